From an optimization exercise on the open Yosys and OpenROAD flow, aimed at small area and a short achievable clock period; shortcuts taken in it are not production practice.
At most, simulation tests tie the RTL to the original design; equivalence was not proved.
Runs are listed by start time; runs that overlapped did not see each other's results, and the first one shown may already differ from the original design.
Some runs may be left out. An edit can pass the tests and still lose a function that they never use.
Only the layout flow was run in run 2; the RTL was not checked for function there.
Power figures rest on the tool's default switching activity, not on a simulated workload.

`design/flow/config.mk`:
```
export PLATFORM = sky130hd
export DESIGN_NAME = game_2048
export DESIGN_NICKNAME = game_2048
export VERILOG_FILES = /design/flow/design.v
export SDC_FILE = /design/flow/constraint.sdc
export NUM_CORES = 4
export LEC_CHECK = 0
export ABC_AREA = 1
export CAP_MARGIN = 20
export CORE_MARGIN = 2
export CORE_UTILIZATION = 40
export SLEW_MARGIN = 20
```
`design/flow/constraint.sdc`:
```
create_clock -name core_clock -period 11.0 [get_ports {clk}]
set_input_delay 2.2000 -clock core_clock [delete_from_list [all_inputs] [get_ports {clk}]]
set_output_delay 2.2000 -clock core_clock [all_outputs]
set_load 0.01 [all_outputs]
```
`design/flow/design.v`:
```
`timescale 1ns / 1ps
module StartGame(
   input wire start,
   output wire [63:0] Board
    );
   assign Board = 64'h0100_0000_0000_0010;
endmodule
`timescale 1ns / 1ps
module CheckBoard(
   input wire [63:0] slots,
   input wire [15:0] nz,
   input wire [23:0] adj_eq,
   output wire over,
   output wire full,
   output wire success
    );
   wire [15:0] is11;
   genvar k;
   generate for (k = 0; k < 16; k = k + 1) begin : g
      assign is11[k] = (slots[4*k +: 4] == 4'd11);
   end endgenerate
   assign full = &nz;
   assign success = |is11;
   assign over = full & ~(|adj_eq);
endmodule
`timescale 1ns / 1ps
module Line(
   input wire [15:0] v,
   input wire [15:0] inc,
   input wire [3:0] nz,
   input wire e01, e02, e03, e12, e13, e23,
   output wire [15:0] y,
   output wire [3:0] occ
    );
   wire E0 = nz[0] & (nz[1] ? e01 : nz[2] ? e02 : e03);
   wire E1 = nz[1] & (nz[2] ? e12 : e13);
   wire E2 = nz[2] & e23;
   wire M0 = E0;
   wire A1 = nz[0] & M0;                        
   wire M1 = E1 & ~A1;
   wire A2 = nz[1] ? M1 : (nz[0] & M0);         
   wire M2 = E2 & ~A2;
   wire A3 = nz[2] ? M2 : nz[1] ? M1 : (nz[0] & M0);
   wire [3:0] M = {1'b0, M2, M1, M0};
   wire [3:0] A = {A3, A2, A1, 1'b0};
   wire [3:0] f15;
   wire [3:0] K;           
   wire [15:0] val;
   genvar i;
   generate for (i = 0; i < 4; i = i + 1) begin : t
      assign f15[i] = &v[4*i +: 4];
      assign K[i] = nz[i] & ~A[i] & ~(M[i] & f15[i]);
      assign val[4*i +: 4] = M[i] ? inc[4*i +: 4] : v[4*i +: 4];
   end endgenerate
   wire [3:0] s0 = {~K[0] & ~K[1] & ~K[2] & K[3], ~K[0] & ~K[1] & K[2], ~K[0] & K[1], K[0]};
   wire [3:0] s1;
   assign s1[0] = 1'b0;
   assign s1[1] = K[0] & K[1];
   assign s1[2] = K[2] & (K[0] ^ K[1]);
   assign s1[3] = K[3] & ((K[0] + K[1] + K[2]) == 2'd1);
   wire [3:0] s2;
   assign s2[0] = 1'b0;
   assign s2[1] = 1'b0;
   assign s2[2] = K[0] & K[1] & K[2];
   assign s2[3] = K[3] & ((K[0] + K[1] + K[2]) == 2'd2);
   wire [3:0] s3 = {&K, 3'b000};
   function [3:0] sel4(input [3:0] s, input [15:0] d);
      sel4 = ({4{s[0]}} & d[3:0]) | ({4{s[1]}} & d[7:4]) | ({4{s[2]}} & d[11:8]) | ({4{s[3]}} & d[15:12]);
   endfunction
   assign y = {sel4(s3, val), sel4(s2, val), sel4(s1, val), sel4(s0, val)};
   assign occ = {|s3, |s2, |s1, |s0};
endmodule
module Event(
   input wire [63:0] slots,
   input wire dR, dL, dU, dD,         
   output wire [63:0] uy,             
   output wire [15:0] nz,
   output wire [23:0] adj_eq
    );
   function [3:0] cl(input [63:0] b, input integer c);
      cl = b[4*c +: 4];
   endfunction
   genvar k, l;
   generate for (k = 0; k < 16; k = k + 1) begin : gc
      assign nz[k] = |slots[4*k +: 4];
   end endgenerate
   wire [15:0] uocc;
   wire [3:0] F;
   wire [3:0] uall;
   wire [15:0] ubefore;
   generate for (l = 0; l < 4; l = l + 1) begin : un
      wire h01 = cl(slots, 4*l) == cl(slots, 4*l+1);
      wire h02 = cl(slots, 4*l) == cl(slots, 4*l+2);
      wire h03 = cl(slots, 4*l) == cl(slots, 4*l+3);
      wire h12 = cl(slots, 4*l+1) == cl(slots, 4*l+2);
      wire h13 = cl(slots, 4*l+1) == cl(slots, 4*l+3);
      wire h23 = cl(slots, 4*l+2) == cl(slots, 4*l+3);
      wire v01 = cl(slots, l) == cl(slots, l+4);
      wire v02 = cl(slots, l) == cl(slots, l+8);
      wire v03 = cl(slots, l) == cl(slots, l+12);
      wire v12 = cl(slots, l+4) == cl(slots, l+8);
      wire v13 = cl(slots, l+4) == cl(slots, l+12);
      wire v23 = cl(slots, l+8) == cl(slots, l+12);
      assign adj_eq[6*l +: 6] = {h01, h12, h23, v01, v12, v23};
      wire [15:0] v;
      wire [3:0] n;
      genvar p;
      for (p = 0; p < 4; p = p + 1) begin : ip
         assign v[4*p +: 4] = ({4{dR}} & cl(slots, 4*l+3-p)) | ({4{dL}} & cl(slots, 4*l+p))
                            | ({4{dU}} & cl(slots, 4*p+l))   | ({4{dD}} & cl(slots, 4*(3-p)+l));
         assign n[p] = (dR & nz[4*l+3-p]) | (dL & nz[4*l+p]) | (dU & nz[4*p+l]) | (dD & nz[4*(3-p)+l]);
      end
      wire e01 = (dR & h23) | (dL & h01) | (dU & v01) | (dD & v23);
      wire e02 = (dR & h13) | (dL & h02) | (dU & v02) | (dD & v13);
      wire e03 = (dR & h03) | (dL & h03) | (dU & v03) | (dD & v03);
      wire e12 = (dR & h12) | (dL & h12) | (dU & v12) | (dD & v12);
      wire e13 = (dR & h02) | (dL & h13) | (dU & v13) | (dD & v02);
      wire e23 = (dR & h01) | (dL & h23) | (dU & v23) | (dD & v01);
      wire [15:0] inc = {v[15:12] + 4'd1, v[11:8] + 4'd1, v[7:4] + 4'd1, v[3:0] + 4'd1};
      wire [15:0] y;
      wire [3:0] o;
      Line u(.v(v), .inc(inc), .nz(n), .e01(e01), .e02(e02), .e03(e03), .e12(e12), .e13(e13), .e23(e23), .y(y), .occ(o));
      assign uocc[4*l +: 4] = o;
      wire [3:0] t;
      for (p = 0; p < 4; p = p + 1) begin : tp
         assign t[p] = ((dR | dD) & (p == 3) & F[l])
                     | (dL & F[l] & ~o[p] & (p == 0 ? 1'b1 : o[(p+3)%4]))
                     | (dU & ~o[p] & (p == 0 ? 1'b1 : uall[(p+3)%4]) & ubefore[4*p+l]);
      end
      assign uy[16*l +: 16] = y | {3'b000, t[3], 3'b000, t[2], 3'b000, t[1], 3'b000, t[0]};
   end endgenerate
   wire [3:0] last = {uocc[15], uocc[11], uocc[7], uocc[3]};
   assign F = ~last & {last[0] & last[1] & last[2], last[0] & last[1], last[0], 1'b1};
   generate for (k = 0; k < 4; k = k + 1) begin : ua
      assign uall[k] = uocc[k] & uocc[4+k] & uocc[8+k] & uocc[12+k];
      assign ubefore[4*k +: 4] = {uocc[k] & uocc[4+k] & uocc[8+k], uocc[k] & uocc[4+k], uocc[k], 1'b1};
   end endgenerate
endmodule
`timescale 1ns / 1ps
module game_2048(
   input wire clk,
   input wire [3:0] btn,
   input wire start,
   input wire load,
   input wire [63:0] load_board,
   output wire [63:0] Board_out,
   output wire full,
   output wire ifEnd,
   output wire success
    );
   reg [63:0] temp;
   wire [63:0] InitialBoard;
   wire [63:0] uy;
   wire [15:0] nz;
   wire [23:0] adj_eq;
   wire dR = btn[0];
   wire dL = ~btn[0] & btn[1];
   wire dU = ~btn[0] & ~btn[1] & btn[2];
   wire dD = ~btn[0] & ~btn[1] & ~btn[2] & btn[3];
   StartGame d0(.start(start), .Board(InitialBoard));
   Event d1(.slots(temp), .dR(dR), .dL(dL), .dU(dU), .dD(dD), .uy(uy), .nz(nz), .adj_eq(adj_eq));
   CheckBoard d2(.slots(temp), .nz(nz), .adj_eq(adj_eq), .over(ifEnd), .full(full), .success(success));
   wire [63:0] moved;
   genvar r, c;
   generate for (r = 0; r < 4; r = r + 1) begin : gr
      for (c = 0; c < 4; c = c + 1) begin : gcol
         assign moved[4*(4*r+c) +: 4] = ({4{dR}} & uy[16*r + 4*(3-c) +: 4]) | ({4{dL}} & uy[16*r + 4*c +: 4])
                                      | ({4{dU}} & uy[16*c + 4*r +: 4])     | ({4{dD}} & uy[16*c + 4*(3-r) +: 4]);
      end
   end endgenerate
   always @(posedge clk) begin
      if (start)
         temp <= InitialBoard;
      else if (load)
         temp <= load_board;
      else if (|btn)
         temp <= moved;
   end
   assign Board_out = temp;
endmodule
```
`design/flow/run.sh`:
```
#!/bin/bash
# synth_recipe.tcl (not shown) runs the flow's synth.tcl, then flattens the netlist and writes it again
# the make line also repeats each setting of config.mk as NAME=value (left out here)
make -C /OpenROAD-flow-scripts/flow DESIGN_CONFIG=/design/flow/config.mk WORK_HOME=/design/flow/orfs CLKGATE_MAP_FILE= SYNTH_SCRIPT=/design/flow/synth_recipe.tcl finish
```
==> metrics.cfg, run 1 <==
[synthesis]
ys_warn_count = 3
synth_edf_count = 0
synthCells = 2316
yosys_most_used_dff = dfxtp_1
async_flop_share_pct = 0
postSynthAreaPerCell_um2 = 5.51
ys_types = 57
synth-seq-cells = 64
yosysMostFrequentCell = nand2_1
yosysTopAreaCellShare_pct = 21.5
synth_common_cells = nand2_1 (733), nor2_1 (230), inv_1 (188), nand3_1 (144), a21oi_1 (130)
ys_seq_area_share_pct = 10.0
synth_top_area_cell = nand2_1
synthesis.area_um2 = 12800
syn_nets = 2418
synth_area_leaders = nand2_1 (22%), dfxtp_1 (10%), xor2_1 (8.2%)

[setup_path]
cp_max_fo = 26
start_kind = primary input
critPathArrivalTime_ps = 8110
critical-path-slowest-cell = clkinv_1
required_ps = 11290
r2r_end = temp[52]
critPathMaxStageDelay_ps = 710
reg2reg_slack_ps = 5590
setup.worst_path.start = btn[1]
reg2reg_depth = 24
crit_path_frequent_cell = nand3_1
crit_buf_inv = 5
crit_type = primary input to flop
cp_cell_sequence = clkdlybuf4s50_1 > inv_2 > nor2_8 > inv_2 > nand2_2 > clkinv_1 > o221ai_1 > ha_1 > inv_1 > nor2_1 > nand3_1 > nand3_1 > fa_1 > nor2_1 > nand4_1 > nand2_1 > nand3_1 > nor2_2 > nand4_1 > nand3_2 > nand2_1 > nand3_1 > nand2_1 > a21oi_2
path_delay_family = simple AND/OR/NAND/NOR gates
r2r-start = temp[16]
cp-end-kind = flop

[global_route]
grt_max_degree = 82
grt_pass1_vias = 15591
antenna_found_initial = 0
grt_pass1_wl_um = 105000
overflow = 0
grt_use_total_pct = 42.4

[clock_tree]
clock-sinks = 64
postCtsSetupRepairBufs = 0
cts_made_buffers = 9
cts_root_buffer = clkbuf_16
cts_max_path_buffers = 2
cts_tree = done
cts-resized-gates = 0
cts_hold_buf = 0
cts-htree-levels = 3
insertion_delay_ps = 370
path_clk_slew_ps = 60

[timing]
relSlewSlack_pct = 16.8
fin_tns_setup_ps = 0
min_period_ps = 7820
fmax_mhz = 128
slew_viol_final = 0
rsz0062_at_grt = false
post-route-period-util_pct = 71.1
timing.final.ws_setup_ps = 3180
worst_pin_slew_ps = 1240
hold_viol = 0
finalSetupViolCount = 0
fin_skew_ps = 10.4

[place]
io_buffers = 137
pre_cts_slack_ps = 3020
gp_congestion = 1.05
hpwl_um = 53500

[hold_path]
min_from = temp[11]
holdPathStages = 2
min_to = temp[11]
hold_path.class = flop to flop

[floorplanning]
initial_core_util_pct = 40.6
die_h_um = 183
core_area_um2 = 31500
die-area_um2 = 33400
ioPinCount = 138
die_x_um = 183
num_rows = 65

[pwr]
p_leak_uw = 0.00667
switchingPower_uw = 892
internal_power_uw = 733
p_per_area_nw_per_um2 = 112
combPwrFrac_pct = 60.8
p_seq_share_pct = 19.9
power_frac_clock_pct = 19.3
switching_share_pct = 54.9
ir_drop_v = 0.000118

[route]
totalWireLength_um = 72300
drcViolationCount = 0
detail_route.first_pass.iterations = 6
routedWlPerCell_um = 26.2
ant_nets = 0
drt-vias-per-instance = 6.23
first_iter_violations = 2702
vias = 17237

[finish]
syn_to_final_growth_pct = 13.9
top_register = temp
top_regs = temp: 64 flops
largest_reg_flops = 64
drive_above_1_share_pct = 6.73
layout.nets = 2461
antennaDiodeCount = 0

[run_status]
status = finished clean

[job]
max_cap_viol_count = 0

worst reg2reg max path, stage by stage (launching register included):
cell     delay (ps)
dfxtp_1         960
inv_1           530
o21ai_0         380
nor2_1           70
nand3_1         110
nand2_1         100
a21oi_1         130
nand2_1         100
nand2_2         160
nand2_1         150
nor2_1          180
nand3_1          90
nand3_1         210
fa_1            500
nor2_1          130
nand4_1         210
nand2_1         340
nand3_1         160
nor2_2          220
nand4_1         140
nand3_2         140
nand2_1          60
nand3_1         100
nand2_1          60
a21oi_2         120
logic make-up (layout without fill, tap and decap cells):
| logic type | Yosys count | count (layout) | share of synthesized area [%] |
|---|---|---|---|
| and+or+nand+nor | 1285 | 1285 | 44.7 |
| AOI/OAI and AO/OA | 427 | 427 | 20.0 |
| muxes | 1 | 1 | 0.0784 |
| DFF | 64 | 64 | 10.0 |
| adders and majority gates | 31 | 31 | 3.27 |
| buffers and inverters | 363 | 411 | 12.0 |
| xor gates and xnor gates | 145 | 145 | 9.95 |
power groups by stage:
| stage | clock network, µW | registers (µW) | logic (µW) |
|---|---|---|---|
| floorplan | 0 | 274 | 642 |
| global placement | 0 | 323 | 948 |
| detailed placement | 0 | 324 | 945 |
| CTS | 313 | 318 | 950 |
| global route | 319 | 323 | 1060 |
| finish | 313 | 324 | 989 |
routing by layer:
metal | vias to the layer above | GRT usage (%) | share of wire (%)
li1 | 7723 | - | -
met3 | 270 | 11.3 | 13
met1 | 7959 | 58.2 | 41
met2 | 1285 | 60.8 | 40
met5 | - | 0.593 | 0
met4 | 0 | 21.1 | 5.4
metrics by stage:
step	utilization, %	area (µm²)	total power [µW]	hold WS (ps)	std cells
finish	46.2	14500	1630	476	2766
global route	46.2	14500	1700	531	2766
CTS	46.2	14500	1580	479	2766
detailed placement	45.3	14200	1270	469	2750
global placement	45.3	14200	1270	454	2750
floorplan	-	12800	916	631	2316
placed cells by master (no fill, tap or decap), types with 12 or more instances in the layout:
cell type / instances
inv_1: 187
nand2_2: 15
nand4_1: 82
nand2_1: 733
o221ai_1: 28
ha_1: 27
o22ai_1: 58
a21oi_1: 130
nor3_1: 17
nand3_1: 144
o21ai_1: 14
o21a_1: 22
o21ai_0: 104
xnor2_1: 26
dfxtp_1: 64
clkdlybuf4s50_1: 134
nor2_1: 230
buf_4: 45
inv_2: 19
xor2_1: 119
a22oi_1: 12
a31oi_1: 19
nand3_2: 14
worst max path at each step:
stage	end	cells past startpoint
after floorplan	temp[52]	27
after global placement	temp[24]	24
after detailed placement	temp[32]	24
after CTS	temp[32]	24
after global routing	temp[28]	24
final	temp[52]	24
area by class of cell:
class | count | area, µm²
flip-flops and latches | 64 | 1280
multi-input cells | 1889 | 9960
fillers | 3446 | 16900
clock buffers | 9 | 225
repair buffers | 182 | 1690
clock inverters | 7 | 78.8
inverters | 213 | 803
well taps | 402 | 503
==> inputs of run 2 (changes only) <==
==> design/flow/design.v (replaced) <==
`timescale 1ns / 1ps
module StartGame(
   input wire start,
   output wire [63:0] Board
    );
   assign Board = 64'h0100_0000_0000_0010;
endmodule
`timescale 1ns / 1ps
module CheckBoard(
   input wire [63:0] slots,
   input wire [15:0] nz,
   input wire [23:0] adj_eq,
   output wire over,
   output wire full,
   output wire success
    );
   wire [15:0] is11;
   genvar k;
   generate for (k = 0; k < 16; k = k + 1) begin : g
      assign is11[k] = (slots[4*k +: 4] == 4'd11);
   end endgenerate
   assign full = &nz;
   assign success = |is11;
   assign over = full & ~(|adj_eq);
endmodule
`timescale 1ns / 1ps
module LineCtl(
   input wire [3:0] nz,
   input wire [3:0] f15,
   input wire e01, e02, e03, e12, e13, e23,
   output wire s0_0, s0_1, s0_2, s0_3, s1_1, s1_2, s1_3, s2_2, s2_3, s3_3,
   output wire m0, m1, m2,
   output wire [3:0] occ
    );
   wire E0 = nz[0] & (nz[1] ? e01 : nz[2] ? e02 : e03);
   wire E1 = nz[1] & (nz[2] ? e12 : e13);
   wire E2 = nz[2] & e23;
   wire M0 = E0;
   wire A1 = nz[1] & M0;
   wire M1 = E1 & ~A1;
   wire A2 = nz[1] ? M1 : M0;
   wire M2 = E2 & ~A2;
   wire A3 = nz[2] ? M2 : nz[1] ? M1 : M0;
   wire K0 = nz[0] & ~(M0 & f15[0]);
   wire K1 = nz[1] & ~A1 & ~(M1 & f15[1]);
   wire K2 = nz[2] & ~A2 & ~(M2 & f15[2]);
   wire K3 = nz[3] & ~A3;
   assign s0_0 = K0;
   assign s0_1 = ~K0 & K1;
   assign s0_2 = ~K0 & ~K1 & K2;
   assign s0_3 = ~K0 & ~K1 & ~K2 & K3;
   assign s1_1 = K0 & K1;
   assign s1_2 = K2 & (K0 ^ K1);
   assign s1_3 = K3 & ((K0 & ~K1 & ~K2) | (~K0 & K1 & ~K2) | (~K0 & ~K1 & K2));
   assign s2_2 = K0 & K1 & K2;
   assign s2_3 = K3 & ((K0 & K1 & ~K2) | (K0 & ~K1 & K2) | (~K0 & K1 & K2));
   assign s3_3 = K0 & K1 & K2 & K3;
   assign m0 = (s0_0 & M0) | (s0_1 & M1) | (s0_2 & M2);
   assign m1 = (s1_1 & M1) | (s1_2 & M2);
   assign m2 = s2_2 & M2;
   assign occ = {s3_3, s2_2 | s2_3, s1_1 | s1_2 | s1_3, s0_0 | s0_1 | s0_2 | s0_3};
endmodule
module Event(
   input wire [63:0] slots,
   input wire dR, dL, dU, dD,         
   input wire hold, ld, st,           
   input wire [63:0] load_board,
   input wire [63:0] init_board,
   output wire [63:0] next,           
   output wire [15:0] nz,
   output wire [23:0] adj_eq
    );
   wire [3:0] c [0:15];
   wire [15:0] f15;
   genvar k;
   generate for (k = 0; k < 16; k = k + 1) begin : gc
      assign c[k] = slots[4*k +: 4];
      assign nz[k] = |slots[4*k +: 4];
      assign f15[k] = &slots[4*k +: 4];
   end endgenerate
   wire h0_01 = c[0] == c[1];
   wire v0_01 = c[0] == c[4];
   wire h0_02 = c[0] == c[2];
   wire v0_02 = c[0] == c[8];
   wire h0_03 = c[0] == c[3];
   wire v0_03 = c[0] == c[12];
   wire h0_12 = c[1] == c[2];
   wire v0_12 = c[4] == c[8];
   wire h0_13 = c[1] == c[3];
   wire v0_13 = c[4] == c[12];
   wire h0_23 = c[2] == c[3];
   wire v0_23 = c[8] == c[12];
   wire h1_01 = c[4] == c[5];
   wire v1_01 = c[1] == c[5];
   wire h1_02 = c[4] == c[6];
   wire v1_02 = c[1] == c[9];
   wire h1_03 = c[4] == c[7];
   wire v1_03 = c[1] == c[13];
   wire h1_12 = c[5] == c[6];
   wire v1_12 = c[5] == c[9];
   wire h1_13 = c[5] == c[7];
   wire v1_13 = c[5] == c[13];
   wire h1_23 = c[6] == c[7];
   wire v1_23 = c[9] == c[13];
   wire h2_01 = c[8] == c[9];
   wire v2_01 = c[2] == c[6];
   wire h2_02 = c[8] == c[10];
   wire v2_02 = c[2] == c[10];
   wire h2_03 = c[8] == c[11];
   wire v2_03 = c[2] == c[14];
   wire h2_12 = c[9] == c[10];
   wire v2_12 = c[6] == c[10];
   wire h2_13 = c[9] == c[11];
   wire v2_13 = c[6] == c[14];
   wire h2_23 = c[10] == c[11];
   wire v2_23 = c[10] == c[14];
   wire h3_01 = c[12] == c[13];
   wire v3_01 = c[3] == c[7];
   wire h3_02 = c[12] == c[14];
   wire v3_02 = c[3] == c[11];
   wire h3_03 = c[12] == c[15];
   wire v3_03 = c[3] == c[15];
   wire h3_12 = c[13] == c[14];
   wire v3_12 = c[7] == c[11];
   wire h3_13 = c[13] == c[15];
   wire v3_13 = c[7] == c[15];
   wire h3_23 = c[14] == c[15];
   wire v3_23 = c[11] == c[15];
   assign adj_eq = {h0_01, h0_12, h0_23, v0_01, v0_12, v0_23, h1_01, h1_12, h1_23, v1_01, v1_12, v1_23, h2_01, h2_12, h2_23, v2_01, v2_12, v2_23, h3_01, h3_12, h3_23, v3_01, v3_12, v3_23};
   wire R0_s0_0,R0_s0_1,R0_s0_2,R0_s0_3,R0_s1_1,R0_s1_2,R0_s1_3,R0_s2_2,R0_s2_3,R0_s3_3;
   wire R0_m0, R0_m1, R0_m2;
   wire [3:0] R0_o;
   LineCtl uR0(.nz({nz[0], nz[1], nz[2], nz[3]}), .f15({f15[0], f15[1], f15[2], f15[3]}), .e01(h0_23), .e02(h0_13), .e03(h0_03), .e12(h0_12), .e13(h0_02), .e23(h0_01),
      .s0_0(R0_s0_0), .s0_1(R0_s0_1), .s0_2(R0_s0_2), .s0_3(R0_s0_3), .s1_1(R0_s1_1), .s1_2(R0_s1_2), .s1_3(R0_s1_3), .s2_2(R0_s2_2), .s2_3(R0_s2_3), .s3_3(R0_s3_3),
      .m0(R0_m0), .m1(R0_m1), .m2(R0_m2), .occ(R0_o));
   wire R1_s0_0,R1_s0_1,R1_s0_2,R1_s0_3,R1_s1_1,R1_s1_2,R1_s1_3,R1_s2_2,R1_s2_3,R1_s3_3;
   wire R1_m0, R1_m1, R1_m2;
   wire [3:0] R1_o;
   LineCtl uR1(.nz({nz[4], nz[5], nz[6], nz[7]}), .f15({f15[4], f15[5], f15[6], f15[7]}), .e01(h1_23), .e02(h1_13), .e03(h1_03), .e12(h1_12), .e13(h1_02), .e23(h1_01),
      .s0_0(R1_s0_0), .s0_1(R1_s0_1), .s0_2(R1_s0_2), .s0_3(R1_s0_3), .s1_1(R1_s1_1), .s1_2(R1_s1_2), .s1_3(R1_s1_3), .s2_2(R1_s2_2), .s2_3(R1_s2_3), .s3_3(R1_s3_3),
      .m0(R1_m0), .m1(R1_m1), .m2(R1_m2), .occ(R1_o));
   wire R2_s0_0,R2_s0_1,R2_s0_2,R2_s0_3,R2_s1_1,R2_s1_2,R2_s1_3,R2_s2_2,R2_s2_3,R2_s3_3;
   wire R2_m0, R2_m1, R2_m2;
   wire [3:0] R2_o;
   LineCtl uR2(.nz({nz[8], nz[9], nz[10], nz[11]}), .f15({f15[8], f15[9], f15[10], f15[11]}), .e01(h2_23), .e02(h2_13), .e03(h2_03), .e12(h2_12), .e13(h2_02), .e23(h2_01),
      .s0_0(R2_s0_0), .s0_1(R2_s0_1), .s0_2(R2_s0_2), .s0_3(R2_s0_3), .s1_1(R2_s1_1), .s1_2(R2_s1_2), .s1_3(R2_s1_3), .s2_2(R2_s2_2), .s2_3(R2_s2_3), .s3_3(R2_s3_3),
      .m0(R2_m0), .m1(R2_m1), .m2(R2_m2), .occ(R2_o));
   wire R3_s0_0,R3_s0_1,R3_s0_2,R3_s0_3,R3_s1_1,R3_s1_2,R3_s1_3,R3_s2_2,R3_s2_3,R3_s3_3;
   wire R3_m0, R3_m1, R3_m2;
   wire [3:0] R3_o;
   LineCtl uR3(.nz({nz[12], nz[13], nz[14], nz[15]}), .f15({f15[12], f15[13], f15[14], f15[15]}), .e01(h3_23), .e02(h3_13), .e03(h3_03), .e12(h3_12), .e13(h3_02), .e23(h3_01),
      .s0_0(R3_s0_0), .s0_1(R3_s0_1), .s0_2(R3_s0_2), .s0_3(R3_s0_3), .s1_1(R3_s1_1), .s1_2(R3_s1_2), .s1_3(R3_s1_3), .s2_2(R3_s2_2), .s2_3(R3_s2_3), .s3_3(R3_s3_3),
      .m0(R3_m0), .m1(R3_m1), .m2(R3_m2), .occ(R3_o));
   wire L0_s0_0,L0_s0_1,L0_s0_2,L0_s0_3,L0_s1_1,L0_s1_2,L0_s1_3,L0_s2_2,L0_s2_3,L0_s3_3;
   wire L0_m0, L0_m1, L0_m2;
   wire [3:0] L0_o;
   LineCtl uL0(.nz({nz[3], nz[2], nz[1], nz[0]}), .f15({f15[3], f15[2], f15[1], f15[0]}), .e01(h0_01), .e02(h0_02), .e03(h0_03), .e12(h0_12), .e13(h0_13), .e23(h0_23),
      .s0_0(L0_s0_0), .s0_1(L0_s0_1), .s0_2(L0_s0_2), .s0_3(L0_s0_3), .s1_1(L0_s1_1), .s1_2(L0_s1_2), .s1_3(L0_s1_3), .s2_2(L0_s2_2), .s2_3(L0_s2_3), .s3_3(L0_s3_3),
      .m0(L0_m0), .m1(L0_m1), .m2(L0_m2), .occ(L0_o));
   wire L1_s0_0,L1_s0_1,L1_s0_2,L1_s0_3,L1_s1_1,L1_s1_2,L1_s1_3,L1_s2_2,L1_s2_3,L1_s3_3;
   wire L1_m0, L1_m1, L1_m2;
   wire [3:0] L1_o;
   LineCtl uL1(.nz({nz[7], nz[6], nz[5], nz[4]}), .f15({f15[7], f15[6], f15[5], f15[4]}), .e01(h1_01), .e02(h1_02), .e03(h1_03), .e12(h1_12), .e13(h1_13), .e23(h1_23),
      .s0_0(L1_s0_0), .s0_1(L1_s0_1), .s0_2(L1_s0_2), .s0_3(L1_s0_3), .s1_1(L1_s1_1), .s1_2(L1_s1_2), .s1_3(L1_s1_3), .s2_2(L1_s2_2), .s2_3(L1_s2_3), .s3_3(L1_s3_3),
      .m0(L1_m0), .m1(L1_m1), .m2(L1_m2), .occ(L1_o));
   wire L2_s0_0,L2_s0_1,L2_s0_2,L2_s0_3,L2_s1_1,L2_s1_2,L2_s1_3,L2_s2_2,L2_s2_3,L2_s3_3;
   wire L2_m0, L2_m1, L2_m2;
   wire [3:0] L2_o;
   LineCtl uL2(.nz({nz[11], nz[10], nz[9], nz[8]}), .f15({f15[11], f15[10], f15[9], f15[8]}), .e01(h2_01), .e02(h2_02), .e03(h2_03), .e12(h2_12), .e13(h2_13), .e23(h2_23),
      .s0_0(L2_s0_0), .s0_1(L2_s0_1), .s0_2(L2_s0_2), .s0_3(L2_s0_3), .s1_1(L2_s1_1), .s1_2(L2_s1_2), .s1_3(L2_s1_3), .s2_2(L2_s2_2), .s2_3(L2_s2_3), .s3_3(L2_s3_3),
      .m0(L2_m0), .m1(L2_m1), .m2(L2_m2), .occ(L2_o));
   wire L3_s0_0,L3_s0_1,L3_s0_2,L3_s0_3,L3_s1_1,L3_s1_2,L3_s1_3,L3_s2_2,L3_s2_3,L3_s3_3;
   wire L3_m0, L3_m1, L3_m2;
   wire [3:0] L3_o;
   LineCtl uL3(.nz({nz[15], nz[14], nz[13], nz[12]}), .f15({f15[15], f15[14], f15[13], f15[12]}), .e01(h3_01), .e02(h3_02), .e03(h3_03), .e12(h3_12), .e13(h3_13), .e23(h3_23),
      .s0_0(L3_s0_0), .s0_1(L3_s0_1), .s0_2(L3_s0_2), .s0_3(L3_s0_3), .s1_1(L3_s1_1), .s1_2(L3_s1_2), .s1_3(L3_s1_3), .s2_2(L3_s2_2), .s2_3(L3_s2_3), .s3_3(L3_s3_3),
      .m0(L3_m0), .m1(L3_m1), .m2(L3_m2), .occ(L3_o));
   wire U0_s0_0,U0_s0_1,U0_s0_2,U0_s0_3,U0_s1_1,U0_s1_2,U0_s1_3,U0_s2_2,U0_s2_3,U0_s3_3;
   wire U0_m0, U0_m1, U0_m2;
   wire [3:0] U0_o;
   LineCtl uU0(.nz({nz[12], nz[8], nz[4], nz[0]}), .f15({f15[12], f15[8], f15[4], f15[0]}), .e01(v0_01), .e02(v0_02), .e03(v0_03), .e12(v0_12), .e13(v0_13), .e23(v0_23),
      .s0_0(U0_s0_0), .s0_1(U0_s0_1), .s0_2(U0_s0_2), .s0_3(U0_s0_3), .s1_1(U0_s1_1), .s1_2(U0_s1_2), .s1_3(U0_s1_3), .s2_2(U0_s2_2), .s2_3(U0_s2_3), .s3_3(U0_s3_3),
      .m0(U0_m0), .m1(U0_m1), .m2(U0_m2), .occ(U0_o));
   wire U1_s0_0,U1_s0_1,U1_s0_2,U1_s0_3,U1_s1_1,U1_s1_2,U1_s1_3,U1_s2_2,U1_s2_3,U1_s3_3;
   wire U1_m0, U1_m1, U1_m2;
   wire [3:0] U1_o;
   LineCtl uU1(.nz({nz[13], nz[9], nz[5], nz[1]}), .f15({f15[13], f15[9], f15[5], f15[1]}), .e01(v1_01), .e02(v1_02), .e03(v1_03), .e12(v1_12), .e13(v1_13), .e23(v1_23),
      .s0_0(U1_s0_0), .s0_1(U1_s0_1), .s0_2(U1_s0_2), .s0_3(U1_s0_3), .s1_1(U1_s1_1), .s1_2(U1_s1_2), .s1_3(U1_s1_3), .s2_2(U1_s2_2), .s2_3(U1_s2_3), .s3_3(U1_s3_3),
      .m0(U1_m0), .m1(U1_m1), .m2(U1_m2), .occ(U1_o));
   wire U2_s0_0,U2_s0_1,U2_s0_2,U2_s0_3,U2_s1_1,U2_s1_2,U2_s1_3,U2_s2_2,U2_s2_3,U2_s3_3;
   wire U2_m0, U2_m1, U2_m2;
   wire [3:0] U2_o;
   LineCtl uU2(.nz({nz[14], nz[10], nz[6], nz[2]}), .f15({f15[14], f15[10], f15[6], f15[2]}), .e01(v2_01), .e02(v2_02), .e03(v2_03), .e12(v2_12), .e13(v2_13), .e23(v2_23),
      .s0_0(U2_s0_0), .s0_1(U2_s0_1), .s0_2(U2_s0_2), .s0_3(U2_s0_3), .s1_1(U2_s1_1), .s1_2(U2_s1_2), .s1_3(U2_s1_3), .s2_2(U2_s2_2), .s2_3(U2_s2_3), .s3_3(U2_s3_3),
      .m0(U2_m0), .m1(U2_m1), .m2(U2_m2), .occ(U2_o));
   wire U3_s0_0,U3_s0_1,U3_s0_2,U3_s0_3,U3_s1_1,U3_s1_2,U3_s1_3,U3_s2_2,U3_s2_3,U3_s3_3;
   wire U3_m0, U3_m1, U3_m2;
   wire [3:0] U3_o;
   LineCtl uU3(.nz({nz[15], nz[11], nz[7], nz[3]}), .f15({f15[15], f15[11], f15[7], f15[3]}), .e01(v3_01), .e02(v3_02), .e03(v3_03), .e12(v3_12), .e13(v3_13), .e23(v3_23),
      .s0_0(U3_s0_0), .s0_1(U3_s0_1), .s0_2(U3_s0_2), .s0_3(U3_s0_3), .s1_1(U3_s1_1), .s1_2(U3_s1_2), .s1_3(U3_s1_3), .s2_2(U3_s2_2), .s2_3(U3_s2_3), .s3_3(U3_s3_3),
      .m0(U3_m0), .m1(U3_m1), .m2(U3_m2), .occ(U3_o));
   wire D0_s0_0,D0_s0_1,D0_s0_2,D0_s0_3,D0_s1_1,D0_s1_2,D0_s1_3,D0_s2_2,D0_s2_3,D0_s3_3;
   wire D0_m0, D0_m1, D0_m2;
   wire [3:0] D0_o;
   LineCtl uD0(.nz({nz[0], nz[4], nz[8], nz[12]}), .f15({f15[0], f15[4], f15[8], f15[12]}), .e01(v0_23), .e02(v0_13), .e03(v0_03), .e12(v0_12), .e13(v0_02), .e23(v0_01),
      .s0_0(D0_s0_0), .s0_1(D0_s0_1), .s0_2(D0_s0_2), .s0_3(D0_s0_3), .s1_1(D0_s1_1), .s1_2(D0_s1_2), .s1_3(D0_s1_3), .s2_2(D0_s2_2), .s2_3(D0_s2_3), .s3_3(D0_s3_3),
      .m0(D0_m0), .m1(D0_m1), .m2(D0_m2), .occ(D0_o));
   wire D1_s0_0,D1_s0_1,D1_s0_2,D1_s0_3,D1_s1_1,D1_s1_2,D1_s1_3,D1_s2_2,D1_s2_3,D1_s3_3;
   wire D1_m0, D1_m1, D1_m2;
   wire [3:0] D1_o;
   LineCtl uD1(.nz({nz[1], nz[5], nz[9], nz[13]}), .f15({f15[1], f15[5], f15[9], f15[13]}), .e01(v1_23), .e02(v1_13), .e03(v1_03), .e12(v1_12), .e13(v1_02), .e23(v1_01),
      .s0_0(D1_s0_0), .s0_1(D1_s0_1), .s0_2(D1_s0_2), .s0_3(D1_s0_3), .s1_1(D1_s1_1), .s1_2(D1_s1_2), .s1_3(D1_s1_3), .s2_2(D1_s2_2), .s2_3(D1_s2_3), .s3_3(D1_s3_3),
      .m0(D1_m0), .m1(D1_m1), .m2(D1_m2), .occ(D1_o));
   wire D2_s0_0,D2_s0_1,D2_s0_2,D2_s0_3,D2_s1_1,D2_s1_2,D2_s1_3,D2_s2_2,D2_s2_3,D2_s3_3;
   wire D2_m0, D2_m1, D2_m2;
   wire [3:0] D2_o;
   LineCtl uD2(.nz({nz[2], nz[6], nz[10], nz[14]}), .f15({f15[2], f15[6], f15[10], f15[14]}), .e01(v2_23), .e02(v2_13), .e03(v2_03), .e12(v2_12), .e13(v2_02), .e23(v2_01),
      .s0_0(D2_s0_0), .s0_1(D2_s0_1), .s0_2(D2_s0_2), .s0_3(D2_s0_3), .s1_1(D2_s1_1), .s1_2(D2_s1_2), .s1_3(D2_s1_3), .s2_2(D2_s2_2), .s2_3(D2_s2_3), .s3_3(D2_s3_3),
      .m0(D2_m0), .m1(D2_m1), .m2(D2_m2), .occ(D2_o));
   wire D3_s0_0,D3_s0_1,D3_s0_2,D3_s0_3,D3_s1_1,D3_s1_2,D3_s1_3,D3_s2_2,D3_s2_3,D3_s3_3;
   wire D3_m0, D3_m1, D3_m2;
   wire [3:0] D3_o;
   LineCtl uD3(.nz({nz[3], nz[7], nz[11], nz[15]}), .f15({f15[3], f15[7], f15[11], f15[15]}), .e01(v3_23), .e02(v3_13), .e03(v3_03), .e12(v3_12), .e13(v3_02), .e23(v3_01),
      .s0_0(D3_s0_0), .s0_1(D3_s0_1), .s0_2(D3_s0_2), .s0_3(D3_s0_3), .s1_1(D3_s1_1), .s1_2(D3_s1_2), .s1_3(D3_s1_3), .s2_2(D3_s2_2), .s2_3(D3_s2_3), .s3_3(D3_s3_3),
      .m0(D3_m0), .m1(D3_m1), .m2(D3_m2), .occ(D3_o));
   wire [15:0] occR = {R3_o[0], R3_o[1], R3_o[2], R3_o[3], R2_o[0], R2_o[1], R2_o[2], R2_o[3], R1_o[0], R1_o[1], R1_o[2], R1_o[3], R0_o[0], R0_o[1], R0_o[2], R0_o[3]};
   wire [15:0] occL = {L3_o[3], L3_o[2], L3_o[1], L3_o[0], L2_o[3], L2_o[2], L2_o[1], L2_o[0], L1_o[3], L1_o[2], L1_o[1], L1_o[0], L0_o[3], L0_o[2], L0_o[1], L0_o[0]};
   wire [15:0] occU = {U3_o[3], U2_o[3], U1_o[3], U0_o[3], U3_o[2], U2_o[2], U1_o[2], U0_o[2], U3_o[1], U2_o[1], U1_o[1], U0_o[1], U3_o[0], U2_o[0], U1_o[0], U0_o[0]};
   wire [15:0] occD = {D3_o[0], D2_o[0], D1_o[0], D0_o[0], D3_o[1], D2_o[1], D1_o[1], D0_o[1], D3_o[2], D2_o[2], D1_o[2], D0_o[2], D3_o[3], D2_o[3], D1_o[3], D0_o[3]};
   function [15:0] first_empty(input [15:0] o);
      integer i;
      reg f;
      begin
         f = 1'b1;
         for (i = 0; i < 16; i = i + 1) begin
            first_empty[i] = f & ~o[i];
            f = f & o[i];
         end
      end
   endfunction
   wire [3:0] fR = first_empty({12'hfff, occR[12], occR[8], occR[4], occR[0]});
   wire [15:0] tR = {3'b000, fR[3], 3'b000, fR[2], 3'b000, fR[1], 3'b000, fR[0]};
   wire [15:0] tD = {12'h000, first_empty({12'hfff, occD[3:0]})};
   wire [15:0] tL = first_empty(occL);
   wire [15:0] tU = first_empty(occU);
   wire g0_0 = (dR & R0_s3_3) | (dL & L0_s0_0) | (dU & U0_s0_0) | (dD & D0_s3_3) | hold;
   wire g0_1 = (dL & L0_s0_1);
   wire g0_2 = (dL & L0_s0_2);
   wire g0_3 = (dL & L0_s0_3);
   wire g0_4 = (dU & U0_s0_1);
   wire g0_8 = (dU & U0_s0_2);
   wire g0_12 = (dU & U0_s0_3);
   wire [3:0] sel0 = ({4{g0_0}} & c[0]) | ({4{g0_1}} & c[1]) | ({4{g0_2}} & c[2]) | ({4{g0_3}} & c[3]) | ({4{g0_4}} & c[4]) | ({4{g0_8}} & c[8]) | ({4{g0_12}} & c[12]) | ({4{ld}} & load_board[3:0]);
   wire mg0 = (dL & L0_m0) | (dU & U0_m0);
   wire t0 = (dR & tR[0]) | (dL & tL[0]) | (dU & tU[0]) | (dD & tD[0]);
   assign next[3:0] = (sel0 + {3'b000, mg0}) | {3'b000, t0} | ({4{st}} & init_board[3:0]);
   wire g1_0 = (dR & R0_s2_3);
   wire g1_1 = (dR & R0_s2_2) | (dL & L0_s1_1) | (dU & U1_s0_0) | (dD & D1_s3_3) | hold;
   wire g1_2 = (dL & L0_s1_2);
   wire g1_3 = (dL & L0_s1_3);
   wire g1_5 = (dU & U1_s0_1);
   wire g1_9 = (dU & U1_s0_2);
   wire g1_13 = (dU & U1_s0_3);
   wire [3:0] sel1 = ({4{g1_0}} & c[0]) | ({4{g1_1}} & c[1]) | ({4{g1_2}} & c[2]) | ({4{g1_3}} & c[3]) | ({4{g1_5}} & c[5]) | ({4{g1_9}} & c[9]) | ({4{g1_13}} & c[13]) | ({4{ld}} & load_board[7:4]);
   wire mg1 = (dR & R0_m2) | (dL & L0_m1) | (dU & U1_m0);
   wire t1 = (dR & tR[1]) | (dL & tL[1]) | (dU & tU[1]) | (dD & tD[1]);
   assign next[7:4] = (sel1 + {3'b000, mg1}) | {3'b000, t1} | ({4{st}} & init_board[7:4]);
   wire g2_0 = (dR & R0_s1_3);
   wire g2_1 = (dR & R0_s1_2);
   wire g2_2 = (dR & R0_s1_1) | (dL & L0_s2_2) | (dU & U2_s0_0) | (dD & D2_s3_3) | hold;
   wire g2_3 = (dL & L0_s2_3);
   wire g2_6 = (dU & U2_s0_1);
   wire g2_10 = (dU & U2_s0_2);
   wire g2_14 = (dU & U2_s0_3);
   wire [3:0] sel2 = ({4{g2_0}} & c[0]) | ({4{g2_1}} & c[1]) | ({4{g2_2}} & c[2]) | ({4{g2_3}} & c[3]) | ({4{g2_6}} & c[6]) | ({4{g2_10}} & c[10]) | ({4{g2_14}} & c[14]) | ({4{ld}} & load_board[11:8]);
   wire mg2 = (dR & R0_m1) | (dL & L0_m2) | (dU & U2_m0);
   wire t2 = (dR & tR[2]) | (dL & tL[2]) | (dU & tU[2]) | (dD & tD[2]);
   assign next[11:8] = (sel2 + {3'b000, mg2}) | {3'b000, t2} | ({4{st}} & init_board[11:8]);
   wire g3_0 = (dR & R0_s0_3);
   wire g3_1 = (dR & R0_s0_2);
   wire g3_2 = (dR & R0_s0_1);
   wire g3_3 = (dR & R0_s0_0) | (dL & L0_s3_3) | (dU & U3_s0_0) | (dD & D3_s3_3) | hold;
   wire g3_7 = (dU & U3_s0_1);
   wire g3_11 = (dU & U3_s0_2);
   wire g3_15 = (dU & U3_s0_3);
   wire [3:0] sel3 = ({4{g3_0}} & c[0]) | ({4{g3_1}} & c[1]) | ({4{g3_2}} & c[2]) | ({4{g3_3}} & c[3]) | ({4{g3_7}} & c[7]) | ({4{g3_11}} & c[11]) | ({4{g3_15}} & c[15]) | ({4{ld}} & load_board[15:12]);
   wire mg3 = (dR & R0_m0) | (dU & U3_m0);
   wire t3 = (dR & tR[3]) | (dL & tL[3]) | (dU & tU[3]) | (dD & tD[3]);
   assign next[15:12] = (sel3 + {3'b000, mg3}) | {3'b000, t3} | ({4{st}} & init_board[15:12]);
   wire g4_0 = (dD & D0_s2_3);
   wire g4_4 = (dR & R1_s3_3) | (dL & L1_s0_0) | (dU & U0_s1_1) | (dD & D0_s2_2) | hold;
   wire g4_5 = (dL & L1_s0_1);
   wire g4_6 = (dL & L1_s0_2);
   wire g4_7 = (dL & L1_s0_3);
   wire g4_8 = (dU & U0_s1_2);
   wire g4_12 = (dU & U0_s1_3);
   wire [3:0] sel4 = ({4{g4_0}} & c[0]) | ({4{g4_4}} & c[4]) | ({4{g4_5}} & c[5]) | ({4{g4_6}} & c[6]) | ({4{g4_7}} & c[7]) | ({4{g4_8}} & c[8]) | ({4{g4_12}} & c[12]) | ({4{ld}} & load_board[19:16]);
   wire mg4 = (dL & L1_m0) | (dU & U0_m1) | (dD & D0_m2);
   wire t4 = (dR & tR[4]) | (dL & tL[4]) | (dU & tU[4]) | (dD & tD[4]);
   assign next[19:16] = (sel4 + {3'b000, mg4}) | {3'b000, t4} | ({4{st}} & init_board[19:16]);
   wire g5_1 = (dD & D1_s2_3);
   wire g5_4 = (dR & R1_s2_3);
   wire g5_5 = (dR & R1_s2_2) | (dL & L1_s1_1) | (dU & U1_s1_1) | (dD & D1_s2_2) | hold;
   wire g5_6 = (dL & L1_s1_2);
   wire g5_7 = (dL & L1_s1_3);
   wire g5_9 = (dU & U1_s1_2);
   wire g5_13 = (dU & U1_s1_3);
   wire [3:0] sel5 = ({4{g5_1}} & c[1]) | ({4{g5_4}} & c[4]) | ({4{g5_5}} & c[5]) | ({4{g5_6}} & c[6]) | ({4{g5_7}} & c[7]) | ({4{g5_9}} & c[9]) | ({4{g5_13}} & c[13]) | ({4{ld}} & load_board[23:20]);
   wire mg5 = (dR & R1_m2) | (dL & L1_m1) | (dU & U1_m1) | (dD & D1_m2);
   wire t5 = (dR & tR[5]) | (dL & tL[5]) | (dU & tU[5]) | (dD & tD[5]);
   assign next[23:20] = (sel5 + {3'b000, mg5}) | {3'b000, t5} | ({4{st}} & init_board[23:20]);
   wire g6_2 = (dD & D2_s2_3);
   wire g6_4 = (dR & R1_s1_3);
   wire g6_5 = (dR & R1_s1_2);
   wire g6_6 = (dR & R1_s1_1) | (dL & L1_s2_2) | (dU & U2_s1_1) | (dD & D2_s2_2) | hold;
   wire g6_7 = (dL & L1_s2_3);
   wire g6_10 = (dU & U2_s1_2);
   wire g6_14 = (dU & U2_s1_3);
   wire [3:0] sel6 = ({4{g6_2}} & c[2]) | ({4{g6_4}} & c[4]) | ({4{g6_5}} & c[5]) | ({4{g6_6}} & c[6]) | ({4{g6_7}} & c[7]) | ({4{g6_10}} & c[10]) | ({4{g6_14}} & c[14]) | ({4{ld}} & load_board[27:24]);
   wire mg6 = (dR & R1_m1) | (dL & L1_m2) | (dU & U2_m1) | (dD & D2_m2);
   wire t6 = (dR & tR[6]) | (dL & tL[6]) | (dU & tU[6]) | (dD & tD[6]);
   assign next[27:24] = (sel6 + {3'b000, mg6}) | {3'b000, t6} | ({4{st}} & init_board[27:24]);
   wire g7_3 = (dD & D3_s2_3);
   wire g7_4 = (dR & R1_s0_3);
   wire g7_5 = (dR & R1_s0_2);
   wire g7_6 = (dR & R1_s0_1);
   wire g7_7 = (dR & R1_s0_0) | (dL & L1_s3_3) | (dU & U3_s1_1) | (dD & D3_s2_2) | hold;
   wire g7_11 = (dU & U3_s1_2);
   wire g7_15 = (dU & U3_s1_3);
   wire [3:0] sel7 = ({4{g7_3}} & c[3]) | ({4{g7_4}} & c[4]) | ({4{g7_5}} & c[5]) | ({4{g7_6}} & c[6]) | ({4{g7_7}} & c[7]) | ({4{g7_11}} & c[11]) | ({4{g7_15}} & c[15]) | ({4{ld}} & load_board[31:28]);
   wire mg7 = (dR & R1_m0) | (dU & U3_m1) | (dD & D3_m2);
   wire t7 = (dR & tR[7]) | (dL & tL[7]) | (dU & tU[7]) | (dD & tD[7]);
   assign next[31:28] = (sel7 + {3'b000, mg7}) | {3'b000, t7} | ({4{st}} & init_board[31:28]);
   wire g8_0 = (dD & D0_s1_3);
   wire g8_4 = (dD & D0_s1_2);
   wire g8_8 = (dR & R2_s3_3) | (dL & L2_s0_0) | (dU & U0_s2_2) | (dD & D0_s1_1) | hold;
   wire g8_9 = (dL & L2_s0_1);
   wire g8_10 = (dL & L2_s0_2);
   wire g8_11 = (dL & L2_s0_3);
   wire g8_12 = (dU & U0_s2_3);
   wire [3:0] sel8 = ({4{g8_0}} & c[0]) | ({4{g8_4}} & c[4]) | ({4{g8_8}} & c[8]) | ({4{g8_9}} & c[9]) | ({4{g8_10}} & c[10]) | ({4{g8_11}} & c[11]) | ({4{g8_12}} & c[12]) | ({4{ld}} & load_board[35:32]);
   wire mg8 = (dL & L2_m0) | (dU & U0_m2) | (dD & D0_m1);
   wire t8 = (dR & tR[8]) | (dL & tL[8]) | (dU & tU[8]) | (dD & tD[8]);
   assign next[35:32] = (sel8 + {3'b000, mg8}) | {3'b000, t8} | ({4{st}} & init_board[35:32]);
   wire g9_1 = (dD & D1_s1_3);
   wire g9_5 = (dD & D1_s1_2);
   wire g9_8 = (dR & R2_s2_3);
   wire g9_9 = (dR & R2_s2_2) | (dL & L2_s1_1) | (dU & U1_s2_2) | (dD & D1_s1_1) | hold;
   wire g9_10 = (dL & L2_s1_2);
   wire g9_11 = (dL & L2_s1_3);
   wire g9_13 = (dU & U1_s2_3);
   wire [3:0] sel9 = ({4{g9_1}} & c[1]) | ({4{g9_5}} & c[5]) | ({4{g9_8}} & c[8]) | ({4{g9_9}} & c[9]) | ({4{g9_10}} & c[10]) | ({4{g9_11}} & c[11]) | ({4{g9_13}} & c[13]) | ({4{ld}} & load_board[39:36]);
   wire mg9 = (dR & R2_m2) | (dL & L2_m1) | (dU & U1_m2) | (dD & D1_m1);
   wire t9 = (dR & tR[9]) | (dL & tL[9]) | (dU & tU[9]) | (dD & tD[9]);
   assign next[39:36] = (sel9 + {3'b000, mg9}) | {3'b000, t9} | ({4{st}} & init_board[39:36]);
   wire g10_2 = (dD & D2_s1_3);
   wire g10_6 = (dD & D2_s1_2);
   wire g10_8 = (dR & R2_s1_3);
   wire g10_9 = (dR & R2_s1_2);
   wire g10_10 = (dR & R2_s1_1) | (dL & L2_s2_2) | (dU & U2_s2_2) | (dD & D2_s1_1) | hold;
   wire g10_11 = (dL & L2_s2_3);
   wire g10_14 = (dU & U2_s2_3);
   wire [3:0] sel10 = ({4{g10_2}} & c[2]) | ({4{g10_6}} & c[6]) | ({4{g10_8}} & c[8]) | ({4{g10_9}} & c[9]) | ({4{g10_10}} & c[10]) | ({4{g10_11}} & c[11]) | ({4{g10_14}} & c[14]) | ({4{ld}} & load_board[43:40]);
   wire mg10 = (dR & R2_m1) | (dL & L2_m2) | (dU & U2_m2) | (dD & D2_m1);
   wire t10 = (dR & tR[10]) | (dL & tL[10]) | (dU & tU[10]) | (dD & tD[10]);
   assign next[43:40] = (sel10 + {3'b000, mg10}) | {3'b000, t10} | ({4{st}} & init_board[43:40]);
   wire g11_3 = (dD & D3_s1_3);
   wire g11_7 = (dD & D3_s1_2);
   wire g11_8 = (dR & R2_s0_3);
   wire g11_9 = (dR & R2_s0_2);
   wire g11_10 = (dR & R2_s0_1);
   wire g11_11 = (dR & R2_s0_0) | (dL & L2_s3_3) | (dU & U3_s2_2) | (dD & D3_s1_1) | hold;
   wire g11_15 = (dU & U3_s2_3);
   wire [3:0] sel11 = ({4{g11_3}} & c[3]) | ({4{g11_7}} & c[7]) | ({4{g11_8}} & c[8]) | ({4{g11_9}} & c[9]) | ({4{g11_10}} & c[10]) | ({4{g11_11}} & c[11]) | ({4{g11_15}} & c[15]) | ({4{ld}} & load_board[47:44]);
   wire mg11 = (dR & R2_m0) | (dU & U3_m2) | (dD & D3_m1);
   wire t11 = (dR & tR[11]) | (dL & tL[11]) | (dU & tU[11]) | (dD & tD[11]);
   assign next[47:44] = (sel11 + {3'b000, mg11}) | {3'b000, t11} | ({4{st}} & init_board[47:44]);
   wire g12_0 = (dD & D0_s0_3);
   wire g12_4 = (dD & D0_s0_2);
   wire g12_8 = (dD & D0_s0_1);
   wire g12_12 = (dR & R3_s3_3) | (dL & L3_s0_0) | (dU & U0_s3_3) | (dD & D0_s0_0) | hold;
   wire g12_13 = (dL & L3_s0_1);
   wire g12_14 = (dL & L3_s0_2);
   wire g12_15 = (dL & L3_s0_3);
   wire [3:0] sel12 = ({4{g12_0}} & c[0]) | ({4{g12_4}} & c[4]) | ({4{g12_8}} & c[8]) | ({4{g12_12}} & c[12]) | ({4{g12_13}} & c[13]) | ({4{g12_14}} & c[14]) | ({4{g12_15}} & c[15]) | ({4{ld}} & load_board[51:48]);
   wire mg12 = (dL & L3_m0) | (dD & D0_m0);
   wire t12 = (dR & tR[12]) | (dL & tL[12]) | (dU & tU[12]) | (dD & tD[12]);
   assign next[51:48] = (sel12 + {3'b000, mg12}) | {3'b000, t12} | ({4{st}} & init_board[51:48]);
   wire g13_1 = (dD & D1_s0_3);
   wire g13_5 = (dD & D1_s0_2);
   wire g13_9 = (dD & D1_s0_1);
   wire g13_12 = (dR & R3_s2_3);
   wire g13_13 = (dR & R3_s2_2) | (dL & L3_s1_1) | (dU & U1_s3_3) | (dD & D1_s0_0) | hold;
   wire g13_14 = (dL & L3_s1_2);
   wire g13_15 = (dL & L3_s1_3);
   wire [3:0] sel13 = ({4{g13_1}} & c[1]) | ({4{g13_5}} & c[5]) | ({4{g13_9}} & c[9]) | ({4{g13_12}} & c[12]) | ({4{g13_13}} & c[13]) | ({4{g13_14}} & c[14]) | ({4{g13_15}} & c[15]) | ({4{ld}} & load_board[55:52]);
   wire mg13 = (dR & R3_m2) | (dL & L3_m1) | (dD & D1_m0);
   wire t13 = (dR & tR[13]) | (dL & tL[13]) | (dU & tU[13]) | (dD & tD[13]);
   assign next[55:52] = (sel13 + {3'b000, mg13}) | {3'b000, t13} | ({4{st}} & init_board[55:52]);
   wire g14_2 = (dD & D2_s0_3);
   wire g14_6 = (dD & D2_s0_2);
   wire g14_10 = (dD & D2_s0_1);
   wire g14_12 = (dR & R3_s1_3);
   wire g14_13 = (dR & R3_s1_2);
   wire g14_14 = (dR & R3_s1_1) | (dL & L3_s2_2) | (dU & U2_s3_3) | (dD & D2_s0_0) | hold;
   wire g14_15 = (dL & L3_s2_3);
   wire [3:0] sel14 = ({4{g14_2}} & c[2]) | ({4{g14_6}} & c[6]) | ({4{g14_10}} & c[10]) | ({4{g14_12}} & c[12]) | ({4{g14_13}} & c[13]) | ({4{g14_14}} & c[14]) | ({4{g14_15}} & c[15]) | ({4{ld}} & load_board[59:56]);
   wire mg14 = (dR & R3_m1) | (dL & L3_m2) | (dD & D2_m0);
   wire t14 = (dR & tR[14]) | (dL & tL[14]) | (dU & tU[14]) | (dD & tD[14]);
   assign next[59:56] = (sel14 + {3'b000, mg14}) | {3'b000, t14} | ({4{st}} & init_board[59:56]);
   wire g15_3 = (dD & D3_s0_3);
   wire g15_7 = (dD & D3_s0_2);
   wire g15_11 = (dD & D3_s0_1);
   wire g15_12 = (dR & R3_s0_3);
   wire g15_13 = (dR & R3_s0_2);
   wire g15_14 = (dR & R3_s0_1);
   wire g15_15 = (dR & R3_s0_0) | (dL & L3_s3_3) | (dU & U3_s3_3) | (dD & D3_s0_0) | hold;
   wire [3:0] sel15 = ({4{g15_3}} & c[3]) | ({4{g15_7}} & c[7]) | ({4{g15_11}} & c[11]) | ({4{g15_12}} & c[12]) | ({4{g15_13}} & c[13]) | ({4{g15_14}} & c[14]) | ({4{g15_15}} & c[15]) | ({4{ld}} & load_board[63:60]);
   wire mg15 = (dR & R3_m0) | (dD & D3_m0);
   wire t15 = (dR & tR[15]) | (dL & tL[15]) | (dU & tU[15]) | (dD & tD[15]);
   assign next[63:60] = (sel15 + {3'b000, mg15}) | {3'b000, t15} | ({4{st}} & init_board[63:60]);
endmodule
`timescale 1ns / 1ps
module game_2048(
   input wire clk,
   input wire [3:0] btn,
   input wire start,
   input wire load,
   input wire [63:0] load_board,
   output wire [63:0] Board_out,
   output wire full,
   output wire ifEnd,
   output wire success
    );
   reg [63:0] temp;
   wire [63:0] InitialBoard;
   wire [63:0] next;
   wire [15:0] nz;
   wire [23:0] adj_eq;
   wire st = start;
   wire ld = ~start & load;
   wire mv = ~start & ~load;
   wire dR = mv & btn[0];
   wire dL = mv & ~btn[0] & btn[1];
   wire dU = mv & ~btn[0] & ~btn[1] & btn[2];
   wire dD = mv & ~btn[0] & ~btn[1] & ~btn[2] & btn[3];
   wire hold = mv & ~(|btn);
   StartGame d0(.start(start), .Board(InitialBoard));
   Event d1(.slots(temp), .dR(dR), .dL(dL), .dU(dU), .dD(dD), .hold(hold), .ld(ld), .st(st),
            .load_board(load_board), .init_board(InitialBoard), .next(next), .nz(nz), .adj_eq(adj_eq));
   CheckBoard d2(.slots(temp), .nz(nz), .adj_eq(adj_eq), .over(ifEnd), .full(full), .success(success));
   always @(posedge clk)
      temp <= next;
   assign Board_out = temp;
endmodule
==> design/flow/flow/run.sh (new file) <==
#!/bin/bash
# Layout flow: the standard flow with fast port buffers and a timing repair
# that aims for 5 ns of setup slack (the clock period and constraints are unchanged).
export BUFFER_PORTS_ARGS="-buffer_cell sky130_fd_sc_hd__buf_4"
export SETUP_SLACK_MARGIN=5
bash standard.sh > standard.log 2>&1
==> design/flow/standard.sh (new file) <==
#!/bin/bash
# synth_recipe.tcl (not shown) runs the flow's synth.tcl, then flattens the netlist and writes it again
# the make line also repeats each setting of config.mk as NAME=value (left out here)
make -C /OpenROAD-flow-scripts/flow DESIGN_CONFIG=/design/flow/config.mk WORK_HOME=/design/flow/orfs CLKGATE_MAP_FILE= SYNTH_SCRIPT=/design/flow/synth_recipe.tcl "${@:-finish}"
removed: design/flow/run.sh
==> run 2 against run 1 <==
Non-clock buffer count is 35 higher. Worst setup slack better by 2100 ps. Combinational power grew 72%. Wire length is 46% higher. Cell area up 22%. Die area grew 24%. Critical path type is now flop to primary output. Critical endpoint is now ifEnd. Highest routed layer is now met5.
==> metrics.cfg, run 2 <==
[synthesis]
synth-seq-cells = 64  ; unchanged
yosysMostFrequentCell = nand2_1
ys_warn_count = 2  ; -1
yosysTopAreaCellShare_pct = 20.8  ; -0.76 points
yosys_most_used_dff = dfxtp_1
postSynthAreaPerCell_um2 = 5.51  ; about the same
async_flop_share_pct = 0  ; unchanged
synth_top_area_cell = nand2_1
synth_common_cells = nand2_1 (878), nor2_1 (390), inv_1 (293), nand3_1 (258), xor2_1 (136)
ys_seq_area_share_pct = 8.08  ; -2.0 points
synthCells = 2876  ; +24%
ys_types = 64  ; +12%
synth_edf_count = 0  ; unchanged
synth_area_leaders = nand2_1 (21%), nor2_1 (9.2%), nand3_1 (8.1%)
synthesis.area_um2 = 15900  ; +24%
syn_nets = 3045  ; +26%

[finish]
drive_above_1_share_pct = 13.8  ; +7.1 points
top_regs = temp: 64 flops
top_register = temp
largest_reg_flops = 64  ; unchanged
final_cells = 3516  ; +27%
final_common_cell = nand2_1
layout_common_cells = nand2_1 (878), nor2_1 (390), inv_1 (293), nand3_1 (258), buf_4 (217)
layout.nets = 3161  ; +28%
syn_to_final_growth_pct = 11.5

[setup_path]
required_ps = 8800  ; -2490 ps
r2r-start = temp[20]
cp_max_fo = 13  ; -50%
critPathArrivalTime_ps = 3540  ; -4570 ps
cp-end-kind = primary output
start_kind = flop
setup.worst_path.start = temp[2]
crit_type = flop to primary output

[job]
max_cap_viol_count = 0  ; unchanged

[timing]
rsz0062_at_grt = false
finalSetupViolCount = 0  ; unchanged
slew_viol_final = 0  ; unchanged
min_period_ps = 5740  ; -2080 ps
fin_skew_ps = 17.6  ; +7.19 ps
hold_viol = 0  ; unchanged
fmax_mhz = 174  ; +36%
post-route-period-util_pct = 52.2  ; -19 points
relSlewSlack_pct = 39.9  ; +23 points
worst_pin_slew_ps = 898  ; -338 ps
fin_tns_setup_ps = 0  ; unchanged

[clock_tree]
cts_root_buffer = clkbuf_16
insertion_delay_ps = 420  ; +50 ps
cts_made_buffers = 9  ; unchanged
cts-htree-levels = 3  ; unchanged
postCtsSetupRepairBufs = 0  ; unchanged
clock-sinks = 64  ; unchanged
cts_tree = done
cts-resized-gates = 0  ; unchanged
cts_hold_buf = 0  ; unchanged
cts_max_path_buffers = 2  ; unchanged
path_clk_slew_ps = 70  ; about the same

[global_route]
antenna_found_initial = 3  ; +3
grt_use_total_pct = 50.4  ; +8.0 points
overflow = 0  ; unchanged
grt_pass1_vias = 20805  ; +33%
grt_pass1_wl_um = 148000  ; +41%
grt_max_degree = 39  ; -52%

[pwr]
ir_drop_v = 0.0000992  ; -16%
p_per_area_nw_per_um2 = 130  ; +16%
p_leak_uw = 0.00935  ; +40%

[route]
routedWlPerCell_um = 30.1  ; +15%
detail_route.first_pass.iterations = 9  ; +3
first_iter_violations = 3126  ; +16%
drcViolationCount = 0  ; unchanged
ant_nets = 0  ; unchanged
drt-vias-per-instance = 6.27  ; +0.55%
totalWireLength_um = 106000  ; +46%
vias = 22031  ; +28%

[place]
dpl.cell_count = 3499  ; +27%
gp_congestion = 1.16  ; +10%
hpwl_um = 81100  ; +51%
io_buffers = 137  ; unchanged

[floorplanning]
core_area_um2 = 38900  ; +24%
ioPinCount = 138  ; unchanged
die-area_um2 = 41300  ; +24%
num_rows = 72  ; +11%
die_x_um = 203  ; +11%
die_h_um = 203  ; +11%
initial_core_util_pct = 40.7  ; +0.17 points

[run_status]
status = finished clean

[hold_path]
min_from = temp[11]
hold_path.class = flop to flop

run 2: changes by cell type after synthesis, moves of 26 or more:
| cell | before | now |
|---|---|---|
| o22ai_1 | 58 | 14 |
| nand2_1 | 733 | 878 |
| o21ai_0 | 104 | 77 |
| ha_1 | 27 | 98 |
| a21oi_1 | 130 | 72 |
| clkbuf_1 | 42 | 16 |
| nand3_1 | 144 | 258 |
| buf_4 | 7 | 51 |
| nor2_1 | 230 | 390 |
| inv_1 | 188 | 293 |
| inv_2 | 19 | 54 |
| nor3_1 | 18 | 45 |
| buf_2 | 76 | 28 |
run 2: logic make-up after synthesis:
family                     count (synthesis)  share of synthesized area (%)
xor gates and xnor gates                 147                           8.12
buffers and inverters                    463                           13.0
and+or+nand+nor                         1804                           51.1
AOI/OAI and AO/OA                        300                           11.9
DFF                                       64                           8.08
adders and majority gates                 98                           7.73
run 2: final timing paths:
kind              endpoint  slack, ps  depth (start not counted)
setup reg to reg  temp[20]       5820                         18
hold reg to reg   temp[11]        850                          5
setup / recovery     ifEnd       5260                          8
hold / removal    temp[11]        850                          5
run 2: per-layer routing:
layer	share of wire, %	vias to the layer above	GRT usage, %
met5	0.013	-	0
met4	9.2	2	37.2
met3	15	530	18.9
met2	39	1847	71.7
met1	37	10077	61.7
li1	-	9575	-
run 2: critical path, cell delays in order (launching register included):
cell and delay [ps]:
dfxtp_1 310, buf_4 310, inv_1 350, nand4_2 470, nand4_1 230, nor4_1 540
nand4_1 150, nor4_1 540, buf_4 220
run 2: final cells by class:
class / count / area, µm²
fillers: 4416 / 21200
multi-input cells: 2349 / 12500
repair buffers: 217 / 1630
inverters: 351 / 1320
flip-flops and latches: 64 / 1280
well taps: 518 / 648
clock buffers: 11 / 233
clock inverters: 5 / 57.6
diodes: 1 / 2.50
run 2: per-stage QoR:
stage	util [%]	cell area [µm²]	setup slack (ps)	hold WS (ps)	total power, µW
floorplan	-	15900	6570	791	1280
global placement	44.7	17400	5410	807	1850
detailed placement	44.7	17400	5490	820	1860
CTS	45.4	17700	5500	830	2200
global route	45.4	17700	5330	894	2380
finish	45.5	17700	5260	848	2300
run 2: power by group:
part	total [µW]	switching, µW	internal (µW)
Combinational	1700	1270	426
Clock	339	163	176
Sequential	266	13.4	253
==> inputs of run 3 (changes only) <==
--- a/design/flow/design.v
+++ b/design/flow/design.v
@@ -27,14 +27,11 @@
 module LineCtl(
    input wire [3:0] nz,
    input wire [3:0] f15,
-   input wire e01, e02, e03, e12, e13, e23,
+   input wire E0, E1, E2,
    output wire s0_0, s0_1, s0_2, s0_3, s1_1, s1_2, s1_3, s2_2, s2_3, s3_3,
    output wire m0, m1, m2,
    output wire [3:0] occ
     );
-   wire E0 = nz[0] & (nz[1] ? e01 : nz[2] ? e02 : e03);
-   wire E1 = nz[1] & (nz[2] ? e12 : e13);
-   wire E2 = nz[2] & e23;
    wire M0 = E0;
    wire A1 = nz[1] & M0;
    wire M1 = E1 & ~A1;
@@ -45,20 +42,23 @@
    wire K1 = nz[1] & ~A1 & ~(M1 & f15[1]);
    wire K2 = nz[2] & ~A2 & ~(M2 & f15[2]);
    wire K3 = nz[3] & ~A3;
+   wire b1_1 = K0;
+   wire b2_1 = K0 | K1, b2_2 = K0 & K1;
+   wire b3_1 = b2_1 | K2, b3_2 = b2_2 | (b2_1 & K2), b3_3 = b2_2 & K2;
    assign s0_0 = K0;
-   assign s0_1 = ~K0 & K1;
-   assign s0_2 = ~K0 & ~K1 & K2;
-   assign s0_3 = ~K0 & ~K1 & ~K2 & K3;
-   assign s1_1 = K0 & K1;
-   assign s1_2 = K2 & (K0 ^ K1);
-   assign s1_3 = K3 & ((K0 & ~K1 & ~K2) | (~K0 & K1 & ~K2) | (~K0 & ~K1 & K2));
-   assign s2_2 = K0 & K1 & K2;
-   assign s2_3 = K3 & ((K0 & K1 & ~K2) | (K0 & ~K1 & K2) | (~K0 & K1 & K2));
-   assign s3_3 = K0 & K1 & K2 & K3;
+   assign s0_1 = K1 & ~b1_1;
+   assign s0_2 = K2 & ~b2_1;
+   assign s0_3 = K3 & ~b3_1;
+   assign s1_1 = K1 & b1_1;
+   assign s1_2 = K2 & b2_1 & ~b2_2;
+   assign s1_3 = K3 & b3_1 & ~b3_2;
+   assign s2_2 = K2 & b2_2;
+   assign s2_3 = K3 & b3_2 & ~b3_3;
+   assign s3_3 = K3 & b3_3;
    assign m0 = (s0_0 & M0) | (s0_1 & M1) | (s0_2 & M2);
    assign m1 = (s1_1 & M1) | (s1_2 & M2);
    assign m2 = s2_2 & M2;
-   assign occ = {s3_3, s2_2 | s2_3, s1_1 | s1_2 | s1_3, s0_0 | s0_1 | s0_2 | s0_3};
+   assign occ = {K3 & b3_3, b3_3 | (K3 & b3_2), b3_2 | (K3 & b3_1), b3_1 | K3};
 endmodule
 module Event(
    input wire [63:0] slots,
@@ -78,149 +78,165 @@
       assign nz[k] = |slots[4*k +: 4];
       assign f15[k] = &slots[4*k +: 4];
    end endgenerate
-   wire h0_01 = c[0] == c[1];
-   wire v0_01 = c[0] == c[4];
-   wire h0_02 = c[0] == c[2];
-   wire v0_02 = c[0] == c[8];
-   wire h0_03 = c[0] == c[3];
-   wire v0_03 = c[0] == c[12];
-   wire h0_12 = c[1] == c[2];
-   wire v0_12 = c[4] == c[8];
-   wire h0_13 = c[1] == c[3];
-   wire v0_13 = c[4] == c[12];
-   wire h0_23 = c[2] == c[3];
-   wire v0_23 = c[8] == c[12];
-   wire h1_01 = c[4] == c[5];
-   wire v1_01 = c[1] == c[5];
-   wire h1_02 = c[4] == c[6];
-   wire v1_02 = c[1] == c[9];
-   wire h1_03 = c[4] == c[7];
-   wire v1_03 = c[1] == c[13];
-   wire h1_12 = c[5] == c[6];
-   wire v1_12 = c[5] == c[9];
-   wire h1_13 = c[5] == c[7];
-   wire v1_13 = c[5] == c[13];
-   wire h1_23 = c[6] == c[7];
-   wire v1_23 = c[9] == c[13];
-   wire h2_01 = c[8] == c[9];
-   wire v2_01 = c[2] == c[6];
-   wire h2_02 = c[8] == c[10];
-   wire v2_02 = c[2] == c[10];
-   wire h2_03 = c[8] == c[11];
-   wire v2_03 = c[2] == c[14];
-   wire h2_12 = c[9] == c[10];
-   wire v2_12 = c[6] == c[10];
-   wire h2_13 = c[9] == c[11];
-   wire v2_13 = c[6] == c[14];
-   wire h2_23 = c[10] == c[11];
-   wire v2_23 = c[10] == c[14];
-   wire h3_01 = c[12] == c[13];
-   wire v3_01 = c[3] == c[7];
-   wire h3_02 = c[12] == c[14];
-   wire v3_02 = c[3] == c[11];
-   wire h3_03 = c[12] == c[15];
-   wire v3_03 = c[3] == c[15];
-   wire h3_12 = c[13] == c[14];
-   wire v3_12 = c[7] == c[11];
-   wire h3_13 = c[13] == c[15];
-   wire v3_13 = c[7] == c[15];
-   wire h3_23 = c[14] == c[15];
-   wire v3_23 = c[11] == c[15];
-   assign adj_eq = {h0_01, h0_12, h0_23, v0_01, v0_12, v0_23, h1_01, h1_12, h1_23, v1_01, v1_12, v1_23, h2_01, h2_12, h2_23, v2_01, v2_12, v2_23, h3_01, h3_12, h3_23, v3_01, v3_12, v3_23};
+   wire [3:0] h0_n0 = c[1] | ({4{~nz[1]}} & (c[2] | ({4{~nz[2]}} & c[3])));
+   wire [3:0] h0_n1 = c[2] | ({4{~nz[2]}} & c[3]);
+   wire h0_NE0 = nz[0] & (c[0] == h0_n0);
+   wire h0_NE1 = nz[1] & (c[1] == h0_n1);
+   wire h0_NE2 = nz[2] & (c[2] == c[3]);
+   wire h0_PE3 = nz[3] & (nz[2] ? h0_NE2 : nz[1] ? h0_NE1 : h0_NE0);
+   wire h0_PE2 = nz[2] & (nz[1] ? h0_NE1 : h0_NE0);
+   wire h0_PE1 = nz[1] & h0_NE0;
+   wire [3:0] h1_n0 = c[5] | ({4{~nz[5]}} & (c[6] | ({4{~nz[6]}} & c[7])));
+   wire [3:0] h1_n1 = c[6] | ({4{~nz[6]}} & c[7]);
+   wire h1_NE0 = nz[4] & (c[4] == h1_n0);
+   wire h1_NE1 = nz[5] & (c[5] == h1_n1);
+   wire h1_NE2 = nz[6] & (c[6] == c[7]);
+   wire h1_PE3 = nz[7] & (nz[6] ? h1_NE2 : nz[5] ? h1_NE1 : h1_NE0);
+   wire h1_PE2 = nz[6] & (nz[5] ? h1_NE1 : h1_NE0);
+   wire h1_PE1 = nz[5] & h1_NE0;
+   wire [3:0] h2_n0 = c[9] | ({4{~nz[9]}} & (c[10] | ({4{~nz[10]}} & c[11])));
+   wire [3:0] h2_n1 = c[10] | ({4{~nz[10]}} & c[11]);
+   wire h2_NE0 = nz[8] & (c[8] == h2_n0);
+   wire h2_NE1 = nz[9] & (c[9] == h2_n1);
+   wire h2_NE2 = nz[10] & (c[10] == c[11]);
+   wire h2_PE3 = nz[11] & (nz[10] ? h2_NE2 : nz[9] ? h2_NE1 : h2_NE0);
+   wire h2_PE2 = nz[10] & (nz[9] ? h2_NE1 : h2_NE0);
+   wire h2_PE1 = nz[9] & h2_NE0;
+   wire [3:0] h3_n0 = c[13] | ({4{~nz[13]}} & (c[14] | ({4{~nz[14]}} & c[15])));
+   wire [3:0] h3_n1 = c[14] | ({4{~nz[14]}} & c[15]);
+   wire h3_NE0 = nz[12] & (c[12] == h3_n0);
+   wire h3_NE1 = nz[13] & (c[13] == h3_n1);
+   wire h3_NE2 = nz[14] & (c[14] == c[15]);
+   wire h3_PE3 = nz[15] & (nz[14] ? h3_NE2 : nz[13] ? h3_NE1 : h3_NE0);
+   wire h3_PE2 = nz[14] & (nz[13] ? h3_NE1 : h3_NE0);
+   wire h3_PE1 = nz[13] & h3_NE0;
+   wire [3:0] v0_n0 = c[4] | ({4{~nz[4]}} & (c[8] | ({4{~nz[8]}} & c[12])));
+   wire [3:0] v0_n1 = c[8] | ({4{~nz[8]}} & c[12]);
+   wire v0_NE0 = nz[0] & (c[0] == v0_n0);
+   wire v0_NE1 = nz[4] & (c[4] == v0_n1);
+   wire v0_NE2 = nz[8] & (c[8] == c[12]);
+   wire v0_PE3 = nz[12] & (nz[8] ? v0_NE2 : nz[4] ? v0_NE1 : v0_NE0);
+   wire v0_PE2 = nz[8] & (nz[4] ? v0_NE1 : v0_NE0);
+   wire v0_PE1 = nz[4] & v0_NE0;
+   wire [3:0] v1_n0 = c[5] | ({4{~nz[5]}} & (c[9] | ({4{~nz[9]}} & c[13])));
+   wire [3:0] v1_n1 = c[9] | ({4{~nz[9]}} & c[13]);
+   wire v1_NE0 = nz[1] & (c[1] == v1_n0);
+   wire v1_NE1 = nz[5] & (c[5] == v1_n1);
+   wire v1_NE2 = nz[9] & (c[9] == c[13]);
+   wire v1_PE3 = nz[13] & (nz[9] ? v1_NE2 : nz[5] ? v1_NE1 : v1_NE0);
+   wire v1_PE2 = nz[9] & (nz[5] ? v1_NE1 : v1_NE0);
+   wire v1_PE1 = nz[5] & v1_NE0;
+   wire [3:0] v2_n0 = c[6] | ({4{~nz[6]}} & (c[10] | ({4{~nz[10]}} & c[14])));
+   wire [3:0] v2_n1 = c[10] | ({4{~nz[10]}} & c[14]);
+   wire v2_NE0 = nz[2] & (c[2] == v2_n0);
+   wire v2_NE1 = nz[6] & (c[6] == v2_n1);
+   wire v2_NE2 = nz[10] & (c[10] == c[14]);
+   wire v2_PE3 = nz[14] & (nz[10] ? v2_NE2 : nz[6] ? v2_NE1 : v2_NE0);
+   wire v2_PE2 = nz[10] & (nz[6] ? v2_NE1 : v2_NE0);
+   wire v2_PE1 = nz[6] & v2_NE0;
+   wire [3:0] v3_n0 = c[7] | ({4{~nz[7]}} & (c[11] | ({4{~nz[11]}} & c[15])));
+   wire [3:0] v3_n1 = c[11] | ({4{~nz[11]}} & c[15]);
+   wire v3_NE0 = nz[3] & (c[3] == v3_n0);
+   wire v3_NE1 = nz[7] & (c[7] == v3_n1);
+   wire v3_NE2 = nz[11] & (c[11] == c[15]);
+   wire v3_PE3 = nz[15] & (nz[11] ? v3_NE2 : nz[7] ? v3_NE1 : v3_NE0);
+   wire v3_PE2 = nz[11] & (nz[7] ? v3_NE1 : v3_NE0);
+   wire v3_PE1 = nz[7] & v3_NE0;
+   assign adj_eq = {h0_NE0, h0_NE1, h0_NE2, v0_NE0, v0_NE1, v0_NE2, h1_NE0, h1_NE1, h1_NE2, v1_NE0, v1_NE1, v1_NE2, h2_NE0, h2_NE1, h2_NE2, v2_NE0, v2_NE1, v2_NE2, h3_NE0, h3_NE1, h3_NE2, v3_NE0, v3_NE1, v3_NE2};
    wire R0_s0_0,R0_s0_1,R0_s0_2,R0_s0_3,R0_s1_1,R0_s1_2,R0_s1_3,R0_s2_2,R0_s2_3,R0_s3_3;
    wire R0_m0, R0_m1, R0_m2;
    wire [3:0] R0_o;
-   LineCtl uR0(.nz({nz[0], nz[1], nz[2], nz[3]}), .f15({f15[0], f15[1], f15[2], f15[3]}), .e01(h0_23), .e02(h0_13), .e03(h0_03), .e12(h0_12), .e13(h0_02), .e23(h0_01),
+   LineCtl uR0(.nz({nz[0], nz[1], nz[2], nz[3]}), .f15({f15[0], f15[1], f15[2], f15[3]}), .E0(h0_PE3), .E1(h0_PE2), .E2(h0_PE1),
       .s0_0(R0_s0_0), .s0_1(R0_s0_1), .s0_2(R0_s0_2), .s0_3(R0_s0_3), .s1_1(R0_s1_1), .s1_2(R0_s1_2), .s1_3(R0_s1_3), .s2_2(R0_s2_2), .s2_3(R0_s2_3), .s3_3(R0_s3_3),
       .m0(R0_m0), .m1(R0_m1), .m2(R0_m2), .occ(R0_o));
    wire R1_s0_0,R1_s0_1,R1_s0_2,R1_s0_3,R1_s1_1,R1_s1_2,R1_s1_3,R1_s2_2,R1_s2_3,R1_s3_3;
    wire R1_m0, R1_m1, R1_m2;
    wire [3:0] R1_o;
-   LineCtl uR1(.nz({nz[4], nz[5], nz[6], nz[7]}), .f15({f15[4], f15[5], f15[6], f15[7]}), .e01(h1_23), .e02(h1_13), .e03(h1_03), .e12(h1_12), .e13(h1_02), .e23(h1_01),
+   LineCtl uR1(.nz({nz[4], nz[5], nz[6], nz[7]}), .f15({f15[4], f15[5], f15[6], f15[7]}), .E0(h1_PE3), .E1(h1_PE2), .E2(h1_PE1),
       .s0_0(R1_s0_0), .s0_1(R1_s0_1), .s0_2(R1_s0_2), .s0_3(R1_s0_3), .s1_1(R1_s1_1), .s1_2(R1_s1_2), .s1_3(R1_s1_3), .s2_2(R1_s2_2), .s2_3(R1_s2_3), .s3_3(R1_s3_3),
       .m0(R1_m0), .m1(R1_m1), .m2(R1_m2), .occ(R1_o));
    wire R2_s0_0,R2_s0_1,R2_s0_2,R2_s0_3,R2_s1_1,R2_s1_2,R2_s1_3,R2_s2_2,R2_s2_3,R2_s3_3;
    wire R2_m0, R2_m1, R2_m2;
    wire [3:0] R2_o;
-   LineCtl uR2(.nz({nz[8], nz[9], nz[10], nz[11]}), .f15({f15[8], f15[9], f15[10], f15[11]}), .e01(h2_23), .e02(h2_13), .e03(h2_03), .e12(h2_12), .e13(h2_02), .e23(h2_01),
+   LineCtl uR2(.nz({nz[8], nz[9], nz[10], nz[11]}), .f15({f15[8], f15[9], f15[10], f15[11]}), .E0(h2_PE3), .E1(h2_PE2), .E2(h2_PE1),
       .s0_0(R2_s0_0), .s0_1(R2_s0_1), .s0_2(R2_s0_2), .s0_3(R2_s0_3), .s1_1(R2_s1_1), .s1_2(R2_s1_2), .s1_3(R2_s1_3), .s2_2(R2_s2_2), .s2_3(R2_s2_3), .s3_3(R2_s3_3),
       .m0(R2_m0), .m1(R2_m1), .m2(R2_m2), .occ(R2_o));
    wire R3_s0_0,R3_s0_1,R3_s0_2,R3_s0_3,R3_s1_1,R3_s1_2,R3_s1_3,R3_s2_2,R3_s2_3,R3_s3_3;
    wire R3_m0, R3_m1, R3_m2;
    wire [3:0] R3_o;
-   LineCtl uR3(.nz({nz[12], nz[13], nz[14], nz[15]}), .f15({f15[12], f15[13], f15[14], f15[15]}), .e01(h3_23), .e02(h3_13), .e03(h3_03), .e12(h3_12), .e13(h3_02), .e23(h3_01),
+   LineCtl uR3(.nz({nz[12], nz[13], nz[14], nz[15]}), .f15({f15[12], f15[13], f15[14], f15[15]}), .E0(h3_PE3), .E1(h3_PE2), .E2(h3_PE1),
       .s0_0(R3_s0_0), .s0_1(R3_s0_1), .s0_2(R3_s0_2), .s0_3(R3_s0_3), .s1_1(R3_s1_1), .s1_2(R3_s1_2), .s1_3(R3_s1_3), .s2_2(R3_s2_2), .s2_3(R3_s2_3), .s3_3(R3_s3_3),
       .m0(R3_m0), .m1(R3_m1), .m2(R3_m2), .occ(R3_o));
    wire L0_s0_0,L0_s0_1,L0_s0_2,L0_s0_3,L0_s1_1,L0_s1_2,L0_s1_3,L0_s2_2,L0_s2_3,L0_s3_3;
    wire L0_m0, L0_m1, L0_m2;
    wire [3:0] L0_o;
-   LineCtl uL0(.nz({nz[3], nz[2], nz[1], nz[0]}), .f15({f15[3], f15[2], f15[1], f15[0]}), .e01(h0_01), .e02(h0_02), .e03(h0_03), .e12(h0_12), .e13(h0_13), .e23(h0_23),
+   LineCtl uL0(.nz({nz[3], nz[2], nz[1], nz[0]}), .f15({f15[3], f15[2], f15[1], f15[0]}), .E0(h0_NE0), .E1(h0_NE1), .E2(h0_NE2),
       .s0_0(L0_s0_0), .s0_1(L0_s0_1), .s0_2(L0_s0_2), .s0_3(L0_s0_3), .s1_1(L0_s1_1), .s1_2(L0_s1_2), .s1_3(L0_s1_3), .s2_2(L0_s2_2), .s2_3(L0_s2_3), .s3_3(L0_s3_3),
       .m0(L0_m0), .m1(L0_m1), .m2(L0_m2), .occ(L0_o));
    wire L1_s0_0,L1_s0_1,L1_s0_2,L1_s0_3,L1_s1_1,L1_s1_2,L1_s1_3,L1_s2_2,L1_s2_3,L1_s3_3;
    wire L1_m0, L1_m1, L1_m2;
    wire [3:0] L1_o;
-   LineCtl uL1(.nz({nz[7], nz[6], nz[5], nz[4]}), .f15({f15[7], f15[6], f15[5], f15[4]}), .e01(h1_01), .e02(h1_02), .e03(h1_03), .e12(h1_12), .e13(h1_13), .e23(h1_23),
+   LineCtl uL1(.nz({nz[7], nz[6], nz[5], nz[4]}), .f15({f15[7], f15[6], f15[5], f15[4]}), .E0(h1_NE0), .E1(h1_NE1), .E2(h1_NE2),
       .s0_0(L1_s0_0), .s0_1(L1_s0_1), .s0_2(L1_s0_2), .s0_3(L1_s0_3), .s1_1(L1_s1_1), .s1_2(L1_s1_2), .s1_3(L1_s1_3), .s2_2(L1_s2_2), .s2_3(L1_s2_3), .s3_3(L1_s3_3),
       .m0(L1_m0), .m1(L1_m1), .m2(L1_m2), .occ(L1_o));
    wire L2_s0_0,L2_s0_1,L2_s0_2,L2_s0_3,L2_s1_1,L2_s1_2,L2_s1_3,L2_s2_2,L2_s2_3,L2_s3_3;
    wire L2_m0, L2_m1, L2_m2;
    wire [3:0] L2_o;
-   LineCtl uL2(.nz({nz[11], nz[10], nz[9], nz[8]}), .f15({f15[11], f15[10], f15[9], f15[8]}), .e01(h2_01), .e02(h2_02), .e03(h2_03), .e12(h2_12), .e13(h2_13), .e23(h2_23),
+   LineCtl uL2(.nz({nz[11], nz[10], nz[9], nz[8]}), .f15({f15[11], f15[10], f15[9], f15[8]}), .E0(h2_NE0), .E1(h2_NE1), .E2(h2_NE2),
       .s0_0(L2_s0_0), .s0_1(L2_s0_1), .s0_2(L2_s0_2), .s0_3(L2_s0_3), .s1_1(L2_s1_1), .s1_2(L2_s1_2), .s1_3(L2_s1_3), .s2_2(L2_s2_2), .s2_3(L2_s2_3), .s3_3(L2_s3_3),
       .m0(L2_m0), .m1(L2_m1), .m2(L2_m2), .occ(L2_o));
    wire L3_s0_0,L3_s0_1,L3_s0_2,L3_s0_3,L3_s1_1,L3_s1_2,L3_s1_3,L3_s2_2,L3_s2_3,L3_s3_3;
    wire L3_m0, L3_m1, L3_m2;
    wire [3:0] L3_o;
-   LineCtl uL3(.nz({nz[15], nz[14], nz[13], nz[12]}), .f15({f15[15], f15[14], f15[13], f15[12]}), .e01(h3_01), .e02(h3_02), .e03(h3_03), .e12(h3_12), .e13(h3_13), .e23(h3_23),
+   LineCtl uL3(.nz({nz[15], nz[14], nz[13], nz[12]}), .f15({f15[15], f15[14], f15[13], f15[12]}), .E0(h3_NE0), .E1(h3_NE1), .E2(h3_NE2),
       .s0_0(L3_s0_0), .s0_1(L3_s0_1), .s0_2(L3_s0_2), .s0_3(L3_s0_3), .s1_1(L3_s1_1), .s1_2(L3_s1_2), .s1_3(L3_s1_3), .s2_2(L3_s2_2), .s2_3(L3_s2_3), .s3_3(L3_s3_3),
       .m0(L3_m0), .m1(L3_m1), .m2(L3_m2), .occ(L3_o));
    wire U0_s0_0,U0_s0_1,U0_s0_2,U0_s0_3,U0_s1_1,U0_s1_2,U0_s1_3,U0_s2_2,U0_s2_3,U0_s3_3;
    wire U0_m0, U0_m1, U0_m2;
    wire [3:0] U0_o;
-   LineCtl uU0(.nz({nz[12], nz[8], nz[4], nz[0]}), .f15({f15[12], f15[8], f15[4], f15[0]}), .e01(v0_01), .e02(v0_02), .e03(v0_03), .e12(v0_12), .e13(v0_13), .e23(v0_23),
+   LineCtl uU0(.nz({nz[12], nz[8], nz[4], nz[0]}), .f15({f15[12], f15[8], f15[4], f15[0]}), .E0(v0_NE0), .E1(v0_NE1), .E2(v0_NE2),
       .s0_0(U0_s0_0), .s0_1(U0_s0_1), .s0_2(U0_s0_2), .s0_3(U0_s0_3), .s1_1(U0_s1_1), .s1_2(U0_s1_2), .s1_3(U0_s1_3), .s2_2(U0_s2_2), .s2_3(U0_s2_3), .s3_3(U0_s3_3),
       .m0(U0_m0), .m1(U0_m1), .m2(U0_m2), .occ(U0_o));
    wire U1_s0_0,U1_s0_1,U1_s0_2,U1_s0_3,U1_s1_1,U1_s1_2,U1_s1_3,U1_s2_2,U1_s2_3,U1_s3_3;
    wire U1_m0, U1_m1, U1_m2;
    wire [3:0] U1_o;
-   LineCtl uU1(.nz({nz[13], nz[9], nz[5], nz[1]}), .f15({f15[13], f15[9], f15[5], f15[1]}), .e01(v1_01), .e02(v1_02), .e03(v1_03), .e12(v1_12), .e13(v1_13), .e23(v1_23),
+   LineCtl uU1(.nz({nz[13], nz[9], nz[5], nz[1]}), .f15({f15[13], f15[9], f15[5], f15[1]}), .E0(v1_NE0), .E1(v1_NE1), .E2(v1_NE2),
       .s0_0(U1_s0_0), .s0_1(U1_s0_1), .s0_2(U1_s0_2), .s0_3(U1_s0_3), .s1_1(U1_s1_1), .s1_2(U1_s1_2), .s1_3(U1_s1_3), .s2_2(U1_s2_2), .s2_3(U1_s2_3), .s3_3(U1_s3_3),
       .m0(U1_m0), .m1(U1_m1), .m2(U1_m2), .occ(U1_o));
    wire U2_s0_0,U2_s0_1,U2_s0_2,U2_s0_3,U2_s1_1,U2_s1_2,U2_s1_3,U2_s2_2,U2_s2_3,U2_s3_3;
    wire U2_m0, U2_m1, U2_m2;
    wire [3:0] U2_o;
-   LineCtl uU2(.nz({nz[14], nz[10], nz[6], nz[2]}), .f15({f15[14], f15[10], f15[6], f15[2]}), .e01(v2_01), .e02(v2_02), .e03(v2_03), .e12(v2_12), .e13(v2_13), .e23(v2_23),
+   LineCtl uU2(.nz({nz[14], nz[10], nz[6], nz[2]}), .f15({f15[14], f15[10], f15[6], f15[2]}), .E0(v2_NE0), .E1(v2_NE1), .E2(v2_NE2),
       .s0_0(U2_s0_0), .s0_1(U2_s0_1), .s0_2(U2_s0_2), .s0_3(U2_s0_3), .s1_1(U2_s1_1), .s1_2(U2_s1_2), .s1_3(U2_s1_3), .s2_2(U2_s2_2), .s2_3(U2_s2_3), .s3_3(U2_s3_3),
       .m0(U2_m0), .m1(U2_m1), .m2(U2_m2), .occ(U2_o));
    wire U3_s0_0,U3_s0_1,U3_s0_2,U3_s0_3,U3_s1_1,U3_s1_2,U3_s1_3,U3_s2_2,U3_s2_3,U3_s3_3;
    wire U3_m0, U3_m1, U3_m2;
    wire [3:0] U3_o;
-   LineCtl uU3(.nz({nz[15], nz[11], nz[7], nz[3]}), .f15({f15[15], f15[11], f15[7], f15[3]}), .e01(v3_01), .e02(v3_02), .e03(v3_03), .e12(v3_12), .e13(v3_13), .e23(v3_23),
+   LineCtl uU3(.nz({nz[15], nz[11], nz[7], nz[3]}), .f15({f15[15], f15[11], f15[7], f15[3]}), .E0(v3_NE0), .E1(v3_NE1), .E2(v3_NE2),
       .s0_0(U3_s0_0), .s0_1(U3_s0_1), .s0_2(U3_s0_2), .s0_3(U3_s0_3), .s1_1(U3_s1_1), .s1_2(U3_s1_2), .s1_3(U3_s1_3), .s2_2(U3_s2_2), .s2_3(U3_s2_3), .s3_3(U3_s3_3),
       .m0(U3_m0), .m1(U3_m1), .m2(U3_m2), .occ(U3_o));
    wire D0_s0_0,D0_s0_1,D0_s0_2,D0_s0_3,D0_s1_1,D0_s1_2,D0_s1_3,D0_s2_2,D0_s2_3,D0_s3_3;
    wire D0_m0, D0_m1, D0_m2;
    wire [3:0] D0_o;
-   LineCtl uD0(.nz({nz[0], nz[4], nz[8], nz[12]}), .f15({f15[0], f15[4], f15[8], f15[12]}), .e01(v0_23), .e02(v0_13), .e03(v0_03), .e12(v0_12), .e13(v0_02), .e23(v0_01),
+   LineCtl uD0(.nz({nz[0], nz[4], nz[8], nz[12]}), .f15({f15[0], f15[4], f15[8], f15[12]}), .E0(v0_PE3), .E1(v0_PE2), .E2(v0_PE1),
       .s0_0(D0_s0_0), .s0_1(D0_s0_1), .s0_2(D0_s0_2), .s0_3(D0_s0_3), .s1_1(D0_s1_1), .s1_2(D0_s1_2), .s1_3(D0_s1_3), .s2_2(D0_s2_2), .s2_3(D0_s2_3), .s3_3(D0_s3_3),
       .m0(D0_m0), .m1(D0_m1), .m2(D0_m2), .occ(D0_o));
    wire D1_s0_0,D1_s0_1,D1_s0_2,D1_s0_3,D1_s1_1,D1_s1_2,D1_s1_3,D1_s2_2,D1_s2_3,D1_s3_3;
    wire D1_m0, D1_m1, D1_m2;
    wire [3:0] D1_o;
-   LineCtl uD1(.nz({nz[1], nz[5], nz[9], nz[13]}), .f15({f15[1], f15[5], f15[9], f15[13]}), .e01(v1_23), .e02(v1_13), .e03(v1_03), .e12(v1_12), .e13(v1_02), .e23(v1_01),
+   LineCtl uD1(.nz({nz[1], nz[5], nz[9], nz[13]}), .f15({f15[1], f15[5], f15[9], f15[13]}), .E0(v1_PE3), .E1(v1_PE2), .E2(v1_PE1),
       .s0_0(D1_s0_0), .s0_1(D1_s0_1), .s0_2(D1_s0_2), .s0_3(D1_s0_3), .s1_1(D1_s1_1), .s1_2(D1_s1_2), .s1_3(D1_s1_3), .s2_2(D1_s2_2), .s2_3(D1_s2_3), .s3_3(D1_s3_3),
       .m0(D1_m0), .m1(D1_m1), .m2(D1_m2), .occ(D1_o));
    wire D2_s0_0,D2_s0_1,D2_s0_2,D2_s0_3,D2_s1_1,D2_s1_2,D2_s1_3,D2_s2_2,D2_s2_3,D2_s3_3;
    wire D2_m0, D2_m1, D2_m2;
    wire [3:0] D2_o;
-   LineCtl uD2(.nz({nz[2], nz[6], nz[10], nz[14]}), .f15({f15[2], f15[6], f15[10], f15[14]}), .e01(v2_23), .e02(v2_13), .e03(v2_03), .e12(v2_12), .e13(v2_02), .e23(v2_01),
+   LineCtl uD2(.nz({nz[2], nz[6], nz[10], nz[14]}), .f15({f15[2], f15[6], f15[10], f15[14]}), .E0(v2_PE3), .E1(v2_PE2), .E2(v2_PE1),
       .s0_0(D2_s0_0), .s0_1(D2_s0_1), .s0_2(D2_s0_2), .s0_3(D2_s0_3), .s1_1(D2_s1_1), .s1_2(D2_s1_2), .s1_3(D2_s1_3), .s2_2(D2_s2_2), .s2_3(D2_s2_3), .s3_3(D2_s3_3),
       .m0(D2_m0), .m1(D2_m1), .m2(D2_m2), .occ(D2_o));
    wire D3_s0_0,D3_s0_1,D3_s0_2,D3_s0_3,D3_s1_1,D3_s1_2,D3_s1_3,D3_s2_2,D3_s2_3,D3_s3_3;
    wire D3_m0, D3_m1, D3_m2;
    wire [3:0] D3_o;
-   LineCtl uD3(.nz({nz[3], nz[7], nz[11], nz[15]}), .f15({f15[3], f15[7], f15[11], f15[15]}), .e01(v3_23), .e02(v3_13), .e03(v3_03), .e12(v3_12), .e13(v3_02), .e23(v3_01),
+   LineCtl uD3(.nz({nz[3], nz[7], nz[11], nz[15]}), .f15({f15[3], f15[7], f15[11], f15[15]}), .E0(v3_PE3), .E1(v3_PE2), .E2(v3_PE1),
       .s0_0(D3_s0_0), .s0_1(D3_s0_1), .s0_2(D3_s0_2), .s0_3(D3_s0_3), .s1_1(D3_s1_1), .s1_2(D3_s1_2), .s1_3(D3_s1_3), .s2_2(D3_s2_2), .s2_3(D3_s2_3), .s3_3(D3_s3_3),
       .m0(D3_m0), .m1(D3_m1), .m2(D3_m2), .occ(D3_o));
    wire [15:0] occR = {R3_o[0], R3_o[1], R3_o[2], R3_o[3], R2_o[0], R2_o[1], R2_o[2], R2_o[3], R1_o[0], R1_o[1], R1_o[2], R1_o[3], R0_o[0], R0_o[1], R0_o[2], R0_o[3]};
==> design/flow/flow/run.sh (replaced) <==
#!/bin/bash
# Layout flow: the standard flow with small port buffers and a timing repair
# that aims for 6 ns of setup slack (the clock period and constraints are unchanged).
export BUFFER_PORTS_ARGS="-buffer_cell sky130_fd_sc_hd__buf_1"
export SETUP_SLACK_MARGIN=6
bash standard.sh > standard.log 2>&1
==> run 3 against run 2 <==
First-iteration DRC count down 0.32%. Worst setup slack improved by 520 ps. Clock skew grew 12 ps. Sequential share of layout area increased by 1.1 points. Hold slack worse by 120 ps. Final cell count down 8.6%. Critical path depth grew 1. Fmax up 10%. Combinational power is 12% lower. Register-to-register slack improved by 530 ps. Largest cell class unchanged. Largest power group unchanged.
==> metrics.cfg, run 3 <==
[finish]
top_regs = temp: 64 flops
syn_to_final_growth_pct = 14.6
final_area_um2 = 16400  ; -7.5%
drive_above_1_share_pct = 17.9  ; +4.1 points
ff_latch_area_um2 = 1360  ; +6.3%
multi_input_area_um2 = 11500  ; -8.5%
layout_common_cells = nand2_1 (771), nor2_1 (306), nand3_1 (258), inv_1 (200), buf_1 (135)
largest_reg_flops = 64  ; unchanged
utilization_pct = 46.3  ; +0.89 points
top_register = temp
final_common_cell = nand2_1
fillers = 3919  ; -11%
layout.nets = 2848  ; -9.9%

[global_route]
grt_use_total_pct = 51.1  ; +0.70 points
overflow = 0  ; unchanged
grt_max_degree = 44  ; +13%
grt_pass1_vias = 18837  ; -9.5%
antenna_found_initial = 3  ; unchanged
grt_pass1_wl_um = 133000  ; -9.6%

[pwr]
switching_share_pct = 61.5  ; -1.3 points
ir_drop_v = 0.0000968  ; -2.4%
p_per_area_nw_per_um2 = 134  ; +3.3%
power_frac_clock_pct = 17.3  ; +2.6 points
p_leak_uw = 0.00757  ; -19%
combPwrFrac_pct = 67.9  ; -5.8 points
internal_power_uw = 847  ; -0.95%
p_seq_share_pct = 14.8  ; +3.2 points
switchingPower_uw = 1350  ; -6.5%

[clock_tree]
cts_root_buffer = clkbuf_16
clock-sinks = 64  ; unchanged
cts_made_buffers = 9  ; unchanged
cts_tree = done
cts-htree-levels = 3  ; unchanged
insertion_delay_ps = 420  ; about the same
path_clk_slew_ps = 70  ; about the same
cts_hold_buf = 0  ; unchanged
cts_max_path_buffers = 2  ; unchanged

[floorplanning]
core_area_um2 = 35300  ; -9.3%
die-area_um2 = 37200  ; -9.8%
num_rows = 69  ; -4.2%
die_h_um = 193  ; -5.0%
initial_core_util_pct = 40.4  ; -0.33 points
die_x_um = 193  ; -5.0%
ioPinCount = 138  ; unchanged

[route]
drt-vias-per-instance = 6.49  ; +3.6%
ant_nets = 0  ; unchanged
totalWireLength_um = 96000  ; -9.2%
detail_route.first_pass.iterations = 7  ; -2
first_iter_violations = 3116  ; -0.32%
vias = 20864  ; -5.3%
drcViolationCount = 0  ; unchanged
routedWlPerCell_um = 29.9  ; -0.62%

[synthesis]
synth_common_cells = nand2_1 (778), nor2_1 (312), nand3_1 (259), inv_1 (220), nand4_1 (125)
ys_seq_area_share_pct = 8.98  ; +0.90 points
postSynthAreaPerCell_um2 = 5.51  ; -0.14%
ys_warn_count = 2  ; unchanged
async_flop_share_pct = 0  ; unchanged
synthesis.area_um2 = 14300  ; -10%
ys_types = 74  ; +16%
synth_top_area_cell = nand2_1
synth_edf_count = 0  ; unchanged
synthCells = 2592  ; -9.9%
yosysTopAreaCellShare_pct = 20.5  ; -0.32 points
yosysMostFrequentCell = nand2_1
syn_nets = 2695  ; -11%
synth_area_leaders = nand2_1 (20%), nand3_1 (9.1%), dfxtp_1 (9.0%)
yosys_most_used_dff = dfxtp_1
synth-seq-cells = 64  ; unchanged

[place]
gp_congestion = 1.14  ; -1.8%
io_buffers = 137  ; unchanged
place_area_um2 = 15200  ; -13%
hpwl_um = 73700  ; -9.1%
pre_cts_slack_ps = 5070  ; -420 ps

[hold_path]
hold_path.class = flop to flop

[setup_path]
r2r-start = temp[37]
cp_max_fo = 11  ; -2
crit_end = ifEnd
r2r_end = temp[32]
crit_type = flop to primary output
start_kind = flop
critPathArrivalTime_ps = 3020  ; -520 ps
reg2reg_depth = 21  ; +3
reg2reg_slack_ps = 6350  ; +530 ps
cp-end-kind = primary output
required_ps = 8800  ; about the same
setup.worst_path.start = temp[37]

[timing]
timing.final.ws_setup_ps = 5780  ; +522 ps
hold_ws_ps = 725  ; -124 ps
worst_pin_slew_ps = 1040  ; +140 ps
finalSetupViolCount = 0  ; unchanged
relSlewSlack_pct = 30.2  ; -9.7 points
fin_skew_ps = 29.9  ; +12.3 ps
min_period_ps = 5220  ; -522 ps
post-route-period-util_pct = 47.5  ; -4.7 points
fmax_mhz = 192  ; +10%
slew_viol_final = 0  ; unchanged
hold_viol = 0  ; unchanged
fin_tns_setup_ps = 0  ; unchanged
rsz0062_at_grt = true

[job]
max_cap_viol_count = 0  ; unchanged

[run_status]
status = finished clean

[run 3: changes by cell type after synthesis, moves of 38 or more]
cell	delta
inv_1	-73
ha_1	-66
nor2_1	-78
nand2_1	-100
xor2_1	-106
buf_4	-38
nand2_2	+48
[run 3: power by group through the flow]
stage	clock network [µW]	registers (µW)	logic [µW]
floorplan	0	285	910
global placement	0	316	1340
detailed placement	0	318	1330
CTS	374	317	1390
global route	383	321	1560
finish	380	325	1490
[run 3: kinds of logic (layout without fill, tap and decap cells)]
group	after synthesis	count (layout)	share of synthesized area [%]
compound gates	284	284	12.8
xor+xnor	35	35	2.25
fa+ha+maj	32	32	2.81
buf+inv	386	543	11.9
flops	64	64	8.98
other cells	0	3	0
simple gates	1791	1791	61.3
[run 3: metrics by stage]
step	std cells	total power, µW
floorplan	2592	1190
global placement	3145	1650
detailed placement	3145	1650
CTS	3192	2080
global route	3211	2260
finish	3213	2200
[run 3: worst min path at each step]
stage / startpoint / endpoint / slack, ps / depth (start not counted)
6_report: temp[3] / temp[3] / 720 / 4
3_3_place_gp: temp[51] / temp[51] / 750 / 4
2_1_floorplan: temp[15] / temp[47] / 700 / 3
3_5_place_dp: temp[51] / temp[51] / 780 / 4
4_1_cts: temp[3] / temp[3] / 700 / 4
5_1_grt: temp[3] / temp[3] / 770 / 4
[run 3: layer usage]
layer	up-vias	track usage, %	share of wire [%]
met3	495	19.1	15
met2	1849	71.3	39
met1	9517	63.8	37
li1	8999	-	-
met5	-	0	0.027
met4	4	37.0	8.9
[run 3: cell type report]
cell class                 count  area share, %
sequential                    64           8.33
inverter                     292           7.56
tap                          461           3.53
multi-input combinational   2142           70.0
antenna                        3         0.0459
clock inverter                 6          0.665
clock buffer                   9           1.38
timing repair buffer         236           8.50
[run 3: critical path, cell delays in order (launching register included)]
cell and delay (ps):
dfxtp_2 670, inv_1 280, nand2_1 270, nand3_1 220, a21oi_1 270, nor2_4 80, nand3_4 150, nand4_1 160
nor4_4 320, buf_2 200
[run 3: repair_timing]
| action | CTS | global route |
|---|---|---|
| buffers inserted | 32 | 18 |
| setup endpoints to repair | 57 | 43 |
| resized for setup | 110 | 45 |
| pin swaps | 9 | 8 |
==> inputs of run 4 (changes only) <==
==> design/flow/flow/run.sh (replaced) <==
#!/bin/bash
# Layout flow: the standard flow with small port buffers and a timing repair
# that aims for 5.8 ns of setup slack (the clock period and constraints are unchanged).
export BUFFER_PORTS_ARGS="-buffer_cell sky130_fd_sc_hd__buf_1"
export SETUP_SLACK_MARGIN=5.8
bash standard.sh > standard.log 2>&1
==> run 4 against run 3 <==
Final cell count grew 0.19%. First-iteration DRC count shrank 0.26%. Core utilization shrank 0.34 points. Sequential power is essentially flat. Non-clock buffer count grew 3. Clock-buffer cell count is the same. Largest cell class unchanged.
==> metrics.cfg, run 4 <==
[setup_path]
reg2reg_slack_ps = 6280  ; -70 ps
required_ps = 8800  ; about the same
cp_cell_sequence = inv_1 > nand2_1 > a22o_1 > nor3_1 > nand2_1 > nand4_1 > a211oi_1 > nand4_1 > nor4_4 > buf_2
start_kind = flop
cp_max_fo = 11  ; unchanged
critPathArrivalTime_ps = 3150  ; +130 ps
cp-end-kind = primary output
crit_type = flop to primary output
critical-path-slowest-cell = dfxtp_2
critPathMaxStageDelay_ps = 680  ; about the same

[synthesis]
synth_common_cells = nand2_1 (778), nor2_1 (312), nand3_1 (259), inv_1 (220), nand4_1 (125)
async_flop_share_pct = 0  ; unchanged
syn_nets = 2695  ; unchanged
yosysTopAreaCellShare_pct = 20.5  ; unchanged
synth-seq-cells = 64  ; unchanged
synthesis.area_um2 = 14300  ; unchanged
synth_area_leaders = nand2_1 (20%), nand3_1 (9.1%), dfxtp_1 (9.0%)
yosys_most_used_dff = dfxtp_1
synthCells = 2592  ; unchanged
ys_warn_count = 2  ; unchanged
yosysMostFrequentCell = nand2_1
synth_top_area_cell = nand2_1
ys_types = 74  ; unchanged
postSynthAreaPerCell_um2 = 5.51  ; unchanged
synth_edf_count = 0  ; unchanged
ys_seq_area_share_pct = 8.98  ; unchanged

[clock_tree]
cts_max_path_buffers = 2  ; unchanged
cts_root_buffer = clkbuf_16
insertion_delay_ps = 400  ; -20 ps
cts_tree = done
cts_made_buffers = 9  ; unchanged
clock-sinks = 64  ; unchanged
cts-htree-levels = 3  ; unchanged
cts_hold_buf = 0  ; unchanged
path_clk_slew_ps = 70  ; about the same

[route]
ant_nets = 0  ; unchanged
vias = 20940  ; +0.36%
detail_route.first_pass.iterations = 7  ; unchanged
drcViolationCount = 0  ; unchanged
totalWireLength_um = 95800  ; -0.19%
routedWlPerCell_um = 29.8  ; -0.37%
drt-vias-per-instance = 6.51  ; +0.18%
first_iter_violations = 3108  ; -0.26%

[global_route]
grt_pass1_wl_um = 133000  ; -0.67%
grt_max_degree = 44  ; unchanged
overflow = 0  ; unchanged
grt_use_total_pct = 50.8  ; -0.36 points
grt_pass1_vias = 18782  ; -0.29%
antenna_found_initial = 2  ; -1

[pwr]
p_leak_uw = 0.00754  ; -0.44%
ir_drop_v = 0.0000934  ; -3.5%
p_per_area_nw_per_um2 = 135  ; +0.42%

[place]
gp_congestion = 1.14  ; unchanged
pre_cts_slack_ps = 5070  ; unchanged
io_buffers = 137  ; unchanged
hpwl_um = 73700  ; unchanged

[finish]
layout_common_cells = nand2_1 (774), nor2_1 (309), nand3_1 (259), inv_1 (203), buf_1 (135)
syn_to_final_growth_pct = 13.8
top_register = temp
top_regs = temp: 64 flops
final_common_cell = nand2_1
largest_reg_flops = 64  ; unchanged
drive_above_1_share_pct = 17.5  ; -0.38 points
layout.nets = 2851  ; +0.11%

[timing]
finalSetupViolCount = 0  ; unchanged
worst_pin_slew_ps = 1070  ; +27.0 ps
fin_skew_ps = 24.5  ; -5.43 ps
timing.final.ws_setup_ps = 5650  ; -125 ps
fin_tns_setup_ps = 0  ; unchanged
hold_viol = 0  ; unchanged
post-route-period-util_pct = 48.6  ; +1.1 points
relSlewSlack_pct = 28.4  ; -1.8 points
fmax_mhz = 187  ; -2.3%
min_period_ps = 5350  ; +125 ps
slew_viol_final = 0  ; unchanged
rsz0062_at_grt = true

[hold_path]
hold_path.class = flop to flop

[floorplanning]
ioPinCount = 138  ; unchanged
initial_core_util_pct = 40.4  ; unchanged
die_x_um = 193  ; unchanged
die_h_um = 193  ; unchanged
die-area_um2 = 37200  ; unchanged
core_area_um2 = 35300  ; unchanged
num_rows = 69  ; unchanged

[job]
max_cap_viol_count = 0  ; unchanged

[run_status]
status = finished clean

## run 4: cell counts after synthesis
Identical to the previous run, type by type.
## run 4: path summary, 6_finish.rpt
path	start	to	cells after the start
worst min-delay path	temp[3]	temp[3]	4
worst max register to register	temp[23]	temp[16]	21
worst min register to register	temp[3]	temp[3]	4
worst max-delay path	temp[36]	ifEnd	10
## run 4: power by group
part / leakage [µW] / internal [µW] / switching (µW) / total (µW)
combinational: 0.00683 / 369 / 1120 / 1490
clock: 0.000165 / 220 / 157 / 378
sequential: 0.000543 / 255 / 67.9 / 323
total: 0.00754 / 845 / 1350 / 2190
## run 4: kinds of logic (layout without fill, tap and decap cells)
family / Yosys count / after routing / share of synthesized area (%)
adders and majority gates: 32 / 32 / 2.81
DFF: 64 / 64 / 8.98
AOI/OAI and AO/OA: 284 / 284 / 12.8
other: 0 / 6 / 0
and+or+nand+nor: 1791 / 1791 / 61.3
xor gates and xnor gates: 35 / 35 / 2.25
buffers and inverters: 386 / 546 / 11.9
## run 4: layout make-up
type                            instances  area, µm²
Tap cell                              461        577
Inverter                              292       1210
Clock buffer                            9        225
Sequential cell                        64       1360
Fill cell                            3918      19100
Timing Repair Buffer                  239       1360
Multi-Input combinational cell       2142      11400
Antenna cell                            6       15.0
Clock inverter                          6        109
## run 4: routing by layer
metal | global-route usage, % | vias up | part of all wire, % | wire [µm]
li1 | - | 8990 | - | -
met1 | 63.4 | 9697 | 37 | 35700
met2 | 71.0 | 1777 | 39 | 37600
met3 | 18.5 | 476 | 15 | 14000
met4 | 36.8 | 0 | 8.8 | 8390
met5 | 1.10 | - | 0 | 0
## run 4: critical path, delay by kind of cell, from the launching register on
kind	cells	cell delay [ps]
and+or+nand+nor	6	1160
DFF	1	680
buffers and inverters	2	540
AOI/OAI and AO/OA	2	370
## run 4: repair_timing
action | in CTS | in global routing
endpoints found under the setup margin | 30 | 20
pin swaps | 2 | 8
buffers inserted | 11 | 42
gates resized for setup | 37 | 77
## run 4: per-stage QoR
stage | instance area (µm²) | hold WS [ps] | instances | power (µW) | util [%]
floorplan | 14300 | 704 | 2592 | 1190 | -
global placement | 15200 | 754 | 3145 | 1650 | 43.0
detailed placement | 15200 | 784 | 3145 | 1650 | 43.0
CTS | 15700 | 800 | 3171 | 2040 | 44.4
global route | 16200 | 770 | 3214 | 2250 | 46.0
finish | 16200 | 722 | 3219 | 2190 | 46.0
==> inputs of run 5 (changes only) <==
--- a/design/flow/design.v
+++ b/design/flow/design.v
@@ -78,64 +78,64 @@
       assign nz[k] = |slots[4*k +: 4];
       assign f15[k] = &slots[4*k +: 4];
    end endgenerate
-   wire [3:0] h0_n0 = c[1] | ({4{~nz[1]}} & (c[2] | ({4{~nz[2]}} & c[3])));
-   wire [3:0] h0_n1 = c[2] | ({4{~nz[2]}} & c[3]);
+   wire [3:0] h0_n1 = nz[2] ? c[2] : c[3];
+   wire [3:0] h0_n0 = nz[1] ? c[1] : h0_n1;
    wire h0_NE0 = nz[0] & (c[0] == h0_n0);
    wire h0_NE1 = nz[1] & (c[1] == h0_n1);
    wire h0_NE2 = nz[2] & (c[2] == c[3]);
    wire h0_PE3 = nz[3] & (nz[2] ? h0_NE2 : nz[1] ? h0_NE1 : h0_NE0);
    wire h0_PE2 = nz[2] & (nz[1] ? h0_NE1 : h0_NE0);
    wire h0_PE1 = nz[1] & h0_NE0;
-   wire [3:0] h1_n0 = c[5] | ({4{~nz[5]}} & (c[6] | ({4{~nz[6]}} & c[7])));
-   wire [3:0] h1_n1 = c[6] | ({4{~nz[6]}} & c[7]);
+   wire [3:0] h1_n1 = nz[6] ? c[6] : c[7];
+   wire [3:0] h1_n0 = nz[5] ? c[5] : h1_n1;
    wire h1_NE0 = nz[4] & (c[4] == h1_n0);
    wire h1_NE1 = nz[5] & (c[5] == h1_n1);
    wire h1_NE2 = nz[6] & (c[6] == c[7]);
    wire h1_PE3 = nz[7] & (nz[6] ? h1_NE2 : nz[5] ? h1_NE1 : h1_NE0);
    wire h1_PE2 = nz[6] & (nz[5] ? h1_NE1 : h1_NE0);
    wire h1_PE1 = nz[5] & h1_NE0;
-   wire [3:0] h2_n0 = c[9] | ({4{~nz[9]}} & (c[10] | ({4{~nz[10]}} & c[11])));
-   wire [3:0] h2_n1 = c[10] | ({4{~nz[10]}} & c[11]);
+   wire [3:0] h2_n1 = nz[10] ? c[10] : c[11];
+   wire [3:0] h2_n0 = nz[9] ? c[9] : h2_n1;
    wire h2_NE0 = nz[8] & (c[8] == h2_n0);
    wire h2_NE1 = nz[9] & (c[9] == h2_n1);
    wire h2_NE2 = nz[10] & (c[10] == c[11]);
    wire h2_PE3 = nz[11] & (nz[10] ? h2_NE2 : nz[9] ? h2_NE1 : h2_NE0);
    wire h2_PE2 = nz[10] & (nz[9] ? h2_NE1 : h2_NE0);
    wire h2_PE1 = nz[9] & h2_NE0;
-   wire [3:0] h3_n0 = c[13] | ({4{~nz[13]}} & (c[14] | ({4{~nz[14]}} & c[15])));
-   wire [3:0] h3_n1 = c[14] | ({4{~nz[14]}} & c[15]);
+   wire [3:0] h3_n1 = nz[14] ? c[14] : c[15];
+   wire [3:0] h3_n0 = nz[13] ? c[13] : h3_n1;
    wire h3_NE0 = nz[12] & (c[12] == h3_n0);
    wire h3_NE1 = nz[13] & (c[13] == h3_n1);
    wire h3_NE2 = nz[14] & (c[14] == c[15]);
    wire h3_PE3 = nz[15] & (nz[14] ? h3_NE2 : nz[13] ? h3_NE1 : h3_NE0);
    wire h3_PE2 = nz[14] & (nz[13] ? h3_NE1 : h3_NE0);
    wire h3_PE1 = nz[13] & h3_NE0;
-   wire [3:0] v0_n0 = c[4] | ({4{~nz[4]}} & (c[8] | ({4{~nz[8]}} & c[12])));
-   wire [3:0] v0_n1 = c[8] | ({4{~nz[8]}} & c[12]);
+   wire [3:0] v0_n1 = nz[8] ? c[8] : c[12];
+   wire [3:0] v0_n0 = nz[4] ? c[4] : v0_n1;
    wire v0_NE0 = nz[0] & (c[0] == v0_n0);
    wire v0_NE1 = nz[4] & (c[4] == v0_n1);
    wire v0_NE2 = nz[8] & (c[8] == c[12]);
    wire v0_PE3 = nz[12] & (nz[8] ? v0_NE2 : nz[4] ? v0_NE1 : v0_NE0);
    wire v0_PE2 = nz[8] & (nz[4] ? v0_NE1 : v0_NE0);
    wire v0_PE1 = nz[4] & v0_NE0;
-   wire [3:0] v1_n0 = c[5] | ({4{~nz[5]}} & (c[9] | ({4{~nz[9]}} & c[13])));
-   wire [3:0] v1_n1 = c[9] | ({4{~nz[9]}} & c[13]);
+   wire [3:0] v1_n1 = nz[9] ? c[9] : c[13];
+   wire [3:0] v1_n0 = nz[5] ? c[5] : v1_n1;
    wire v1_NE0 = nz[1] & (c[1] == v1_n0);
    wire v1_NE1 = nz[5] & (c[5] == v1_n1);
    wire v1_NE2 = nz[9] & (c[9] == c[13]);
    wire v1_PE3 = nz[13] & (nz[9] ? v1_NE2 : nz[5] ? v1_NE1 : v1_NE0);
    wire v1_PE2 = nz[9] & (nz[5] ? v1_NE1 : v1_NE0);
    wire v1_PE1 = nz[5] & v1_NE0;
-   wire [3:0] v2_n0 = c[6] | ({4{~nz[6]}} & (c[10] | ({4{~nz[10]}} & c[14])));
-   wire [3:0] v2_n1 = c[10] | ({4{~nz[10]}} & c[14]);
+   wire [3:0] v2_n1 = nz[10] ? c[10] : c[14];
+   wire [3:0] v2_n0 = nz[6] ? c[6] : v2_n1;
    wire v2_NE0 = nz[2] & (c[2] == v2_n0);
    wire v2_NE1 = nz[6] & (c[6] == v2_n1);
    wire v2_NE2 = nz[10] & (c[10] == c[14]);
    wire v2_PE3 = nz[14] & (nz[10] ? v2_NE2 : nz[6] ? v2_NE1 : v2_NE0);
    wire v2_PE2 = nz[10] & (nz[6] ? v2_NE1 : v2_NE0);
    wire v2_PE1 = nz[6] & v2_NE0;
-   wire [3:0] v3_n0 = c[7] | ({4{~nz[7]}} & (c[11] | ({4{~nz[11]}} & c[15])));
-   wire [3:0] v3_n1 = c[11] | ({4{~nz[11]}} & c[15]);
+   wire [3:0] v3_n1 = nz[11] ? c[11] : c[15];
+   wire [3:0] v3_n0 = nz[7] ? c[7] : v3_n1;
    wire v3_NE0 = nz[3] & (c[3] == v3_n0);
    wire v3_NE1 = nz[7] & (c[7] == v3_n1);
    wire v3_NE2 = nz[11] & (c[11] == c[15]);
==> run 5 against run 4 <==
Sequential power fell by 6%. Hold slack better by 100 ps. Combinational power up 3%. Worst setup slack got worse by 87 ps. Critical path type unchanged. Highest routed layer is now met5.
==> metrics.cfg, run 5 <==
[clock_tree]
cts_max_path_buffers = 2  ; unchanged
cts_root_buffer = clkbuf_16
cts-htree-levels = 3  ; unchanged
cts_hold_buf = 0  ; unchanged
path_clk_slew_ps = 80  ; about the same
insertion_delay_ps = 390  ; about the same
clock-sinks = 64  ; unchanged
cts_made_buffers = 9  ; unchanged
cts_tree = done

[synthesis]
ys_seq_area_share_pct = 8.87  ; -0.11 points
yosysTopAreaCellShare_pct = 20.8  ; +0.37 points
yosys_most_used_dff = dfxtp_1
synth_edf_count = 0  ; unchanged
syn_nets = 2761  ; +2.4%
yosysMostFrequentCell = nand2_1
synth_top_area_cell = nand2_1
ys_warn_count = 2  ; unchanged
synthesis.area_um2 = 14500  ; +1.3%
synthCells = 2658  ; +2.5%
synth_area_leaders = nand2_1 (21%), nand3_1 (9.7%), dfxtp_1 (8.9%)
ys_types = 69  ; -6.8%
postSynthAreaPerCell_um2 = 5.44  ; -1.3%
synth-seq-cells = 64  ; unchanged
async_flop_share_pct = 0  ; unchanged
synth_common_cells = nand2_1 (802), nor2_1 (337), nand3_1 (279), inv_1 (239), nand4_1 (112)

[floorplanning]
ioPinCount = 138  ; unchanged
die_x_um = 194  ; +0.61%
die-area_um2 = 37700  ; +1.2%
initial_core_util_pct = 40.6  ; +0.21 points
core_area_um2 = 35600  ; +0.73%
die_h_um = 194  ; +0.61%
num_rows = 69  ; unchanged

[finish]
syn_to_final_growth_pct = 12.6
largest_reg_flops = 64  ; unchanged
layout.nets = 2911  ; +2.1%
drive_above_1_share_pct = 16.5  ; -0.98 points
top_regs = temp: 64 flops
final_common_cell = nand2_1
layout_common_cells = nand2_1 (800), nor2_1 (336), nand3_1 (278), inv_1 (227), buf_1 (136)
final_cells = 3279  ; +1.9%
top_register = temp

[setup_path]
cp-end-kind = primary output
start_kind = flop
required_ps = 8800  ; about the same
critPathArrivalTime_ps = 3230  ; +80 ps
cp_max_fo = 8  ; -3
crit_type = flop to primary output

[global_route]
grt_max_degree = 42  ; -4.5%
grt_util_met1_pct = 61.0  ; -2.4 points
use_met2_pct = 71.4  ; +0.38 points
antenna_found_initial = 5  ; +3
overflow = 0  ; unchanged
grt_pass1_wl_um = 138000  ; +4.0%
grt_use_total_pct = 50.8  ; about the same
grt-busiest-layer = met2
globalRouteMet3Util_pct = 21.0  ; +2.5 points
grt_pass1_vias = 19508  ; +3.9%

[run_status]
status = finished clean

[route]
ant_nets = 0  ; unchanged
first_iter_violations = 3124  ; +0.51%
vias = 21370  ; +2.1%
drt-vias-per-instance = 6.52  ; +0.19%
detail_route.first_pass.iterations = 7  ; unchanged
totalWireLength_um = 100000  ; +4.4%
routedWlPerCell_um = 30.5  ; +2.5%
drcViolationCount = 0  ; unchanged

[timing]
post-route-period-util_pct = 49.4  ; +0.79 points
fmax_mhz = 184  ; -1.6%
finalSetupViolCount = 0  ; unchanged
fin_tns_setup_ps = 0  ; unchanged
hold_ws_ps = 824  ; +101 ps
rsz0062_at_grt = true
timing.final.ws_setup_ps = 5570  ; -87.2 ps
worst_pin_slew_ps = 1180  ; +113 ps
min_period_ps = 5430  ; +87.2 ps
fin_skew_ps = 15.7  ; -8.83 ps
relSlewSlack_pct = 20.7  ; -7.7 points
hold_viol = 0  ; unchanged
slew_viol_final = 0  ; unchanged

[hold_path]
hold_path.class = flop to flop

[pwr]
p_leak_uw = 0.00766  ; +1.5%
ir_drop_v = 0.0000979  ; +4.7%
p_per_area_nw_per_um2 = 133  ; -1.7%

[place]
hpwl_um = 77300  ; +4.9%
dpl.cell_count = 3218  ; +2.3%
gp_congestion = 1.17  ; +3.1%
pre_cts_slack_ps = 5190  ; +120 ps
io_buffers = 137  ; unchanged

[job]
max_cap_viol_count = 0  ; unchanged

run 5: cell types whose count changed after synthesis, moves of 13 or more:
cell	before	now
nand3_1	259	279
a21oi_1	88	64
nand2_1	778	802
nand3_2	40	27
nand4_1	125	112
nor2_1	312	337
xnor2_1	3	17
inv_1	220	239
nand2_2	65	80
run 5: critical path, cell delays in order (launching register included):
cell and delay [ps]:
dfxtp_1 690, buf_4 330, nand3_1 90, nand2_1 130, nand2_1 80, nand2_1 80, nand2_1 50, nand2_1 130
nor2_4 50, nand3_4 80, nand2_2 120, nor3_2 300, nand4_1 210, nor4_4 300, buf_1 190
run 5: per-layer routing:
| layer | routed length, µm | vias up |
|---|---|---|
| met2 | 39000 | 1971 |
| met5 | 108 | - |
| met4 | 9300 | 2 |
| li1 | - | 9104 |
| met3 | 15800 | 545 |
| met1 | 35800 | 9748 |
run 5: cells by family (layout without fill, tap and decap cells):
| family | Yosys count | count (layout) | share of synthesized area (%) |
|---|---|---|---|
| other cells | 0 | 5 | 0 |
| fa+ha+maj | 32 | 32 | 2.77 |
| compound gates | 246 | 246 | 11.2 |
| buf+inv | 404 | 559 | 12.1 |
| simple gates | 1861 | 1861 | 61.9 |
| flops | 64 | 64 | 8.87 |
| xor+xnor | 51 | 51 | 3.14 |
run 5: path summary, 6_finish.rpt:
check / start / to / slack, ps / cells past startpoint
worst min register to register: temp[51] / temp[51] / 820 / 5
worst max-delay path: temp[63] / ifEnd / 5570 / 14
worst max register to register: temp[9] / temp[12] / 6180 / 18
worst min-delay path: temp[51] / temp[51] / 820 / 5
run 5: timing repair:
action	CTS	global route
pin swaps	1	2
setup buffers	15	25
endpoints found under the setup margin	26	12
gates resized for setup	39	32
run 5: through the flow:
step | total power [µW] | area (µm²) | util [%]
after floorplan | 1240 | 14500 | -
after global placement | 1690 | 15400 | 43.3
after detailed placement | 1700 | 15400 | 43.3
after CTS | 2030 | 15900 | 44.8
after global routing | 2230 | 16300 | 45.7
final | 2160 | 16300 | 45.8
run 5: final cells by class:
type,count,area [µm²]
timing repair buffer,235,1290
inverter,308,1230
sequential,64,1310
clock inverter,5,32.5
fill,3990,19300
antenna,5,12.5
tap,461,577
clock buffer,11,243
multi-input combinational,2190,11600
run 5: where the power goes:
part | internal [µW] | switching (µW)
combinational | 382 | 1160
sequential | 254 | 50.0
clock | 159 | 153
==> inputs of run 6 (changes only) <==
==> design/flow/design.v: back to that of run 3 <==
==> design/flow/flow/run.sh (replaced) <==
#!/bin/bash
# Layout flow: the standard flow with small port buffers and a timing repair
# that aims for 6 ns of setup slack (the clock period and constraints are unchanged).
export BUFFER_PORTS_ARGS="-buffer_cell sky130_fd_sc_hd__buf_1"
export SETUP_SLACK_MARGIN=6
bash standard.sh > standard.log 2>&1
--- a/design/flow/config.mk
+++ b/design/flow/config.mk
@@ -8,5 +8,5 @@
 export ABC_AREA = 1
 export CAP_MARGIN = 20
 export CORE_MARGIN = 2
-export CORE_UTILIZATION = 40
+export CORE_UTILIZATION = 50
 export SLEW_MARGIN = 20
==> run 6 against run 5 <==
Register-to-register slack gained 190 ps. Hold slack lost 130 ps. Fmax grew 5.9%. Die area shrank 21%. Non-clock buffer count grew 8. Clock power grew 17%. Core utilization grew 13 points. Clock skew is essentially flat. Largest power group unchanged.
==> metrics.cfg, run 6 <==
[run_status]
status = finished clean

[setup_path]
reg2reg_depth = 21  ; +3
r2r-start = temp[36]
start_kind = flop
crit_type = flop to primary output
r2r_end = temp[32]
reg2reg_slack_ps = 6370  ; +190 ps
critPathArrivalTime_ps = 2930  ; -300 ps
cp-end-kind = primary output
cp_max_fo = 9  ; +1
required_ps = 8800  ; about the same

[timing]
hold_viol = 0  ; unchanged
fmax_mhz = 195  ; +5.9%
post-route-period-util_pct = 46.7  ; -2.7 points
fin_skew_ps = 16.0  ; +0.355 ps
min_period_ps = 5130  ; -301 ps
slew_viol_final = 0  ; unchanged
fin_tns_setup_ps = 0  ; unchanged
rsz0062_at_grt = true
finalSetupViolCount = 0  ; unchanged
relSlewSlack_pct = 29.3  ; +8.5 points
worst_pin_slew_ps = 1060  ; -121 ps

[route]
first_iter_violations = 4446  ; +42%
ant_nets = 0  ; unchanged
drcViolationCount = 0  ; unchanged
vias = 21619  ; +1.2%
detail_route.first_pass.iterations = 33  ; +26
totalWireLength_um = 90600  ; -9.3%
routedWlPerCell_um = 28.9  ; -5.2%
drt-vias-per-instance = 6.89  ; +5.7%

[global_route]
grt_max_degree = 45  ; +7.1%
grt_pass1_vias = 19578  ; +0.36%
overflow = 0  ; unchanged
grt_use_total_pct = 57.5  ; +6.7 points
antenna_found_initial = 3  ; -2
grt_pass1_wl_um = 127000  ; -7.9%

[hold_path]
hold_path.class = flop to flop
min_from = temp[3]
min_to = temp[3]
holdPathStages = 4  ; -1

[finish]
top_register = temp
final_area_um2 = 16400  ; +0.65%
drive_above_1_share_pct = 18.2  ; +1.7 points
layout.nets = 2855  ; -1.9%
top_regs = temp: 64 flops
largest_reg_flops = 64  ; unchanged
multi_input_area_um2 = 11500  ; -0.82%
utilization_pct = 58.6  ; +13 points
ff_latch_area_um2 = 1380  ; +5.2%
final_common_cell = nand2_1
syn_to_final_growth_pct = 14.8
fillers = 2842  ; -29%
layout_common_cells = nand2_1 (768), nor2_1 (307), nand3_1 (255), inv_1 (196), buf_1 (135)

[synthesis]
postSynthAreaPerCell_um2 = 5.51  ; +1.3%
synth_area_leaders = nand2_1 (20%), nand3_1 (9.1%), dfxtp_1 (9.0%)
syn_nets = 2695  ; -2.4%
yosysMostFrequentCell = nand2_1
yosys_most_used_dff = dfxtp_1
synth_mux_area_share_pct = 0  ; unchanged
synthAdderAreaFrac_pct = 2.81  ; +0.035 points
synth_compound_area_share_pct = 12.8  ; +1.6 points
synth_top_family_by_area = simple AND/OR/NAND/NOR gates
synth-simple-area-share_pct = 61.3  ; -0.59 points
synth_xor_area_share_pct = 2.25  ; -0.89 points
synth-seq-cells = 64  ; unchanged
yosysTopAreaCellShare_pct = 20.5  ; -0.37 points
synthesis.area_um2 = 14300  ; -1.2%
ys_seq_area_share_pct = 8.98  ; +0.11 points
ys_warn_count = 2  ; unchanged
synth_edf_count = 0  ; unchanged
synthCells = 2592  ; -2.5%
ys_types = 74  ; +7.2%
async_flop_share_pct = 0  ; unchanged
synth_top_area_cell = nand2_1
synth_common_cells = nand2_1 (778), nor2_1 (312), nand3_1 (259), inv_1 (220), nand4_1 (125)

[clock_tree]
path_clk_slew_ps = 70  ; about the same
cts_hold_buf = 0  ; unchanged
cts-htree-levels = 3  ; unchanged
cts_tree = done
insertion_delay_ps = 390  ; about the same
cts_max_path_buffers = 2  ; unchanged
clock-sinks = 64  ; unchanged
cts_made_buffers = 9  ; unchanged
cts_root_buffer = clkbuf_16

[place]
hpwl_um = 67800  ; -12%
gp_congestion = 1.15  ; -2.0%
io_buffers = 137  ; unchanged
place_area_um2 = 15100  ; -2.3%

[pwr]
p_leak_uw = 0.00764  ; -0.22%
ir_drop_v = 0.0000987  ; +0.88%
p_per_area_nw_per_um2 = 133  ; about the same

[floorplanning]
die_h_um = 173  ; -11%
num_rows = 61  ; -12%
ioPinCount = 138  ; unchanged
initial_core_util_pct = 51.1  ; +10 points
core_area_um2 = 27900  ; -21%
die_x_um = 173  ; -11%
die-area_um2 = 29900  ; -21%

[job]
max_cap_viol_count = 0  ; unchanged

==> run 6: cell count changes in the layout (fill, tap and decap cells not counted), moves of 14 or more <==
cell / change
nor2_1: -29
inv_1: -31
nand3_1: -23
dfxtp_4: +20
nand2_1: -32
a21oi_1: +22
xnor2_1: -14
dfxtp_1: -14
nand3_2: +15
==> run 6: through the flow <==
step	std cells	worst slack [ps]	power, µW	hold WS, ps
2_1_floorplan	2592	6350	1190	704
3_5_place_dp	3060	5000	1600	735
3_3_place_gp	3060	5070	1590	703
4_1_cts	3125	5980	2020	741
5_1_grt	3135	5900	2210	710
6_report	3138	5870	2170	690
==> run 6: how the worst max path moves through the flow <==
stage,startpoint,endpoint,slack (ps),cells after the start
global route,temp[47],ifEnd,5900,13
floorplan,temp[3],ifEnd,6350,10
CTS,temp[61],ifEnd,5980,13
detailed placement,start,temp[6],5000,12
global placement,start,temp[32],5070,12
finish,temp[10],ifEnd,5870,13
==> run 6: worst max-delay path, stage by stage (launching register included) <==
cell,delay [ps]
dfxtp_1,330
buf_6,240
clkinv_4,190
nand3_4,160
inv_2,100
nand2_1,120
nand3_2,170
nand2_1,110
nand2_1,60
and3_1,200
nand3_2,140
nand4_1,170
nor4_4,320
buf_2,200
==> run 6: kinds of logic (layout without fill, tap and decap cells) <==
family	after synthesis	after routing
AOI/OAI and AO/OA	284	284
xor gates and xnor gates	35	35
adders and majority gates	32	32
buffers and inverters	386	551
DFF	64	64
other	0	3
and+or+nand+nor	1791	1791
==> run 6: cell type report <==
cell class	instances	share of cell area [%]
Antenna cell	3	0.0458
Clock buffer	11	1.54
Clock inverter	5	0.527
Inverter	292	7.62
Multi-Input combinational cell	2142	70.1
Sequential cell	64	8.40
Tap cell	378	2.89
Timing Repair Buffer	243	8.91
==> run 6: metal layers <==
metal  up-vias  GRT usage [%]  part of all wire, %
met5         -           1.60                 0.17
met4        10           48.2                   12
met3       791           29.0                   19
met2      2343           77.4                   36
met1      9467           67.1                   33
li1       9008              -                    -
==> run 6: where the power goes <==
group          internal (µW)  switching, µW  total, µW
clock                    214            153        366
combinational            375           1120       1500
sequential               254           58.1        312
==> run 6: what timing repair did <==
action	CTS	global route
pin swaps	10	11
gates resized for setup	100	69
endpoints found under the setup margin	61	46
gates cloned	0	0
buffers inserted	49	10
==> inputs of run 7 (changes only) <==
--- a/design/flow/config.mk
+++ b/design/flow/config.mk
@@ -8,5 +8,6 @@
 export ABC_AREA = 1
 export CAP_MARGIN = 20
 export CORE_MARGIN = 2
-export CORE_UTILIZATION = 50
+export CORE_UTILIZATION = 40
+export PLACE_DENSITY = 0.75
 export SLEW_MARGIN = 20
==> run 7 against run 6 <==
Still clean on timing, DRC and antenna. Synthesized area stayed put. Clock-buffer cell count stayed put. Sequential share of layout area decreased by 0.077 points. Synthesized cell count stayed put.
==> metrics.cfg, run 7 <==
[setup_path]
cp_cell_sequence = inv_1 > nand2_1 > a22o_1 > nor3_2 > nand2_1 > nand4_1 > a211oi_2 > nand4_1 > nor4_4 > buf_2
r2r-start = temp[24]
reg2reg_slack_ps = 6460  ; +90 ps
crit_end = ifEnd
cp-end-kind = primary output
r2r_end = temp[16]
worst-path-stages = 10  ; -3
critPathMaxStageDelay_ps = 550  ; +220 ps
critical-path-slowest-cell = dfxtp_4
crit_buf_inv = 2  ; -2
crit_type = flop to primary output
setup.worst_path.start = temp[37]
required_ps = 8800  ; about the same
reg2reg_depth = 23  ; +9.5%
cp_max_fo = 11  ; +2
critPathArrivalTime_ps = 2920  ; about the same
start_kind = flop
path_delay_family = simple AND/OR/NAND/NOR gates

[synthesis]
synthCells = 2592  ; unchanged
synth_top_area_cell = nand2_1
ys_seq_area_share_pct = 8.98  ; unchanged
synth_common_cells = nand2_1 (778), nor2_1 (312), nand3_1 (259), inv_1 (220), nand4_1 (125)
synth-seq-cells = 64  ; unchanged
synth_edf_count = 0  ; unchanged
ys_warn_count = 2  ; unchanged
syn_nets = 2695  ; unchanged
ys_types = 74  ; unchanged
async_flop_share_pct = 0  ; unchanged
yosysMostFrequentCell = nand2_1
yosysTopAreaCellShare_pct = 20.5  ; unchanged
synth_area_leaders = nand2_1 (20%), nand3_1 (9.1%), dfxtp_1 (9.0%)
synthesis.area_um2 = 14300  ; unchanged
yosys_most_used_dff = dfxtp_1
postSynthAreaPerCell_um2 = 5.51  ; unchanged

[global_route]
grt_pass1_vias = 18706  ; -4.5%
grt_max_degree = 41  ; -8.9%
antenna_found_initial = 5  ; +2
grt_use_total_pct = 48.3  ; -9.2 points
overflow = 0  ; unchanged
grt_pass1_wl_um = 128000  ; +0.42%

[clock_tree]
insertion_delay_ps = 410  ; +20 ps
clock-sinks = 64  ; unchanged
cts_tree = done
cts_hold_buf = 0  ; unchanged
cts-htree-levels = 3  ; unchanged
cts_root_buffer = clkbuf_16
cts_max_path_buffers = 2  ; unchanged
path_clk_slew_ps = 70  ; about the same
cts_made_buffers = 9  ; unchanged

[timing]
fin_tns_setup_ps = 0  ; unchanged
slew_viol_final = 0  ; unchanged
relSlewSlack_pct = 31.8  ; +2.5 points
hold_ws_ps = 644  ; -46.3 ps
rsz0062_at_grt = true
worst_pin_slew_ps = 1020  ; -42.1 ps
hold_viol = 0  ; unchanged
finalSetupViolCount = 0  ; unchanged
fin_skew_ps = 13.4  ; -2.60 ps
fmax_mhz = 195  ; +0.16%
post-route-period-util_pct = 46.6  ; -0.076 points
min_period_ps = 5120  ; -8.34 ps

[finish]
largest_reg_flops = 64  ; unchanged
top_regs = temp: 64 flops
top_register = temp
final_common_cell = nand2_1
syn_to_final_growth_pct = 18.6
fillers = 3845  ; +35%
layout.nets = 2908  ; +1.9%
layout_common_cells = nand2_1 (772), nor2_1 (309), nand3_1 (256), inv_1 (195)
drive_above_1_share_pct = 19.8  ; +1.5 points

[place]
gp_congestion = 1.15  ; +0.46%
io_buffers = 137  ; unchanged
hpwl_um = 68200  ; +0.60%

[floorplanning]
num_rows = 69  ; +13%
die-area_um2 = 37200  ; +24%
core_area_um2 = 35300  ; +26%
ioPinCount = 138  ; unchanged
initial_core_util_pct = 40.4  ; -11 points
die_h_um = 193  ; +12%
die_x_um = 193  ; +12%

[route]
detail_route.first_pass.iterations = 7  ; -79%
ant_nets = 0  ; unchanged
first_iter_violations = 3317  ; -25%
drt-vias-per-instance = 6.47  ; -6.1%
drcViolationCount = 0  ; unchanged
totalWireLength_um = 91200  ; +0.63%
vias = 21202  ; -1.9%
routedWlPerCell_um = 27.8  ; -3.7%

[pwr]
p_per_area_nw_per_um2 = 127  ; -4.6%
ir_drop_v = 0.0000965  ; -2.2%
p_leak_uw = 0.00785  ; +2.8%

[run_status]
status = finished clean

[job]
max_cap_viol_count = 0  ; unchanged

[hold_path]
hold_path.class = flop to flop

run 7: cell counts after synthesis:
No cell type changed its count.
run 7: report_power, final:
group	switching, µW	internal [µW]	total (µW)
logic	1120	411	1530
clock network	153	152	305
registers	57.6	254	311
total	1330	817	2140
run 7: stage by stage:
stage	cell area [µm²]	util (%)	worst slack (ps)	instances	total power (µW)
finish	16900	47.9	5880	3279	2140
global route	16900	47.9	5920	3270	2210
CTS	16000	45.3	5880	3197	1950
detailed placement	15200	42.9	5270	3142	1610
global placement	15200	42.9	5230	3142	1620
floorplan	14300	-	6350	2592	1190
run 7: cell families (layout without fill, tap and decap cells):
| group | after synthesis | count (layout) | share of synthesized area [%] |
|---|---|---|---|
| simple gates | 1791 | 1792 | 61.3 |
| buf+inv | 386 | 602 | 11.9 |
| compound gates | 284 | 284 | 12.8 |
| flops | 64 | 64 | 8.98 |
| xor+xnor | 35 | 35 | 2.25 |
| fa+ha+maj | 32 | 32 | 2.81 |
| other cells | 0 | 9 | 0 |
run 7: per-layer routing:
metal	up-vias	track usage [%]	wire [µm]
met4	0	34.2	8400
met5	-	0.137	0
li1	9140	-	-
met2	1969	66.4	34800
met1	9555	59.7	32600
met3	538	20.4	15500
run 7: tightest hold or removal path: stages, from the launching register on:
cell,delay (ps)
dfxtp_4,370
nand2_1,60
nand2_1,70
nand2_1,70
nand2_1,40
run 7: area by class of cell:
class / instances / area, µm² / area share (%)
inverter: 292 / 1310 / 7.72
multi-input combinational: 2143 / 11500 / 67.7
timing repair buffer: 295 / 1880 / 11.1
clock inverter: 4 / 32.5 / 0.192
sequential: 64 / 1410 / 8.32
tap: 461 / 577 / 3.41
antenna: 9 / 22.5 / 0.133
clock buffer: 11 / 233 / 1.38
run 7: timing repair:
item	in CTS	in global routing
endpoints found under the setup margin	39	34
setup buffers	40	72
resized for setup	106	87
gates cloned	0	1
pin swaps	7	16
run 7: worst min-delay path by stage:
stage               startpoint        to  slack [ps]  cells past startpoint
floorplan             temp[15]  temp[47]         700                      3
global placement       temp[3]   temp[3]         820                      4
detailed placement     temp[3]   temp[3]         830                      4
CTS                    temp[3]   temp[3]         700                      4
global route           temp[3]   temp[3]         680                      4
finish                 temp[3]   temp[3]         640                      4
==> inputs of run 8 (changes only) <==
--- a/design/flow/config.mk
+++ b/design/flow/config.mk
@@ -9,5 +9,5 @@
 export CAP_MARGIN = 20
 export CORE_MARGIN = 2
 export CORE_UTILIZATION = 40
-export PLACE_DENSITY = 0.75
+export CTS_BUF_LIST = sky130_fd_sc_hd__clkbuf_8
 export SLEW_MARGIN = 20
==> run 8 against run 7 <==
Still clean on timing, DRC and antenna. Register-to-register slack better by 30 ps. Wire length increased by 7.3%. Worst setup slack better by 67 ps. Combinational power grew 6%. Synthesized cell count stayed put. Hold slack better by 34 ps. Largest power group unchanged.
==> metrics.cfg, run 8 <==
[run_status]
status = finished clean

[finish]
top_regs = temp: 64 flops
largest_reg_flops = 64  ; unchanged
layout_common_cells = nand2_1 (765), nor2_1 (302), nand3_1 (257), inv_1 (189), buf_4 (159)
syn_to_final_growth_pct = 21.6
top_register = temp
final_common_cell = nand2_1
layout.nets = 2942  ; +1.2%
drive_above_1_share_pct = 21.7  ; +1.9 points

[floorplanning]
ioPinCount = 138  ; unchanged
die_x_um = 193  ; unchanged
die_h_um = 193  ; unchanged
initial_core_util_pct = 40.4  ; unchanged
num_rows = 69  ; unchanged
core_area_um2 = 35300  ; unchanged
die-area_um2 = 37200  ; unchanged

[setup_path]
cp_max_fo = 9  ; -2
critPathMaxStageDelay_ps = 840  ; +290 ps
cp_cell_sequence = buf_4 > nand2_1 > nor3_1 > nor4_1 > nand4_1 > buf_1
r2r-start = temp[23]
r2r_end = temp[16]
critical-path-slowest-cell = nor4_1
cp-end-kind = primary output
crit_buf_inv = 2  ; unchanged
critPathArrivalTime_ps = 2860  ; -60 ps
required_ps = 8800  ; about the same
path_delay_family = simple AND/OR/NAND/NOR gates
reg2reg_slack_ps = 6490  ; +30 ps
reg2reg_depth = 23  ; unchanged
start_kind = flop
worst-path-stages = 6  ; -4
crit_type = flop to primary output

[route]
drt-vias-per-instance = 6.50  ; +0.52%
detail_route.first_pass.iterations = 10  ; +3
totalWireLength_um = 97900  ; +7.3%
routedWlPerCell_um = 29.6  ; +6.5%
first_iter_violations = 3102  ; -6.5%
vias = 21482  ; +1.3%
drcViolationCount = 0  ; unchanged
ant_nets = 0  ; unchanged

[pwr]
p_per_area_nw_per_um2 = 128  ; +1.3%
totalPowerFinal_uw = 2230  ; +3.9%
p_leak_uw = 0.00805  ; +2.6%
ir_drop_v = 0.0000888  ; -8.0%

[global_route]
grt_pass1_wl_um = 135000  ; +5.9%
overflow = 0  ; unchanged
grt_max_degree = 44  ; +7.3%
antenna_found_initial = 2  ; -3
grt_pass1_vias = 19078  ; +2.0%
grt_use_total_pct = 51.9  ; +3.6 points

[synthesis]
synth_compound_area_share_pct = 12.8  ; unchanged
synthCells = 2592  ; unchanged
synth_xor_area_share_pct = 2.25  ; unchanged
ys_warn_count = 2  ; unchanged
synth_top_family_by_area = simple AND/OR/NAND/NOR gates
synth_area_leaders = nand2_1 (20%), nand3_1 (9.1%), dfxtp_1 (9.0%)
synth_common_cells = nand2_1 (778), nor2_1 (312), nand3_1 (259), inv_1 (220), nand4_1 (125)
synth_edf_count = 0  ; unchanged
synthesis.area_um2 = 14300  ; unchanged
yosysMostFrequentCell = nand2_1
yosysTopAreaCellShare_pct = 20.5  ; unchanged
synth_top_area_cell = nand2_1
synthAdderAreaFrac_pct = 2.81  ; unchanged
async_flop_share_pct = 0  ; unchanged
ys_seq_area_share_pct = 8.98  ; unchanged
postSynthAreaPerCell_um2 = 5.51  ; unchanged
synth_mux_area_share_pct = 0  ; unchanged
syn_nets = 2695  ; unchanged
ys_types = 74  ; unchanged
synth-simple-area-share_pct = 61.3  ; unchanged
synth-seq-cells = 64  ; unchanged
yosys_most_used_dff = dfxtp_1

[place]
hpwl_um = 73700  ; +8.1%
io_buffers = 137  ; unchanged
gp_congestion = 1.14  ; -1.5%

[job]
max_cap_viol_count = 0  ; unchanged

[clock_tree]
cts_tree = done
clock-sinks = 64  ; unchanged
insertion_delay_ps = 470  ; +60 ps
cts-htree-levels = 3  ; unchanged
cts_root_buffer = clkbuf_8
cts_made_buffers = 9  ; unchanged
path_clk_slew_ps = 100  ; +30 ps
cts_max_path_buffers = 2  ; unchanged

[timing]
fin_skew_ps = 32.8  ; +19.3 ps
rsz0062_at_grt = true
fin_tns_setup_ps = 0  ; unchanged
min_period_ps = 5060  ; -67.2 ps
worst_pin_slew_ps = 1060  ; +40.8 ps
post-route-period-util_pct = 46.0  ; -0.61 points
fmax_mhz = 198  ; +1.3%
hold_viol = 0  ; unchanged
finalSetupViolCount = 0  ; unchanged
slew_viol_final = 0  ; unchanged
relSlewSlack_pct = 29.1  ; -2.7 points

[hold_path]
holdPathStages = 4  ; unchanged
min_to = temp[3]
min_from = temp[3]
hold_path.class = flop to flop

==> run 8: cell counts after synthesis <==
No cell type changed its count.
==> run 8: report_power, final <==
| group | total [µW] | leakage (µW) | internal [µW] | switching [µW] |
|---|---|---|---|---|
| Combinational | 1620 | 0.00738 | 440 | 1180 |
| Clock | 301 | 0.000119 | 149 | 152 |
| Sequential | 302 | 0.000554 | 254 | 48.0 |
==> run 8: tightest hold or removal path: stages (launching register included) <==
cell and delay (ps):
dfxtp_4 390, nand2_1 70, nand2_1 60, nand2_1 70, nand2_1 50
==> run 8: worst max-delay path by stage <==
| stage | slack, ps | start | to |
|---|---|---|---|
| finish | 5940 | temp[57] | success |
| floorplan | 6350 | temp[3] | ifEnd |
| detailed placement | 5070 | start | temp[14] |
| global route | 5950 | temp[8] | ifEnd |
| CTS | 5940 | temp[5] | ifEnd |
| global placement | 5060 | start | temp[14] |
==> run 8: cell families (layout without fill, tap and decap cells) <==
logic type,count (synthesis),count (layout)
AO/OA/AOI/OAI,284,284
AND/OR/NAND/NOR,1791,1791
other,0,1
flip-flops,64,64
adder cells (fa/ha/maj),32,32
XOR/XNOR,35,35
buffers and inverters,386,637
==> run 8: final cells by class <==
| cell class | count | area [µm²] |
|---|---|---|
| Clock inverter | 6 | 109 |
| Antenna cell | 1 | 2.50 |
| Sequential cell | 64 | 1430 |
| Fill cell | 3824 | 18000 |
| Inverter | 292 | 1320 |
| Timing Repair Buffer | 330 | 2250 |
| Clock buffer | 9 | 124 |
| Tap cell | 461 | 577 |
| Multi-Input combinational cell | 2142 | 11500 |
==> run 8: timing repair <==
item	CTS	global route
setup endpoints to repair	49	32
pin swaps	11	21
setup buffers	65	79
resized for setup	156	115
hold buffers	0	0
==> run 8: through the flow <==
step	hold slack (ps)	std cells	util, %	cell area (µm²)	setup WS, ps
detailed placement	784	3145	43.0	15200	5070
global placement	754	3145	43.0	15200	5060
global route	707	3304	49.1	17400	5950
CTS	686	3225	46.4	16400	5940
finish	678	3305	49.1	17400	5940
floorplan	704	2592	-	14300	6350
==> run 8: layer usage <==
layer	part of all wire [%]	vias up	routed length [µm]	GRT usage (%)
met5	0.011	-	11	0
met4	9.3	2	9060	39.3
met3	15	549	14800	19.1
met2	39	1911	38300	71.7
met1	36	9837	35700	64.7
li1	-	9183	-	-
==> inputs of run 9 (changes only) <==
--- a/design/flow/config.mk
+++ b/design/flow/config.mk
@@ -9,5 +9,5 @@
 export CAP_MARGIN = 20
 export CORE_MARGIN = 2
 export CORE_UTILIZATION = 40
-export CTS_BUF_LIST = sky130_fd_sc_hd__clkbuf_8
+export GPL_TIMING_DRIVEN = 0
 export SLEW_MARGIN = 20
==> run 9 against run 8 <==
Still clean on timing, DRC and antenna. Critical path depth is 6 higher. Via count rose by 1.6%. Clock power increased by 7.3%. Die area unchanged.
==> metrics.cfg, run 9 <==
[timing]
worst_pin_slew_ps = 1050  ; -10.1 ps
min_period_ps = 5220  ; +164 ps
finalSetupViolCount = 0  ; unchanged
hold_viol = 0  ; unchanged
post-route-period-util_pct = 47.5  ; +1.5 points
fmax_mhz = 192  ; -3.1%
slew_viol_final = 0  ; unchanged
relSlewSlack_pct = 30.3  ; +1.2 points
fin_skew_ps = 11.4  ; -21.4 ps
fin_tns_setup_ps = 0  ; unchanged
timing.final.ws_setup_ps = 5780  ; -164 ps
rsz0062_at_grt = true

[finish]
largest_reg_flops = 64  ; unchanged
final_common_cell = nand2_1
fillers = 3944  ; +3.1%
syn_to_final_growth_pct = 19.7
final_cells = 3300  ; -0.15%
drive_above_1_share_pct = 20.0  ; -1.7 points
top_register = temp
top_regs = temp: 64 flops
layout.nets = 2935  ; -0.24%
layout_common_cells = nand2_1 (775), nor2_1 (306), nand3_1 (258), inv_1 (192), buf_1 (135)

[global_route]
grt_max_degree = 13  ; -70%
grt_use_total_pct = 55.1  ; +3.2 points
antenna_found_initial = 10  ; +8
grt_pass1_wl_um = 142000  ; +5.0%
grt-busiest-layer = met2
globalRouteMet3Util_pct = 24.4  ; +5.3 points
grt_pass1_vias = 19676  ; +3.1%
use_met2_pct = 73.6  ; +1.9 points
grt_util_met1_pct = 66.7  ; +2.0 points
overflow = 0  ; unchanged

[run_status]
status = finished clean

[synthesis]
syn_nets = 2695  ; unchanged
ys_seq_area_share_pct = 8.98  ; unchanged
synth_common_cells = nand2_1 (778), nor2_1 (312), nand3_1 (259), inv_1 (220), nand4_1 (125)
ys_warn_count = 2  ; unchanged
synth_area_leaders = nand2_1 (20%), nand3_1 (9.1%), dfxtp_1 (9.0%)
async_flop_share_pct = 0  ; unchanged
yosys_most_used_dff = dfxtp_1
synth-seq-cells = 64  ; unchanged
synthesis.area_um2 = 14300  ; unchanged
yosysMostFrequentCell = nand2_1
synth_edf_count = 0  ; unchanged
ys_types = 74  ; unchanged
yosysTopAreaCellShare_pct = 20.5  ; unchanged
synthCells = 2592  ; unchanged
postSynthAreaPerCell_um2 = 5.51  ; unchanged
synth_top_area_cell = nand2_1

[clock_tree]
cts_root_buffer = clkbuf_16
cts_tree = done
cts_made_buffers = 9  ; unchanged
path_clk_slew_ps = 70  ; -30 ps
insertion_delay_ps = 400  ; -70 ps
clock-sinks = 64  ; unchanged
cts-htree-levels = 3  ; unchanged
cts_max_path_buffers = 2  ; unchanged

[pwr]
ir_drop_v = 0.0000892  ; +0.48%
p_leak_uw = 0.00799  ; -0.79%
p_per_area_nw_per_um2 = 131  ; +2.1%
switching_share_pct = 63.0  ; +0.87 points
combPwrFrac_pct = 72.7  ; -0.2 points
internal_power_uw = 827  ; -1.8%
switchingPower_uw = 1410  ; +1.9%
power_frac_clock_pct = 14.4  ; +0.9 points
p_seq_share_pct = 12.9  ; -0.7 points

[setup_path]
critical-path-slowest-cell = dfxtp_1
crit_type = flop to primary output
start_kind = flop
worst-path-stages = 12  ; +6
critPathMaxStageDelay_ps = 410  ; -430 ps
cp_max_fo = 10  ; +1
critPathArrivalTime_ps = 3020  ; +160 ps
cp-end-kind = primary output
reg2reg_depth = 21  ; -8.7%
required_ps = 8800  ; about the same
cp_cell_sequence = buf_6 > clkinvlp_4 > nand2_1 > a21oi_1 > nand2_1 > nor2_1 > inv_2 > nand4_1 > a211oi_2 > nand4_1 > nor4_4 > buf_2
crit_buf_inv = 4  ; +2
path_delay_family = simple AND/OR/NAND/NOR gates

[floorplanning]
die-area_um2 = 37200  ; unchanged
initial_core_util_pct = 40.4  ; unchanged
num_rows = 69  ; unchanged
core_area_um2 = 35300  ; unchanged
ioPinCount = 138  ; unchanged
die_h_um = 193  ; unchanged
die_x_um = 193  ; unchanged

[place]
pre_cts_slack_ps = 4110  ; -959 ps
io_buffers = 137  ; unchanged
gp_congestion = 1.17  ; +2.7%
hpwl_um = 77900  ; +5.7%
dpl.cell_count = 3192  ; +1.5%

[hold_path]
holdPathStages = 4  ; unchanged
hold_path.class = flop to flop

[job]
max_cap_viol_count = 0  ; unchanged

[route]
ant_nets = 0  ; unchanged
drcViolationCount = 0  ; unchanged
first_iter_violations = 3835  ; +24%
drt-vias-per-instance = 6.61  ; +1.8%
vias = 21828  ; +1.6%
detail_route.first_pass.iterations = 8  ; -2
totalWireLength_um = 104000  ; +6.3%
routedWlPerCell_um = 31.5  ; +6.5%

## run 9: tightest hold or removal path, delay by kind of cell, from the launching register on
kind	cells	cell delay, ps
simple gates	2	160
flops	1	350
buf+inv	1	110
xor+xnor	1	60
## run 9: layout make-up
| cell class | instances | area, µm² | share of cell area [%] |
|---|---|---|---|
| Sequential cell | 64 | 1320 | 7.74 |
| Timing Repair Buffer | 229 | 1240 | 7.28 |
| Tap cell | 461 | 577 | 3.38 |
| Multi-Input combinational cell | 2142 | 11400 | 67.0 |
| Inverter | 292 | 1280 | 7.52 |
| Buffer | 94 | 913 | 5.35 |
| Clock inverter | 6 | 43.8 | 0.256 |
| Clock buffer | 10 | 239 | 1.40 |
| Antenna cell | 2 | 5.00 | 0.0293 |
## run 9: timing repair
action	4_1_cts	5_1_grt
endpoints found under the setup margin	67	28
pin swaps	10	9
buffers inserted	61	28
cloned	0	0
gates resized for setup	186	46
hold buffers	0	0
## run 9: worst paths after layout
kind | startpoint | endpoint | slack (ps)
setup reg to reg | temp[40] | temp[8] | 6310
hold / removal | temp[54] | temp[54] | 730
setup / recovery | temp[46] | ifEnd | 5780
hold reg to reg | temp[54] | temp[54] | 730
## run 9: routing by layer
| metal | up-vias | wire length (µm) |
|---|---|---|
| met3 | 618 | 17100 |
| li1 | 9178 | - |
| met1 | 9991 | 37300 |
| met4 | 12 | 10600 |
| met5 | - | 216 |
| met2 | 2029 | 38800 |
## run 9: cells by family after synthesis
group | synth area share, %
buf+inv | 11.9
compound gates | 12.8
simple gates | 61.3
xor+xnor | 2.25
flops | 8.98
fa+ha+maj | 2.81
## run 9: power by group through the flow
stage | clock network, µW | logic, µW | registers [µW]
floorplan | 0 | 910 | 285
global placement | 0 | 1380 | 287
detailed placement | 0 | 1390 | 288
CTS | 314 | 1490 | 285
global route | 322 | 1670 | 289
finish | 323 | 1630 | 288
## run 9: metrics by stage
stage	area, µm²	hold WS (ps)	total power (µW)	utilization, %
2_1_floorplan	14300	704	1190	-
3_3_place_gp	15400	780	1670	43.5
3_5_place_dp	15400	782	1680	43.6
4_1_cts	16700	771	2090	47.3
5_1_grt	17100	779	2290	48.4
6_report	17100	730	2240	48.4

==> what the ideal ports hide <==
In the flow no input, the clock included, has a driving cell. The finished layouts below were timed again as built, in two steps.
Step 1 (the two cells are an assumption about what drives the block):
set clk [get_ports {clk}]
set_driving_cell -lib_cell sky130_fd_sc_hd__clkbuf_16 $clk
set_driving_cell -lib_cell sky130_fd_sc_hd__buf_2 [delete_from_list [all_inputs] $clk]
Step 2 adds t to the input delays and takes it off the output delays; t is the mean of the earliest and latest rising clock arrival at the registers after step 1. Input paths then give back, and output paths get back, about the clock's delay inside the block.
Three values: no drivers, after step 1, after step 2; two values: the first two.
run | t (ns) | setup slack, ns | hold slack, ns | worst setup path at the end | worst register clock-pin slew, ns
run 1 | 0.410 | 3.177 / 3.197 / 2.787 | 0.476 / 0.476 / 0.476 | input to register | 0.07 / 0.07
run 2 | 0.465 | 5.257 / 5.200 / 5.316 | 0.848 / 0.848 / 0.848 | input to register | 0.08 / 0.08
run 3 | 0.460 | 5.779 / 5.723 / 5.695 | 0.725 / 0.725 / 0.725 | input to register | 0.09 / 0.09
run 4 | 0.449 | 5.654 / 5.598 / 5.489 | 0.722 / 0.722 / 0.722 | input to register | 0.09 / 0.09
run 5 | 0.442 | 5.567 / 5.508 / 5.332 | 0.824 / 0.824 / 0.824 | input to register | 0.08 / 0.08
run 6 | 0.435 | 5.867 / 5.812 / 5.571 | 0.690 / 0.690 / 0.690 | input to register | 0.08 / 0.08
run 7 | 0.455 | 5.876 / 5.824 / 5.623 | 0.644 / 0.644 / 0.644 | input to register | 0.07 / 0.07
run 8 | 0.512 | 5.943 / 5.888 / 5.643 | 0.678 / 0.678 / 0.678 | input to register | 0.12 / 0.12
run 9 | 0.448 | 5.779 / 5.721 / 5.479 | 0.730 / 0.730 / 0.730 | input to register | 0.07 / 0.07
After both steps every run listed still meets setup and hold. The setup slack of run 1, which loses most, moves by +0.020 ns with the drivers and by -0.390 ns with both steps.
